From an optimization exercise on the open Yosys and OpenROAD flow, aimed at small area and a short achievable clock period; shortcuts taken in it are not production practice. The RTL was checked by simulation tests, not by an equivalence proof against the original design. Order is by start time. A run may have started before the one above it ended, and the first run may already hold edits. Not every run is shown, and edits may drop behaviour that the tests do not exercise. Power is estimated from default activity; no workload was simulated.

### design.v
module mux37 (
	input [36:0]in,
	input [5:0]config_in,
	input config_reset,
	output reg out
);
wire [63:0] in_ext = {27'h7ffffff, in};
always @ (*) begin
	if (config_reset) begin
		out = 1'b1;
	end else begin
		out = in_ext[config_in];
	end
end
endmodule
module fle (
	input [7:0]in,
	input [66:0]config_in,
	input config_reset,
	input clk,
	output [1:0]out,
	output [1:0]out_reg
);
wire out_lut4_0;
wire out_lut4_1;
wire out_lut4_2;
wire out_lut4_3;
wire in_4;
wire in_5;
mux2_inner fracture_lut_in_4 ( .config_in(config_in[64]), .config_reset(1'b0), .in({in[4], in[2]}), .out(in_4) );
mux2_inner fracture_lut_in_5 ( .config_in(config_in[64]), .config_reset(1'b0), .in({in[5], in[3]}), .out(in_5) );
lut4 lut4_0 ( .config_in(config_in[15:0]), .config_reset(config_reset), .in(in[3:0]), .out(out_lut4_0) );
lut4 lut4_1 ( .config_in(config_in[31:16]), .config_reset(config_reset), .in(in[3:0]), .out(out_lut4_1) );
lut4 lut4_2 ( .config_in(config_in[47:32]), .config_reset(config_reset), .in({in_5, in_4, in[1:0]}), .out(out_lut4_2) );
lut4 lut4_3 ( .config_in(config_in[63:48]), .config_reset(config_reset), .in({in_5, in_4, in[1:0]}), .out(out_lut4_3) );
wire out_lut5_0;
wire out_lut5_1;
wire out_lut6;
mux2_inner lut5_0_0 ( .config_in(in[6]), .config_reset(config_reset), .in({out_lut4_1, out_lut4_0}), .out(out_lut5_0) );  
mux2_inner lut5_0_1 ( .config_in(in[6]), .config_reset(config_reset), .in({out_lut4_3, out_lut4_2}), .out(out_lut5_1) ); 
mux2_inner lut6 ( .config_in(in[7]), .config_reset(config_reset), .in({out_lut5_1, out_lut5_0}), .out(out_lut6) );  
wire out_lut_0;
wire out_lut_1;
wire out_ff_0;
wire out_ff_1;
mux2_inner fracture_lut ( .config_in(config_in[64]), .config_reset(config_reset), .in({out_lut5_0, out_lut6}), .out(out_lut_0) ); 
mux2_inner lut5_1 ( .config_in(in[7]), .config_reset(config_reset), .in({out_lut4_3, out_lut4_2}), .out(out_lut_1) );  
ff ff_0 ( .D(out_lut_0), .clk(clk), .Q(out_ff_0) );
ff ff_1 ( .D(out_lut_1), .clk(clk), .Q(out_ff_1) );
assign out_reg = {out_ff_1, out_ff_0};
mux2_inner mux_bypass_0 ( .config_in(config_in[65]), .config_reset(config_reset), .in({out_ff_0, out_lut_0}), .out(out[0]) );
mux2_inner mux_bypass_1 ( .config_in(config_in[66]), .config_reset(config_reset), .in({out_ff_1, out_lut_1}), .out(out[1]) );
endmodule
module lut4 ( input [15:0]config_in, input config_reset, input [3:0]in, output reg out );
wire [3:0]in_flip;
assign in_flip = {in[0], in[1], in[2], in[3]};
always @ (*) begin
	if (config_reset) begin
		out = 1'b1;
	end else begin
		case(in)
			4'd0: out = config_in[0];
			4'd1: out = config_in[1];
			4'd2: out = config_in[2];
			4'd3: out = config_in[3];
			4'd4: out = config_in[4];
			4'd5: out = config_in[5];
			4'd6: out = config_in[6];
			4'd7: out = config_in[7];
			4'd8: out = config_in[8];
			4'd9: out = config_in[9];
			4'd10: out = config_in[10];
			4'd11: out = config_in[11];
			4'd12: out = config_in[12];
			4'd13: out = config_in[13];
			4'd14: out = config_in[14];
			4'd15: out = config_in[15];
		endcase
	end
end
endmodule
module ff ( input D, input clk, output reg Q );
always @ (posedge clk) begin
	Q <= D;
end
endmodule
module mux2_inner (
	input [1:0]in,
	input [0:0]config_in,
	input config_reset,
	output reg out
);
always @ (*) begin
	if (config_reset) begin
		out = 1'b1;
	end else begin
		case(config_in)
			1'd0: out = in[0];
			1'd1: out = in[1];
			default: out = 1'b1;
		endcase
	end
end
endmodule
module clb (
	input [12:0]I1,
	input [12:0]I2,
	input [12:0]I3,
	input [12:0]I4,
	input clk,
	output [19:0]O,
	input [1149:0]config_in,
	input config_reset
);
wire ground;
wire [7:0]in_fle_0; 
wire [0:0]clk_fle_0; 
wire [1:0]out_fle_0; 
wire [1:0]reg_fle_0; 
wire [7:0]in_fle_1; 
wire [0:0]clk_fle_1; 
wire [1:0]out_fle_1; 
wire [1:0]reg_fle_1; 
wire [7:0]in_fle_2; 
wire [0:0]clk_fle_2; 
wire [1:0]out_fle_2; 
wire [1:0]reg_fle_2; 
wire [7:0]in_fle_3; 
wire [0:0]clk_fle_3; 
wire [1:0]out_fle_3; 
wire [1:0]reg_fle_3; 
wire [7:0]in_fle_4; 
wire [0:0]clk_fle_4; 
wire [1:0]out_fle_4; 
wire [1:0]reg_fle_4; 
wire [7:0]in_fle_5; 
wire [0:0]clk_fle_5; 
wire [1:0]out_fle_5; 
wire [1:0]reg_fle_5; 
wire [7:0]in_fle_6; 
wire [0:0]clk_fle_6; 
wire [1:0]out_fle_6; 
wire [1:0]reg_fle_6; 
wire [7:0]in_fle_7; 
wire [0:0]clk_fle_7; 
wire [1:0]out_fle_7; 
wire [1:0]reg_fle_7; 
wire [7:0]in_fle_8; 
wire [0:0]clk_fle_8; 
wire [1:0]out_fle_8; 
wire [1:0]reg_fle_8; 
wire [7:0]in_fle_9; 
wire [0:0]clk_fle_9; 
wire [1:0]out_fle_9; 
wire [1:0]reg_fle_9; 
mux37 mux_0 ( .in({I4[0], I4[1], I4[2], I4[3], I4[4], I4[5], I4[6], I4[7], I4[8], I4[9], I4[10], I4[11], I4[12], I3[0], I3[1], I3[2], I3[3], I3[4], I3[5], I3[6], I3[7], I3[8], I3[9], I3[10], I3[11], I3[12], reg_fle_0[0], reg_fle_0[1], reg_fle_1[0], reg_fle_1[1], reg_fle_2[0], reg_fle_2[1], reg_fle_3[0], reg_fle_3[1], reg_fle_8[0], reg_fle_8[1], ground}), .config_in(config_in[5:0]), .config_reset(config_reset), .out(in_fle_0[0]) );
mux37 mux_6 ( .in({I3[0], I3[1], I3[2], I3[3], I3[4], I3[5], I3[6], I3[7], I3[8], I3[9], I3[10], I3[11], I3[12], I2[0], I2[1], I2[2], I2[3], I2[4], I2[5], I2[6], I2[7], I2[8], I2[9], I2[10], I2[11], I2[12], reg_fle_2[0], reg_fle_2[1], reg_fle_3[0], reg_fle_3[1], reg_fle_4[0], reg_fle_4[1], reg_fle_5[0], reg_fle_5[1], reg_fle_9[0], reg_fle_9[1], ground}), .config_in(config_in[11:6]), .config_reset(config_reset), .out(in_fle_0[1]) );
mux37 mux_12 ( .in({I2[0], I2[1], I2[2], I2[3], I2[4], I2[5], I2[6], I2[7], I2[8], I2[9], I2[10], I2[11], I2[12], I1[0], I1[1], I1[2], I1[3], I1[4], I1[5], I1[6], I1[7], I1[8], I1[9], I1[10], I1[11], I1[12], reg_fle_4[0], reg_fle_4[1], reg_fle_5[0], reg_fle_5[1], reg_fle_6[0], reg_fle_6[1], reg_fle_7[0], reg_fle_7[1], reg_fle_8[0], reg_fle_8[1], ground}), .config_in(config_in[17:12]), .config_reset(config_reset), .out(in_fle_0[2]) );
mux37 mux_18 ( .in({I4[0], I4[1], I4[2], I4[3], I4[4], I4[5], I4[6], I4[7], I4[8], I4[9], I4[10], I4[11], I4[12], I2[0], I2[1], I2[2], I2[3], I2[4], I2[5], I2[6], I2[7], I2[8], I2[9], I2[10], I2[11], I2[12], reg_fle_0[0], reg_fle_0[1], reg_fle_1[0], reg_fle_1[1], reg_fle_4[0], reg_fle_4[1], reg_fle_5[0], reg_fle_5[1], reg_fle_9[0], reg_fle_9[1], ground}), .config_in(config_in[23:18]), .config_reset(config_reset), .out(in_fle_0[3]) );
mux37 mux_24 ( .in({I3[0], I3[1], I3[2], I3[3], I3[4], I3[5], I3[6], I3[7], I3[8], I3[9], I3[10], I3[11], I3[12], I1[0], I1[1], I1[2], I1[3], I1[4], I1[5], I1[6], I1[7], I1[8], I1[9], I1[10], I1[11], I1[12], reg_fle_2[0], reg_fle_2[1], reg_fle_3[0], reg_fle_3[1], reg_fle_6[0], reg_fle_6[1], reg_fle_7[0], reg_fle_7[1], reg_fle_8[0], reg_fle_8[1], ground}), .config_in(config_in[29:24]), .config_reset(config_reset), .out(in_fle_0[4]) );
mux37 mux_30 ( .in({I4[0], I4[1], I4[2], I4[3], I4[4], I4[5], I4[6], I4[7], I4[8], I4[9], I4[10], I4[11], I4[12], I1[0], I1[1], I1[2], I1[3], I1[4], I1[5], I1[6], I1[7], I1[8], I1[9], I1[10], I1[11], I1[12], reg_fle_0[0], reg_fle_0[1], reg_fle_1[0], reg_fle_1[1], reg_fle_6[0], reg_fle_6[1], reg_fle_7[0], reg_fle_7[1], reg_fle_9[0], reg_fle_9[1], ground}), .config_in(config_in[35:30]), .config_reset(config_reset), .out(in_fle_0[5]) );
mux37 mux_36 ( .in({I4[0], I4[1], I4[2], I4[3], I4[4], I4[5], I4[6], I4[7], I4[8], I4[9], I4[10], I4[11], I4[12], I3[0], I3[1], I3[2], I3[3], I3[4], I3[5], I3[6], I3[7], I3[8], I3[9], I3[10], I3[11], I3[12], reg_fle_0[0], reg_fle_0[1], reg_fle_1[0], reg_fle_1[1], reg_fle_2[0], reg_fle_2[1], reg_fle_3[0], reg_fle_3[1], reg_fle_8[0], reg_fle_8[1], ground}), .config_in(config_in[41:36]), .config_reset(config_reset), .out(in_fle_0[6]) );
mux37 mux_42 ( .in({I3[0], I3[1], I3[2], I3[3], I3[4], I3[5], I3[6], I3[7], I3[8], I3[9], I3[10], I3[11], I3[12], I2[0], I2[1], I2[2], I2[3], I2[4], I2[5], I2[6], I2[7], I2[8], I2[9], I2[10], I2[11], I2[12], reg_fle_2[0], reg_fle_2[1], reg_fle_3[0], reg_fle_3[1], reg_fle_4[0], reg_fle_4[1], reg_fle_5[0], reg_fle_5[1], reg_fle_9[0], reg_fle_9[1], ground}), .config_in(config_in[47:42]), .config_reset(config_reset), .out(in_fle_0[7]) );
assign clk_fle_0[0] = clk;
fle fle_0 ( .clk(clk_fle_0), .in(in_fle_0), .out(out_fle_0), .out_reg(reg_fle_0), .config_in(config_in[114:48]), .config_reset(config_reset) );  
mux37 mux_115 ( .in({I4[0], I4[1], I4[2], I4[3], I4[4], I4[5], I4[6], I4[7], I4[8], I4[9], I4[10], I4[11], I4[12], I3[0], I3[1], I3[2], I3[3], I3[4], I3[5], I3[6], I3[7], I3[8], I3[9], I3[10], I3[11], I3[12], reg_fle_0[0], reg_fle_0[1], reg_fle_1[0], reg_fle_1[1], reg_fle_2[0], reg_fle_2[1], reg_fle_3[0], reg_fle_3[1], reg_fle_8[0], reg_fle_8[1], ground}), .config_in(config_in[120:115]), .config_reset(config_reset), .out(in_fle_1[0]) );
mux37 mux_121 ( .in({I3[0], I3[1], I3[2], I3[3], I3[4], I3[5], I3[6], I3[7], I3[8], I3[9], I3[10], I3[11], I3[12], I2[0], I2[1], I2[2], I2[3], I2[4], I2[5], I2[6], I2[7], I2[8], I2[9], I2[10], I2[11], I2[12], reg_fle_2[0], reg_fle_2[1], reg_fle_3[0], reg_fle_3[1], reg_fle_4[0], reg_fle_4[1], reg_fle_5[0], reg_fle_5[1], reg_fle_9[0], reg_fle_9[1], ground}), .config_in(config_in[126:121]), .config_reset(config_reset), .out(in_fle_1[1]) );
mux37 mux_127 ( .in({I2[0], I2[1], I2[2], I2[3], I2[4], I2[5], I2[6], I2[7], I2[8], I2[9], I2[10], I2[11], I2[12], I1[0], I1[1], I1[2], I1[3], I1[4], I1[5], I1[6], I1[7], I1[8], I1[9], I1[10], I1[11], I1[12], reg_fle_4[0], reg_fle_4[1], reg_fle_5[0], reg_fle_5[1], reg_fle_6[0], reg_fle_6[1], reg_fle_7[0], reg_fle_7[1], reg_fle_8[0], reg_fle_8[1], ground}), .config_in(config_in[132:127]), .config_reset(config_reset), .out(in_fle_1[2]) );
mux37 mux_133 ( .in({I4[0], I4[1], I4[2], I4[3], I4[4], I4[5], I4[6], I4[7], I4[8], I4[9], I4[10], I4[11], I4[12], I2[0], I2[1], I2[2], I2[3], I2[4], I2[5], I2[6], I2[7], I2[8], I2[9], I2[10], I2[11], I2[12], reg_fle_0[0], reg_fle_0[1], reg_fle_1[0], reg_fle_1[1], reg_fle_4[0], reg_fle_4[1], reg_fle_5[0], reg_fle_5[1], reg_fle_9[0], reg_fle_9[1], ground}), .config_in(config_in[138:133]), .config_reset(config_reset), .out(in_fle_1[3]) );
mux37 mux_139 ( .in({I3[0], I3[1], I3[2], I3[3], I3[4], I3[5], I3[6], I3[7], I3[8], I3[9], I3[10], I3[11], I3[12], I1[0], I1[1], I1[2], I1[3], I1[4], I1[5], I1[6], I1[7], I1[8], I1[9], I1[10], I1[11], I1[12], reg_fle_2[0], reg_fle_2[1], reg_fle_3[0], reg_fle_3[1], reg_fle_6[0], reg_fle_6[1], reg_fle_7[0], reg_fle_7[1], reg_fle_8[0], reg_fle_8[1], ground}), .config_in(config_in[144:139]), .config_reset(config_reset), .out(in_fle_1[4]) );
mux37 mux_145 ( .in({I4[0], I4[1], I4[2], I4[3], I4[4], I4[5], I4[6], I4[7], I4[8], I4[9], I4[10], I4[11], I4[12], I1[0], I1[1], I1[2], I1[3], I1[4], I1[5], I1[6], I1[7], I1[8], I1[9], I1[10], I1[11], I1[12], reg_fle_0[0], reg_fle_0[1], reg_fle_1[0], reg_fle_1[1], reg_fle_6[0], reg_fle_6[1], reg_fle_7[0], reg_fle_7[1], reg_fle_9[0], reg_fle_9[1], ground}), .config_in(config_in[150:145]), .config_reset(config_reset), .out(in_fle_1[5]) );
mux37 mux_151 ( .in({I4[0], I4[1], I4[2], I4[3], I4[4], I4[5], I4[6], I4[7], I4[8], I4[9], I4[10], I4[11], I4[12], I3[0], I3[1], I3[2], I3[3], I3[4], I3[5], I3[6], I3[7], I3[8], I3[9], I3[10], I3[11], I3[12], reg_fle_0[0], reg_fle_0[1], reg_fle_1[0], reg_fle_1[1], reg_fle_2[0], reg_fle_2[1], reg_fle_3[0], reg_fle_3[1], reg_fle_8[0], reg_fle_8[1], ground}), .config_in(config_in[156:151]), .config_reset(config_reset), .out(in_fle_1[6]) );
mux37 mux_157 ( .in({I3[0], I3[1], I3[2], I3[3], I3[4], I3[5], I3[6], I3[7], I3[8], I3[9], I3[10], I3[11], I3[12], I2[0], I2[1], I2[2], I2[3], I2[4], I2[5], I2[6], I2[7], I2[8], I2[9], I2[10], I2[11], I2[12], reg_fle_2[0], reg_fle_2[1], reg_fle_3[0], reg_fle_3[1], reg_fle_4[0], reg_fle_4[1], reg_fle_5[0], reg_fle_5[1], reg_fle_9[0], reg_fle_9[1], ground}), .config_in(config_in[162:157]), .config_reset(config_reset), .out(in_fle_1[7]) );
assign clk_fle_1[0] = clk;
fle fle_1 ( .clk(clk_fle_1), .in(in_fle_1), .out(out_fle_1), .out_reg(reg_fle_1), .config_in(config_in[229:163]), .config_reset(config_reset) );  
mux37 mux_230 ( .in({I4[0], I4[1], I4[2], I4[3], I4[4], I4[5], I4[6], I4[7], I4[8], I4[9], I4[10], I4[11], I4[12], I3[0], I3[1], I3[2], I3[3], I3[4], I3[5], I3[6], I3[7], I3[8], I3[9], I3[10], I3[11], I3[12], reg_fle_0[0], reg_fle_0[1], reg_fle_1[0], reg_fle_1[1], reg_fle_2[0], reg_fle_2[1], reg_fle_3[0], reg_fle_3[1], reg_fle_8[0], reg_fle_8[1], ground}), .config_in(config_in[235:230]), .config_reset(config_reset), .out(in_fle_2[0]) );
mux37 mux_236 ( .in({I3[0], I3[1], I3[2], I3[3], I3[4], I3[5], I3[6], I3[7], I3[8], I3[9], I3[10], I3[11], I3[12], I2[0], I2[1], I2[2], I2[3], I2[4], I2[5], I2[6], I2[7], I2[8], I2[9], I2[10], I2[11], I2[12], reg_fle_2[0], reg_fle_2[1], reg_fle_3[0], reg_fle_3[1], reg_fle_4[0], reg_fle_4[1], reg_fle_5[0], reg_fle_5[1], reg_fle_9[0], reg_fle_9[1], ground}), .config_in(config_in[241:236]), .config_reset(config_reset), .out(in_fle_2[1]) );
mux37 mux_242 ( .in({I2[0], I2[1], I2[2], I2[3], I2[4], I2[5], I2[6], I2[7], I2[8], I2[9], I2[10], I2[11], I2[12], I1[0], I1[1], I1[2], I1[3], I1[4], I1[5], I1[6], I1[7], I1[8], I1[9], I1[10], I1[11], I1[12], reg_fle_4[0], reg_fle_4[1], reg_fle_5[0], reg_fle_5[1], reg_fle_6[0], reg_fle_6[1], reg_fle_7[0], reg_fle_7[1], reg_fle_8[0], reg_fle_8[1], ground}), .config_in(config_in[247:242]), .config_reset(config_reset), .out(in_fle_2[2]) );
mux37 mux_248 ( .in({I4[0], I4[1], I4[2], I4[3], I4[4], I4[5], I4[6], I4[7], I4[8], I4[9], I4[10], I4[11], I4[12], I2[0], I2[1], I2[2], I2[3], I2[4], I2[5], I2[6], I2[7], I2[8], I2[9], I2[10], I2[11], I2[12], reg_fle_0[0], reg_fle_0[1], reg_fle_1[0], reg_fle_1[1], reg_fle_4[0], reg_fle_4[1], reg_fle_5[0], reg_fle_5[1], reg_fle_9[0], reg_fle_9[1], ground}), .config_in(config_in[253:248]), .config_reset(config_reset), .out(in_fle_2[3]) );
mux37 mux_254 ( .in({I3[0], I3[1], I3[2], I3[3], I3[4], I3[5], I3[6], I3[7], I3[8], I3[9], I3[10], I3[11], I3[12], I1[0], I1[1], I1[2], I1[3], I1[4], I1[5], I1[6], I1[7], I1[8], I1[9], I1[10], I1[11], I1[12], reg_fle_2[0], reg_fle_2[1], reg_fle_3[0], reg_fle_3[1], reg_fle_6[0], reg_fle_6[1], reg_fle_7[0], reg_fle_7[1], reg_fle_8[0], reg_fle_8[1], ground}), .config_in(config_in[259:254]), .config_reset(config_reset), .out(in_fle_2[4]) );
mux37 mux_260 ( .in({I4[0], I4[1], I4[2], I4[3], I4[4], I4[5], I4[6], I4[7], I4[8], I4[9], I4[10], I4[11], I4[12], I1[0], I1[1], I1[2], I1[3], I1[4], I1[5], I1[6], I1[7], I1[8], I1[9], I1[10], I1[11], I1[12], reg_fle_0[0], reg_fle_0[1], reg_fle_1[0], reg_fle_1[1], reg_fle_6[0], reg_fle_6[1], reg_fle_7[0], reg_fle_7[1], reg_fle_9[0], reg_fle_9[1], ground}), .config_in(config_in[265:260]), .config_reset(config_reset), .out(in_fle_2[5]) );
mux37 mux_266 ( .in({I4[0], I4[1], I4[2], I4[3], I4[4], I4[5], I4[6], I4[7], I4[8], I4[9], I4[10], I4[11], I4[12], I3[0], I3[1], I3[2], I3[3], I3[4], I3[5], I3[6], I3[7], I3[8], I3[9], I3[10], I3[11], I3[12], reg_fle_0[0], reg_fle_0[1], reg_fle_1[0], reg_fle_1[1], reg_fle_2[0], reg_fle_2[1], reg_fle_3[0], reg_fle_3[1], reg_fle_8[0], reg_fle_8[1], ground}), .config_in(config_in[271:266]), .config_reset(config_reset), .out(in_fle_2[6]) );
mux37 mux_272 ( .in({I3[0], I3[1], I3[2], I3[3], I3[4], I3[5], I3[6], I3[7], I3[8], I3[9], I3[10], I3[11], I3[12], I2[0], I2[1], I2[2], I2[3], I2[4], I2[5], I2[6], I2[7], I2[8], I2[9], I2[10], I2[11], I2[12], reg_fle_2[0], reg_fle_2[1], reg_fle_3[0], reg_fle_3[1], reg_fle_4[0], reg_fle_4[1], reg_fle_5[0], reg_fle_5[1], reg_fle_9[0], reg_fle_9[1], ground}), .config_in(config_in[277:272]), .config_reset(config_reset), .out(in_fle_2[7]) );
assign clk_fle_2[0] = clk;
fle fle_2 ( .clk(clk_fle_2), .in(in_fle_2), .out(out_fle_2), .out_reg(reg_fle_2), .config_in(config_in[344:278]), .config_reset(config_reset) );  
mux37 mux_345 ( .in({I4[0], I4[1], I4[2], I4[3], I4[4], I4[5], I4[6], I4[7], I4[8], I4[9], I4[10], I4[11], I4[12], I3[0], I3[1], I3[2], I3[3], I3[4], I3[5], I3[6], I3[7], I3[8], I3[9], I3[10], I3[11], I3[12], reg_fle_0[0], reg_fle_0[1], reg_fle_1[0], reg_fle_1[1], reg_fle_2[0], reg_fle_2[1], reg_fle_3[0], reg_fle_3[1], reg_fle_8[0], reg_fle_8[1], ground}), .config_in(config_in[350:345]), .config_reset(config_reset), .out(in_fle_3[0]) );
mux37 mux_351 ( .in({I3[0], I3[1], I3[2], I3[3], I3[4], I3[5], I3[6], I3[7], I3[8], I3[9], I3[10], I3[11], I3[12], I2[0], I2[1], I2[2], I2[3], I2[4], I2[5], I2[6], I2[7], I2[8], I2[9], I2[10], I2[11], I2[12], reg_fle_2[0], reg_fle_2[1], reg_fle_3[0], reg_fle_3[1], reg_fle_4[0], reg_fle_4[1], reg_fle_5[0], reg_fle_5[1], reg_fle_9[0], reg_fle_9[1], ground}), .config_in(config_in[356:351]), .config_reset(config_reset), .out(in_fle_3[1]) );
mux37 mux_357 ( .in({I2[0], I2[1], I2[2], I2[3], I2[4], I2[5], I2[6], I2[7], I2[8], I2[9], I2[10], I2[11], I2[12], I1[0], I1[1], I1[2], I1[3], I1[4], I1[5], I1[6], I1[7], I1[8], I1[9], I1[10], I1[11], I1[12], reg_fle_4[0], reg_fle_4[1], reg_fle_5[0], reg_fle_5[1], reg_fle_6[0], reg_fle_6[1], reg_fle_7[0], reg_fle_7[1], reg_fle_8[0], reg_fle_8[1], ground}), .config_in(config_in[362:357]), .config_reset(config_reset), .out(in_fle_3[2]) );
mux37 mux_363 ( .in({I4[0], I4[1], I4[2], I4[3], I4[4], I4[5], I4[6], I4[7], I4[8], I4[9], I4[10], I4[11], I4[12], I2[0], I2[1], I2[2], I2[3], I2[4], I2[5], I2[6], I2[7], I2[8], I2[9], I2[10], I2[11], I2[12], reg_fle_0[0], reg_fle_0[1], reg_fle_1[0], reg_fle_1[1], reg_fle_4[0], reg_fle_4[1], reg_fle_5[0], reg_fle_5[1], reg_fle_9[0], reg_fle_9[1], ground}), .config_in(config_in[368:363]), .config_reset(config_reset), .out(in_fle_3[3]) );
mux37 mux_369 ( .in({I3[0], I3[1], I3[2], I3[3], I3[4], I3[5], I3[6], I3[7], I3[8], I3[9], I3[10], I3[11], I3[12], I1[0], I1[1], I1[2], I1[3], I1[4], I1[5], I1[6], I1[7], I1[8], I1[9], I1[10], I1[11], I1[12], reg_fle_2[0], reg_fle_2[1], reg_fle_3[0], reg_fle_3[1], reg_fle_6[0], reg_fle_6[1], reg_fle_7[0], reg_fle_7[1], reg_fle_8[0], reg_fle_8[1], ground}), .config_in(config_in[374:369]), .config_reset(config_reset), .out(in_fle_3[4]) );
mux37 mux_375 ( .in({I4[0], I4[1], I4[2], I4[3], I4[4], I4[5], I4[6], I4[7], I4[8], I4[9], I4[10], I4[11], I4[12], I1[0], I1[1], I1[2], I1[3], I1[4], I1[5], I1[6], I1[7], I1[8], I1[9], I1[10], I1[11], I1[12], reg_fle_0[0], reg_fle_0[1], reg_fle_1[0], reg_fle_1[1], reg_fle_6[0], reg_fle_6[1], reg_fle_7[0], reg_fle_7[1], reg_fle_9[0], reg_fle_9[1], ground}), .config_in(config_in[380:375]), .config_reset(config_reset), .out(in_fle_3[5]) );
mux37 mux_381 ( .in({I4[0], I4[1], I4[2], I4[3], I4[4], I4[5], I4[6], I4[7], I4[8], I4[9], I4[10], I4[11], I4[12], I3[0], I3[1], I3[2], I3[3], I3[4], I3[5], I3[6], I3[7], I3[8], I3[9], I3[10], I3[11], I3[12], reg_fle_0[0], reg_fle_0[1], reg_fle_1[0], reg_fle_1[1], reg_fle_2[0], reg_fle_2[1], reg_fle_3[0], reg_fle_3[1], reg_fle_8[0], reg_fle_8[1], ground}), .config_in(config_in[386:381]), .config_reset(config_reset), .out(in_fle_3[6]) );
mux37 mux_387 ( .in({I3[0], I3[1], I3[2], I3[3], I3[4], I3[5], I3[6], I3[7], I3[8], I3[9], I3[10], I3[11], I3[12], I2[0], I2[1], I2[2], I2[3], I2[4], I2[5], I2[6], I2[7], I2[8], I2[9], I2[10], I2[11], I2[12], reg_fle_2[0], reg_fle_2[1], reg_fle_3[0], reg_fle_3[1], reg_fle_4[0], reg_fle_4[1], reg_fle_5[0], reg_fle_5[1], reg_fle_9[0], reg_fle_9[1], ground}), .config_in(config_in[392:387]), .config_reset(config_reset), .out(in_fle_3[7]) );
assign clk_fle_3[0] = clk;
fle fle_3 ( .clk(clk_fle_3), .in(in_fle_3), .out(out_fle_3), .out_reg(reg_fle_3), .config_in(config_in[459:393]), .config_reset(config_reset) );  
mux37 mux_460 ( .in({I4[0], I4[1], I4[2], I4[3], I4[4], I4[5], I4[6], I4[7], I4[8], I4[9], I4[10], I4[11], I4[12], I3[0], I3[1], I3[2], I3[3], I3[4], I3[5], I3[6], I3[7], I3[8], I3[9], I3[10], I3[11], I3[12], reg_fle_0[0], reg_fle_0[1], reg_fle_1[0], reg_fle_1[1], reg_fle_2[0], reg_fle_2[1], reg_fle_3[0], reg_fle_3[1], reg_fle_8[0], reg_fle_8[1], ground}), .config_in(config_in[465:460]), .config_reset(config_reset), .out(in_fle_4[0]) );
mux37 mux_466 ( .in({I3[0], I3[1], I3[2], I3[3], I3[4], I3[5], I3[6], I3[7], I3[8], I3[9], I3[10], I3[11], I3[12], I2[0], I2[1], I2[2], I2[3], I2[4], I2[5], I2[6], I2[7], I2[8], I2[9], I2[10], I2[11], I2[12], reg_fle_2[0], reg_fle_2[1], reg_fle_3[0], reg_fle_3[1], reg_fle_4[0], reg_fle_4[1], reg_fle_5[0], reg_fle_5[1], reg_fle_9[0], reg_fle_9[1], ground}), .config_in(config_in[471:466]), .config_reset(config_reset), .out(in_fle_4[1]) );
mux37 mux_472 ( .in({I2[0], I2[1], I2[2], I2[3], I2[4], I2[5], I2[6], I2[7], I2[8], I2[9], I2[10], I2[11], I2[12], I1[0], I1[1], I1[2], I1[3], I1[4], I1[5], I1[6], I1[7], I1[8], I1[9], I1[10], I1[11], I1[12], reg_fle_4[0], reg_fle_4[1], reg_fle_5[0], reg_fle_5[1], reg_fle_6[0], reg_fle_6[1], reg_fle_7[0], reg_fle_7[1], reg_fle_8[0], reg_fle_8[1], ground}), .config_in(config_in[477:472]), .config_reset(config_reset), .out(in_fle_4[2]) );
mux37 mux_478 ( .in({I4[0], I4[1], I4[2], I4[3], I4[4], I4[5], I4[6], I4[7], I4[8], I4[9], I4[10], I4[11], I4[12], I2[0], I2[1], I2[2], I2[3], I2[4], I2[5], I2[6], I2[7], I2[8], I2[9], I2[10], I2[11], I2[12], reg_fle_0[0], reg_fle_0[1], reg_fle_1[0], reg_fle_1[1], reg_fle_4[0], reg_fle_4[1], reg_fle_5[0], reg_fle_5[1], reg_fle_9[0], reg_fle_9[1], ground}), .config_in(config_in[483:478]), .config_reset(config_reset), .out(in_fle_4[3]) );
mux37 mux_484 ( .in({I3[0], I3[1], I3[2], I3[3], I3[4], I3[5], I3[6], I3[7], I3[8], I3[9], I3[10], I3[11], I3[12], I1[0], I1[1], I1[2], I1[3], I1[4], I1[5], I1[6], I1[7], I1[8], I1[9], I1[10], I1[11], I1[12], reg_fle_2[0], reg_fle_2[1], reg_fle_3[0], reg_fle_3[1], reg_fle_6[0], reg_fle_6[1], reg_fle_7[0], reg_fle_7[1], reg_fle_8[0], reg_fle_8[1], ground}), .config_in(config_in[489:484]), .config_reset(config_reset), .out(in_fle_4[4]) );
mux37 mux_490 ( .in({I4[0], I4[1], I4[2], I4[3], I4[4], I4[5], I4[6], I4[7], I4[8], I4[9], I4[10], I4[11], I4[12], I1[0], I1[1], I1[2], I1[3], I1[4], I1[5], I1[6], I1[7], I1[8], I1[9], I1[10], I1[11], I1[12], reg_fle_0[0], reg_fle_0[1], reg_fle_1[0], reg_fle_1[1], reg_fle_6[0], reg_fle_6[1], reg_fle_7[0], reg_fle_7[1], reg_fle_9[0], reg_fle_9[1], ground}), .config_in(config_in[495:490]), .config_reset(config_reset), .out(in_fle_4[5]) );
mux37 mux_496 ( .in({I4[0], I4[1], I4[2], I4[3], I4[4], I4[5], I4[6], I4[7], I4[8], I4[9], I4[10], I4[11], I4[12], I3[0], I3[1], I3[2], I3[3], I3[4], I3[5], I3[6], I3[7], I3[8], I3[9], I3[10], I3[11], I3[12], reg_fle_0[0], reg_fle_0[1], reg_fle_1[0], reg_fle_1[1], reg_fle_2[0], reg_fle_2[1], reg_fle_3[0], reg_fle_3[1], reg_fle_8[0], reg_fle_8[1], ground}), .config_in(config_in[501:496]), .config_reset(config_reset), .out(in_fle_4[6]) );
mux37 mux_502 ( .in({I3[0], I3[1], I3[2], I3[3], I3[4], I3[5], I3[6], I3[7], I3[8], I3[9], I3[10], I3[11], I3[12], I2[0], I2[1], I2[2], I2[3], I2[4], I2[5], I2[6], I2[7], I2[8], I2[9], I2[10], I2[11], I2[12], reg_fle_2[0], reg_fle_2[1], reg_fle_3[0], reg_fle_3[1], reg_fle_4[0], reg_fle_4[1], reg_fle_5[0], reg_fle_5[1], reg_fle_9[0], reg_fle_9[1], ground}), .config_in(config_in[507:502]), .config_reset(config_reset), .out(in_fle_4[7]) );
assign clk_fle_4[0] = clk;
fle fle_4 ( .clk(clk_fle_4), .in(in_fle_4), .out(out_fle_4), .out_reg(reg_fle_4), .config_in(config_in[574:508]), .config_reset(config_reset) );  
mux37 mux_575 ( .in({I4[0], I4[1], I4[2], I4[3], I4[4], I4[5], I4[6], I4[7], I4[8], I4[9], I4[10], I4[11], I4[12], I3[0], I3[1], I3[2], I3[3], I3[4], I3[5], I3[6], I3[7], I3[8], I3[9], I3[10], I3[11], I3[12], reg_fle_0[0], reg_fle_0[1], reg_fle_1[0], reg_fle_1[1], reg_fle_2[0], reg_fle_2[1], reg_fle_3[0], reg_fle_3[1], reg_fle_8[0], reg_fle_8[1], ground}), .config_in(config_in[580:575]), .config_reset(config_reset), .out(in_fle_5[0]) );
mux37 mux_581 ( .in({I3[0], I3[1], I3[2], I3[3], I3[4], I3[5], I3[6], I3[7], I3[8], I3[9], I3[10], I3[11], I3[12], I2[0], I2[1], I2[2], I2[3], I2[4], I2[5], I2[6], I2[7], I2[8], I2[9], I2[10], I2[11], I2[12], reg_fle_2[0], reg_fle_2[1], reg_fle_3[0], reg_fle_3[1], reg_fle_4[0], reg_fle_4[1], reg_fle_5[0], reg_fle_5[1], reg_fle_9[0], reg_fle_9[1], ground}), .config_in(config_in[586:581]), .config_reset(config_reset), .out(in_fle_5[1]) );
mux37 mux_587 ( .in({I2[0], I2[1], I2[2], I2[3], I2[4], I2[5], I2[6], I2[7], I2[8], I2[9], I2[10], I2[11], I2[12], I1[0], I1[1], I1[2], I1[3], I1[4], I1[5], I1[6], I1[7], I1[8], I1[9], I1[10], I1[11], I1[12], reg_fle_4[0], reg_fle_4[1], reg_fle_5[0], reg_fle_5[1], reg_fle_6[0], reg_fle_6[1], reg_fle_7[0], reg_fle_7[1], reg_fle_8[0], reg_fle_8[1], ground}), .config_in(config_in[592:587]), .config_reset(config_reset), .out(in_fle_5[2]) );
mux37 mux_593 ( .in({I4[0], I4[1], I4[2], I4[3], I4[4], I4[5], I4[6], I4[7], I4[8], I4[9], I4[10], I4[11], I4[12], I2[0], I2[1], I2[2], I2[3], I2[4], I2[5], I2[6], I2[7], I2[8], I2[9], I2[10], I2[11], I2[12], reg_fle_0[0], reg_fle_0[1], reg_fle_1[0], reg_fle_1[1], reg_fle_4[0], reg_fle_4[1], reg_fle_5[0], reg_fle_5[1], reg_fle_9[0], reg_fle_9[1], ground}), .config_in(config_in[598:593]), .config_reset(config_reset), .out(in_fle_5[3]) );
mux37 mux_599 ( .in({I3[0], I3[1], I3[2], I3[3], I3[4], I3[5], I3[6], I3[7], I3[8], I3[9], I3[10], I3[11], I3[12], I1[0], I1[1], I1[2], I1[3], I1[4], I1[5], I1[6], I1[7], I1[8], I1[9], I1[10], I1[11], I1[12], reg_fle_2[0], reg_fle_2[1], reg_fle_3[0], reg_fle_3[1], reg_fle_6[0], reg_fle_6[1], reg_fle_7[0], reg_fle_7[1], reg_fle_8[0], reg_fle_8[1], ground}), .config_in(config_in[604:599]), .config_reset(config_reset), .out(in_fle_5[4]) );
mux37 mux_605 ( .in({I4[0], I4[1], I4[2], I4[3], I4[4], I4[5], I4[6], I4[7], I4[8], I4[9], I4[10], I4[11], I4[12], I1[0], I1[1], I1[2], I1[3], I1[4], I1[5], I1[6], I1[7], I1[8], I1[9], I1[10], I1[11], I1[12], reg_fle_0[0], reg_fle_0[1], reg_fle_1[0], reg_fle_1[1], reg_fle_6[0], reg_fle_6[1], reg_fle_7[0], reg_fle_7[1], reg_fle_9[0], reg_fle_9[1], ground}), .config_in(config_in[610:605]), .config_reset(config_reset), .out(in_fle_5[5]) );
mux37 mux_611 ( .in({I4[0], I4[1], I4[2], I4[3], I4[4], I4[5], I4[6], I4[7], I4[8], I4[9], I4[10], I4[11], I4[12], I3[0], I3[1], I3[2], I3[3], I3[4], I3[5], I3[6], I3[7], I3[8], I3[9], I3[10], I3[11], I3[12], reg_fle_0[0], reg_fle_0[1], reg_fle_1[0], reg_fle_1[1], reg_fle_2[0], reg_fle_2[1], reg_fle_3[0], reg_fle_3[1], reg_fle_8[0], reg_fle_8[1], ground}), .config_in(config_in[616:611]), .config_reset(config_reset), .out(in_fle_5[6]) );
mux37 mux_617 ( .in({I3[0], I3[1], I3[2], I3[3], I3[4], I3[5], I3[6], I3[7], I3[8], I3[9], I3[10], I3[11], I3[12], I2[0], I2[1], I2[2], I2[3], I2[4], I2[5], I2[6], I2[7], I2[8], I2[9], I2[10], I2[11], I2[12], reg_fle_2[0], reg_fle_2[1], reg_fle_3[0], reg_fle_3[1], reg_fle_4[0], reg_fle_4[1], reg_fle_5[0], reg_fle_5[1], reg_fle_9[0], reg_fle_9[1], ground}), .config_in(config_in[622:617]), .config_reset(config_reset), .out(in_fle_5[7]) );
assign clk_fle_5[0] = clk;
fle fle_5 ( .clk(clk_fle_5), .in(in_fle_5), .out(out_fle_5), .out_reg(reg_fle_5), .config_in(config_in[689:623]), .config_reset(config_reset) );  
mux37 mux_690 ( .in({I4[0], I4[1], I4[2], I4[3], I4[4], I4[5], I4[6], I4[7], I4[8], I4[9], I4[10], I4[11], I4[12], I3[0], I3[1], I3[2], I3[3], I3[4], I3[5], I3[6], I3[7], I3[8], I3[9], I3[10], I3[11], I3[12], reg_fle_0[0], reg_fle_0[1], reg_fle_1[0], reg_fle_1[1], reg_fle_2[0], reg_fle_2[1], reg_fle_3[0], reg_fle_3[1], reg_fle_8[0], reg_fle_8[1], ground}), .config_in(config_in[695:690]), .config_reset(config_reset), .out(in_fle_6[0]) );
mux37 mux_696 ( .in({I3[0], I3[1], I3[2], I3[3], I3[4], I3[5], I3[6], I3[7], I3[8], I3[9], I3[10], I3[11], I3[12], I2[0], I2[1], I2[2], I2[3], I2[4], I2[5], I2[6], I2[7], I2[8], I2[9], I2[10], I2[11], I2[12], reg_fle_2[0], reg_fle_2[1], reg_fle_3[0], reg_fle_3[1], reg_fle_4[0], reg_fle_4[1], reg_fle_5[0], reg_fle_5[1], reg_fle_9[0], reg_fle_9[1], ground}), .config_in(config_in[701:696]), .config_reset(config_reset), .out(in_fle_6[1]) );
mux37 mux_702 ( .in({I2[0], I2[1], I2[2], I2[3], I2[4], I2[5], I2[6], I2[7], I2[8], I2[9], I2[10], I2[11], I2[12], I1[0], I1[1], I1[2], I1[3], I1[4], I1[5], I1[6], I1[7], I1[8], I1[9], I1[10], I1[11], I1[12], reg_fle_4[0], reg_fle_4[1], reg_fle_5[0], reg_fle_5[1], reg_fle_6[0], reg_fle_6[1], reg_fle_7[0], reg_fle_7[1], reg_fle_8[0], reg_fle_8[1], ground}), .config_in(config_in[707:702]), .config_reset(config_reset), .out(in_fle_6[2]) );
mux37 mux_708 ( .in({I4[0], I4[1], I4[2], I4[3], I4[4], I4[5], I4[6], I4[7], I4[8], I4[9], I4[10], I4[11], I4[12], I2[0], I2[1], I2[2], I2[3], I2[4], I2[5], I2[6], I2[7], I2[8], I2[9], I2[10], I2[11], I2[12], reg_fle_0[0], reg_fle_0[1], reg_fle_1[0], reg_fle_1[1], reg_fle_4[0], reg_fle_4[1], reg_fle_5[0], reg_fle_5[1], reg_fle_9[0], reg_fle_9[1], ground}), .config_in(config_in[713:708]), .config_reset(config_reset), .out(in_fle_6[3]) );
mux37 mux_714 ( .in({I3[0], I3[1], I3[2], I3[3], I3[4], I3[5], I3[6], I3[7], I3[8], I3[9], I3[10], I3[11], I3[12], I1[0], I1[1], I1[2], I1[3], I1[4], I1[5], I1[6], I1[7], I1[8], I1[9], I1[10], I1[11], I1[12], reg_fle_2[0], reg_fle_2[1], reg_fle_3[0], reg_fle_3[1], reg_fle_6[0], reg_fle_6[1], reg_fle_7[0], reg_fle_7[1], reg_fle_8[0], reg_fle_8[1], ground}), .config_in(config_in[719:714]), .config_reset(config_reset), .out(in_fle_6[4]) );
mux37 mux_720 ( .in({I4[0], I4[1], I4[2], I4[3], I4[4], I4[5], I4[6], I4[7], I4[8], I4[9], I4[10], I4[11], I4[12], I1[0], I1[1], I1[2], I1[3], I1[4], I1[5], I1[6], I1[7], I1[8], I1[9], I1[10], I1[11], I1[12], reg_fle_0[0], reg_fle_0[1], reg_fle_1[0], reg_fle_1[1], reg_fle_6[0], reg_fle_6[1], reg_fle_7[0], reg_fle_7[1], reg_fle_9[0], reg_fle_9[1], ground}), .config_in(config_in[725:720]), .config_reset(config_reset), .out(in_fle_6[5]) );
mux37 mux_726 ( .in({I4[0], I4[1], I4[2], I4[3], I4[4], I4[5], I4[6], I4[7], I4[8], I4[9], I4[10], I4[11], I4[12], I3[0], I3[1], I3[2], I3[3], I3[4], I3[5], I3[6], I3[7], I3[8], I3[9], I3[10], I3[11], I3[12], reg_fle_0[0], reg_fle_0[1], reg_fle_1[0], reg_fle_1[1], reg_fle_2[0], reg_fle_2[1], reg_fle_3[0], reg_fle_3[1], reg_fle_8[0], reg_fle_8[1], ground}), .config_in(config_in[731:726]), .config_reset(config_reset), .out(in_fle_6[6]) );
mux37 mux_732 ( .in({I3[0], I3[1], I3[2], I3[3], I3[4], I3[5], I3[6], I3[7], I3[8], I3[9], I3[10], I3[11], I3[12], I2[0], I2[1], I2[2], I2[3], I2[4], I2[5], I2[6], I2[7], I2[8], I2[9], I2[10], I2[11], I2[12], reg_fle_2[0], reg_fle_2[1], reg_fle_3[0], reg_fle_3[1], reg_fle_4[0], reg_fle_4[1], reg_fle_5[0], reg_fle_5[1], reg_fle_9[0], reg_fle_9[1], ground}), .config_in(config_in[737:732]), .config_reset(config_reset), .out(in_fle_6[7]) );
assign clk_fle_6[0] = clk;
fle fle_6 ( .clk(clk_fle_6), .in(in_fle_6), .out(out_fle_6), .out_reg(reg_fle_6), .config_in(config_in[804:738]), .config_reset(config_reset) );  
mux37 mux_805 ( .in({I4[0], I4[1], I4[2], I4[3], I4[4], I4[5], I4[6], I4[7], I4[8], I4[9], I4[10], I4[11], I4[12], I3[0], I3[1], I3[2], I3[3], I3[4], I3[5], I3[6], I3[7], I3[8], I3[9], I3[10], I3[11], I3[12], reg_fle_0[0], reg_fle_0[1], reg_fle_1[0], reg_fle_1[1], reg_fle_2[0], reg_fle_2[1], reg_fle_3[0], reg_fle_3[1], reg_fle_8[0], reg_fle_8[1], ground}), .config_in(config_in[810:805]), .config_reset(config_reset), .out(in_fle_7[0]) );
mux37 mux_811 ( .in({I3[0], I3[1], I3[2], I3[3], I3[4], I3[5], I3[6], I3[7], I3[8], I3[9], I3[10], I3[11], I3[12], I2[0], I2[1], I2[2], I2[3], I2[4], I2[5], I2[6], I2[7], I2[8], I2[9], I2[10], I2[11], I2[12], reg_fle_2[0], reg_fle_2[1], reg_fle_3[0], reg_fle_3[1], reg_fle_4[0], reg_fle_4[1], reg_fle_5[0], reg_fle_5[1], reg_fle_9[0], reg_fle_9[1], ground}), .config_in(config_in[816:811]), .config_reset(config_reset), .out(in_fle_7[1]) );
mux37 mux_817 ( .in({I2[0], I2[1], I2[2], I2[3], I2[4], I2[5], I2[6], I2[7], I2[8], I2[9], I2[10], I2[11], I2[12], I1[0], I1[1], I1[2], I1[3], I1[4], I1[5], I1[6], I1[7], I1[8], I1[9], I1[10], I1[11], I1[12], reg_fle_4[0], reg_fle_4[1], reg_fle_5[0], reg_fle_5[1], reg_fle_6[0], reg_fle_6[1], reg_fle_7[0], reg_fle_7[1], reg_fle_8[0], reg_fle_8[1], ground}), .config_in(config_in[822:817]), .config_reset(config_reset), .out(in_fle_7[2]) );
mux37 mux_823 ( .in({I4[0], I4[1], I4[2], I4[3], I4[4], I4[5], I4[6], I4[7], I4[8], I4[9], I4[10], I4[11], I4[12], I2[0], I2[1], I2[2], I2[3], I2[4], I2[5], I2[6], I2[7], I2[8], I2[9], I2[10], I2[11], I2[12], reg_fle_0[0], reg_fle_0[1], reg_fle_1[0], reg_fle_1[1], reg_fle_4[0], reg_fle_4[1], reg_fle_5[0], reg_fle_5[1], reg_fle_9[0], reg_fle_9[1], ground}), .config_in(config_in[828:823]), .config_reset(config_reset), .out(in_fle_7[3]) );
mux37 mux_829 ( .in({I3[0], I3[1], I3[2], I3[3], I3[4], I3[5], I3[6], I3[7], I3[8], I3[9], I3[10], I3[11], I3[12], I1[0], I1[1], I1[2], I1[3], I1[4], I1[5], I1[6], I1[7], I1[8], I1[9], I1[10], I1[11], I1[12], reg_fle_2[0], reg_fle_2[1], reg_fle_3[0], reg_fle_3[1], reg_fle_6[0], reg_fle_6[1], reg_fle_7[0], reg_fle_7[1], reg_fle_8[0], reg_fle_8[1], ground}), .config_in(config_in[834:829]), .config_reset(config_reset), .out(in_fle_7[4]) );
mux37 mux_835 ( .in({I4[0], I4[1], I4[2], I4[3], I4[4], I4[5], I4[6], I4[7], I4[8], I4[9], I4[10], I4[11], I4[12], I1[0], I1[1], I1[2], I1[3], I1[4], I1[5], I1[6], I1[7], I1[8], I1[9], I1[10], I1[11], I1[12], reg_fle_0[0], reg_fle_0[1], reg_fle_1[0], reg_fle_1[1], reg_fle_6[0], reg_fle_6[1], reg_fle_7[0], reg_fle_7[1], reg_fle_9[0], reg_fle_9[1], ground}), .config_in(config_in[840:835]), .config_reset(config_reset), .out(in_fle_7[5]) );
mux37 mux_841 ( .in({I4[0], I4[1], I4[2], I4[3], I4[4], I4[5], I4[6], I4[7], I4[8], I4[9], I4[10], I4[11], I4[12], I3[0], I3[1], I3[2], I3[3], I3[4], I3[5], I3[6], I3[7], I3[8], I3[9], I3[10], I3[11], I3[12], reg_fle_0[0], reg_fle_0[1], reg_fle_1[0], reg_fle_1[1], reg_fle_2[0], reg_fle_2[1], reg_fle_3[0], reg_fle_3[1], reg_fle_8[0], reg_fle_8[1], ground}), .config_in(config_in[846:841]), .config_reset(config_reset), .out(in_fle_7[6]) );
mux37 mux_847 ( .in({I3[0], I3[1], I3[2], I3[3], I3[4], I3[5], I3[6], I3[7], I3[8], I3[9], I3[10], I3[11], I3[12], I2[0], I2[1], I2[2], I2[3], I2[4], I2[5], I2[6], I2[7], I2[8], I2[9], I2[10], I2[11], I2[12], reg_fle_2[0], reg_fle_2[1], reg_fle_3[0], reg_fle_3[1], reg_fle_4[0], reg_fle_4[1], reg_fle_5[0], reg_fle_5[1], reg_fle_9[0], reg_fle_9[1], ground}), .config_in(config_in[852:847]), .config_reset(config_reset), .out(in_fle_7[7]) );
assign clk_fle_7[0] = clk;
fle fle_7 ( .clk(clk_fle_7), .in(in_fle_7), .out(out_fle_7), .out_reg(reg_fle_7), .config_in(config_in[919:853]), .config_reset(config_reset) );  
mux37 mux_920 ( .in({I4[0], I4[1], I4[2], I4[3], I4[4], I4[5], I4[6], I4[7], I4[8], I4[9], I4[10], I4[11], I4[12], I3[0], I3[1], I3[2], I3[3], I3[4], I3[5], I3[6], I3[7], I3[8], I3[9], I3[10], I3[11], I3[12], reg_fle_0[0], reg_fle_0[1], reg_fle_1[0], reg_fle_1[1], reg_fle_2[0], reg_fle_2[1], reg_fle_3[0], reg_fle_3[1], reg_fle_8[0], reg_fle_8[1], ground}), .config_in(config_in[925:920]), .config_reset(config_reset), .out(in_fle_8[0]) );
mux37 mux_926 ( .in({I3[0], I3[1], I3[2], I3[3], I3[4], I3[5], I3[6], I3[7], I3[8], I3[9], I3[10], I3[11], I3[12], I2[0], I2[1], I2[2], I2[3], I2[4], I2[5], I2[6], I2[7], I2[8], I2[9], I2[10], I2[11], I2[12], reg_fle_2[0], reg_fle_2[1], reg_fle_3[0], reg_fle_3[1], reg_fle_4[0], reg_fle_4[1], reg_fle_5[0], reg_fle_5[1], reg_fle_9[0], reg_fle_9[1], ground}), .config_in(config_in[931:926]), .config_reset(config_reset), .out(in_fle_8[1]) );
mux37 mux_932 ( .in({I2[0], I2[1], I2[2], I2[3], I2[4], I2[5], I2[6], I2[7], I2[8], I2[9], I2[10], I2[11], I2[12], I1[0], I1[1], I1[2], I1[3], I1[4], I1[5], I1[6], I1[7], I1[8], I1[9], I1[10], I1[11], I1[12], reg_fle_4[0], reg_fle_4[1], reg_fle_5[0], reg_fle_5[1], reg_fle_6[0], reg_fle_6[1], reg_fle_7[0], reg_fle_7[1], reg_fle_8[0], reg_fle_8[1], ground}), .config_in(config_in[937:932]), .config_reset(config_reset), .out(in_fle_8[2]) );
mux37 mux_938 ( .in({I4[0], I4[1], I4[2], I4[3], I4[4], I4[5], I4[6], I4[7], I4[8], I4[9], I4[10], I4[11], I4[12], I2[0], I2[1], I2[2], I2[3], I2[4], I2[5], I2[6], I2[7], I2[8], I2[9], I2[10], I2[11], I2[12], reg_fle_0[0], reg_fle_0[1], reg_fle_1[0], reg_fle_1[1], reg_fle_4[0], reg_fle_4[1], reg_fle_5[0], reg_fle_5[1], reg_fle_9[0], reg_fle_9[1], ground}), .config_in(config_in[943:938]), .config_reset(config_reset), .out(in_fle_8[3]) );
mux37 mux_944 ( .in({I3[0], I3[1], I3[2], I3[3], I3[4], I3[5], I3[6], I3[7], I3[8], I3[9], I3[10], I3[11], I3[12], I1[0], I1[1], I1[2], I1[3], I1[4], I1[5], I1[6], I1[7], I1[8], I1[9], I1[10], I1[11], I1[12], reg_fle_2[0], reg_fle_2[1], reg_fle_3[0], reg_fle_3[1], reg_fle_6[0], reg_fle_6[1], reg_fle_7[0], reg_fle_7[1], reg_fle_8[0], reg_fle_8[1], ground}), .config_in(config_in[949:944]), .config_reset(config_reset), .out(in_fle_8[4]) );
mux37 mux_950 ( .in({I4[0], I4[1], I4[2], I4[3], I4[4], I4[5], I4[6], I4[7], I4[8], I4[9], I4[10], I4[11], I4[12], I1[0], I1[1], I1[2], I1[3], I1[4], I1[5], I1[6], I1[7], I1[8], I1[9], I1[10], I1[11], I1[12], reg_fle_0[0], reg_fle_0[1], reg_fle_1[0], reg_fle_1[1], reg_fle_6[0], reg_fle_6[1], reg_fle_7[0], reg_fle_7[1], reg_fle_9[0], reg_fle_9[1], ground}), .config_in(config_in[955:950]), .config_reset(config_reset), .out(in_fle_8[5]) );
mux37 mux_956 ( .in({I4[0], I4[1], I4[2], I4[3], I4[4], I4[5], I4[6], I4[7], I4[8], I4[9], I4[10], I4[11], I4[12], I3[0], I3[1], I3[2], I3[3], I3[4], I3[5], I3[6], I3[7], I3[8], I3[9], I3[10], I3[11], I3[12], reg_fle_0[0], reg_fle_0[1], reg_fle_1[0], reg_fle_1[1], reg_fle_2[0], reg_fle_2[1], reg_fle_3[0], reg_fle_3[1], reg_fle_8[0], reg_fle_8[1], ground}), .config_in(config_in[961:956]), .config_reset(config_reset), .out(in_fle_8[6]) );
mux37 mux_962 ( .in({I3[0], I3[1], I3[2], I3[3], I3[4], I3[5], I3[6], I3[7], I3[8], I3[9], I3[10], I3[11], I3[12], I2[0], I2[1], I2[2], I2[3], I2[4], I2[5], I2[6], I2[7], I2[8], I2[9], I2[10], I2[11], I2[12], reg_fle_2[0], reg_fle_2[1], reg_fle_3[0], reg_fle_3[1], reg_fle_4[0], reg_fle_4[1], reg_fle_5[0], reg_fle_5[1], reg_fle_9[0], reg_fle_9[1], ground}), .config_in(config_in[967:962]), .config_reset(config_reset), .out(in_fle_8[7]) );
assign clk_fle_8[0] = clk;
fle fle_8 ( .clk(clk_fle_8), .in(in_fle_8), .out(out_fle_8), .out_reg(reg_fle_8), .config_in(config_in[1034:968]), .config_reset(config_reset) );  
mux37 mux_1035 ( .in({I4[0], I4[1], I4[2], I4[3], I4[4], I4[5], I4[6], I4[7], I4[8], I4[9], I4[10], I4[11], I4[12], I3[0], I3[1], I3[2], I3[3], I3[4], I3[5], I3[6], I3[7], I3[8], I3[9], I3[10], I3[11], I3[12], reg_fle_0[0], reg_fle_0[1], reg_fle_1[0], reg_fle_1[1], reg_fle_2[0], reg_fle_2[1], reg_fle_3[0], reg_fle_3[1], reg_fle_8[0], reg_fle_8[1], ground}), .config_in(config_in[1040:1035]), .config_reset(config_reset), .out(in_fle_9[0]) );
mux37 mux_1041 ( .in({I3[0], I3[1], I3[2], I3[3], I3[4], I3[5], I3[6], I3[7], I3[8], I3[9], I3[10], I3[11], I3[12], I2[0], I2[1], I2[2], I2[3], I2[4], I2[5], I2[6], I2[7], I2[8], I2[9], I2[10], I2[11], I2[12], reg_fle_2[0], reg_fle_2[1], reg_fle_3[0], reg_fle_3[1], reg_fle_4[0], reg_fle_4[1], reg_fle_5[0], reg_fle_5[1], reg_fle_9[0], reg_fle_9[1], ground}), .config_in(config_in[1046:1041]), .config_reset(config_reset), .out(in_fle_9[1]) );
mux37 mux_1047 ( .in({I2[0], I2[1], I2[2], I2[3], I2[4], I2[5], I2[6], I2[7], I2[8], I2[9], I2[10], I2[11], I2[12], I1[0], I1[1], I1[2], I1[3], I1[4], I1[5], I1[6], I1[7], I1[8], I1[9], I1[10], I1[11], I1[12], reg_fle_4[0], reg_fle_4[1], reg_fle_5[0], reg_fle_5[1], reg_fle_6[0], reg_fle_6[1], reg_fle_7[0], reg_fle_7[1], reg_fle_8[0], reg_fle_8[1], ground}), .config_in(config_in[1052:1047]), .config_reset(config_reset), .out(in_fle_9[2]) );
mux37 mux_1053 ( .in({I4[0], I4[1], I4[2], I4[3], I4[4], I4[5], I4[6], I4[7], I4[8], I4[9], I4[10], I4[11], I4[12], I2[0], I2[1], I2[2], I2[3], I2[4], I2[5], I2[6], I2[7], I2[8], I2[9], I2[10], I2[11], I2[12], reg_fle_0[0], reg_fle_0[1], reg_fle_1[0], reg_fle_1[1], reg_fle_4[0], reg_fle_4[1], reg_fle_5[0], reg_fle_5[1], reg_fle_9[0], reg_fle_9[1], ground}), .config_in(config_in[1058:1053]), .config_reset(config_reset), .out(in_fle_9[3]) );
mux37 mux_1059 ( .in({I3[0], I3[1], I3[2], I3[3], I3[4], I3[5], I3[6], I3[7], I3[8], I3[9], I3[10], I3[11], I3[12], I1[0], I1[1], I1[2], I1[3], I1[4], I1[5], I1[6], I1[7], I1[8], I1[9], I1[10], I1[11], I1[12], reg_fle_2[0], reg_fle_2[1], reg_fle_3[0], reg_fle_3[1], reg_fle_6[0], reg_fle_6[1], reg_fle_7[0], reg_fle_7[1], reg_fle_8[0], reg_fle_8[1], ground}), .config_in(config_in[1064:1059]), .config_reset(config_reset), .out(in_fle_9[4]) );
mux37 mux_1065 ( .in({I4[0], I4[1], I4[2], I4[3], I4[4], I4[5], I4[6], I4[7], I4[8], I4[9], I4[10], I4[11], I4[12], I1[0], I1[1], I1[2], I1[3], I1[4], I1[5], I1[6], I1[7], I1[8], I1[9], I1[10], I1[11], I1[12], reg_fle_0[0], reg_fle_0[1], reg_fle_1[0], reg_fle_1[1], reg_fle_6[0], reg_fle_6[1], reg_fle_7[0], reg_fle_7[1], reg_fle_9[0], reg_fle_9[1], ground}), .config_in(config_in[1070:1065]), .config_reset(config_reset), .out(in_fle_9[5]) );
mux37 mux_1071 ( .in({I4[0], I4[1], I4[2], I4[3], I4[4], I4[5], I4[6], I4[7], I4[8], I4[9], I4[10], I4[11], I4[12], I3[0], I3[1], I3[2], I3[3], I3[4], I3[5], I3[6], I3[7], I3[8], I3[9], I3[10], I3[11], I3[12], reg_fle_0[0], reg_fle_0[1], reg_fle_1[0], reg_fle_1[1], reg_fle_2[0], reg_fle_2[1], reg_fle_3[0], reg_fle_3[1], reg_fle_8[0], reg_fle_8[1], ground}), .config_in(config_in[1076:1071]), .config_reset(config_reset), .out(in_fle_9[6]) );
mux37 mux_1077 ( .in({I3[0], I3[1], I3[2], I3[3], I3[4], I3[5], I3[6], I3[7], I3[8], I3[9], I3[10], I3[11], I3[12], I2[0], I2[1], I2[2], I2[3], I2[4], I2[5], I2[6], I2[7], I2[8], I2[9], I2[10], I2[11], I2[12], reg_fle_2[0], reg_fle_2[1], reg_fle_3[0], reg_fle_3[1], reg_fle_4[0], reg_fle_4[1], reg_fle_5[0], reg_fle_5[1], reg_fle_9[0], reg_fle_9[1], ground}), .config_in(config_in[1082:1077]), .config_reset(config_reset), .out(in_fle_9[7]) );
assign clk_fle_9[0] = clk;
fle fle_9 ( .clk(clk_fle_9), .in(in_fle_9), .out(out_fle_9), .out_reg(reg_fle_9), .config_in(config_in[1149:1083]), .config_reset(config_reset) );  
assign O[0] = out_fle_0[0];
assign O[1] = out_fle_1[0];
assign O[2] = out_fle_2[0];
assign O[3] = out_fle_3[0];
assign O[4] = out_fle_4[0];
assign O[5] = out_fle_5[0];
assign O[6] = out_fle_6[0];
assign O[7] = out_fle_7[0];
assign O[8] = out_fle_8[0];
assign O[9] = out_fle_9[0];
assign O[10] = out_fle_0[1];
assign O[11] = out_fle_1[1];
assign O[12] = out_fle_2[1];
assign O[13] = out_fle_3[1];
assign O[14] = out_fle_4[1];
assign O[15] = out_fle_5[1];
assign O[16] = out_fle_6[1];
assign O[17] = out_fle_7[1];
assign O[18] = out_fle_8[1];
assign O[19] = out_fle_9[1];
assign ground = 1'b0;
endmodule
module clb_tile (
	input clk,
	input config_in,
	input config_en,
	input config_reset,
	input [12:0]I1,
	input [12:0]I2,
	input [12:0]I3,
	input [12:0]I4,
	output [19:0]O
);
reg [1149:0]config_out;
wire [1149:0]config_wire;
assign config_wire = {config_out[1148:0], config_in};
always @ (posedge clk) begin
	if (config_en) begin
		config_out <= config_wire;
	end
end
clb clb_0 ( .I1(I1), .I2(I2), .I3(I3), .I4(I4), .clk(clk), .O(O), .config_in(config_out), .config_reset(config_reset) );
endmodule
### run.sh
#!/bin/bash
# synth_recipe.tcl (not shown) runs the flow's synth.tcl, then flattens the netlist and writes it again
# the make line also repeats each setting of config.mk as NAME=value (left out here)
make -C /OpenROAD-flow-scripts/flow DESIGN_CONFIG=/design/flow/config.mk WORK_HOME=/design/flow/orfs CLKGATE_MAP_FILE= SYNTH_SCRIPT=/design/flow/synth_recipe.tcl finish
### config.mk
export PLATFORM = sky130hd
export DESIGN_NAME = clb_tile
export DESIGN_NICKNAME = clb_tile
export VERILOG_FILES = /design/flow/design.v
export SDC_FILE = /design/flow/constraint.sdc
export NUM_CORES = 4
export LEC_CHECK = 0
export CAP_MARGIN = 20
export CORE_MARGIN = 2
export CORE_UTILIZATION = 40
export SLEW_MARGIN = 20
### constraint.sdc
create_clock -name core_clock -period 10.0 [get_ports {clk}]
set_input_delay 2.0000 -clock core_clock [delete_from_list [all_inputs] [get_ports {clk}]]
set_output_delay 2.0000 -clock core_clock [all_outputs]
set_load 0.01 [all_outputs]
==> metrics.yaml, run 1 <==
clock_tree:
  cts_buffer_depth: 3
  postCtsHoldBufs: 0
  tritoncts: "built"
  htree_levels: 4
  cts_root_buf: "clkbuf_16"
  clkLatencyLatePin_ns: 0.82
  number_of_gates_resized_after_cts: 0
  clock_sinks: 1170
  cts_buffers: 135
  cts.repair_timing.setup_buffer_count: 0
  cts.reportedPaths.clkPinSlew_ns: 0.06
setup_path:
  max_stage_delay_ns: 0.94
  cpMaxStageDelayCell: "clkdlybuf4s50_1"
  critPathKind: "in -> out"
  cp_data_required_time_ns: 8.00
  cp_max_fo: 21
  critPathLaunchType: "input pin"
  crit_path_cell_trace: "clkdlybuf4s50_1, buf_4, mux4_2, mux2_2, nor4b_1, o311ai_2, nand2_1, mux2i_1, o211ai_1, o311ai_0, nand2_1, a31o_2, clkdlybuf4s50_1"
  critPathArrivalTime_ns: 7.39
  crit_path_end_kind: "primary output"
logic_synthesis:
  synth.most_common_cell: "edfxtp_1"
  area_fraction_in_compound_gates_after_synthesis: 0.111
  synthDistinctLibCells: 114
  ys.warnings.count: 5
  synth-simple-area-share: 0.0883
  synthDominantCellAreaShare: 0.486
  synth_nets: 5346
  yosys.area_share.xor_xnor: 0
  synth_sequential_area_ratio: 0.491
  synth.area.mux_share: 0.266
  yosys.area_share.adder: 0
  synth.ff_latch_count: 1170
  syn_inst: 5290
  synth_async_sr_flop_share: 0
  post_synth.cell_area_avg_um2: 13.4
  synth_area_leaders: "edfxtp_1 49%, mux4_2 18%, mux2i_1 5.4%"
  synth_flop_cell: "edfxtp_1"
  synth.top_cells.by_count: "1150 x edfxtp_1, 577 x mux4_2, 450 x clkbuf_1, 386 x mux2i_1, 276 x nand2_1"
  netlist_area_um2: 71100
  synth_edf_count: 1150
  synth.largest_area_cell: "edfxtp_1"
  combinational_family_with_the_most_area_after_synthesis: "multiplexers"
grt:
  via_count_of_the_first_global_routing_pass: 49100
  globalRouteOverflowTotal: 0
  grt_first_pass_wirelength_mm: 354
  grt_use_total: 0.265
  number_of_antenna_violations_at_the_first_check_in_global_routing: 10
  grt_start_max_net_pins: 179
timing:
  final_hold_violation_count: 0
  setup_viol: 0
  tightestPinTransition_ns: 1.34
  max-slew-margin-rel: 0.104
  setup_ws_ns: 0.613
  clock-skew-final_ns: 0.0282
  setup-tns-final_ns: 0
  slew_violations: 0
  setup_repair_after_global_routing_missed_its_margin: "no"
  final_worst_path_cycle_share: 0.939
  finalWorstPathRequiredPeriod_ns: 9.39
  hold_ws_ns: 0.432
  achievable-frequency_ghz: 0.107
power_and_ir_drop:
  overall_power_mw: 13.8
  netSwitchingFraction: 0.294
  peakVddDrop_uv: 194
  power.density_cell_area_nw_per_um2: 176
  clock_power_share: 0.372
  switchingPower_mw: 4.06
  combPwrFrac: 0.179
  p_seq_frac: 0.449
  static-leakage-power_nw: 26.2
  internal_power_mw: 9.75
run_status:
  result_of_the_run: "complete, no violations"
finish:
  fraction_of_layout_cells_with_a_size_suffix_above_1: 0.254
  layout.cell_area.non_filler_um2: 78400
  max_ffs_per_register: 1150
  area_delta_synth_final_pct: 10.3
  final_util: 0.445
  final_cells: 7544
  largest-register: "config_out"
  design.final.nets: 5147
die:
  die_y_um: 426
  core-area_um2: 176000
  core.rowCount: 154
  die_area_um2: 181000
  initial_utilization: 0.403
  die_width_um: 426
  top_level_ports: 76
routing:
  drt-vias-per-instance: 6.90
  drt_pre_antenna_iters: 6
  routed-via-count: 52000
  drcViolationCount: 0
  routed_wl_mm: 244
  drtAntennaViolNets: 0
  routed_wire_length_per_instance_um: 32.4
  drt_iter0_drc: 7958
place:
  routability_congestion_estimate_from_global_placement: 0.936
  place_inst: 7294
  placement.cell_area_um2: 73900
  port_buffers: 75
  dpl.hpwl_mm: 152
  place_worst_setup_slack_ns: 0.766
hold_path:
  worstHoldPathType: "reg -> reg"
flow_run:
  maxCapViolations: 0
## final timing paths
check,start,endpoint,slack [ns],cells after the start
worst min-delay path,config_out[510],config_out[511],0.43,0
worst min register to register,config_out[510],config_out[511],0.43,0
worst max register to register,clb_0.fle_9.ff_0.Q,clb_0.fle_7.ff_1.Q,4.81,13
worst max-delay path,I1[7],O[19],0.61,13
## critical path, delay by kind of cell
| family | cells | cell delay [ns] |
|---|---|---|
| muxes | 3 | 1.02 |
| AOI/OAI and AO/OA | 4 | 1.34 |
| and+or+nand+nor | 3 | 1.13 |
| buffers and inverters | 3 | 1.86 |
## placed cells by master (no fill, tap or decap), drive strengths merged, types with 150 or more instances in the layout
cell and instances:
mux2 178, nand2 277, buf 261, mux2i 386, mux4 579, nor2 203, o21ai 173, clkbuf 167
edfxtp 1150, a21oi 150
## metal layers
| layer | track usage | part of all wire | routed length, um | up-vias |
|---|---|---|---|---|
| met4 | 0.126 | 0.054 | 13100 | 10 |
| met2 | 0.380 | 0.43 | 104000 | 3852 |
| met5 | 0 | 0.00026 | 64 | - |
| met1 | 0.367 | 0.39 | 94400 | 26300 |
| met3 | 0.0796 | 0.13 | 32300 | 725 |
| li1 | - | - | - | 21100 |
## final cells by class
cell class / count / area, um2
Inverter: 110 / 413
Clock inverter: 78 / 903
Tap cell: 2340 / 2930
Fill cell: 15700 / 97900
Multi-Input combinational cell: 3379 / 33200
Antenna cell: 5 / 12.5
Sequential cell: 1170 / 35000
Timing Repair Buffer: 295 / 2460
Clock buffer: 167 / 3570
## cells by family (layout without fill, tap and decap cells)
logic type,count (synthesis),in the layout
simple gates,1175,1175
flops,1170,1170
mux,1143,1143
compound gates,1061,1061
buf+inv,741,650
other cells,0,5
## power by group through the flow
stage	Combinational, mW	Sequential [mW]	Clock, mW
3_3_place_gp	2.37	6.28	0
6_report	2.47	6.21	5.13
5_1_grt	2.56	6.25	5.37
2_1_floorplan	1.71	5.95	0
4_1_cts	2.40	6.19	5.19
3_5_place_dp	2.39	6.29	0
==> inputs of run 2 (changes only) <==
==> design.v (replaced) <==
module xmux (
	input [35:0]in,
	input [5:0]sel,
	output out
);
wire [7:0]dec;
dec8 u_dec ( .s(sel[2:0]), .y(dec) );
wire [4:0]g;
grp7 u_g0 ( .d(in[6:0]), .e(dec[7:1]), .y(g[0]) );
grp8 u_g1 ( .d(in[14:7]), .e(dec), .y(g[1]) );
grp8 u_g2 ( .d(in[22:15]), .e(dec), .y(g[2]) );
grp8 u_g3 ( .d(in[30:23]), .e(dec), .y(g[3]) );
grp5 u_g4 ( .d(in[35:31]), .e(dec[4:0]), .s(sel[2:0]), .y(g[4]) );
wire [4:0]e;
dec5 u_dec2 ( .s(sel[5:3]), .y(e) );
wire [2:0]t;
aoi222 u_t0 ( .a0(g[0]), .b0(e[0]), .a1(g[1]), .b1(e[1]), .a2(g[2]), .b2(e[2]), .y(t[0]) );
aoi22 u_t1 ( .a0(g[3]), .b0(e[3]), .a1(g[4]), .b1(e[4]), .y(t[1]) );
oai21 u_t2 ( .a0(sel[4]), .a1(sel[3]), .b(sel[5]), .y(t[2]) );
nand3 u_o ( .a(t[0]), .b(t[1]), .c(t[2]), .y(out) );
endmodule
module dec8 (
	input [2:0]s,
	output [7:0]y
);
wire [2:0]n;
inv u_n0 ( .a(s[0]), .y(n[0]) );
inv u_n1 ( .a(s[1]), .y(n[1]) );
inv u_n2 ( .a(s[2]), .y(n[2]) );
nor3 u_y0 ( .a(s[2]), .b(s[1]), .c(s[0]), .y(y[0]) );
nor3 u_y1 ( .a(s[2]), .b(s[1]), .c(n[0]), .y(y[1]) );
nor3 u_y2 ( .a(s[2]), .b(n[1]), .c(s[0]), .y(y[2]) );
nor3 u_y3 ( .a(s[2]), .b(n[1]), .c(n[0]), .y(y[3]) );
nor3 u_y4 ( .a(n[2]), .b(s[1]), .c(s[0]), .y(y[4]) );
nor3 u_y5 ( .a(n[2]), .b(s[1]), .c(n[0]), .y(y[5]) );
nor3 u_y6 ( .a(n[2]), .b(n[1]), .c(s[0]), .y(y[6]) );
nor3 u_y7 ( .a(n[2]), .b(n[1]), .c(n[0]), .y(y[7]) );
endmodule
module dec5 (
	input [2:0]s,
	output [4:0]y
);
wire [2:0]n;
inv u_n0 ( .a(s[0]), .y(n[0]) );
inv u_n1 ( .a(s[1]), .y(n[1]) );
inv u_n2 ( .a(s[2]), .y(n[2]) );
nor3 u_y0 ( .a(s[2]), .b(s[1]), .c(s[0]), .y(y[0]) );
nor3 u_y1 ( .a(s[2]), .b(s[1]), .c(n[0]), .y(y[1]) );
nor3 u_y2 ( .a(s[2]), .b(n[1]), .c(s[0]), .y(y[2]) );
nor3 u_y3 ( .a(s[2]), .b(n[1]), .c(n[0]), .y(y[3]) );
nor3 u_y4 ( .a(n[2]), .b(s[1]), .c(s[0]), .y(y[4]) );
endmodule
module grp8 (
	input [7:0]d,
	input [7:0]e,
	output y
);
wire [2:0]t;
aoi222 u_t0 ( .a0(d[0]), .b0(e[0]), .a1(d[1]), .b1(e[1]), .a2(d[2]), .b2(e[2]), .y(t[0]) );
aoi222 u_t1 ( .a0(d[3]), .b0(e[3]), .a1(d[4]), .b1(e[4]), .a2(d[5]), .b2(e[5]), .y(t[1]) );
aoi22 u_t2 ( .a0(d[6]), .b0(e[6]), .a1(d[7]), .b1(e[7]), .y(t[2]) );
nand3 u_y ( .a(t[0]), .b(t[1]), .c(t[2]), .y(y) );
endmodule
module grp7 (
	input [6:0]d,
	input [6:0]e,
	output y
);
wire [2:0]t;
aoi222 u_t0 ( .a0(d[0]), .b0(e[0]), .a1(d[1]), .b1(e[1]), .a2(d[2]), .b2(e[2]), .y(t[0]) );
aoi222 u_t1 ( .a0(d[3]), .b0(e[3]), .a1(d[4]), .b1(e[4]), .a2(d[5]), .b2(e[5]), .y(t[1]) );
nand2 u_t2 ( .a(d[6]), .b(e[6]), .y(t[2]) );
nand3 u_y ( .a(t[0]), .b(t[1]), .c(t[2]), .y(y) );
endmodule
module grp5 (
	input [4:0]d,
	input [4:0]e,
	input [2:0]s,
	output y
);
wire [2:0]t;
aoi222 u_t0 ( .a0(d[0]), .b0(e[0]), .a1(d[1]), .b1(e[1]), .a2(d[2]), .b2(e[2]), .y(t[0]) );
aoi22 u_t1 ( .a0(d[3]), .b0(e[3]), .a1(d[4]), .b1(e[4]), .y(t[1]) );
oai21 u_t2 ( .a0(s[1]), .a1(s[0]), .b(s[2]), .y(t[2]) );
nand3 u_y ( .a(t[0]), .b(t[1]), .c(t[2]), .y(y) );
endmodule
module inv ( input a, output y );
assign y = ~a;
endmodule
module nand2 ( input a, input b, output y );
assign y = ~(a & b);
endmodule
module nand3 ( input a, input b, input c, output y );
assign y = ~(a & b & c);
endmodule
module nor2 ( input a, input b, output y );
assign y = ~(a | b);
endmodule
module nor3 ( input a, input b, input c, output y );
assign y = ~(a | b | c);
endmodule
module or2 ( input a, input b, output y );
assign y = a | b;
endmodule
module or3 ( input a, input b, input c, output y );
assign y = a | b | c;
endmodule
module oai21 ( input a0, input a1, input b, output y );
assign y = ~((a0 | a1) & b);
endmodule
module aoi21 ( input a0, input a1, input b, output y );
assign y = ~((a0 & a1) | b);
endmodule
module aoi22 ( input a0, input b0, input a1, input b1, output y );
assign y = ~((a0 & b0) | (a1 & b1));
endmodule
module aoi222 ( input a0, input b0, input a1, input b1, input a2, input b2, output y );
assign y = ~((a0 & b0) | (a1 & b1) | (a2 & b2));
endmodule
module mux2 ( input [1:0]d, input s, output y );
assign y = s ? d[1] : d[0];
endmodule
module mux4 ( input [3:0]d, input [1:0]s, output y );
assign y = d[s];
endmodule
module fle (
	input [7:0]x,
	input [66:0]c,
	input rst,
	input [1:0]q,
	output [1:0]d,
	output [1:0]out
);
wire in4, in5;
mux2 u_in4 ( .d({x[4], x[2]}), .s(c[64]), .y(in4) );
mux2 u_in5 ( .d({x[5], x[3]}), .s(c[64]), .y(in5) );
wire [3:0]a01, a23, b01, b23;
dec4 u_a01 ( .s(x[1:0]), .y(a01) );
dec4 u_a23 ( .s(x[1:0]), .y(a23) );
dec4 u_b01 ( .s(x[3:2]), .y(b01) );
dec4 u_b23 ( .s({in5, in4}), .y(b23) );
wire [3:0]l;
lut4 u_l0 ( .c(c[15:0]), .a(a01), .b(b01), .y(l[0]) );
lut4 u_l1 ( .c(c[31:16]), .a(a01), .b(b01), .y(l[1]) );
lut4 u_l2 ( .c(c[47:32]), .a(a23), .b(b23), .y(l[2]) );
lut4 u_l3 ( .c(c[63:48]), .a(a23), .b(b23), .y(l[3]) );
wire y7;
andn2 u_y7 ( .a(x[7]), .b(c[64]), .y(y7) );
wire lut0, lut1;
mux4 u_lut0 ( .d(l), .s({y7, x[6]}), .y(lut0) );
mux2 u_lut1 ( .d(l[3:2]), .s(x[7]), .y(lut1) );
or2 u_d0 ( .a(lut0), .b(rst), .y(d[0]) );
or2 u_d1 ( .a(lut1), .b(rst), .y(d[1]) );
wire ny7, nx6, nx7;
inv u_ny7 ( .a(y7), .y(ny7) );
inv u_nx6 ( .a(x[6]), .y(nx6) );
inv u_nx7 ( .a(x[7]), .y(nx7) );
wire [3:0]e0;
nor3 u_e00 ( .a(y7), .b(x[6]), .c(c[65]), .y(e0[0]) );
nor3 u_e01 ( .a(y7), .b(nx6), .c(c[65]), .y(e0[1]) );
nor3 u_e02 ( .a(ny7), .b(x[6]), .c(c[65]), .y(e0[2]) );
nor3 u_e03 ( .a(ny7), .b(nx6), .c(c[65]), .y(e0[3]) );
wire [2:0]t0;
aoi22 u_t00 ( .a0(l[0]), .b0(e0[0]), .a1(l[1]), .b1(e0[1]), .y(t0[0]) );
aoi22 u_t01 ( .a0(l[2]), .b0(e0[2]), .a1(l[3]), .b1(e0[3]), .y(t0[1]) );
aoi21 u_t02 ( .a0(q[0]), .a1(c[65]), .b(rst), .y(t0[2]) );
nand3 u_o0 ( .a(t0[0]), .b(t0[1]), .c(t0[2]), .y(out[0]) );
wire [1:0]e1;
nor2 u_e10 ( .a(x[7]), .b(c[66]), .y(e1[0]) );
nor2 u_e11 ( .a(nx7), .b(c[66]), .y(e1[1]) );
wire [1:0]t1;
aoi22 u_t10 ( .a0(l[2]), .b0(e1[0]), .a1(l[3]), .b1(e1[1]), .y(t1[0]) );
aoi21 u_t11 ( .a0(q[1]), .a1(c[66]), .b(rst), .y(t1[1]) );
nand2 u_o1 ( .a(t1[0]), .b(t1[1]), .y(out[1]) );
endmodule
module dec4 (
	input [1:0]s,
	output [3:0]y
);
wire [1:0]n;
inv u_n0 ( .a(s[0]), .y(n[0]) );
inv u_n1 ( .a(s[1]), .y(n[1]) );
nor2 u_y0 ( .a(s[1]), .b(s[0]), .y(y[0]) );
nor2 u_y1 ( .a(s[1]), .b(n[0]), .y(y[1]) );
nor2 u_y2 ( .a(n[1]), .b(s[0]), .y(y[2]) );
nor2 u_y3 ( .a(n[1]), .b(n[0]), .y(y[3]) );
endmodule
module lut4 (
	input [15:0]c,
	input [3:0]a,
	input [3:0]b,
	output y
);
wire [3:0]t;
sel4 u_t0 ( .d(c[3:0]), .e(a), .y(t[0]) );
sel4 u_t1 ( .d(c[7:4]), .e(a), .y(t[1]) );
sel4 u_t2 ( .d(c[11:8]), .e(a), .y(t[2]) );
sel4 u_t3 ( .d(c[15:12]), .e(a), .y(t[3]) );
sel4 u_y ( .d(t), .e(b), .y(y) );
endmodule
module sel4 (
	input [3:0]d,
	input [3:0]e,
	output y
);
wire [1:0]t;
aoi22 u_t0 ( .a0(d[0]), .b0(e[0]), .a1(d[1]), .b1(e[1]), .y(t[0]) );
aoi22 u_t1 ( .a0(d[2]), .b0(e[2]), .a1(d[3]), .b1(e[3]), .y(t[1]) );
nand2 u_y ( .a(t[0]), .b(t[1]), .y(y) );
endmodule
module andn2 ( input a, input b, output y );
assign y = a & ~b;
endmodule
module clb (
	input [12:0]I1,
	input [12:0]I2,
	input [12:0]I3,
	input [12:0]I4,
	output [19:0]O,
	output [19:0]d,
	input [19:0]q,
	input [1149:0]cfg,
	input config_reset
);
wire [7:0]x0;
wire [7:0]x1;
wire [7:0]x2;
wire [7:0]x3;
wire [7:0]x4;
wire [7:0]x5;
wire [7:0]x6;
wire [7:0]x7;
wire [7:0]x8;
wire [7:0]x9;
xmux xm_0_0 ( .in({I4[0], I4[1], I4[2], I4[3], I4[4], I4[5], I4[6], I4[7], I4[8], I4[9], I4[10], I4[11], I4[12], I3[0], I3[1], I3[2], I3[3], I3[4], I3[5], I3[6], I3[7], I3[8], I3[9], I3[10], I3[11], I3[12], q[0], q[10], q[1], q[11], q[2], q[12], q[3], q[13], q[8], q[18]}), .sel(cfg[5:0]), .out(x0[0]) );
xmux xm_0_1 ( .in({I3[0], I3[1], I3[2], I3[3], I3[4], I3[5], I3[6], I3[7], I3[8], I3[9], I3[10], I3[11], I3[12], I2[0], I2[1], I2[2], I2[3], I2[4], I2[5], I2[6], I2[7], I2[8], I2[9], I2[10], I2[11], I2[12], q[2], q[12], q[3], q[13], q[4], q[14], q[5], q[15], q[9], q[19]}), .sel(cfg[11:6]), .out(x0[1]) );
xmux xm_0_2 ( .in({I2[0], I2[1], I2[2], I2[3], I2[4], I2[5], I2[6], I2[7], I2[8], I2[9], I2[10], I2[11], I2[12], I1[0], I1[1], I1[2], I1[3], I1[4], I1[5], I1[6], I1[7], I1[8], I1[9], I1[10], I1[11], I1[12], q[4], q[14], q[5], q[15], q[6], q[16], q[7], q[17], q[8], q[18]}), .sel(cfg[17:12]), .out(x0[2]) );
xmux xm_0_3 ( .in({I4[0], I4[1], I4[2], I4[3], I4[4], I4[5], I4[6], I4[7], I4[8], I4[9], I4[10], I4[11], I4[12], I2[0], I2[1], I2[2], I2[3], I2[4], I2[5], I2[6], I2[7], I2[8], I2[9], I2[10], I2[11], I2[12], q[0], q[10], q[1], q[11], q[4], q[14], q[5], q[15], q[9], q[19]}), .sel(cfg[23:18]), .out(x0[3]) );
xmux xm_0_4 ( .in({I3[0], I3[1], I3[2], I3[3], I3[4], I3[5], I3[6], I3[7], I3[8], I3[9], I3[10], I3[11], I3[12], I1[0], I1[1], I1[2], I1[3], I1[4], I1[5], I1[6], I1[7], I1[8], I1[9], I1[10], I1[11], I1[12], q[2], q[12], q[3], q[13], q[6], q[16], q[7], q[17], q[8], q[18]}), .sel(cfg[29:24]), .out(x0[4]) );
xmux xm_0_5 ( .in({I4[0], I4[1], I4[2], I4[3], I4[4], I4[5], I4[6], I4[7], I4[8], I4[9], I4[10], I4[11], I4[12], I1[0], I1[1], I1[2], I1[3], I1[4], I1[5], I1[6], I1[7], I1[8], I1[9], I1[10], I1[11], I1[12], q[0], q[10], q[1], q[11], q[6], q[16], q[7], q[17], q[9], q[19]}), .sel(cfg[35:30]), .out(x0[5]) );
xmux xm_0_6 ( .in({I4[0], I4[1], I4[2], I4[3], I4[4], I4[5], I4[6], I4[7], I4[8], I4[9], I4[10], I4[11], I4[12], I3[0], I3[1], I3[2], I3[3], I3[4], I3[5], I3[6], I3[7], I3[8], I3[9], I3[10], I3[11], I3[12], q[0], q[10], q[1], q[11], q[2], q[12], q[3], q[13], q[8], q[18]}), .sel(cfg[41:36]), .out(x0[6]) );
xmux xm_0_7 ( .in({I3[0], I3[1], I3[2], I3[3], I3[4], I3[5], I3[6], I3[7], I3[8], I3[9], I3[10], I3[11], I3[12], I2[0], I2[1], I2[2], I2[3], I2[4], I2[5], I2[6], I2[7], I2[8], I2[9], I2[10], I2[11], I2[12], q[2], q[12], q[3], q[13], q[4], q[14], q[5], q[15], q[9], q[19]}), .sel(cfg[47:42]), .out(x0[7]) );
fle fle_0 ( .x(x0), .c(cfg[114:48]), .rst(config_reset), .q({q[10], q[0]}), .d({d[10], d[0]}), .out({O[10], O[0]}) );
xmux xm_1_0 ( .in({I4[0], I4[1], I4[2], I4[3], I4[4], I4[5], I4[6], I4[7], I4[8], I4[9], I4[10], I4[11], I4[12], I3[0], I3[1], I3[2], I3[3], I3[4], I3[5], I3[6], I3[7], I3[8], I3[9], I3[10], I3[11], I3[12], q[0], q[10], q[1], q[11], q[2], q[12], q[3], q[13], q[8], q[18]}), .sel(cfg[120:115]), .out(x1[0]) );
xmux xm_1_1 ( .in({I3[0], I3[1], I3[2], I3[3], I3[4], I3[5], I3[6], I3[7], I3[8], I3[9], I3[10], I3[11], I3[12], I2[0], I2[1], I2[2], I2[3], I2[4], I2[5], I2[6], I2[7], I2[8], I2[9], I2[10], I2[11], I2[12], q[2], q[12], q[3], q[13], q[4], q[14], q[5], q[15], q[9], q[19]}), .sel(cfg[126:121]), .out(x1[1]) );
xmux xm_1_2 ( .in({I2[0], I2[1], I2[2], I2[3], I2[4], I2[5], I2[6], I2[7], I2[8], I2[9], I2[10], I2[11], I2[12], I1[0], I1[1], I1[2], I1[3], I1[4], I1[5], I1[6], I1[7], I1[8], I1[9], I1[10], I1[11], I1[12], q[4], q[14], q[5], q[15], q[6], q[16], q[7], q[17], q[8], q[18]}), .sel(cfg[132:127]), .out(x1[2]) );
xmux xm_1_3 ( .in({I4[0], I4[1], I4[2], I4[3], I4[4], I4[5], I4[6], I4[7], I4[8], I4[9], I4[10], I4[11], I4[12], I2[0], I2[1], I2[2], I2[3], I2[4], I2[5], I2[6], I2[7], I2[8], I2[9], I2[10], I2[11], I2[12], q[0], q[10], q[1], q[11], q[4], q[14], q[5], q[15], q[9], q[19]}), .sel(cfg[138:133]), .out(x1[3]) );
xmux xm_1_4 ( .in({I3[0], I3[1], I3[2], I3[3], I3[4], I3[5], I3[6], I3[7], I3[8], I3[9], I3[10], I3[11], I3[12], I1[0], I1[1], I1[2], I1[3], I1[4], I1[5], I1[6], I1[7], I1[8], I1[9], I1[10], I1[11], I1[12], q[2], q[12], q[3], q[13], q[6], q[16], q[7], q[17], q[8], q[18]}), .sel(cfg[144:139]), .out(x1[4]) );
xmux xm_1_5 ( .in({I4[0], I4[1], I4[2], I4[3], I4[4], I4[5], I4[6], I4[7], I4[8], I4[9], I4[10], I4[11], I4[12], I1[0], I1[1], I1[2], I1[3], I1[4], I1[5], I1[6], I1[7], I1[8], I1[9], I1[10], I1[11], I1[12], q[0], q[10], q[1], q[11], q[6], q[16], q[7], q[17], q[9], q[19]}), .sel(cfg[150:145]), .out(x1[5]) );
xmux xm_1_6 ( .in({I4[0], I4[1], I4[2], I4[3], I4[4], I4[5], I4[6], I4[7], I4[8], I4[9], I4[10], I4[11], I4[12], I3[0], I3[1], I3[2], I3[3], I3[4], I3[5], I3[6], I3[7], I3[8], I3[9], I3[10], I3[11], I3[12], q[0], q[10], q[1], q[11], q[2], q[12], q[3], q[13], q[8], q[18]}), .sel(cfg[156:151]), .out(x1[6]) );
xmux xm_1_7 ( .in({I3[0], I3[1], I3[2], I3[3], I3[4], I3[5], I3[6], I3[7], I3[8], I3[9], I3[10], I3[11], I3[12], I2[0], I2[1], I2[2], I2[3], I2[4], I2[5], I2[6], I2[7], I2[8], I2[9], I2[10], I2[11], I2[12], q[2], q[12], q[3], q[13], q[4], q[14], q[5], q[15], q[9], q[19]}), .sel(cfg[162:157]), .out(x1[7]) );
fle fle_1 ( .x(x1), .c(cfg[229:163]), .rst(config_reset), .q({q[11], q[1]}), .d({d[11], d[1]}), .out({O[11], O[1]}) );
xmux xm_2_0 ( .in({I4[0], I4[1], I4[2], I4[3], I4[4], I4[5], I4[6], I4[7], I4[8], I4[9], I4[10], I4[11], I4[12], I3[0], I3[1], I3[2], I3[3], I3[4], I3[5], I3[6], I3[7], I3[8], I3[9], I3[10], I3[11], I3[12], q[0], q[10], q[1], q[11], q[2], q[12], q[3], q[13], q[8], q[18]}), .sel(cfg[235:230]), .out(x2[0]) );
xmux xm_2_1 ( .in({I3[0], I3[1], I3[2], I3[3], I3[4], I3[5], I3[6], I3[7], I3[8], I3[9], I3[10], I3[11], I3[12], I2[0], I2[1], I2[2], I2[3], I2[4], I2[5], I2[6], I2[7], I2[8], I2[9], I2[10], I2[11], I2[12], q[2], q[12], q[3], q[13], q[4], q[14], q[5], q[15], q[9], q[19]}), .sel(cfg[241:236]), .out(x2[1]) );
xmux xm_2_2 ( .in({I2[0], I2[1], I2[2], I2[3], I2[4], I2[5], I2[6], I2[7], I2[8], I2[9], I2[10], I2[11], I2[12], I1[0], I1[1], I1[2], I1[3], I1[4], I1[5], I1[6], I1[7], I1[8], I1[9], I1[10], I1[11], I1[12], q[4], q[14], q[5], q[15], q[6], q[16], q[7], q[17], q[8], q[18]}), .sel(cfg[247:242]), .out(x2[2]) );
xmux xm_2_3 ( .in({I4[0], I4[1], I4[2], I4[3], I4[4], I4[5], I4[6], I4[7], I4[8], I4[9], I4[10], I4[11], I4[12], I2[0], I2[1], I2[2], I2[3], I2[4], I2[5], I2[6], I2[7], I2[8], I2[9], I2[10], I2[11], I2[12], q[0], q[10], q[1], q[11], q[4], q[14], q[5], q[15], q[9], q[19]}), .sel(cfg[253:248]), .out(x2[3]) );
xmux xm_2_4 ( .in({I3[0], I3[1], I3[2], I3[3], I3[4], I3[5], I3[6], I3[7], I3[8], I3[9], I3[10], I3[11], I3[12], I1[0], I1[1], I1[2], I1[3], I1[4], I1[5], I1[6], I1[7], I1[8], I1[9], I1[10], I1[11], I1[12], q[2], q[12], q[3], q[13], q[6], q[16], q[7], q[17], q[8], q[18]}), .sel(cfg[259:254]), .out(x2[4]) );
xmux xm_2_5 ( .in({I4[0], I4[1], I4[2], I4[3], I4[4], I4[5], I4[6], I4[7], I4[8], I4[9], I4[10], I4[11], I4[12], I1[0], I1[1], I1[2], I1[3], I1[4], I1[5], I1[6], I1[7], I1[8], I1[9], I1[10], I1[11], I1[12], q[0], q[10], q[1], q[11], q[6], q[16], q[7], q[17], q[9], q[19]}), .sel(cfg[265:260]), .out(x2[5]) );
xmux xm_2_6 ( .in({I4[0], I4[1], I4[2], I4[3], I4[4], I4[5], I4[6], I4[7], I4[8], I4[9], I4[10], I4[11], I4[12], I3[0], I3[1], I3[2], I3[3], I3[4], I3[5], I3[6], I3[7], I3[8], I3[9], I3[10], I3[11], I3[12], q[0], q[10], q[1], q[11], q[2], q[12], q[3], q[13], q[8], q[18]}), .sel(cfg[271:266]), .out(x2[6]) );
xmux xm_2_7 ( .in({I3[0], I3[1], I3[2], I3[3], I3[4], I3[5], I3[6], I3[7], I3[8], I3[9], I3[10], I3[11], I3[12], I2[0], I2[1], I2[2], I2[3], I2[4], I2[5], I2[6], I2[7], I2[8], I2[9], I2[10], I2[11], I2[12], q[2], q[12], q[3], q[13], q[4], q[14], q[5], q[15], q[9], q[19]}), .sel(cfg[277:272]), .out(x2[7]) );
fle fle_2 ( .x(x2), .c(cfg[344:278]), .rst(config_reset), .q({q[12], q[2]}), .d({d[12], d[2]}), .out({O[12], O[2]}) );
xmux xm_3_0 ( .in({I4[0], I4[1], I4[2], I4[3], I4[4], I4[5], I4[6], I4[7], I4[8], I4[9], I4[10], I4[11], I4[12], I3[0], I3[1], I3[2], I3[3], I3[4], I3[5], I3[6], I3[7], I3[8], I3[9], I3[10], I3[11], I3[12], q[0], q[10], q[1], q[11], q[2], q[12], q[3], q[13], q[8], q[18]}), .sel(cfg[350:345]), .out(x3[0]) );
xmux xm_3_1 ( .in({I3[0], I3[1], I3[2], I3[3], I3[4], I3[5], I3[6], I3[7], I3[8], I3[9], I3[10], I3[11], I3[12], I2[0], I2[1], I2[2], I2[3], I2[4], I2[5], I2[6], I2[7], I2[8], I2[9], I2[10], I2[11], I2[12], q[2], q[12], q[3], q[13], q[4], q[14], q[5], q[15], q[9], q[19]}), .sel(cfg[356:351]), .out(x3[1]) );
xmux xm_3_2 ( .in({I2[0], I2[1], I2[2], I2[3], I2[4], I2[5], I2[6], I2[7], I2[8], I2[9], I2[10], I2[11], I2[12], I1[0], I1[1], I1[2], I1[3], I1[4], I1[5], I1[6], I1[7], I1[8], I1[9], I1[10], I1[11], I1[12], q[4], q[14], q[5], q[15], q[6], q[16], q[7], q[17], q[8], q[18]}), .sel(cfg[362:357]), .out(x3[2]) );
xmux xm_3_3 ( .in({I4[0], I4[1], I4[2], I4[3], I4[4], I4[5], I4[6], I4[7], I4[8], I4[9], I4[10], I4[11], I4[12], I2[0], I2[1], I2[2], I2[3], I2[4], I2[5], I2[6], I2[7], I2[8], I2[9], I2[10], I2[11], I2[12], q[0], q[10], q[1], q[11], q[4], q[14], q[5], q[15], q[9], q[19]}), .sel(cfg[368:363]), .out(x3[3]) );
xmux xm_3_4 ( .in({I3[0], I3[1], I3[2], I3[3], I3[4], I3[5], I3[6], I3[7], I3[8], I3[9], I3[10], I3[11], I3[12], I1[0], I1[1], I1[2], I1[3], I1[4], I1[5], I1[6], I1[7], I1[8], I1[9], I1[10], I1[11], I1[12], q[2], q[12], q[3], q[13], q[6], q[16], q[7], q[17], q[8], q[18]}), .sel(cfg[374:369]), .out(x3[4]) );
xmux xm_3_5 ( .in({I4[0], I4[1], I4[2], I4[3], I4[4], I4[5], I4[6], I4[7], I4[8], I4[9], I4[10], I4[11], I4[12], I1[0], I1[1], I1[2], I1[3], I1[4], I1[5], I1[6], I1[7], I1[8], I1[9], I1[10], I1[11], I1[12], q[0], q[10], q[1], q[11], q[6], q[16], q[7], q[17], q[9], q[19]}), .sel(cfg[380:375]), .out(x3[5]) );
xmux xm_3_6 ( .in({I4[0], I4[1], I4[2], I4[3], I4[4], I4[5], I4[6], I4[7], I4[8], I4[9], I4[10], I4[11], I4[12], I3[0], I3[1], I3[2], I3[3], I3[4], I3[5], I3[6], I3[7], I3[8], I3[9], I3[10], I3[11], I3[12], q[0], q[10], q[1], q[11], q[2], q[12], q[3], q[13], q[8], q[18]}), .sel(cfg[386:381]), .out(x3[6]) );
xmux xm_3_7 ( .in({I3[0], I3[1], I3[2], I3[3], I3[4], I3[5], I3[6], I3[7], I3[8], I3[9], I3[10], I3[11], I3[12], I2[0], I2[1], I2[2], I2[3], I2[4], I2[5], I2[6], I2[7], I2[8], I2[9], I2[10], I2[11], I2[12], q[2], q[12], q[3], q[13], q[4], q[14], q[5], q[15], q[9], q[19]}), .sel(cfg[392:387]), .out(x3[7]) );
fle fle_3 ( .x(x3), .c(cfg[459:393]), .rst(config_reset), .q({q[13], q[3]}), .d({d[13], d[3]}), .out({O[13], O[3]}) );
xmux xm_4_0 ( .in({I4[0], I4[1], I4[2], I4[3], I4[4], I4[5], I4[6], I4[7], I4[8], I4[9], I4[10], I4[11], I4[12], I3[0], I3[1], I3[2], I3[3], I3[4], I3[5], I3[6], I3[7], I3[8], I3[9], I3[10], I3[11], I3[12], q[0], q[10], q[1], q[11], q[2], q[12], q[3], q[13], q[8], q[18]}), .sel(cfg[465:460]), .out(x4[0]) );
xmux xm_4_1 ( .in({I3[0], I3[1], I3[2], I3[3], I3[4], I3[5], I3[6], I3[7], I3[8], I3[9], I3[10], I3[11], I3[12], I2[0], I2[1], I2[2], I2[3], I2[4], I2[5], I2[6], I2[7], I2[8], I2[9], I2[10], I2[11], I2[12], q[2], q[12], q[3], q[13], q[4], q[14], q[5], q[15], q[9], q[19]}), .sel(cfg[471:466]), .out(x4[1]) );
xmux xm_4_2 ( .in({I2[0], I2[1], I2[2], I2[3], I2[4], I2[5], I2[6], I2[7], I2[8], I2[9], I2[10], I2[11], I2[12], I1[0], I1[1], I1[2], I1[3], I1[4], I1[5], I1[6], I1[7], I1[8], I1[9], I1[10], I1[11], I1[12], q[4], q[14], q[5], q[15], q[6], q[16], q[7], q[17], q[8], q[18]}), .sel(cfg[477:472]), .out(x4[2]) );
xmux xm_4_3 ( .in({I4[0], I4[1], I4[2], I4[3], I4[4], I4[5], I4[6], I4[7], I4[8], I4[9], I4[10], I4[11], I4[12], I2[0], I2[1], I2[2], I2[3], I2[4], I2[5], I2[6], I2[7], I2[8], I2[9], I2[10], I2[11], I2[12], q[0], q[10], q[1], q[11], q[4], q[14], q[5], q[15], q[9], q[19]}), .sel(cfg[483:478]), .out(x4[3]) );
xmux xm_4_4 ( .in({I3[0], I3[1], I3[2], I3[3], I3[4], I3[5], I3[6], I3[7], I3[8], I3[9], I3[10], I3[11], I3[12], I1[0], I1[1], I1[2], I1[3], I1[4], I1[5], I1[6], I1[7], I1[8], I1[9], I1[10], I1[11], I1[12], q[2], q[12], q[3], q[13], q[6], q[16], q[7], q[17], q[8], q[18]}), .sel(cfg[489:484]), .out(x4[4]) );
xmux xm_4_5 ( .in({I4[0], I4[1], I4[2], I4[3], I4[4], I4[5], I4[6], I4[7], I4[8], I4[9], I4[10], I4[11], I4[12], I1[0], I1[1], I1[2], I1[3], I1[4], I1[5], I1[6], I1[7], I1[8], I1[9], I1[10], I1[11], I1[12], q[0], q[10], q[1], q[11], q[6], q[16], q[7], q[17], q[9], q[19]}), .sel(cfg[495:490]), .out(x4[5]) );
xmux xm_4_6 ( .in({I4[0], I4[1], I4[2], I4[3], I4[4], I4[5], I4[6], I4[7], I4[8], I4[9], I4[10], I4[11], I4[12], I3[0], I3[1], I3[2], I3[3], I3[4], I3[5], I3[6], I3[7], I3[8], I3[9], I3[10], I3[11], I3[12], q[0], q[10], q[1], q[11], q[2], q[12], q[3], q[13], q[8], q[18]}), .sel(cfg[501:496]), .out(x4[6]) );
xmux xm_4_7 ( .in({I3[0], I3[1], I3[2], I3[3], I3[4], I3[5], I3[6], I3[7], I3[8], I3[9], I3[10], I3[11], I3[12], I2[0], I2[1], I2[2], I2[3], I2[4], I2[5], I2[6], I2[7], I2[8], I2[9], I2[10], I2[11], I2[12], q[2], q[12], q[3], q[13], q[4], q[14], q[5], q[15], q[9], q[19]}), .sel(cfg[507:502]), .out(x4[7]) );
fle fle_4 ( .x(x4), .c(cfg[574:508]), .rst(config_reset), .q({q[14], q[4]}), .d({d[14], d[4]}), .out({O[14], O[4]}) );
xmux xm_5_0 ( .in({I4[0], I4[1], I4[2], I4[3], I4[4], I4[5], I4[6], I4[7], I4[8], I4[9], I4[10], I4[11], I4[12], I3[0], I3[1], I3[2], I3[3], I3[4], I3[5], I3[6], I3[7], I3[8], I3[9], I3[10], I3[11], I3[12], q[0], q[10], q[1], q[11], q[2], q[12], q[3], q[13], q[8], q[18]}), .sel(cfg[580:575]), .out(x5[0]) );
xmux xm_5_1 ( .in({I3[0], I3[1], I3[2], I3[3], I3[4], I3[5], I3[6], I3[7], I3[8], I3[9], I3[10], I3[11], I3[12], I2[0], I2[1], I2[2], I2[3], I2[4], I2[5], I2[6], I2[7], I2[8], I2[9], I2[10], I2[11], I2[12], q[2], q[12], q[3], q[13], q[4], q[14], q[5], q[15], q[9], q[19]}), .sel(cfg[586:581]), .out(x5[1]) );
xmux xm_5_2 ( .in({I2[0], I2[1], I2[2], I2[3], I2[4], I2[5], I2[6], I2[7], I2[8], I2[9], I2[10], I2[11], I2[12], I1[0], I1[1], I1[2], I1[3], I1[4], I1[5], I1[6], I1[7], I1[8], I1[9], I1[10], I1[11], I1[12], q[4], q[14], q[5], q[15], q[6], q[16], q[7], q[17], q[8], q[18]}), .sel(cfg[592:587]), .out(x5[2]) );
xmux xm_5_3 ( .in({I4[0], I4[1], I4[2], I4[3], I4[4], I4[5], I4[6], I4[7], I4[8], I4[9], I4[10], I4[11], I4[12], I2[0], I2[1], I2[2], I2[3], I2[4], I2[5], I2[6], I2[7], I2[8], I2[9], I2[10], I2[11], I2[12], q[0], q[10], q[1], q[11], q[4], q[14], q[5], q[15], q[9], q[19]}), .sel(cfg[598:593]), .out(x5[3]) );
xmux xm_5_4 ( .in({I3[0], I3[1], I3[2], I3[3], I3[4], I3[5], I3[6], I3[7], I3[8], I3[9], I3[10], I3[11], I3[12], I1[0], I1[1], I1[2], I1[3], I1[4], I1[5], I1[6], I1[7], I1[8], I1[9], I1[10], I1[11], I1[12], q[2], q[12], q[3], q[13], q[6], q[16], q[7], q[17], q[8], q[18]}), .sel(cfg[604:599]), .out(x5[4]) );
xmux xm_5_5 ( .in({I4[0], I4[1], I4[2], I4[3], I4[4], I4[5], I4[6], I4[7], I4[8], I4[9], I4[10], I4[11], I4[12], I1[0], I1[1], I1[2], I1[3], I1[4], I1[5], I1[6], I1[7], I1[8], I1[9], I1[10], I1[11], I1[12], q[0], q[10], q[1], q[11], q[6], q[16], q[7], q[17], q[9], q[19]}), .sel(cfg[610:605]), .out(x5[5]) );
xmux xm_5_6 ( .in({I4[0], I4[1], I4[2], I4[3], I4[4], I4[5], I4[6], I4[7], I4[8], I4[9], I4[10], I4[11], I4[12], I3[0], I3[1], I3[2], I3[3], I3[4], I3[5], I3[6], I3[7], I3[8], I3[9], I3[10], I3[11], I3[12], q[0], q[10], q[1], q[11], q[2], q[12], q[3], q[13], q[8], q[18]}), .sel(cfg[616:611]), .out(x5[6]) );
xmux xm_5_7 ( .in({I3[0], I3[1], I3[2], I3[3], I3[4], I3[5], I3[6], I3[7], I3[8], I3[9], I3[10], I3[11], I3[12], I2[0], I2[1], I2[2], I2[3], I2[4], I2[5], I2[6], I2[7], I2[8], I2[9], I2[10], I2[11], I2[12], q[2], q[12], q[3], q[13], q[4], q[14], q[5], q[15], q[9], q[19]}), .sel(cfg[622:617]), .out(x5[7]) );
fle fle_5 ( .x(x5), .c(cfg[689:623]), .rst(config_reset), .q({q[15], q[5]}), .d({d[15], d[5]}), .out({O[15], O[5]}) );
xmux xm_6_0 ( .in({I4[0], I4[1], I4[2], I4[3], I4[4], I4[5], I4[6], I4[7], I4[8], I4[9], I4[10], I4[11], I4[12], I3[0], I3[1], I3[2], I3[3], I3[4], I3[5], I3[6], I3[7], I3[8], I3[9], I3[10], I3[11], I3[12], q[0], q[10], q[1], q[11], q[2], q[12], q[3], q[13], q[8], q[18]}), .sel(cfg[695:690]), .out(x6[0]) );
xmux xm_6_1 ( .in({I3[0], I3[1], I3[2], I3[3], I3[4], I3[5], I3[6], I3[7], I3[8], I3[9], I3[10], I3[11], I3[12], I2[0], I2[1], I2[2], I2[3], I2[4], I2[5], I2[6], I2[7], I2[8], I2[9], I2[10], I2[11], I2[12], q[2], q[12], q[3], q[13], q[4], q[14], q[5], q[15], q[9], q[19]}), .sel(cfg[701:696]), .out(x6[1]) );
xmux xm_6_2 ( .in({I2[0], I2[1], I2[2], I2[3], I2[4], I2[5], I2[6], I2[7], I2[8], I2[9], I2[10], I2[11], I2[12], I1[0], I1[1], I1[2], I1[3], I1[4], I1[5], I1[6], I1[7], I1[8], I1[9], I1[10], I1[11], I1[12], q[4], q[14], q[5], q[15], q[6], q[16], q[7], q[17], q[8], q[18]}), .sel(cfg[707:702]), .out(x6[2]) );
xmux xm_6_3 ( .in({I4[0], I4[1], I4[2], I4[3], I4[4], I4[5], I4[6], I4[7], I4[8], I4[9], I4[10], I4[11], I4[12], I2[0], I2[1], I2[2], I2[3], I2[4], I2[5], I2[6], I2[7], I2[8], I2[9], I2[10], I2[11], I2[12], q[0], q[10], q[1], q[11], q[4], q[14], q[5], q[15], q[9], q[19]}), .sel(cfg[713:708]), .out(x6[3]) );
xmux xm_6_4 ( .in({I3[0], I3[1], I3[2], I3[3], I3[4], I3[5], I3[6], I3[7], I3[8], I3[9], I3[10], I3[11], I3[12], I1[0], I1[1], I1[2], I1[3], I1[4], I1[5], I1[6], I1[7], I1[8], I1[9], I1[10], I1[11], I1[12], q[2], q[12], q[3], q[13], q[6], q[16], q[7], q[17], q[8], q[18]}), .sel(cfg[719:714]), .out(x6[4]) );
xmux xm_6_5 ( .in({I4[0], I4[1], I4[2], I4[3], I4[4], I4[5], I4[6], I4[7], I4[8], I4[9], I4[10], I4[11], I4[12], I1[0], I1[1], I1[2], I1[3], I1[4], I1[5], I1[6], I1[7], I1[8], I1[9], I1[10], I1[11], I1[12], q[0], q[10], q[1], q[11], q[6], q[16], q[7], q[17], q[9], q[19]}), .sel(cfg[725:720]), .out(x6[5]) );
xmux xm_6_6 ( .in({I4[0], I4[1], I4[2], I4[3], I4[4], I4[5], I4[6], I4[7], I4[8], I4[9], I4[10], I4[11], I4[12], I3[0], I3[1], I3[2], I3[3], I3[4], I3[5], I3[6], I3[7], I3[8], I3[9], I3[10], I3[11], I3[12], q[0], q[10], q[1], q[11], q[2], q[12], q[3], q[13], q[8], q[18]}), .sel(cfg[731:726]), .out(x6[6]) );
xmux xm_6_7 ( .in({I3[0], I3[1], I3[2], I3[3], I3[4], I3[5], I3[6], I3[7], I3[8], I3[9], I3[10], I3[11], I3[12], I2[0], I2[1], I2[2], I2[3], I2[4], I2[5], I2[6], I2[7], I2[8], I2[9], I2[10], I2[11], I2[12], q[2], q[12], q[3], q[13], q[4], q[14], q[5], q[15], q[9], q[19]}), .sel(cfg[737:732]), .out(x6[7]) );
fle fle_6 ( .x(x6), .c(cfg[804:738]), .rst(config_reset), .q({q[16], q[6]}), .d({d[16], d[6]}), .out({O[16], O[6]}) );
xmux xm_7_0 ( .in({I4[0], I4[1], I4[2], I4[3], I4[4], I4[5], I4[6], I4[7], I4[8], I4[9], I4[10], I4[11], I4[12], I3[0], I3[1], I3[2], I3[3], I3[4], I3[5], I3[6], I3[7], I3[8], I3[9], I3[10], I3[11], I3[12], q[0], q[10], q[1], q[11], q[2], q[12], q[3], q[13], q[8], q[18]}), .sel(cfg[810:805]), .out(x7[0]) );
xmux xm_7_1 ( .in({I3[0], I3[1], I3[2], I3[3], I3[4], I3[5], I3[6], I3[7], I3[8], I3[9], I3[10], I3[11], I3[12], I2[0], I2[1], I2[2], I2[3], I2[4], I2[5], I2[6], I2[7], I2[8], I2[9], I2[10], I2[11], I2[12], q[2], q[12], q[3], q[13], q[4], q[14], q[5], q[15], q[9], q[19]}), .sel(cfg[816:811]), .out(x7[1]) );
xmux xm_7_2 ( .in({I2[0], I2[1], I2[2], I2[3], I2[4], I2[5], I2[6], I2[7], I2[8], I2[9], I2[10], I2[11], I2[12], I1[0], I1[1], I1[2], I1[3], I1[4], I1[5], I1[6], I1[7], I1[8], I1[9], I1[10], I1[11], I1[12], q[4], q[14], q[5], q[15], q[6], q[16], q[7], q[17], q[8], q[18]}), .sel(cfg[822:817]), .out(x7[2]) );
xmux xm_7_3 ( .in({I4[0], I4[1], I4[2], I4[3], I4[4], I4[5], I4[6], I4[7], I4[8], I4[9], I4[10], I4[11], I4[12], I2[0], I2[1], I2[2], I2[3], I2[4], I2[5], I2[6], I2[7], I2[8], I2[9], I2[10], I2[11], I2[12], q[0], q[10], q[1], q[11], q[4], q[14], q[5], q[15], q[9], q[19]}), .sel(cfg[828:823]), .out(x7[3]) );
xmux xm_7_4 ( .in({I3[0], I3[1], I3[2], I3[3], I3[4], I3[5], I3[6], I3[7], I3[8], I3[9], I3[10], I3[11], I3[12], I1[0], I1[1], I1[2], I1[3], I1[4], I1[5], I1[6], I1[7], I1[8], I1[9], I1[10], I1[11], I1[12], q[2], q[12], q[3], q[13], q[6], q[16], q[7], q[17], q[8], q[18]}), .sel(cfg[834:829]), .out(x7[4]) );
xmux xm_7_5 ( .in({I4[0], I4[1], I4[2], I4[3], I4[4], I4[5], I4[6], I4[7], I4[8], I4[9], I4[10], I4[11], I4[12], I1[0], I1[1], I1[2], I1[3], I1[4], I1[5], I1[6], I1[7], I1[8], I1[9], I1[10], I1[11], I1[12], q[0], q[10], q[1], q[11], q[6], q[16], q[7], q[17], q[9], q[19]}), .sel(cfg[840:835]), .out(x7[5]) );
xmux xm_7_6 ( .in({I4[0], I4[1], I4[2], I4[3], I4[4], I4[5], I4[6], I4[7], I4[8], I4[9], I4[10], I4[11], I4[12], I3[0], I3[1], I3[2], I3[3], I3[4], I3[5], I3[6], I3[7], I3[8], I3[9], I3[10], I3[11], I3[12], q[0], q[10], q[1], q[11], q[2], q[12], q[3], q[13], q[8], q[18]}), .sel(cfg[846:841]), .out(x7[6]) );
xmux xm_7_7 ( .in({I3[0], I3[1], I3[2], I3[3], I3[4], I3[5], I3[6], I3[7], I3[8], I3[9], I3[10], I3[11], I3[12], I2[0], I2[1], I2[2], I2[3], I2[4], I2[5], I2[6], I2[7], I2[8], I2[9], I2[10], I2[11], I2[12], q[2], q[12], q[3], q[13], q[4], q[14], q[5], q[15], q[9], q[19]}), .sel(cfg[852:847]), .out(x7[7]) );
fle fle_7 ( .x(x7), .c(cfg[919:853]), .rst(config_reset), .q({q[17], q[7]}), .d({d[17], d[7]}), .out({O[17], O[7]}) );
xmux xm_8_0 ( .in({I4[0], I4[1], I4[2], I4[3], I4[4], I4[5], I4[6], I4[7], I4[8], I4[9], I4[10], I4[11], I4[12], I3[0], I3[1], I3[2], I3[3], I3[4], I3[5], I3[6], I3[7], I3[8], I3[9], I3[10], I3[11], I3[12], q[0], q[10], q[1], q[11], q[2], q[12], q[3], q[13], q[8], q[18]}), .sel(cfg[925:920]), .out(x8[0]) );
xmux xm_8_1 ( .in({I3[0], I3[1], I3[2], I3[3], I3[4], I3[5], I3[6], I3[7], I3[8], I3[9], I3[10], I3[11], I3[12], I2[0], I2[1], I2[2], I2[3], I2[4], I2[5], I2[6], I2[7], I2[8], I2[9], I2[10], I2[11], I2[12], q[2], q[12], q[3], q[13], q[4], q[14], q[5], q[15], q[9], q[19]}), .sel(cfg[931:926]), .out(x8[1]) );
xmux xm_8_2 ( .in({I2[0], I2[1], I2[2], I2[3], I2[4], I2[5], I2[6], I2[7], I2[8], I2[9], I2[10], I2[11], I2[12], I1[0], I1[1], I1[2], I1[3], I1[4], I1[5], I1[6], I1[7], I1[8], I1[9], I1[10], I1[11], I1[12], q[4], q[14], q[5], q[15], q[6], q[16], q[7], q[17], q[8], q[18]}), .sel(cfg[937:932]), .out(x8[2]) );
xmux xm_8_3 ( .in({I4[0], I4[1], I4[2], I4[3], I4[4], I4[5], I4[6], I4[7], I4[8], I4[9], I4[10], I4[11], I4[12], I2[0], I2[1], I2[2], I2[3], I2[4], I2[5], I2[6], I2[7], I2[8], I2[9], I2[10], I2[11], I2[12], q[0], q[10], q[1], q[11], q[4], q[14], q[5], q[15], q[9], q[19]}), .sel(cfg[943:938]), .out(x8[3]) );
xmux xm_8_4 ( .in({I3[0], I3[1], I3[2], I3[3], I3[4], I3[5], I3[6], I3[7], I3[8], I3[9], I3[10], I3[11], I3[12], I1[0], I1[1], I1[2], I1[3], I1[4], I1[5], I1[6], I1[7], I1[8], I1[9], I1[10], I1[11], I1[12], q[2], q[12], q[3], q[13], q[6], q[16], q[7], q[17], q[8], q[18]}), .sel(cfg[949:944]), .out(x8[4]) );
xmux xm_8_5 ( .in({I4[0], I4[1], I4[2], I4[3], I4[4], I4[5], I4[6], I4[7], I4[8], I4[9], I4[10], I4[11], I4[12], I1[0], I1[1], I1[2], I1[3], I1[4], I1[5], I1[6], I1[7], I1[8], I1[9], I1[10], I1[11], I1[12], q[0], q[10], q[1], q[11], q[6], q[16], q[7], q[17], q[9], q[19]}), .sel(cfg[955:950]), .out(x8[5]) );
xmux xm_8_6 ( .in({I4[0], I4[1], I4[2], I4[3], I4[4], I4[5], I4[6], I4[7], I4[8], I4[9], I4[10], I4[11], I4[12], I3[0], I3[1], I3[2], I3[3], I3[4], I3[5], I3[6], I3[7], I3[8], I3[9], I3[10], I3[11], I3[12], q[0], q[10], q[1], q[11], q[2], q[12], q[3], q[13], q[8], q[18]}), .sel(cfg[961:956]), .out(x8[6]) );
xmux xm_8_7 ( .in({I3[0], I3[1], I3[2], I3[3], I3[4], I3[5], I3[6], I3[7], I3[8], I3[9], I3[10], I3[11], I3[12], I2[0], I2[1], I2[2], I2[3], I2[4], I2[5], I2[6], I2[7], I2[8], I2[9], I2[10], I2[11], I2[12], q[2], q[12], q[3], q[13], q[4], q[14], q[5], q[15], q[9], q[19]}), .sel(cfg[967:962]), .out(x8[7]) );
fle fle_8 ( .x(x8), .c(cfg[1034:968]), .rst(config_reset), .q({q[18], q[8]}), .d({d[18], d[8]}), .out({O[18], O[8]}) );
xmux xm_9_0 ( .in({I4[0], I4[1], I4[2], I4[3], I4[4], I4[5], I4[6], I4[7], I4[8], I4[9], I4[10], I4[11], I4[12], I3[0], I3[1], I3[2], I3[3], I3[4], I3[5], I3[6], I3[7], I3[8], I3[9], I3[10], I3[11], I3[12], q[0], q[10], q[1], q[11], q[2], q[12], q[3], q[13], q[8], q[18]}), .sel(cfg[1040:1035]), .out(x9[0]) );
xmux xm_9_1 ( .in({I3[0], I3[1], I3[2], I3[3], I3[4], I3[5], I3[6], I3[7], I3[8], I3[9], I3[10], I3[11], I3[12], I2[0], I2[1], I2[2], I2[3], I2[4], I2[5], I2[6], I2[7], I2[8], I2[9], I2[10], I2[11], I2[12], q[2], q[12], q[3], q[13], q[4], q[14], q[5], q[15], q[9], q[19]}), .sel(cfg[1046:1041]), .out(x9[1]) );
xmux xm_9_2 ( .in({I2[0], I2[1], I2[2], I2[3], I2[4], I2[5], I2[6], I2[7], I2[8], I2[9], I2[10], I2[11], I2[12], I1[0], I1[1], I1[2], I1[3], I1[4], I1[5], I1[6], I1[7], I1[8], I1[9], I1[10], I1[11], I1[12], q[4], q[14], q[5], q[15], q[6], q[16], q[7], q[17], q[8], q[18]}), .sel(cfg[1052:1047]), .out(x9[2]) );
xmux xm_9_3 ( .in({I4[0], I4[1], I4[2], I4[3], I4[4], I4[5], I4[6], I4[7], I4[8], I4[9], I4[10], I4[11], I4[12], I2[0], I2[1], I2[2], I2[3], I2[4], I2[5], I2[6], I2[7], I2[8], I2[9], I2[10], I2[11], I2[12], q[0], q[10], q[1], q[11], q[4], q[14], q[5], q[15], q[9], q[19]}), .sel(cfg[1058:1053]), .out(x9[3]) );
xmux xm_9_4 ( .in({I3[0], I3[1], I3[2], I3[3], I3[4], I3[5], I3[6], I3[7], I3[8], I3[9], I3[10], I3[11], I3[12], I1[0], I1[1], I1[2], I1[3], I1[4], I1[5], I1[6], I1[7], I1[8], I1[9], I1[10], I1[11], I1[12], q[2], q[12], q[3], q[13], q[6], q[16], q[7], q[17], q[8], q[18]}), .sel(cfg[1064:1059]), .out(x9[4]) );
xmux xm_9_5 ( .in({I4[0], I4[1], I4[2], I4[3], I4[4], I4[5], I4[6], I4[7], I4[8], I4[9], I4[10], I4[11], I4[12], I1[0], I1[1], I1[2], I1[3], I1[4], I1[5], I1[6], I1[7], I1[8], I1[9], I1[10], I1[11], I1[12], q[0], q[10], q[1], q[11], q[6], q[16], q[7], q[17], q[9], q[19]}), .sel(cfg[1070:1065]), .out(x9[5]) );
xmux xm_9_6 ( .in({I4[0], I4[1], I4[2], I4[3], I4[4], I4[5], I4[6], I4[7], I4[8], I4[9], I4[10], I4[11], I4[12], I3[0], I3[1], I3[2], I3[3], I3[4], I3[5], I3[6], I3[7], I3[8], I3[9], I3[10], I3[11], I3[12], q[0], q[10], q[1], q[11], q[2], q[12], q[3], q[13], q[8], q[18]}), .sel(cfg[1076:1071]), .out(x9[6]) );
xmux xm_9_7 ( .in({I3[0], I3[1], I3[2], I3[3], I3[4], I3[5], I3[6], I3[7], I3[8], I3[9], I3[10], I3[11], I3[12], I2[0], I2[1], I2[2], I2[3], I2[4], I2[5], I2[6], I2[7], I2[8], I2[9], I2[10], I2[11], I2[12], q[2], q[12], q[3], q[13], q[4], q[14], q[5], q[15], q[9], q[19]}), .sel(cfg[1082:1077]), .out(x9[7]) );
fle fle_9 ( .x(x9), .c(cfg[1149:1083]), .rst(config_reset), .q({q[19], q[9]}), .d({d[19], d[9]}), .out({O[19], O[9]}) );
endmodule
module clb_tile (
	input clk,
	input config_in,
	input config_en,
	input config_reset,
	input [12:0]I1,
	input [12:0]I2,
	input [12:0]I3,
	input [12:0]I4,
	output [19:0]O
);
reg [1149:0]cfg;
reg [19:0]q;
wire [19:0]d;
always @ (posedge clk) begin
	if (config_en) begin
		cfg <= {cfg[1148:0], config_in};
	end
end
always @ (posedge clk) begin
	q <= d;
end
clb clb_0 ( .I1(I1), .I2(I2), .I3(I3), .I4(I4), .O(O), .d(d), .q(q), .cfg(cfg), .config_reset(config_reset) );
endmodule
==> flow/run.sh (new file) <==
#!/bin/bash
# Own layout flow: the standard flow, with
#  - one step added between synthesis and floorplan that swaps every
#    combinational cell to the smallest cell of its family (the repair steps
#    later size up what timing needs), and
#  - the port buffers made buf_4 cells instead of the default pick.
# Each tool's output goes to a log file of its own in this folder.
set -euo pipefail
bash standard.sh synth > synth.log 2>&1
DS_DB=orfs/results/${FLOW_PLATFORM}/clb_tile/base/1_synth.odb openroad -no_init -exit flow/downsize.tcl > downsize.log 2>&1
bash standard.sh "BUFFER_PORTS_ARGS=-buffer_cell sky130_fd_sc_hd__buf_4" finish > finish.log 2>&1
==> flow/downsize.tcl (new file) <==
# Swap every combinational cell of the synthesized netlist to the smallest
# cell of its family (same function and pins); among equally small ones the
# strongest. Registers, and cells the platform marks don't-use, are kept.
# The later repair steps size up whatever timing, slew or load needs.
set db_file $::env(DS_DB)
read_db $db_file
set db [ord::get_db]
set block [ord::get_db_block]
set best [dict create]
foreach lib [$db getLibs] {
  foreach m [$lib getMasters] {
    set n [$m getName]
    if { ![regexp {^sky130_fd_sc_hd__(.+)_(\d+)$} $n -> fam drive] } { continue }
    if { [regexp {^(df|edf|sdf|sedf|dl|sdl|lpflow|probe|tap|fill|decap|diode|conb|clkdly|dly)} $fam] } { continue }
    set w [$m getWidth]
    if { ![dict exists $best $fam] } {
      dict set best $fam [list $w $drive $m]
    } else {
      lassign [dict get $best $fam] bw bd bm
      if { $w < $bw || ($w == $bw && $drive > $bd) } {
        dict set best $fam [list $w $drive $m]
      }
    }
  }
}
set swapped 0
foreach inst [$block getInsts] {
  set n [[$inst getMaster] getName]
  if { ![regexp {^sky130_fd_sc_hd__(.+)_(\d+)$} $n -> fam drive] } { continue }
  if { ![dict exists $best $fam] } { continue }
  set m [lindex [dict get $best $fam] 2]
  if { [$m getName] ne $n } {
    if { [$inst swapMaster $m] } { incr swapped }
  }
}
puts "downsize: swapped $swapped instances"
write_db $db_file
==> standard.sh (new file) <==
#!/bin/bash
# synth_recipe.tcl (not shown) runs the flow's synth.tcl, then flattens the netlist and writes it again
# the make line also repeats each setting of config.mk as NAME=value (left out here)
make -C /OpenROAD-flow-scripts/flow DESIGN_CONFIG=/design/flow/config.mk WORK_HOME=/design/flow/orfs CLKGATE_MAP_FILE= SYNTH_SCRIPT=/design/flow/synth_recipe.tcl "${@:-finish}"
--- a/config.mk
+++ b/config.mk
@@ -6,6 +6,14 @@
 export NUM_CORES = 4
 export LEC_CHECK = 0
 export CAP_MARGIN = 20
+export CELL_PAD_IN_SITES_DETAIL_PLACEMENT = 2
+export CELL_PAD_IN_SITES_GLOBAL_PLACEMENT = 2
 export CORE_MARGIN = 2
-export CORE_UTILIZATION = 40
+export CORE_UTILIZATION = 30
+export CTS_CLUSTER_DIAMETER = 80
+export CTS_CLUSTER_SIZE = 20
+export PLACE_DENSITY = 0.4
+export SETUP_SLACK_MARGIN = 3.0
 export SLEW_MARGIN = 20
+export SYNTH_HIERARCHICAL = 1
+export SYNTH_MINIMUM_KEEP_SIZE = 0
removed: run.sh
==> run 2 against run 1 <==
Net effect:
- clock skew grew 0.013 ns
- critical endpoint is now O[2]
- non-clock buffer count grew 40
- clock power shrank 6.8%
- area after synthesis shrank 12%
- still clean
- largest cell class unchanged
- combinational power grew 34%
- routed wire length grew 33%
- worst hold slack gained 0.016 ns
- core utilization shrank 7.8 points
- global-route usage grew 2.1 points
==> metrics.yaml, run 2 <==
timing:
  slew_violations: 0  # unchanged
  final_hold_violation_count: 0  # unchanged
  achievable-frequency_ghz: 0.142  # +34%
  setup_ws_ns: 2.98  # +2.37 ns
  setup_repair_after_global_routing_missed_its_margin: "yes"
  max-slew-margin-rel: 0.215  # +0.111
  finalWorstPathRequiredPeriod_ns: 7.02  # -2.37 ns
  setup-tns-final_ns: 0  # unchanged
  clock-skew-final_ns: 0.0413  # +0.0132 ns
  final_worst_path_cycle_share: 0.702  # -0.237
  setup_viol: 0  # unchanged
  tightestPinTransition_ns: 1.18  # -0.166 ns
flow_run:
  maxCapViolations: 0  # unchanged
finish:
  final_common_cell: "edfxtp_1"
  most_frequent_cells_in_the_layout: "1150 x edfxtp_1, 1080 x nor3_1, 800 x a222oi_1"
  design.final.nets: 6182  # +20%
  max_ffs_per_register: 1150  # unchanged
  filler_cell_count: 21800  # +39%
  top_regs: "cfg x1150, q x20"
  fraction_of_layout_cells_with_a_size_suffix_above_1: 0.243  # -0.0115
  largest-register: "cfg"
  layout.cell_area.non_filler_um2: 76000  # -3.1%
  area_delta_synth_final_pct: 21.3
power_and_ir_drop:
  combPwrFrac: 0.233  # +0.054
  static-leakage-power_nw: 25.8  # -1.6%
  netSwitchingFraction: 0.364  # +0.0699
  switchingPower_mw: 5.18  # +28%
  peakVddDrop_uv: 148  # -24%
  p_seq_frac: 0.432  # -0.017
  internal_power_mw: 9.06  # -7.1%
  clock_power_share: 0.335  # -0.037
  power.density_cell_area_nw_per_um2: 187  # +6.4%
die:
  die_width_um: 461  # +8.3%
  die_y_um: 461  # +8.3%
  die_area_um2: 213000  # +17%
  core.rowCount: 167  # +8.4%
  top_level_ports: 76  # unchanged
  initial_utilization: 0.302  # -0.101
  core-area_um2: 207000  # +18%
setup_path:
  r2r-end: "q[3]"
  crit_end: "O[2]"
  critPathArrivalTime_ns: 5.02  # -2.37 ns
  cp_max_fo: 19  # -9.5%
  ff2ff_path_depth: 14  # +1
  minimum_setup_slack_among_reg_to_reg_paths_ns: 5.60  # +0.79 ns
  critPathKind: "in -> out"
  critPathLaunchType: "input pin"
  timing.rr.start: "q[3]"
  critical_path.startpoint: "I2[2]"
  cp_data_required_time_ns: 8.00  # about the same
  crit_path_end_kind: "primary output"
clock_tree:
  htree_levels: 3  # -1
  cts.reportedPaths.clkPinSlew_ns: 0.09  # +0.03 ns
  cts_buffer_depth: 3  # unchanged
  tritoncts: "built"
  cts_buffers: 109  # -19%
  clkLatencyLatePin_ns: 0.82  # about the same
  postCtsHoldBufs: 0  # unchanged
  clock_sinks: 1170  # unchanged
  cts_root_buf: "clkbuf_16"
routing:
  routed_wl_mm: 325  # +33%
  routed-via-count: 60700  # +17%
  drt-vias-per-instance: 6.74  # -2.4%
  drcViolationCount: 0  # unchanged
  drt_iter0_drc: 11200  # +41%
  routed_wire_length_per_instance_um: 36.0  # +11%
  drt_pre_antenna_iters: 13  # +7
  drtAntennaViolNets: 0  # unchanged
hold_path:
  worstHoldPathType: "reg -> reg"
place:
  placement.cell_area_um2: 67700  # -8.3%
  dpl.hpwl_mm: 186  # +23%
  routability_congestion_estimate_from_global_placement: 0.842  # -10%
  port_buffers: 75  # unchanged
  place_worst_setup_slack_ns: 2.20  # +1.44 ns
grt:
  grt_first_pass_wirelength_mm: 447  # +26%
  grt_start_max_net_pins: 169  # -5.6%
  number_of_antenna_violations_at_the_first_check_in_global_routing: 13  # +3
  via_count_of_the_first_global_routing_pass: 60500  # +23%
  grt_use_total: 0.286  # +0.0205
  globalRouteOverflowTotal: 0  # unchanged
logic_synthesis:
  netlist_area_um2: 62700  # -12%
  ys.warnings.count: 7  # +2
  synth_nets: 5736  # +7.3%
  post_synth.cell_area_avg_um2: 11.0  # -18%
  syn_inst: 5680  # +7.4%
run_status:
  result_of_the_run: "complete, no violations"
-- run 2: power groups by stage --
stage / combinational (mW) / clock [mW] / sequential, mW
after floorplan: 1.25 / 0 / 6.18
after global placement: 2.80 / 0 / 6.23
after detailed placement: 2.83 / 0 / 6.24
after CTS: 2.97 / 4.92 / 6.14
after global routing: 3.45 / 5.04 / 6.19
final: 3.32 / 4.78 / 6.15
-- run 2: worst min path at each step --
stage	startpoint	endpoint	slack, ns	cells after the start
detailed placement	cfg[981]	cfg[982]	0.44	0
finish	cfg[901]	cfg[902]	0.45	0
CTS	cfg[765]	cfg[766]	0.45	0
floorplan	cfg[999]	cfg[1000]	0.43	0
global placement	cfg[969]	cfg[970]	0.43	0
global route	cfg[765]	cfg[766]	0.46	0
-- run 2: final cells by class --
class | count | area, um2 | share of cell area
Timing Repair Buffer | 335 | 4210 | 0.0554
Multi-Input combinational cell | 3920 | 27100 | 0.356
Antenna cell | 6 | 15.0 | 0.000198
Clock buffer | 117 | 2820 | 0.0371
Sequential cell | 1170 | 35000 | 0.460
Tap cell | 2788 | 3490 | 0.0459
Inverter | 590 | 2270 | 0.0299
Clock inverter | 87 | 1160 | 0.0153
-- run 2: repair_timing --
item,in CTS,in global routing
setup endpoints to repair,20,20
gates resized for setup,248,363
pin swaps,50,178
setup buffers,49,69
gates cloned,8,17
endpoints found under the hold margin,0,0
-- run 2: layer usage --
metal  track usage  part of all wire
met1         0.394              0.42
met2         0.440              0.44
met3        0.0553             0.098
met4         0.114             0.047
met5             0           0.00029
-- run 2: stage by stage --
stage / hold WS, ns / util / total power, mW / std cells
4_1_cts: 0.452 / 0.354 / 14.0 / 8921
6_report: 0.448 / 0.367 / 14.2 / 9013
5_1_grt: 0.455 / 0.367 / 14.7 / 9008
2_1_floorplan: 0.427 / - / 7.42 / 5680
3_3_place_gp: 0.431 / 0.327 / 9.04 / 8660
3_5_place_dp: 0.436 / 0.327 / 9.07 / 8660
-- run 2: worst max-delay path: stages --
cell and delay (ns):
buf_8 0.17, clkbuf_16 0.26, a222oi_1 0.57, nand3_1 0.18
a222oi_1 0.36, nand3_1 0.16, mux2_2 0.35, inv_2 0.08
nor2_1 0.06, a22oi_2 0.22, nand2_2 0.11, a22oi_2 0.21
nand3_2 0.11, buf_6 0.14
==> inputs of run 3 (changes only) <==
==> design.v (replaced) <==
module xmux (
	input [35:0]in,
	input [5:0]sel,
	output out
);
wire [63:0] ext = {27'h7ffffff, in, 1'b0};
assign out = ext[sel];
endmodule
module fle (
	input clk,
	input [7:0]x,
	input [66:0]c,
	input rst,
	output [1:0]out,
	output reg [1:0]q
);
wire in4 = c[64] ? x[4] : x[2];
wire in5 = c[64] ? x[5] : x[3];
wire [3:0] ia = x[3:0];
wire [3:0] ib = {in5, in4, x[1:0]};
wire l0 = c[ia];
wire l1 = c[16 + ia];
wire l2 = c[32 + ib];
wire l3 = c[48 + ib];
wire l5a = x[6] ? l1 : l0;
wire l5b = x[6] ? l3 : l2;
wire y7 = x[7] & ~c[64];
wire lut0 = rst | (y7 ? l5b : l5a);
wire lut1 = rst | (x[7] ? l3 : l2);
always @ (posedge clk) begin
	q <= {lut1, lut0};
end
assign out[0] = rst | (c[65] ? q[0] : lut0);
assign out[1] = rst | (c[66] ? q[1] : lut1);
endmodule
module clb (
	input [12:0]I1,
	input [12:0]I2,
	input [12:0]I3,
	input [12:0]I4,
	input clk,
	output [19:0]O,
	input [1149:0]cfg,
	input config_reset
);
wire [7:0]x0;
wire [1:0]q0;
wire [1:0]o0;
wire [7:0]x1;
wire [1:0]q1;
wire [1:0]o1;
wire [7:0]x2;
wire [1:0]q2;
wire [1:0]o2;
wire [7:0]x3;
wire [1:0]q3;
wire [1:0]o3;
wire [7:0]x4;
wire [1:0]q4;
wire [1:0]o4;
wire [7:0]x5;
wire [1:0]q5;
wire [1:0]o5;
wire [7:0]x6;
wire [1:0]q6;
wire [1:0]o6;
wire [7:0]x7;
wire [1:0]q7;
wire [1:0]o7;
wire [7:0]x8;
wire [1:0]q8;
wire [1:0]o8;
wire [7:0]x9;
wire [1:0]q9;
wire [1:0]o9;
xmux xm_0_0 ( .in({I4[0], I4[1], I4[2], I4[3], I4[4], I4[5], I4[6], I4[7], I4[8], I4[9], I4[10], I4[11], I4[12], I3[0], I3[1], I3[2], I3[3], I3[4], I3[5], I3[6], I3[7], I3[8], I3[9], I3[10], I3[11], I3[12], q0[0], q0[1], q1[0], q1[1], q2[0], q2[1], q3[0], q3[1], q8[0], q8[1]}), .sel(cfg[5:0]), .out(x0[0]) );
xmux xm_0_1 ( .in({I3[0], I3[1], I3[2], I3[3], I3[4], I3[5], I3[6], I3[7], I3[8], I3[9], I3[10], I3[11], I3[12], I2[0], I2[1], I2[2], I2[3], I2[4], I2[5], I2[6], I2[7], I2[8], I2[9], I2[10], I2[11], I2[12], q2[0], q2[1], q3[0], q3[1], q4[0], q4[1], q5[0], q5[1], q9[0], q9[1]}), .sel(cfg[11:6]), .out(x0[1]) );
xmux xm_0_2 ( .in({I2[0], I2[1], I2[2], I2[3], I2[4], I2[5], I2[6], I2[7], I2[8], I2[9], I2[10], I2[11], I2[12], I1[0], I1[1], I1[2], I1[3], I1[4], I1[5], I1[6], I1[7], I1[8], I1[9], I1[10], I1[11], I1[12], q4[0], q4[1], q5[0], q5[1], q6[0], q6[1], q7[0], q7[1], q8[0], q8[1]}), .sel(cfg[17:12]), .out(x0[2]) );
xmux xm_0_3 ( .in({I4[0], I4[1], I4[2], I4[3], I4[4], I4[5], I4[6], I4[7], I4[8], I4[9], I4[10], I4[11], I4[12], I2[0], I2[1], I2[2], I2[3], I2[4], I2[5], I2[6], I2[7], I2[8], I2[9], I2[10], I2[11], I2[12], q0[0], q0[1], q1[0], q1[1], q4[0], q4[1], q5[0], q5[1], q9[0], q9[1]}), .sel(cfg[23:18]), .out(x0[3]) );
xmux xm_0_4 ( .in({I3[0], I3[1], I3[2], I3[3], I3[4], I3[5], I3[6], I3[7], I3[8], I3[9], I3[10], I3[11], I3[12], I1[0], I1[1], I1[2], I1[3], I1[4], I1[5], I1[6], I1[7], I1[8], I1[9], I1[10], I1[11], I1[12], q2[0], q2[1], q3[0], q3[1], q6[0], q6[1], q7[0], q7[1], q8[0], q8[1]}), .sel(cfg[29:24]), .out(x0[4]) );
xmux xm_0_5 ( .in({I4[0], I4[1], I4[2], I4[3], I4[4], I4[5], I4[6], I4[7], I4[8], I4[9], I4[10], I4[11], I4[12], I1[0], I1[1], I1[2], I1[3], I1[4], I1[5], I1[6], I1[7], I1[8], I1[9], I1[10], I1[11], I1[12], q0[0], q0[1], q1[0], q1[1], q6[0], q6[1], q7[0], q7[1], q9[0], q9[1]}), .sel(cfg[35:30]), .out(x0[5]) );
xmux xm_0_6 ( .in({I4[0], I4[1], I4[2], I4[3], I4[4], I4[5], I4[6], I4[7], I4[8], I4[9], I4[10], I4[11], I4[12], I3[0], I3[1], I3[2], I3[3], I3[4], I3[5], I3[6], I3[7], I3[8], I3[9], I3[10], I3[11], I3[12], q0[0], q0[1], q1[0], q1[1], q2[0], q2[1], q3[0], q3[1], q8[0], q8[1]}), .sel(cfg[41:36]), .out(x0[6]) );
xmux xm_0_7 ( .in({I3[0], I3[1], I3[2], I3[3], I3[4], I3[5], I3[6], I3[7], I3[8], I3[9], I3[10], I3[11], I3[12], I2[0], I2[1], I2[2], I2[3], I2[4], I2[5], I2[6], I2[7], I2[8], I2[9], I2[10], I2[11], I2[12], q2[0], q2[1], q3[0], q3[1], q4[0], q4[1], q5[0], q5[1], q9[0], q9[1]}), .sel(cfg[47:42]), .out(x0[7]) );
fle fle_0 ( .clk(clk), .x(x0), .c(cfg[114:48]), .rst(config_reset), .out(o0), .q(q0) );
xmux xm_1_0 ( .in({I4[0], I4[1], I4[2], I4[3], I4[4], I4[5], I4[6], I4[7], I4[8], I4[9], I4[10], I4[11], I4[12], I3[0], I3[1], I3[2], I3[3], I3[4], I3[5], I3[6], I3[7], I3[8], I3[9], I3[10], I3[11], I3[12], q0[0], q0[1], q1[0], q1[1], q2[0], q2[1], q3[0], q3[1], q8[0], q8[1]}), .sel(cfg[120:115]), .out(x1[0]) );
xmux xm_1_1 ( .in({I3[0], I3[1], I3[2], I3[3], I3[4], I3[5], I3[6], I3[7], I3[8], I3[9], I3[10], I3[11], I3[12], I2[0], I2[1], I2[2], I2[3], I2[4], I2[5], I2[6], I2[7], I2[8], I2[9], I2[10], I2[11], I2[12], q2[0], q2[1], q3[0], q3[1], q4[0], q4[1], q5[0], q5[1], q9[0], q9[1]}), .sel(cfg[126:121]), .out(x1[1]) );
xmux xm_1_2 ( .in({I2[0], I2[1], I2[2], I2[3], I2[4], I2[5], I2[6], I2[7], I2[8], I2[9], I2[10], I2[11], I2[12], I1[0], I1[1], I1[2], I1[3], I1[4], I1[5], I1[6], I1[7], I1[8], I1[9], I1[10], I1[11], I1[12], q4[0], q4[1], q5[0], q5[1], q6[0], q6[1], q7[0], q7[1], q8[0], q8[1]}), .sel(cfg[132:127]), .out(x1[2]) );
xmux xm_1_3 ( .in({I4[0], I4[1], I4[2], I4[3], I4[4], I4[5], I4[6], I4[7], I4[8], I4[9], I4[10], I4[11], I4[12], I2[0], I2[1], I2[2], I2[3], I2[4], I2[5], I2[6], I2[7], I2[8], I2[9], I2[10], I2[11], I2[12], q0[0], q0[1], q1[0], q1[1], q4[0], q4[1], q5[0], q5[1], q9[0], q9[1]}), .sel(cfg[138:133]), .out(x1[3]) );
xmux xm_1_4 ( .in({I3[0], I3[1], I3[2], I3[3], I3[4], I3[5], I3[6], I3[7], I3[8], I3[9], I3[10], I3[11], I3[12], I1[0], I1[1], I1[2], I1[3], I1[4], I1[5], I1[6], I1[7], I1[8], I1[9], I1[10], I1[11], I1[12], q2[0], q2[1], q3[0], q3[1], q6[0], q6[1], q7[0], q7[1], q8[0], q8[1]}), .sel(cfg[144:139]), .out(x1[4]) );
xmux xm_1_5 ( .in({I4[0], I4[1], I4[2], I4[3], I4[4], I4[5], I4[6], I4[7], I4[8], I4[9], I4[10], I4[11], I4[12], I1[0], I1[1], I1[2], I1[3], I1[4], I1[5], I1[6], I1[7], I1[8], I1[9], I1[10], I1[11], I1[12], q0[0], q0[1], q1[0], q1[1], q6[0], q6[1], q7[0], q7[1], q9[0], q9[1]}), .sel(cfg[150:145]), .out(x1[5]) );
xmux xm_1_6 ( .in({I4[0], I4[1], I4[2], I4[3], I4[4], I4[5], I4[6], I4[7], I4[8], I4[9], I4[10], I4[11], I4[12], I3[0], I3[1], I3[2], I3[3], I3[4], I3[5], I3[6], I3[7], I3[8], I3[9], I3[10], I3[11], I3[12], q0[0], q0[1], q1[0], q1[1], q2[0], q2[1], q3[0], q3[1], q8[0], q8[1]}), .sel(cfg[156:151]), .out(x1[6]) );
xmux xm_1_7 ( .in({I3[0], I3[1], I3[2], I3[3], I3[4], I3[5], I3[6], I3[7], I3[8], I3[9], I3[10], I3[11], I3[12], I2[0], I2[1], I2[2], I2[3], I2[4], I2[5], I2[6], I2[7], I2[8], I2[9], I2[10], I2[11], I2[12], q2[0], q2[1], q3[0], q3[1], q4[0], q4[1], q5[0], q5[1], q9[0], q9[1]}), .sel(cfg[162:157]), .out(x1[7]) );
fle fle_1 ( .clk(clk), .x(x1), .c(cfg[229:163]), .rst(config_reset), .out(o1), .q(q1) );
xmux xm_2_0 ( .in({I4[0], I4[1], I4[2], I4[3], I4[4], I4[5], I4[6], I4[7], I4[8], I4[9], I4[10], I4[11], I4[12], I3[0], I3[1], I3[2], I3[3], I3[4], I3[5], I3[6], I3[7], I3[8], I3[9], I3[10], I3[11], I3[12], q0[0], q0[1], q1[0], q1[1], q2[0], q2[1], q3[0], q3[1], q8[0], q8[1]}), .sel(cfg[235:230]), .out(x2[0]) );
xmux xm_2_1 ( .in({I3[0], I3[1], I3[2], I3[3], I3[4], I3[5], I3[6], I3[7], I3[8], I3[9], I3[10], I3[11], I3[12], I2[0], I2[1], I2[2], I2[3], I2[4], I2[5], I2[6], I2[7], I2[8], I2[9], I2[10], I2[11], I2[12], q2[0], q2[1], q3[0], q3[1], q4[0], q4[1], q5[0], q5[1], q9[0], q9[1]}), .sel(cfg[241:236]), .out(x2[1]) );
xmux xm_2_2 ( .in({I2[0], I2[1], I2[2], I2[3], I2[4], I2[5], I2[6], I2[7], I2[8], I2[9], I2[10], I2[11], I2[12], I1[0], I1[1], I1[2], I1[3], I1[4], I1[5], I1[6], I1[7], I1[8], I1[9], I1[10], I1[11], I1[12], q4[0], q4[1], q5[0], q5[1], q6[0], q6[1], q7[0], q7[1], q8[0], q8[1]}), .sel(cfg[247:242]), .out(x2[2]) );
xmux xm_2_3 ( .in({I4[0], I4[1], I4[2], I4[3], I4[4], I4[5], I4[6], I4[7], I4[8], I4[9], I4[10], I4[11], I4[12], I2[0], I2[1], I2[2], I2[3], I2[4], I2[5], I2[6], I2[7], I2[8], I2[9], I2[10], I2[11], I2[12], q0[0], q0[1], q1[0], q1[1], q4[0], q4[1], q5[0], q5[1], q9[0], q9[1]}), .sel(cfg[253:248]), .out(x2[3]) );
xmux xm_2_4 ( .in({I3[0], I3[1], I3[2], I3[3], I3[4], I3[5], I3[6], I3[7], I3[8], I3[9], I3[10], I3[11], I3[12], I1[0], I1[1], I1[2], I1[3], I1[4], I1[5], I1[6], I1[7], I1[8], I1[9], I1[10], I1[11], I1[12], q2[0], q2[1], q3[0], q3[1], q6[0], q6[1], q7[0], q7[1], q8[0], q8[1]}), .sel(cfg[259:254]), .out(x2[4]) );
xmux xm_2_5 ( .in({I4[0], I4[1], I4[2], I4[3], I4[4], I4[5], I4[6], I4[7], I4[8], I4[9], I4[10], I4[11], I4[12], I1[0], I1[1], I1[2], I1[3], I1[4], I1[5], I1[6], I1[7], I1[8], I1[9], I1[10], I1[11], I1[12], q0[0], q0[1], q1[0], q1[1], q6[0], q6[1], q7[0], q7[1], q9[0], q9[1]}), .sel(cfg[265:260]), .out(x2[5]) );
xmux xm_2_6 ( .in({I4[0], I4[1], I4[2], I4[3], I4[4], I4[5], I4[6], I4[7], I4[8], I4[9], I4[10], I4[11], I4[12], I3[0], I3[1], I3[2], I3[3], I3[4], I3[5], I3[6], I3[7], I3[8], I3[9], I3[10], I3[11], I3[12], q0[0], q0[1], q1[0], q1[1], q2[0], q2[1], q3[0], q3[1], q8[0], q8[1]}), .sel(cfg[271:266]), .out(x2[6]) );
xmux xm_2_7 ( .in({I3[0], I3[1], I3[2], I3[3], I3[4], I3[5], I3[6], I3[7], I3[8], I3[9], I3[10], I3[11], I3[12], I2[0], I2[1], I2[2], I2[3], I2[4], I2[5], I2[6], I2[7], I2[8], I2[9], I2[10], I2[11], I2[12], q2[0], q2[1], q3[0], q3[1], q4[0], q4[1], q5[0], q5[1], q9[0], q9[1]}), .sel(cfg[277:272]), .out(x2[7]) );
fle fle_2 ( .clk(clk), .x(x2), .c(cfg[344:278]), .rst(config_reset), .out(o2), .q(q2) );
xmux xm_3_0 ( .in({I4[0], I4[1], I4[2], I4[3], I4[4], I4[5], I4[6], I4[7], I4[8], I4[9], I4[10], I4[11], I4[12], I3[0], I3[1], I3[2], I3[3], I3[4], I3[5], I3[6], I3[7], I3[8], I3[9], I3[10], I3[11], I3[12], q0[0], q0[1], q1[0], q1[1], q2[0], q2[1], q3[0], q3[1], q8[0], q8[1]}), .sel(cfg[350:345]), .out(x3[0]) );
xmux xm_3_1 ( .in({I3[0], I3[1], I3[2], I3[3], I3[4], I3[5], I3[6], I3[7], I3[8], I3[9], I3[10], I3[11], I3[12], I2[0], I2[1], I2[2], I2[3], I2[4], I2[5], I2[6], I2[7], I2[8], I2[9], I2[10], I2[11], I2[12], q2[0], q2[1], q3[0], q3[1], q4[0], q4[1], q5[0], q5[1], q9[0], q9[1]}), .sel(cfg[356:351]), .out(x3[1]) );
xmux xm_3_2 ( .in({I2[0], I2[1], I2[2], I2[3], I2[4], I2[5], I2[6], I2[7], I2[8], I2[9], I2[10], I2[11], I2[12], I1[0], I1[1], I1[2], I1[3], I1[4], I1[5], I1[6], I1[7], I1[8], I1[9], I1[10], I1[11], I1[12], q4[0], q4[1], q5[0], q5[1], q6[0], q6[1], q7[0], q7[1], q8[0], q8[1]}), .sel(cfg[362:357]), .out(x3[2]) );
xmux xm_3_3 ( .in({I4[0], I4[1], I4[2], I4[3], I4[4], I4[5], I4[6], I4[7], I4[8], I4[9], I4[10], I4[11], I4[12], I2[0], I2[1], I2[2], I2[3], I2[4], I2[5], I2[6], I2[7], I2[8], I2[9], I2[10], I2[11], I2[12], q0[0], q0[1], q1[0], q1[1], q4[0], q4[1], q5[0], q5[1], q9[0], q9[1]}), .sel(cfg[368:363]), .out(x3[3]) );
xmux xm_3_4 ( .in({I3[0], I3[1], I3[2], I3[3], I3[4], I3[5], I3[6], I3[7], I3[8], I3[9], I3[10], I3[11], I3[12], I1[0], I1[1], I1[2], I1[3], I1[4], I1[5], I1[6], I1[7], I1[8], I1[9], I1[10], I1[11], I1[12], q2[0], q2[1], q3[0], q3[1], q6[0], q6[1], q7[0], q7[1], q8[0], q8[1]}), .sel(cfg[374:369]), .out(x3[4]) );
xmux xm_3_5 ( .in({I4[0], I4[1], I4[2], I4[3], I4[4], I4[5], I4[6], I4[7], I4[8], I4[9], I4[10], I4[11], I4[12], I1[0], I1[1], I1[2], I1[3], I1[4], I1[5], I1[6], I1[7], I1[8], I1[9], I1[10], I1[11], I1[12], q0[0], q0[1], q1[0], q1[1], q6[0], q6[1], q7[0], q7[1], q9[0], q9[1]}), .sel(cfg[380:375]), .out(x3[5]) );
xmux xm_3_6 ( .in({I4[0], I4[1], I4[2], I4[3], I4[4], I4[5], I4[6], I4[7], I4[8], I4[9], I4[10], I4[11], I4[12], I3[0], I3[1], I3[2], I3[3], I3[4], I3[5], I3[6], I3[7], I3[8], I3[9], I3[10], I3[11], I3[12], q0[0], q0[1], q1[0], q1[1], q2[0], q2[1], q3[0], q3[1], q8[0], q8[1]}), .sel(cfg[386:381]), .out(x3[6]) );
xmux xm_3_7 ( .in({I3[0], I3[1], I3[2], I3[3], I3[4], I3[5], I3[6], I3[7], I3[8], I3[9], I3[10], I3[11], I3[12], I2[0], I2[1], I2[2], I2[3], I2[4], I2[5], I2[6], I2[7], I2[8], I2[9], I2[10], I2[11], I2[12], q2[0], q2[1], q3[0], q3[1], q4[0], q4[1], q5[0], q5[1], q9[0], q9[1]}), .sel(cfg[392:387]), .out(x3[7]) );
fle fle_3 ( .clk(clk), .x(x3), .c(cfg[459:393]), .rst(config_reset), .out(o3), .q(q3) );
xmux xm_4_0 ( .in({I4[0], I4[1], I4[2], I4[3], I4[4], I4[5], I4[6], I4[7], I4[8], I4[9], I4[10], I4[11], I4[12], I3[0], I3[1], I3[2], I3[3], I3[4], I3[5], I3[6], I3[7], I3[8], I3[9], I3[10], I3[11], I3[12], q0[0], q0[1], q1[0], q1[1], q2[0], q2[1], q3[0], q3[1], q8[0], q8[1]}), .sel(cfg[465:460]), .out(x4[0]) );
xmux xm_4_1 ( .in({I3[0], I3[1], I3[2], I3[3], I3[4], I3[5], I3[6], I3[7], I3[8], I3[9], I3[10], I3[11], I3[12], I2[0], I2[1], I2[2], I2[3], I2[4], I2[5], I2[6], I2[7], I2[8], I2[9], I2[10], I2[11], I2[12], q2[0], q2[1], q3[0], q3[1], q4[0], q4[1], q5[0], q5[1], q9[0], q9[1]}), .sel(cfg[471:466]), .out(x4[1]) );
xmux xm_4_2 ( .in({I2[0], I2[1], I2[2], I2[3], I2[4], I2[5], I2[6], I2[7], I2[8], I2[9], I2[10], I2[11], I2[12], I1[0], I1[1], I1[2], I1[3], I1[4], I1[5], I1[6], I1[7], I1[8], I1[9], I1[10], I1[11], I1[12], q4[0], q4[1], q5[0], q5[1], q6[0], q6[1], q7[0], q7[1], q8[0], q8[1]}), .sel(cfg[477:472]), .out(x4[2]) );
xmux xm_4_3 ( .in({I4[0], I4[1], I4[2], I4[3], I4[4], I4[5], I4[6], I4[7], I4[8], I4[9], I4[10], I4[11], I4[12], I2[0], I2[1], I2[2], I2[3], I2[4], I2[5], I2[6], I2[7], I2[8], I2[9], I2[10], I2[11], I2[12], q0[0], q0[1], q1[0], q1[1], q4[0], q4[1], q5[0], q5[1], q9[0], q9[1]}), .sel(cfg[483:478]), .out(x4[3]) );
xmux xm_4_4 ( .in({I3[0], I3[1], I3[2], I3[3], I3[4], I3[5], I3[6], I3[7], I3[8], I3[9], I3[10], I3[11], I3[12], I1[0], I1[1], I1[2], I1[3], I1[4], I1[5], I1[6], I1[7], I1[8], I1[9], I1[10], I1[11], I1[12], q2[0], q2[1], q3[0], q3[1], q6[0], q6[1], q7[0], q7[1], q8[0], q8[1]}), .sel(cfg[489:484]), .out(x4[4]) );
xmux xm_4_5 ( .in({I4[0], I4[1], I4[2], I4[3], I4[4], I4[5], I4[6], I4[7], I4[8], I4[9], I4[10], I4[11], I4[12], I1[0], I1[1], I1[2], I1[3], I1[4], I1[5], I1[6], I1[7], I1[8], I1[9], I1[10], I1[11], I1[12], q0[0], q0[1], q1[0], q1[1], q6[0], q6[1], q7[0], q7[1], q9[0], q9[1]}), .sel(cfg[495:490]), .out(x4[5]) );
xmux xm_4_6 ( .in({I4[0], I4[1], I4[2], I4[3], I4[4], I4[5], I4[6], I4[7], I4[8], I4[9], I4[10], I4[11], I4[12], I3[0], I3[1], I3[2], I3[3], I3[4], I3[5], I3[6], I3[7], I3[8], I3[9], I3[10], I3[11], I3[12], q0[0], q0[1], q1[0], q1[1], q2[0], q2[1], q3[0], q3[1], q8[0], q8[1]}), .sel(cfg[501:496]), .out(x4[6]) );
xmux xm_4_7 ( .in({I3[0], I3[1], I3[2], I3[3], I3[4], I3[5], I3[6], I3[7], I3[8], I3[9], I3[10], I3[11], I3[12], I2[0], I2[1], I2[2], I2[3], I2[4], I2[5], I2[6], I2[7], I2[8], I2[9], I2[10], I2[11], I2[12], q2[0], q2[1], q3[0], q3[1], q4[0], q4[1], q5[0], q5[1], q9[0], q9[1]}), .sel(cfg[507:502]), .out(x4[7]) );
fle fle_4 ( .clk(clk), .x(x4), .c(cfg[574:508]), .rst(config_reset), .out(o4), .q(q4) );
xmux xm_5_0 ( .in({I4[0], I4[1], I4[2], I4[3], I4[4], I4[5], I4[6], I4[7], I4[8], I4[9], I4[10], I4[11], I4[12], I3[0], I3[1], I3[2], I3[3], I3[4], I3[5], I3[6], I3[7], I3[8], I3[9], I3[10], I3[11], I3[12], q0[0], q0[1], q1[0], q1[1], q2[0], q2[1], q3[0], q3[1], q8[0], q8[1]}), .sel(cfg[580:575]), .out(x5[0]) );
xmux xm_5_1 ( .in({I3[0], I3[1], I3[2], I3[3], I3[4], I3[5], I3[6], I3[7], I3[8], I3[9], I3[10], I3[11], I3[12], I2[0], I2[1], I2[2], I2[3], I2[4], I2[5], I2[6], I2[7], I2[8], I2[9], I2[10], I2[11], I2[12], q2[0], q2[1], q3[0], q3[1], q4[0], q4[1], q5[0], q5[1], q9[0], q9[1]}), .sel(cfg[586:581]), .out(x5[1]) );
xmux xm_5_2 ( .in({I2[0], I2[1], I2[2], I2[3], I2[4], I2[5], I2[6], I2[7], I2[8], I2[9], I2[10], I2[11], I2[12], I1[0], I1[1], I1[2], I1[3], I1[4], I1[5], I1[6], I1[7], I1[8], I1[9], I1[10], I1[11], I1[12], q4[0], q4[1], q5[0], q5[1], q6[0], q6[1], q7[0], q7[1], q8[0], q8[1]}), .sel(cfg[592:587]), .out(x5[2]) );
xmux xm_5_3 ( .in({I4[0], I4[1], I4[2], I4[3], I4[4], I4[5], I4[6], I4[7], I4[8], I4[9], I4[10], I4[11], I4[12], I2[0], I2[1], I2[2], I2[3], I2[4], I2[5], I2[6], I2[7], I2[8], I2[9], I2[10], I2[11], I2[12], q0[0], q0[1], q1[0], q1[1], q4[0], q4[1], q5[0], q5[1], q9[0], q9[1]}), .sel(cfg[598:593]), .out(x5[3]) );
xmux xm_5_4 ( .in({I3[0], I3[1], I3[2], I3[3], I3[4], I3[5], I3[6], I3[7], I3[8], I3[9], I3[10], I3[11], I3[12], I1[0], I1[1], I1[2], I1[3], I1[4], I1[5], I1[6], I1[7], I1[8], I1[9], I1[10], I1[11], I1[12], q2[0], q2[1], q3[0], q3[1], q6[0], q6[1], q7[0], q7[1], q8[0], q8[1]}), .sel(cfg[604:599]), .out(x5[4]) );
xmux xm_5_5 ( .in({I4[0], I4[1], I4[2], I4[3], I4[4], I4[5], I4[6], I4[7], I4[8], I4[9], I4[10], I4[11], I4[12], I1[0], I1[1], I1[2], I1[3], I1[4], I1[5], I1[6], I1[7], I1[8], I1[9], I1[10], I1[11], I1[12], q0[0], q0[1], q1[0], q1[1], q6[0], q6[1], q7[0], q7[1], q9[0], q9[1]}), .sel(cfg[610:605]), .out(x5[5]) );
xmux xm_5_6 ( .in({I4[0], I4[1], I4[2], I4[3], I4[4], I4[5], I4[6], I4[7], I4[8], I4[9], I4[10], I4[11], I4[12], I3[0], I3[1], I3[2], I3[3], I3[4], I3[5], I3[6], I3[7], I3[8], I3[9], I3[10], I3[11], I3[12], q0[0], q0[1], q1[0], q1[1], q2[0], q2[1], q3[0], q3[1], q8[0], q8[1]}), .sel(cfg[616:611]), .out(x5[6]) );
xmux xm_5_7 ( .in({I3[0], I3[1], I3[2], I3[3], I3[4], I3[5], I3[6], I3[7], I3[8], I3[9], I3[10], I3[11], I3[12], I2[0], I2[1], I2[2], I2[3], I2[4], I2[5], I2[6], I2[7], I2[8], I2[9], I2[10], I2[11], I2[12], q2[0], q2[1], q3[0], q3[1], q4[0], q4[1], q5[0], q5[1], q9[0], q9[1]}), .sel(cfg[622:617]), .out(x5[7]) );
fle fle_5 ( .clk(clk), .x(x5), .c(cfg[689:623]), .rst(config_reset), .out(o5), .q(q5) );
xmux xm_6_0 ( .in({I4[0], I4[1], I4[2], I4[3], I4[4], I4[5], I4[6], I4[7], I4[8], I4[9], I4[10], I4[11], I4[12], I3[0], I3[1], I3[2], I3[3], I3[4], I3[5], I3[6], I3[7], I3[8], I3[9], I3[10], I3[11], I3[12], q0[0], q0[1], q1[0], q1[1], q2[0], q2[1], q3[0], q3[1], q8[0], q8[1]}), .sel(cfg[695:690]), .out(x6[0]) );
xmux xm_6_1 ( .in({I3[0], I3[1], I3[2], I3[3], I3[4], I3[5], I3[6], I3[7], I3[8], I3[9], I3[10], I3[11], I3[12], I2[0], I2[1], I2[2], I2[3], I2[4], I2[5], I2[6], I2[7], I2[8], I2[9], I2[10], I2[11], I2[12], q2[0], q2[1], q3[0], q3[1], q4[0], q4[1], q5[0], q5[1], q9[0], q9[1]}), .sel(cfg[701:696]), .out(x6[1]) );
xmux xm_6_2 ( .in({I2[0], I2[1], I2[2], I2[3], I2[4], I2[5], I2[6], I2[7], I2[8], I2[9], I2[10], I2[11], I2[12], I1[0], I1[1], I1[2], I1[3], I1[4], I1[5], I1[6], I1[7], I1[8], I1[9], I1[10], I1[11], I1[12], q4[0], q4[1], q5[0], q5[1], q6[0], q6[1], q7[0], q7[1], q8[0], q8[1]}), .sel(cfg[707:702]), .out(x6[2]) );
xmux xm_6_3 ( .in({I4[0], I4[1], I4[2], I4[3], I4[4], I4[5], I4[6], I4[7], I4[8], I4[9], I4[10], I4[11], I4[12], I2[0], I2[1], I2[2], I2[3], I2[4], I2[5], I2[6], I2[7], I2[8], I2[9], I2[10], I2[11], I2[12], q0[0], q0[1], q1[0], q1[1], q4[0], q4[1], q5[0], q5[1], q9[0], q9[1]}), .sel(cfg[713:708]), .out(x6[3]) );
xmux xm_6_4 ( .in({I3[0], I3[1], I3[2], I3[3], I3[4], I3[5], I3[6], I3[7], I3[8], I3[9], I3[10], I3[11], I3[12], I1[0], I1[1], I1[2], I1[3], I1[4], I1[5], I1[6], I1[7], I1[8], I1[9], I1[10], I1[11], I1[12], q2[0], q2[1], q3[0], q3[1], q6[0], q6[1], q7[0], q7[1], q8[0], q8[1]}), .sel(cfg[719:714]), .out(x6[4]) );
xmux xm_6_5 ( .in({I4[0], I4[1], I4[2], I4[3], I4[4], I4[5], I4[6], I4[7], I4[8], I4[9], I4[10], I4[11], I4[12], I1[0], I1[1], I1[2], I1[3], I1[4], I1[5], I1[6], I1[7], I1[8], I1[9], I1[10], I1[11], I1[12], q0[0], q0[1], q1[0], q1[1], q6[0], q6[1], q7[0], q7[1], q9[0], q9[1]}), .sel(cfg[725:720]), .out(x6[5]) );
xmux xm_6_6 ( .in({I4[0], I4[1], I4[2], I4[3], I4[4], I4[5], I4[6], I4[7], I4[8], I4[9], I4[10], I4[11], I4[12], I3[0], I3[1], I3[2], I3[3], I3[4], I3[5], I3[6], I3[7], I3[8], I3[9], I3[10], I3[11], I3[12], q0[0], q0[1], q1[0], q1[1], q2[0], q2[1], q3[0], q3[1], q8[0], q8[1]}), .sel(cfg[731:726]), .out(x6[6]) );
xmux xm_6_7 ( .in({I3[0], I3[1], I3[2], I3[3], I3[4], I3[5], I3[6], I3[7], I3[8], I3[9], I3[10], I3[11], I3[12], I2[0], I2[1], I2[2], I2[3], I2[4], I2[5], I2[6], I2[7], I2[8], I2[9], I2[10], I2[11], I2[12], q2[0], q2[1], q3[0], q3[1], q4[0], q4[1], q5[0], q5[1], q9[0], q9[1]}), .sel(cfg[737:732]), .out(x6[7]) );
fle fle_6 ( .clk(clk), .x(x6), .c(cfg[804:738]), .rst(config_reset), .out(o6), .q(q6) );
xmux xm_7_0 ( .in({I4[0], I4[1], I4[2], I4[3], I4[4], I4[5], I4[6], I4[7], I4[8], I4[9], I4[10], I4[11], I4[12], I3[0], I3[1], I3[2], I3[3], I3[4], I3[5], I3[6], I3[7], I3[8], I3[9], I3[10], I3[11], I3[12], q0[0], q0[1], q1[0], q1[1], q2[0], q2[1], q3[0], q3[1], q8[0], q8[1]}), .sel(cfg[810:805]), .out(x7[0]) );
xmux xm_7_1 ( .in({I3[0], I3[1], I3[2], I3[3], I3[4], I3[5], I3[6], I3[7], I3[8], I3[9], I3[10], I3[11], I3[12], I2[0], I2[1], I2[2], I2[3], I2[4], I2[5], I2[6], I2[7], I2[8], I2[9], I2[10], I2[11], I2[12], q2[0], q2[1], q3[0], q3[1], q4[0], q4[1], q5[0], q5[1], q9[0], q9[1]}), .sel(cfg[816:811]), .out(x7[1]) );
xmux xm_7_2 ( .in({I2[0], I2[1], I2[2], I2[3], I2[4], I2[5], I2[6], I2[7], I2[8], I2[9], I2[10], I2[11], I2[12], I1[0], I1[1], I1[2], I1[3], I1[4], I1[5], I1[6], I1[7], I1[8], I1[9], I1[10], I1[11], I1[12], q4[0], q4[1], q5[0], q5[1], q6[0], q6[1], q7[0], q7[1], q8[0], q8[1]}), .sel(cfg[822:817]), .out(x7[2]) );
xmux xm_7_3 ( .in({I4[0], I4[1], I4[2], I4[3], I4[4], I4[5], I4[6], I4[7], I4[8], I4[9], I4[10], I4[11], I4[12], I2[0], I2[1], I2[2], I2[3], I2[4], I2[5], I2[6], I2[7], I2[8], I2[9], I2[10], I2[11], I2[12], q0[0], q0[1], q1[0], q1[1], q4[0], q4[1], q5[0], q5[1], q9[0], q9[1]}), .sel(cfg[828:823]), .out(x7[3]) );
xmux xm_7_4 ( .in({I3[0], I3[1], I3[2], I3[3], I3[4], I3[5], I3[6], I3[7], I3[8], I3[9], I3[10], I3[11], I3[12], I1[0], I1[1], I1[2], I1[3], I1[4], I1[5], I1[6], I1[7], I1[8], I1[9], I1[10], I1[11], I1[12], q2[0], q2[1], q3[0], q3[1], q6[0], q6[1], q7[0], q7[1], q8[0], q8[1]}), .sel(cfg[834:829]), .out(x7[4]) );
xmux xm_7_5 ( .in({I4[0], I4[1], I4[2], I4[3], I4[4], I4[5], I4[6], I4[7], I4[8], I4[9], I4[10], I4[11], I4[12], I1[0], I1[1], I1[2], I1[3], I1[4], I1[5], I1[6], I1[7], I1[8], I1[9], I1[10], I1[11], I1[12], q0[0], q0[1], q1[0], q1[1], q6[0], q6[1], q7[0], q7[1], q9[0], q9[1]}), .sel(cfg[840:835]), .out(x7[5]) );
xmux xm_7_6 ( .in({I4[0], I4[1], I4[2], I4[3], I4[4], I4[5], I4[6], I4[7], I4[8], I4[9], I4[10], I4[11], I4[12], I3[0], I3[1], I3[2], I3[3], I3[4], I3[5], I3[6], I3[7], I3[8], I3[9], I3[10], I3[11], I3[12], q0[0], q0[1], q1[0], q1[1], q2[0], q2[1], q3[0], q3[1], q8[0], q8[1]}), .sel(cfg[846:841]), .out(x7[6]) );
xmux xm_7_7 ( .in({I3[0], I3[1], I3[2], I3[3], I3[4], I3[5], I3[6], I3[7], I3[8], I3[9], I3[10], I3[11], I3[12], I2[0], I2[1], I2[2], I2[3], I2[4], I2[5], I2[6], I2[7], I2[8], I2[9], I2[10], I2[11], I2[12], q2[0], q2[1], q3[0], q3[1], q4[0], q4[1], q5[0], q5[1], q9[0], q9[1]}), .sel(cfg[852:847]), .out(x7[7]) );
fle fle_7 ( .clk(clk), .x(x7), .c(cfg[919:853]), .rst(config_reset), .out(o7), .q(q7) );
xmux xm_8_0 ( .in({I4[0], I4[1], I4[2], I4[3], I4[4], I4[5], I4[6], I4[7], I4[8], I4[9], I4[10], I4[11], I4[12], I3[0], I3[1], I3[2], I3[3], I3[4], I3[5], I3[6], I3[7], I3[8], I3[9], I3[10], I3[11], I3[12], q0[0], q0[1], q1[0], q1[1], q2[0], q2[1], q3[0], q3[1], q8[0], q8[1]}), .sel(cfg[925:920]), .out(x8[0]) );
xmux xm_8_1 ( .in({I3[0], I3[1], I3[2], I3[3], I3[4], I3[5], I3[6], I3[7], I3[8], I3[9], I3[10], I3[11], I3[12], I2[0], I2[1], I2[2], I2[3], I2[4], I2[5], I2[6], I2[7], I2[8], I2[9], I2[10], I2[11], I2[12], q2[0], q2[1], q3[0], q3[1], q4[0], q4[1], q5[0], q5[1], q9[0], q9[1]}), .sel(cfg[931:926]), .out(x8[1]) );
xmux xm_8_2 ( .in({I2[0], I2[1], I2[2], I2[3], I2[4], I2[5], I2[6], I2[7], I2[8], I2[9], I2[10], I2[11], I2[12], I1[0], I1[1], I1[2], I1[3], I1[4], I1[5], I1[6], I1[7], I1[8], I1[9], I1[10], I1[11], I1[12], q4[0], q4[1], q5[0], q5[1], q6[0], q6[1], q7[0], q7[1], q8[0], q8[1]}), .sel(cfg[937:932]), .out(x8[2]) );
xmux xm_8_3 ( .in({I4[0], I4[1], I4[2], I4[3], I4[4], I4[5], I4[6], I4[7], I4[8], I4[9], I4[10], I4[11], I4[12], I2[0], I2[1], I2[2], I2[3], I2[4], I2[5], I2[6], I2[7], I2[8], I2[9], I2[10], I2[11], I2[12], q0[0], q0[1], q1[0], q1[1], q4[0], q4[1], q5[0], q5[1], q9[0], q9[1]}), .sel(cfg[943:938]), .out(x8[3]) );
xmux xm_8_4 ( .in({I3[0], I3[1], I3[2], I3[3], I3[4], I3[5], I3[6], I3[7], I3[8], I3[9], I3[10], I3[11], I3[12], I1[0], I1[1], I1[2], I1[3], I1[4], I1[5], I1[6], I1[7], I1[8], I1[9], I1[10], I1[11], I1[12], q2[0], q2[1], q3[0], q3[1], q6[0], q6[1], q7[0], q7[1], q8[0], q8[1]}), .sel(cfg[949:944]), .out(x8[4]) );
xmux xm_8_5 ( .in({I4[0], I4[1], I4[2], I4[3], I4[4], I4[5], I4[6], I4[7], I4[8], I4[9], I4[10], I4[11], I4[12], I1[0], I1[1], I1[2], I1[3], I1[4], I1[5], I1[6], I1[7], I1[8], I1[9], I1[10], I1[11], I1[12], q0[0], q0[1], q1[0], q1[1], q6[0], q6[1], q7[0], q7[1], q9[0], q9[1]}), .sel(cfg[955:950]), .out(x8[5]) );
xmux xm_8_6 ( .in({I4[0], I4[1], I4[2], I4[3], I4[4], I4[5], I4[6], I4[7], I4[8], I4[9], I4[10], I4[11], I4[12], I3[0], I3[1], I3[2], I3[3], I3[4], I3[5], I3[6], I3[7], I3[8], I3[9], I3[10], I3[11], I3[12], q0[0], q0[1], q1[0], q1[1], q2[0], q2[1], q3[0], q3[1], q8[0], q8[1]}), .sel(cfg[961:956]), .out(x8[6]) );
xmux xm_8_7 ( .in({I3[0], I3[1], I3[2], I3[3], I3[4], I3[5], I3[6], I3[7], I3[8], I3[9], I3[10], I3[11], I3[12], I2[0], I2[1], I2[2], I2[3], I2[4], I2[5], I2[6], I2[7], I2[8], I2[9], I2[10], I2[11], I2[12], q2[0], q2[1], q3[0], q3[1], q4[0], q4[1], q5[0], q5[1], q9[0], q9[1]}), .sel(cfg[967:962]), .out(x8[7]) );
fle fle_8 ( .clk(clk), .x(x8), .c(cfg[1034:968]), .rst(config_reset), .out(o8), .q(q8) );
xmux xm_9_0 ( .in({I4[0], I4[1], I4[2], I4[3], I4[4], I4[5], I4[6], I4[7], I4[8], I4[9], I4[10], I4[11], I4[12], I3[0], I3[1], I3[2], I3[3], I3[4], I3[5], I3[6], I3[7], I3[8], I3[9], I3[10], I3[11], I3[12], q0[0], q0[1], q1[0], q1[1], q2[0], q2[1], q3[0], q3[1], q8[0], q8[1]}), .sel(cfg[1040:1035]), .out(x9[0]) );
xmux xm_9_1 ( .in({I3[0], I3[1], I3[2], I3[3], I3[4], I3[5], I3[6], I3[7], I3[8], I3[9], I3[10], I3[11], I3[12], I2[0], I2[1], I2[2], I2[3], I2[4], I2[5], I2[6], I2[7], I2[8], I2[9], I2[10], I2[11], I2[12], q2[0], q2[1], q3[0], q3[1], q4[0], q4[1], q5[0], q5[1], q9[0], q9[1]}), .sel(cfg[1046:1041]), .out(x9[1]) );
xmux xm_9_2 ( .in({I2[0], I2[1], I2[2], I2[3], I2[4], I2[5], I2[6], I2[7], I2[8], I2[9], I2[10], I2[11], I2[12], I1[0], I1[1], I1[2], I1[3], I1[4], I1[5], I1[6], I1[7], I1[8], I1[9], I1[10], I1[11], I1[12], q4[0], q4[1], q5[0], q5[1], q6[0], q6[1], q7[0], q7[1], q8[0], q8[1]}), .sel(cfg[1052:1047]), .out(x9[2]) );
xmux xm_9_3 ( .in({I4[0], I4[1], I4[2], I4[3], I4[4], I4[5], I4[6], I4[7], I4[8], I4[9], I4[10], I4[11], I4[12], I2[0], I2[1], I2[2], I2[3], I2[4], I2[5], I2[6], I2[7], I2[8], I2[9], I2[10], I2[11], I2[12], q0[0], q0[1], q1[0], q1[1], q4[0], q4[1], q5[0], q5[1], q9[0], q9[1]}), .sel(cfg[1058:1053]), .out(x9[3]) );
xmux xm_9_4 ( .in({I3[0], I3[1], I3[2], I3[3], I3[4], I3[5], I3[6], I3[7], I3[8], I3[9], I3[10], I3[11], I3[12], I1[0], I1[1], I1[2], I1[3], I1[4], I1[5], I1[6], I1[7], I1[8], I1[9], I1[10], I1[11], I1[12], q2[0], q2[1], q3[0], q3[1], q6[0], q6[1], q7[0], q7[1], q8[0], q8[1]}), .sel(cfg[1064:1059]), .out(x9[4]) );
xmux xm_9_5 ( .in({I4[0], I4[1], I4[2], I4[3], I4[4], I4[5], I4[6], I4[7], I4[8], I4[9], I4[10], I4[11], I4[12], I1[0], I1[1], I1[2], I1[3], I1[4], I1[5], I1[6], I1[7], I1[8], I1[9], I1[10], I1[11], I1[12], q0[0], q0[1], q1[0], q1[1], q6[0], q6[1], q7[0], q7[1], q9[0], q9[1]}), .sel(cfg[1070:1065]), .out(x9[5]) );
xmux xm_9_6 ( .in({I4[0], I4[1], I4[2], I4[3], I4[4], I4[5], I4[6], I4[7], I4[8], I4[9], I4[10], I4[11], I4[12], I3[0], I3[1], I3[2], I3[3], I3[4], I3[5], I3[6], I3[7], I3[8], I3[9], I3[10], I3[11], I3[12], q0[0], q0[1], q1[0], q1[1], q2[0], q2[1], q3[0], q3[1], q8[0], q8[1]}), .sel(cfg[1076:1071]), .out(x9[6]) );
xmux xm_9_7 ( .in({I3[0], I3[1], I3[2], I3[3], I3[4], I3[5], I3[6], I3[7], I3[8], I3[9], I3[10], I3[11], I3[12], I2[0], I2[1], I2[2], I2[3], I2[4], I2[5], I2[6], I2[7], I2[8], I2[9], I2[10], I2[11], I2[12], q2[0], q2[1], q3[0], q3[1], q4[0], q4[1], q5[0], q5[1], q9[0], q9[1]}), .sel(cfg[1082:1077]), .out(x9[7]) );
fle fle_9 ( .clk(clk), .x(x9), .c(cfg[1149:1083]), .rst(config_reset), .out(o9), .q(q9) );
assign O[0] = o0[0];
assign O[10] = o0[1];
assign O[1] = o1[0];
assign O[11] = o1[1];
assign O[2] = o2[0];
assign O[12] = o2[1];
assign O[3] = o3[0];
assign O[13] = o3[1];
assign O[4] = o4[0];
assign O[14] = o4[1];
assign O[5] = o5[0];
assign O[15] = o5[1];
assign O[6] = o6[0];
assign O[16] = o6[1];
assign O[7] = o7[0];
assign O[17] = o7[1];
assign O[8] = o8[0];
assign O[18] = o8[1];
assign O[9] = o9[0];
assign O[19] = o9[1];
endmodule
module clb_tile (
	input clk,
	input config_in,
	input config_en,
	input config_reset,
	input [12:0]I1,
	input [12:0]I2,
	input [12:0]I3,
	input [12:0]I4,
	output [19:0]O
);
reg [1149:0]cfg;
always @ (posedge clk) begin
	if (config_en) begin
		cfg <= {cfg[1148:0], config_in};
	end
end
clb clb_0 ( .I1(I1), .I2(I2), .I3(I3), .I4(I4), .clk(clk), .O(O), .cfg(cfg), .config_reset(config_reset) );
endmodule
==> config.mk (replaced) <==
export PLATFORM = sky130hd
export DESIGN_NAME = clb_tile
export DESIGN_NICKNAME = clb_tile
export VERILOG_FILES = /design/flow/design.v
export SDC_FILE = /design/flow/constraint.sdc
export NUM_CORES = 4
export LEC_CHECK = 0
export CAP_MARGIN = 20
export CORE_MARGIN = 2
export CORE_UTILIZATION = 40
export CTS_CLUSTER_DIAMETER = 80
export CTS_CLUSTER_SIZE = 20
export SETUP_SLACK_MARGIN = 3.0
export SLEW_MARGIN = 20
==> run 3 against run 2 <==
Net effect:
- still clean on timing, DRC and antenna
- area after synthesis up 8.5%
- cell area up 2.2%
- combinational power down 4%
- cell count down 25%
- worst setup slack worse by 0.72 ns
- routed wire length down 32%
- register-to-register slack worse by 0.24 ns
- die area down 18%
- largest cell class unchanged
==> metrics.yaml, run 3 <==
logic_synthesis:
  synth.largest_area_cell: "edfxtp_1"
  synth_nets: 4536  # -21%
  synth_sequential_area_ratio: 0.512
  combinational_family_with_the_most_area_after_synthesis: "multiplexers"
  synthDominantCellAreaShare: 0.506
  yosys.area_share.xor_xnor: 0
  synth_edf_count: 1150
  synth_async_sr_flop_share: 0
  ys.warnings.count: 2  # -5
  yosys.area_share.adder: 0
  synth_area_leaders: "edfxtp_1 51%, mux4_2 23%, mux2i_1 7.8%"
  post_synth.cell_area_avg_um2: 15.2  # +38%
  synth.most_common_cell: "edfxtp_1"
  area_fraction_in_compound_gates_after_synthesis: 0.0594
  synthDistinctLibCells: 94
  synth.area.mux_share: 0.336
  synth_flop_cell: "edfxtp_1"
  yosys.stat.chipArea_um2: 68200
  synth.ff_latch_count: 1170
  synth-simple-area-share: 0.0573
  netlist_area_um2: 68000  # +8.5%
  syn_inst: 4480  # -21%
  synth.top_cells.by_count: "1150 x edfxtp_1, 709 x mux4_2, 534 x mux2i_1, 436 x clkbuf_1, 197 x nand2_1"
routing:
  wl_met2_mm: 96.9  # -32%
  routed_wl_mm: 221  # -32%
  routed.top_layer: "met5"
  routed-via-count: 46000  # -24%
  drtAntennaViolNets: 0  # unchanged
  drt_iter0_drc: 7212  # -36%
  drt_pre_antenna_iters: 6  # -7
  detailroute.wirelength.met3_mm: 26.4  # -17%
  drcViolationCount: 0  # unchanged
  drt-vias-per-instance: 6.82  # +1.3%
  wl_met1_mm: 83.9  # -38%
  routed_wire_length_per_instance_um: 32.8  # -9.1%
timing:
  achievable-frequency_ghz: 0.129  # -9.3%
  slew_violations: 0  # unchanged
  finalWorstPathRequiredPeriod_ns: 7.74  # +0.718 ns
  max-slew-margin-rel: 0.231  # +0.0165
  setup_repair_after_global_routing_missed_its_margin: "yes"
  final_hold_violation_count: 0  # unchanged
  final_worst_path_cycle_share: 0.774  # +0.0718
  clock-skew-final_ns: 0.0499  # +0.00852 ns
  tightestPinTransition_ns: 1.15  # -0.0248 ns
  setup_ws_ns: 2.26  # -0.718 ns
  hold_ws_ns: 0.425  # -0.0229 ns
  setup_viol: 0  # unchanged
  setup-tns-final_ns: 0  # unchanged
clock_tree:
  tritoncts: "built"
  postCtsHoldBufs: 0  # unchanged
  clock_sinks: 1170  # unchanged
  cts.reportedPaths.clkPinSlew_ns: 0.08  # about the same
  cts_buffer_depth: 3  # unchanged
  clkLatencyLatePin_ns: 0.75  # -0.07 ns
  cts_buffers: 80  # -27%
  cts_root_buf: "clkbuf_16"
  htree_levels: 3  # unchanged
flow_run:
  maxCapViolations: 0  # unchanged
die:
  die_width_um: 416  # -9.7%
  core.rowCount: 151  # -9.6%
  core-area_um2: 169000  # -18%
  top_level_ports: 76  # unchanged
  die_y_um: 416  # -9.7%
  die_area_um2: 173000  # -18%
  initial_utilization: 0.402  # +0.0997
place:
  dpl.hpwl_mm: 123  # -34%
  port_buffers: 75  # unchanged
  placement.cell_area_um2: 70600  # +4.2%
  routability_congestion_estimate_from_global_placement: 0.862  # +2.4%
  place_worst_setup_slack_ns: 1.35  # -0.858 ns
finish:
  final_common_cell: "edfxtp_1"
  most_frequent_cells_in_the_layout: "1150 x edfxtp_1, 719 x mux4_2, 514 x mux2i_1"
  fraction_of_layout_cells_with_a_size_suffix_above_1: 0.366  # +0.123
  design.final.nets: 4506  # -27%
  area_delta_synth_final_pct: 14.3
  final_util: 0.459  # +0.0926
  largest-register: "cfg"
  layout.cell_area.non_filler_um2: 77700  # +2.2%
  filler_cell_count: 14400  # -34%
  max_ffs_per_register: 1150  # unchanged
grt:
  grt_use_total: 0.246  # -0.0402
  via_count_of_the_first_global_routing_pass: 43200  # -29%
  grt_start_max_net_pins: 188  # +11%
  globalRouteOverflowTotal: 0  # unchanged
  grt_first_pass_wirelength_mm: 314  # -30%
  number_of_antenna_violations_at_the_first_check_in_global_routing: 7  # -6
run_status:
  result_of_the_run: "complete, no violations"
power_and_ir_drop:
  power.density_cell_area_nw_per_um2: 165  # -12%
  static-leakage-power_nw: 26.6  # +3.3%
  peakVddDrop_uv: 126  # -14%
setup_path:
  cp_max_fo: 32  # +13
  critPathLaunchType: "input pin"
  crit_path_end_kind: "primary output"
  critPathKind: "in -> out"
  cp_data_required_time_ns: 8.00  # about the same
  critPathArrivalTime_ns: 5.74  # +0.72 ns
hold_path:
  worstHoldPathType: "reg -> reg"
==> run 3: worst max-delay path: stages <==
cell and delay [ns]:
buf_8 0.19, mux4_2 0.51, mux4_2 0.52, or3b_4 0.40, o311ai_4 0.13, buf_12 0.18
buf_16 0.13, mux2i_1 0.21, nand2_1 0.08, o211ai_1 0.09, a32o_2 0.24, nor2_1 0.05
or4_4 0.54, o21a_1 0.25, buf_6 0.13
==> run 3: layout make-up <==
cell class                 instances  area (um2)  share of cell area
antenna                           11        27.5            0.000354
clock buffer                     103        2130              0.0274
clock inverter                    36         482             0.00620
inverter                          63         236             0.00304
multi-input combinational       2706       31800               0.410
sequential                      1170       35000               0.450
tap                             2218        2780              0.0357
timing repair buffer             429        5260              0.0677
==> run 3: repair_timing <==
action | 4_1_cts | 5_1_grt
endpoints found under the setup margin | 20 | 20
cloned | 24 | 11
pin swaps | 76 | 65
buffers inserted | 134 | 48
hold endpoints to repair | 0 | 0
gates resized for setup | 351 | 95
==> run 3: report_power, final <==
part	total, mW	internal [mW]	switching, mW	leakage, nW
combinational	3.18	1.56	1.63	14.0
clock	3.52	1.63	1.89	1.25
sequential	6.15	5.72	0.429	11.4
==> run 3: worst paths after layout <==
| kind | startpoint | to | slack, ns | cells after the start |
|---|---|---|---|---|
| setup / recovery | I2[9] | O[4] | 2.26 | 15 |
| hold / removal | cfg[411] | cfg[412] | 0.43 | 0 |
| setup reg to reg | cfg[697] | clb_0.fle_6.q[1] | 5.36 | 22 |
| hold reg to reg | cfg[411] | cfg[412] | 0.43 | 0 |
==> run 3: kinds of logic after synthesis <==
| logic type | Yosys count |
|---|---|
| mux | 1374 |
| flops | 1170 |
| simple gates | 752 |
| buf+inv | 606 |
| compound gates | 578 |
==> run 3: routing by layer <==
layer / vias to the layer above / global-route usage
met5: - / 0.00445
met4: 8 / 0.123
met3: 741 / 0.0628
met2: 3251 / 0.361
met1: 23600 / 0.338
li1: 18300 / -
==> run 3: through the flow <==
stage | cells | power [mW]
floorplan | 4480 | 7.88
global placement | 6368 | 8.89
detailed placement | 6369 | 8.92
CTS | 6666 | 12.7
global route | 6726 | 13.2
finish | 6736 | 12.8
==> inputs of run 4 (changes only) <==
==> design.v: back to that of run 2 <==
--- a/config.mk
+++ b/config.mk
@@ -6,9 +6,14 @@
 export NUM_CORES = 4
 export LEC_CHECK = 0
 export CAP_MARGIN = 20
+export CELL_PAD_IN_SITES_DETAIL_PLACEMENT = 1
+export CELL_PAD_IN_SITES_GLOBAL_PLACEMENT = 1
 export CORE_MARGIN = 2
-export CORE_UTILIZATION = 40
+export CORE_UTILIZATION = 35
 export CTS_CLUSTER_DIAMETER = 80
 export CTS_CLUSTER_SIZE = 20
+export PLACE_DENSITY = 0.5
 export SETUP_SLACK_MARGIN = 3.0
 export SLEW_MARGIN = 20
+export SYNTH_HIERARCHICAL = 1
+export SYNTH_MINIMUM_KEEP_SIZE = 0
==> run 4 against run 3 <==
Net effect:
- worst setup slack better by 0.77 ns
- largest power group unchanged
- clock-buffer cell count is 5 higher
- worst hold slack better by 0.018 ns
- maximum frequency is 11% higher
- sequential power is 1% higher
- clock skew is 0.018 ns lower
- synthesized cell count is 27% higher
- still clean on timing, DRC and antenna
- sequential share of layout area is 1.7 points higher
- via count is 31% higher
==> metrics.yaml, run 4 <==
power_and_ir_drop:
  overall_power_mw: 13.8  # +7.3%
  netSwitchingFraction: 0.352  # +0.0450
  power.density_cell_area_nw_per_um2: 184  # +11%
  clock_power_share: 0.324  # +0.050
  static-leakage-power_nw: 25.6  # -3.9%
  internal_power_mw: 8.93  # +0.34%
  p_seq_frac: 0.453  # -0.026
  peakVddDrop_uv: 144  # +14%
  combPwrFrac: 0.224  # -0.024
  switchingPower_mw: 4.85  # +23%
setup_path:
  critPathArrivalTime_ns: 4.97  # -0.77 ns
  crit_path_cell_trace: "buf_16, clkbuf_16, buf_4, a222oi_1, nand3_1, a222oi_1, nand3_2, mux2_2, inv_2, nor2_1, a22oi_1, nand2_1, a22oi_1, nand3_1, buf_4"
  crit_path_end_kind: "primary output"
  critPathLaunchType: "input pin"
  critPathKind: "in -> out"
  max_stage_delay_ns: 0.41  # -0.13 ns
  cp_data_required_time_ns: 8.00  # about the same
  cpMaxStageDelayCell: "a222oi_1"
  cp_max_fo: 10  # -69%
finish:
  final_common_cell: "edfxtp_1"
  area_delta_synth_final_pct: 19.5
  most_frequent_cells_in_the_layout: "1150 x edfxtp_1, 1080 x nor3_1, 800 x a222oi_1"
  largest-register: "cfg"
  design.final.nets: 6161  # +37%
  filler_cell_count: 19000  # +32%
  top_regs: "cfg x1150, q x20"
  final_util: 0.420  # -0.0393
  fraction_of_layout_cells_with_a_size_suffix_above_1: 0.230  # -0.135
  max_ffs_per_register: 1150  # unchanged
grt:
  grt_util_met1: 0.422  # +0.0839
  grt_start_max_net_pins: 167  # -11%
  groute.layer.met2.usage: 0.455  # +0.0943
  via_count_of_the_first_global_routing_pass: 57500  # +33%
  busiest_layer: "met2"
  use_met3: 0.0768  # +0.0141
  grt_first_pass_wirelength_mm: 414  # +32%
  number_of_antenna_violations_at_the_first_check_in_global_routing: 16  # +9
  globalRouteOverflowTotal: 0  # unchanged
  grt_use_total: 0.307  # +0.0614
place:
  place_worst_setup_slack_ns: 2.38  # +1.03 ns
  routability_congestion_estimate_from_global_placement: 0.863  # +0.15%
  port_buffers: 75  # unchanged
  dpl.hpwl_mm: 169  # +37%
clock_tree:
  cts_buffer_depth: 3  # unchanged
  cts.reportedPaths.clkPinSlew_ns: 0.08  # about the same
  tritoncts: "built"
  cts_buffers: 99  # +24%
  cts_root_buf: "clkbuf_16"
  postCtsHoldBufs: 0  # unchanged
  clock_sinks: 1170  # unchanged
  clkLatencyLatePin_ns: 0.79  # +0.04 ns
  htree_levels: 3  # unchanged
die:
  die_y_um: 427  # +2.6%
  top_level_ports: 76  # unchanged
  initial_utilization: 0.352  # -0.0505
  die_area_um2: 182000  # +5.3%
  die_width_um: 427  # +2.6%
  core-area_um2: 178000  # +5.4%
  core.rowCount: 155  # +2.6%
timing:
  setup_viol: 0  # unchanged
  final_hold_violation_count: 0  # unchanged
  setup_repair_after_global_routing_missed_its_margin: "no"
  max-slew-margin-rel: 0.128  # -0.104
  clock-skew-final_ns: 0.0318  # -0.0181 ns
  achievable-frequency_ghz: 0.144  # +11%
  slew_violations: 0  # unchanged
  finalWorstPathRequiredPeriod_ns: 6.97  # -0.769 ns
  setup-tns-final_ns: 0  # unchanged
  final_worst_path_cycle_share: 0.697  # -0.0769
  tightestPinTransition_ns: 1.31  # +0.156 ns
  setup_ws_ns: 3.03  # +0.769 ns
logic_synthesis:
  synth_nets: 5736  # +26%
  ys.warnings.count: 7  # +5
  netlist_area_um2: 62700  # -7.8%
  syn_inst: 5680  # +27%
  post_synth.cell_area_avg_um2: 11.0  # -27%
routing:
  routed-via-count: 60400  # +31%
  drt_iter0_drc: 11900  # +65%
  routed_wl_mm: 300  # +36%
  routed_wire_length_per_instance_um: 35.1  # +7.1%
  drt-vias-per-instance: 7.07  # +3.5%
  drt_pre_antenna_iters: 14  # +8
  drtAntennaViolNets: 0  # unchanged
  drcViolationCount: 0  # unchanged
run_status:
  result_of_the_run: "complete, no violations"
flow_run:
  maxCapViolations: 0  # unchanged
hold_path:
  worstHoldPathType: "reg -> reg"
run 4: cell type report:
cell class | instances | area, um2 | share of cell area
Antenna cell | 5 | 12.5 | 0.000167
Multi-Input combinational cell | 3920 | 26800 | 0.358
Tap cell | 2355 | 2950 | 0.0394
Clock inverter | 77 | 1070 | 0.0144
Clock buffer | 108 | 2600 | 0.0347
Sequential cell | 1170 | 35000 | 0.467
Inverter | 590 | 2230 | 0.0297
Timing Repair Buffer | 324 | 4260 | 0.0569
run 4: per-stage QoR:
stage	hold WS (ns)	instances	instance area (um2)
CTS	0.448	8439	72200
floorplan	0.427	5680	62700
global placement	0.429	8204	67000
detailed placement	0.435	8204	67000
finish	0.444	8549	74900
global route	0.459	8544	74900
run 4: worst max-delay path, delay by kind of cell:
kind | cells | cell delay (ns)
AND/OR/NAND/NOR | 5 | 0.69
buffers and inverters | 5 | 0.78
AO/OA/AOI/OAI | 4 | 1.12
multiplexers | 1 | 0.35
run 4: worst paths after layout:
kind,start,endpoint,slack (ns),cells past startpoint
min,cfg[394],cfg[395],0.44,0
max,I2[7],O[7],3.03,15
max reg2reg,q[1],q[6],5.67,16
min reg2reg,cfg[394],cfg[395],0.44,0
run 4: layer usage:
metal | up-vias | share of wire | routed length (um)
met5 | - | 0.00018 | 53
met2 | 3907 | 0.42 | 126000
met3 | 991 | 0.12 | 36500
met4 | 8 | 0.059 | 17700
li1 | 25500 | - | -
met1 | 30000 | 0.40 | 119000
run 4: repair_timing:
| action | in CTS | in global routing |
|---|---|---|
| setup endpoints to repair | 20 | 20 |
| cloned | 10 | 24 |
| hold endpoints to repair | 0 | 0 |
| buffers inserted | 40 | 81 |
| pin swaps | 42 | 165 |
| resized for setup | 227 | 315 |
run 4: power by group through the flow:
stage                     combinational (mW)  clock [mW]  sequential, mW
after floorplan                         1.25           0            6.18
after global placement                  2.59           0            6.32
after detailed placement                2.61           0            6.33
after CTS                               2.73        4.58            6.22
after global routing                    3.20        4.72            6.28
final                                   3.08        4.46            6.24

afterwards: timing with drivers on the ports:
In the flow no input, the clock included, has a driving cell. The finished layouts below were timed again as built, in two steps.
Step 1, drivers: a clkbuf_16 drives clk and a buf_2 each remaining input, both assumed.
Step 2 times the ports against the registers' clock, not the clock port: input delays grow and output delays shrink by t, the midpoint of the rising clock arrivals with the driver on.
Three values: ideal ports, drivers, drivers and shift; two values: the first two.
| run | t (ns) | setup WS [ns] | worst setup path after step 2 | worst slew at a driven data input, ns |
|---|---|---|---|---|
| run 1 | 0.901 | 0.613 / 0.588 / 0.588 | input to output | 0.08 |
| run 2 | 0.884 | 2.982 / 2.878 / 2.878 | input to output | 0.37 |
| run 3 | 0.806 | 2.264 / 2.211 / 2.211 | input to output | 0.31 |
| run 4 | 0.865 | 3.033 / 2.845 / 2.845 | input to output | 0.40 |
After both steps every run listed still meets setup and hold. The setup slack of run 4, which loses most, moves by -0.188 ns with the drivers and by -0.188 ns with both steps.
